Background: an optimization exercise with open tools, aiming at small area, a short achievable clock period and few clock cycles per item. Do not read the settings as production practice.
In this exercise RTL edits were held to simulation tests only and were not proved equivalent to the original.
Order is by start time. A run may have started before the one above it ended, and the first run may already hold edits.
Not every run is shown, and edits may drop behaviour that the tests do not exercise.

$ cat flow/config.mk
export PLATFORM = sky130hd
export DESIGN_NAME = md5_crack
export DESIGN_NICKNAME = md5_crack
export VERILOG_FILES = /design/flow/design.v
export SDC_FILE = /design/flow/constraint.sdc
export NUM_CORES = 4
export LEC_CHECK = 0
export CAP_MARGIN = 20
export CORE_MARGIN = 2
export CORE_UTILIZATION = 40
export SLEW_MARGIN = 20
$ cat flow/constraint.sdc
create_clock -name core_clock -period 5.0 [get_ports {clk}]
set_input_delay 1.0000 -clock core_clock [delete_from_list [all_inputs] [get_ports {clk}]]
set_output_delay 1.0000 -clock core_clock [all_outputs]
set_load 0.01 [all_outputs]
$ cat flow/design.v
`timescale 1ns / 1ps
module md5_crack(
  input clk,
  input reset_n,
  input start,               
  input [31:0] first,        
  input [127:0] target,      
  output done,               
  output found,              
  output [31:0] password     
    );
wire [0:127] passwd_hash = target;
localparam [3:0] S_MAIN_INIT = 0,     S_MAIN_WAIT = 1,     S_MAIN_IDLE = 2,     S_MAIN_RESET = 3,
				 S_MAIN_MEMSET = 4,   S_MAIN_MEMCPY = 5,   S_MAIN_BREAK = 6,    S_MAIN_IF_ELSE = 7,
				 S_MAIN_ASSIGN1 = 8,  S_MAIN_ROTATE = 9,   S_MAIN_ASSIGN2 = 10, S_MAIN_ADD_CHUNK = 11,
				 S_MAIN_STORE = 12,   S_MAIN_COMPARE = 13, S_MAIN_BUF = 14,     S_MAIN_SHOW = 15;
reg [31:0]  h0;
reg [31:0]  h1;
reg [31:0]  h2;
reg [31:0]  h3;
reg [31:0]  a;
reg [31:0]  b;
reg [31:0]  c;
reg [31:0]  d;
reg [31:0]  f;
reg [31:0]  g;
reg [31:0]  temp;
reg [31:0]  x;
reg [31:0]  y;
reg [31:0]  z;
reg done_r;
reg [7:0]msg[0:119];
reg [7:0]index[0:7];
reg [31:0]w[0:15];
reg [7:0]hash[0:15];
reg [3:0]    P,P_next;
reg [31:0]   i;
reg finish;
wire last_index = (index[0] == 8'h39) && (index[1] == 8'h39) && (index[2] == 8'h39) && (index[3] == 8'h39) &&
                  (index[4] == 8'h39) && (index[5] == 8'h39) && (index[6] == 8'h39) && (index[7] == 8'h39);
assign done = (P == S_MAIN_SHOW);
assign found = finish;
assign password = { index[0][3:0], index[1][3:0], index[2][3:0], index[3][3:0],
                    index[4][3:0], index[5][3:0], index[6][3:0], index[7][3:0] };
function [31:0] r_rom(input [5:0] n);
  case (n[5:4])
    2'd0: case (n[1:0]) 2'd0: r_rom = 32'd7; 2'd1: r_rom = 32'd12; 2'd2: r_rom = 32'd17; default: r_rom = 32'd22; endcase
    2'd1: case (n[1:0]) 2'd0: r_rom = 32'd5; 2'd1: r_rom = 32'd9;  2'd2: r_rom = 32'd14; default: r_rom = 32'd20; endcase
    2'd2: case (n[1:0]) 2'd0: r_rom = 32'd4; 2'd1: r_rom = 32'd11; 2'd2: r_rom = 32'd16; default: r_rom = 32'd23; endcase
    default: case (n[1:0]) 2'd0: r_rom = 32'd6; 2'd1: r_rom = 32'd10; 2'd2: r_rom = 32'd15; default: r_rom = 32'd21; endcase
  endcase
endfunction
function [31:0] k_rom(input [5:0] n);
  case (n)
    6'd0 : k_rom = 32'hd76aa478; 6'd1 : k_rom = 32'he8c7b756; 6'd2 : k_rom = 32'h242070db; 6'd3 : k_rom = 32'hc1bdceee;
    6'd4 : k_rom = 32'hf57c0faf; 6'd5 : k_rom = 32'h4787c62a; 6'd6 : k_rom = 32'ha8304613; 6'd7 : k_rom = 32'hfd469501;
    6'd8 : k_rom = 32'h698098d8; 6'd9 : k_rom = 32'h8b44f7af; 6'd10: k_rom = 32'hffff5bb1; 6'd11: k_rom = 32'h895cd7be;
    6'd12: k_rom = 32'h6b901122; 6'd13: k_rom = 32'hfd987193; 6'd14: k_rom = 32'ha679438e; 6'd15: k_rom = 32'h49b40821;
    6'd16: k_rom = 32'hf61e2562; 6'd17: k_rom = 32'hc040b340; 6'd18: k_rom = 32'h265e5a51; 6'd19: k_rom = 32'he9b6c7aa;
    6'd20: k_rom = 32'hd62f105d; 6'd21: k_rom = 32'h02441453; 6'd22: k_rom = 32'hd8a1e681; 6'd23: k_rom = 32'he7d3fbc8;
    6'd24: k_rom = 32'h21e1cde6; 6'd25: k_rom = 32'hc33707d6; 6'd26: k_rom = 32'hf4d50d87; 6'd27: k_rom = 32'h455a14ed;
    6'd28: k_rom = 32'ha9e3e905; 6'd29: k_rom = 32'hfcefa3f8; 6'd30: k_rom = 32'h676f02d9; 6'd31: k_rom = 32'h8d2a4c8a;
    6'd32: k_rom = 32'hfffa3942; 6'd33: k_rom = 32'h8771f681; 6'd34: k_rom = 32'h6d9d6122; 6'd35: k_rom = 32'hfde5380c;
    6'd36: k_rom = 32'ha4beea44; 6'd37: k_rom = 32'h4bdecfa9; 6'd38: k_rom = 32'hf6bb4b60; 6'd39: k_rom = 32'hbebfbc70;
    6'd40: k_rom = 32'h289b7ec6; 6'd41: k_rom = 32'heaa127fa; 6'd42: k_rom = 32'hd4ef3085; 6'd43: k_rom = 32'h04881d05;
    6'd44: k_rom = 32'hd9d4d039; 6'd45: k_rom = 32'he6db99e5; 6'd46: k_rom = 32'h1fa27cf8; 6'd47: k_rom = 32'hc4ac5665;
    6'd48: k_rom = 32'hf4292244; 6'd49: k_rom = 32'h432aff97; 6'd50: k_rom = 32'hab9423a7; 6'd51: k_rom = 32'hfc93a039;
    6'd52: k_rom = 32'h655b59c3; 6'd53: k_rom = 32'h8f0ccc92; 6'd54: k_rom = 32'hffeff47d; 6'd55: k_rom = 32'h85845dd1;
    6'd56: k_rom = 32'h6fa87e4f; 6'd57: k_rom = 32'hfe2ce6e0; 6'd58: k_rom = 32'ha3014314; 6'd59: k_rom = 32'h4e0811a1;
    6'd60: k_rom = 32'hf7537e82; 6'd61: k_rom = 32'hbd3af235; 6'd62: k_rom = 32'h2ad7d2bb; default: k_rom = 32'heb86d391;
  endcase
endfunction
always@(posedge clk)begin
    if(~reset_n) begin
        P <= S_MAIN_WAIT;
		end
    else begin
		P <= P_next;
		end
end
always@(*)begin
    case (P)
        S_MAIN_INIT:
            P_next = S_MAIN_WAIT;
		S_MAIN_WAIT:
			if (start == 1) P_next = S_MAIN_IDLE;
			else P_next = S_MAIN_WAIT;
		S_MAIN_IDLE:
			P_next = S_MAIN_RESET;
		S_MAIN_RESET:
			P_next = S_MAIN_MEMSET;
		S_MAIN_MEMSET:
			P_next = S_MAIN_MEMCPY;
		S_MAIN_MEMCPY:
			P_next = S_MAIN_BREAK;
		S_MAIN_BREAK:
			P_next = S_MAIN_IF_ELSE;
		S_MAIN_IF_ELSE:
			P_next = S_MAIN_ASSIGN1;
		S_MAIN_ASSIGN1:
			P_next = S_MAIN_ROTATE;
		S_MAIN_ROTATE:
			P_next = S_MAIN_ASSIGN2;
		S_MAIN_ASSIGN2:
			if (done_r == 1) P_next = S_MAIN_ADD_CHUNK;
			else P_next = S_MAIN_IF_ELSE;
		S_MAIN_ADD_CHUNK:
			P_next = S_MAIN_STORE;
		S_MAIN_STORE:
			P_next = S_MAIN_COMPARE;
		S_MAIN_COMPARE:
			P_next = S_MAIN_BUF;
		S_MAIN_BUF:
			if (finish == 1 || last_index) P_next = S_MAIN_SHOW;
			else P_next = S_MAIN_IDLE;
		S_MAIN_SHOW:
			if (start == 1) P_next = S_MAIN_IDLE;
			else P_next = S_MAIN_SHOW;
    endcase
end
always @(posedge clk) begin
	if ((P == S_MAIN_WAIT || P == S_MAIN_SHOW) && P_next == S_MAIN_IDLE) begin
		{ index[0], index[1], index[2], index[3], index[4], index[5], index[6], index[7] } <=
		{ 4'h3, first[31:28], 4'h3, first[27:24], 4'h3, first[23:20], 4'h3, first[19:16],
		  4'h3, first[15:12], 4'h3, first[11:8],  4'h3, first[7:4],   4'h3, first[3:0] };
		end else if (P == S_MAIN_BUF && P_next == S_MAIN_IDLE) begin
			if (index[7] != 8'h39) index[7] <= index[7] + 1;
			else if (index[6] != 8'h39) begin index[6] <= index[6] + 1; index[7] <= 8'h30; end
			else if (index[5] != 8'h39) begin index[5] <= index[5] + 1; index[7] <= 8'h30; index[6] <= 8'h30; end
			else if (index[4] != 8'h39) begin index[4] <= index[4] + 1; index[7] <= 8'h30; index[6] <= 8'h30; index[5] <= 8'h30; end
			else if (index[3] != 8'h39) begin index[3] <= index[3] + 1; index[7] <= 8'h30; index[6] <= 8'h30; index[5] <= 8'h30; index[4] <= 8'h30; end
			else if (index[2] != 8'h39) begin index[2] <= index[2] + 1; index[7] <= 8'h30; index[6] <= 8'h30; index[5] <= 8'h30; index[4] <= 8'h30; index[3] <= 8'h30; end
			else if (index[1] != 8'h39) begin index[1] <= index[1] + 1; index[7] <= 8'h30; index[6] <= 8'h30; index[5] <= 8'h30; index[4] <= 8'h30; index[3] <= 8'h30; index[2] <= 8'h30; end
			else if (index[0] != 8'h39) begin index[0] <= index[0] + 1; index[7] <= 8'h30; index[6] <= 8'h30; index[5] <= 8'h30; index[4] <= 8'h30; index[3] <= 8'h30; index[2] <= 8'h30; index[1] <= 8'h30; end
			end
end
integer m;
always @(posedge clk) begin
	if (P == S_MAIN_MEMSET) begin
		for (m = 0; m < 120; m = m + 1) msg[m] <= 8'h0;
		end
    if (P == S_MAIN_MEMCPY) begin
        { msg[0], msg[1], msg[2], msg[3], msg[4], msg[5], msg[6], msg[7], msg[8]} <=
        { index[0], index[1], index[2], index[3], index[4], index[5], index[6], index[7], 8'd128} ;
        msg[56] <= {8'd64};
        end
end
always @(posedge clk) begin
	if (P == S_MAIN_BREAK) begin
		w[0 ] <= { msg[3 ], msg[2 ], msg[1 ], msg[0 ]};
		w[1 ] <= { msg[7 ], msg[6 ], msg[5 ], msg[4 ]};
		w[2 ] <= { msg[11], msg[10], msg[9 ], msg[8 ]};
		w[3 ] <= { msg[15], msg[14], msg[13], msg[12]};
		w[4 ] <= { msg[19], msg[18], msg[17], msg[16]};
		w[5 ] <= { msg[23], msg[22], msg[21], msg[20]};
		w[6 ] <= { msg[27], msg[26], msg[25], msg[24]};
		w[7 ] <= { msg[31], msg[30], msg[29], msg[28]};
		w[8 ] <= { msg[35], msg[34], msg[33], msg[32]};
		w[9 ] <= { msg[39], msg[38], msg[37], msg[36]};
		w[10] <= { msg[43], msg[42], msg[41], msg[40]};
		w[11] <= { msg[47], msg[46], msg[45], msg[44]};
		w[12] <= { msg[51], msg[50], msg[49], msg[48]};
		w[13] <= { msg[55], msg[54], msg[53], msg[52]};
		w[14] <= { msg[59], msg[58], msg[57], msg[56]};
		w[15] <= { msg[63], msg[62], msg[61], msg[60]};
		end
end
always @(posedge clk) begin
	if (P == S_MAIN_IF_ELSE) begin
		if (i < 16) begin
			f <= (b & c) | ((~b) & d);
			g <= i;
		end else if (i < 32) begin
			f <= (d & b) | ((~d) & c);
			g <= (5*i + 1) % 16;
		end else if (i < 48) begin
			f <= b ^ c ^ d;
			g <= (3*i + 5) % 16;
		end else begin
			f <= c ^ (b | (~d));
			g <= (7*i) % 16;
		end
	end
end
always @(posedge clk) begin
    if (P == S_MAIN_BREAK) begin c <= h2; d <= h3; end
	if (P == S_MAIN_ASSIGN1) begin
		temp <= d;
		d <= c;
		c <= b;
		x <= a + f + k_rom(i[5:0]) + w[g[3:0]];
		y <= r_rom(i[5:0]);
		end
end
always @(posedge clk) begin
	if (P == S_MAIN_ROTATE) begin
		z <= (((x) << (y)) | ((x) >> (32 - (y))));
		end
end
always @(posedge clk) begin
    if (P == S_MAIN_RESET) begin  i <= 32'd0; done_r <= 0; end
    if (P == S_MAIN_ADD_CHUNK)  done_r <= 0;
    if (P == S_MAIN_BREAK) begin a <= h0; b <= h1; end
	if (P == S_MAIN_ASSIGN2) begin
		b <= b + z;
		a <= temp;
		if (i < 32'd64) begin
			i <= i + 32'd1;
			done_r <= (i >= 32'd62);
			end
		end
end
always @(posedge clk) begin
    if (P == S_MAIN_RESET) begin
		h0 <= 32'h67452301;
		h1 <= 32'hefcdab89;
		h2 <= 32'h98badcfe;
		h3 <= 32'h10325476;
		end
	if (P == S_MAIN_ADD_CHUNK) begin
		h0 <= h0 + a;
        h1 <= h1 + b;
        h2 <= h2 + c;
        h3 <= h3 + d;
		end
end
always @(posedge clk) begin
	if (P == S_MAIN_RESET) begin
        { hash[0 ], hash[1 ], hash[2 ], hash[3 ], hash[4 ], hash[5 ], hash[6 ], hash[7 ],
           hash[8 ], hash[9 ], hash[10], hash[11], hash[12], hash[13], hash[14], hash[15]} <=
        { 8'd0, 8'd0, 8'd0, 8'd0, 8'd0, 8'd0, 8'd0, 8'd0,
          8'd0, 8'd0, 8'd0, 8'd0, 8'd0, 8'd0, 8'd0, 8'd0};
        end
	if (P == S_MAIN_STORE) begin
		hash[0 ] <= h0[7 :0 ];
		hash[1 ] <= h0[15:8 ];
		hash[2 ] <= h0[23:16];
		hash[3 ] <= h0[31:24];
		hash[4 ] <= h1[7 :0 ];
		hash[5 ] <= h1[15:8 ];
		hash[6 ] <= h1[23:16];
		hash[7 ] <= h1[31:24];
		hash[8 ] <= h2[7 :0 ];
		hash[9 ] <= h2[15:8 ];
		hash[10] <= h2[23:16];
		hash[11] <= h2[31:24];
		hash[12] <= h3[7 :0 ];
		hash[13] <= h3[15:8 ];
		hash[14] <= h3[23:16];
		hash[15] <= h3[31:24];
		end
end
always @(posedge clk) begin
    if (P == S_MAIN_RESET) finish <= 0;
	if (P == S_MAIN_COMPARE) begin
		if ( hash[0 ] == passwd_hash[0  :7  ] && hash[1 ] == passwd_hash[8  :15 ] && hash[2 ] == passwd_hash[16 :23 ] && hash[3 ] == passwd_hash[24 :31 ] &&
			 hash[4 ] == passwd_hash[32 :39 ] && hash[5 ] == passwd_hash[40 :47 ] && hash[6 ] == passwd_hash[48 :55 ] && hash[7 ] == passwd_hash[56 :63 ] &&
			 hash[8 ] == passwd_hash[64 :71 ] && hash[9 ] == passwd_hash[72 :79 ] && hash[10] == passwd_hash[80 :87 ] && hash[11] == passwd_hash[88 :95 ] &&
		     hash[12] == passwd_hash[96 :103] && hash[13] == passwd_hash[104:111] && hash[14] == passwd_hash[112:119] && hash[15] == passwd_hash[120:127] )
			 finish <= 1;
			 else finish <= 0;
		end
end
endmodule
$ cat flow/run.sh
#!/bin/bash
# synth_recipe.tcl (not shown) runs the flow's synth.tcl, then flattens the netlist and writes it again
# the make line also repeats each setting of config.mk as NAME=value (left out here)
make -C /OpenROAD-flow-scripts/flow DESIGN_CONFIG=/design/flow/config.mk WORK_HOME=/design/flow/orfs CLKGATE_MAP_FILE= SYNTH_SCRIPT=/design/flow/synth_recipe.tcl finish
==> results of run 1 <==
[worst max-delay path by stage]
stage / start / to / slack, ps / depth (start not counted)
finish: g[3] / x[30] / 350 / 16
global route: g[3] / x[30] / 10 / 16
CTS: g[3] / x[30] / 390 / 16
detailed placement: g[3] / x[30] / 390 / 16
global placement: g[3] / x[30] / 330 / 16
floorplan: P[1] / c[0] / 40 / 6
[cell families (layout without fill, tap and decap cells)]
family                   count (synthesis)  in the layout  share of synthesized area (%)
other                                    0              1                              0
AND/OR/NAND/NOR                       1642           1642                           15.6
XOR/XNOR                               328            328                           5.75
flip-flops                             785            785                           45.1
adder cells (fa/ha/maj)                301            301                           8.57
buffers and inverters                  446            599                           3.72
AO/OA/AOI/OAI                         1268           1268                           16.5
multiplexers                           192            192                           4.73
[cells in the mapped netlist (102+ instances only)]
| master | instances | area share, % |
|---|---|---|
| sky130_fd_sc_hd__xor2_1 | 182 | 3.2 |
| sky130_fd_sc_hd__edfxtp_1 | 683 | 41 |
| sky130_fd_sc_hd__dfxtp_1 | 102 | 4.1 |
| sky130_fd_sc_hd__mux2_2 | 103 | 2.3 |
| sky130_fd_sc_hd__ha_1 | 232 | 5.8 |
| sky130_fd_sc_hd__inv_1 | 103 | 0.77 |
| sky130_fd_sc_hd__and3_1 | 158 | 2.0 |
| sky130_fd_sc_hd__nor3_1 | 126 | 1.3 |
| sky130_fd_sc_hd__clkbuf_1 | 227 | 1.7 |
| sky130_fd_sc_hd__a21oi_1 | 278 | 2.8 |
| sky130_fd_sc_hd__xnor2_1 | 146 | 2.6 |
| sky130_fd_sc_hd__nor2_1 | 378 | 2.8 |
| sky130_fd_sc_hd__nand2_1 | 551 | 4.1 |
| sky130_fd_sc_hd__o21ai_0 | 371 | 3.7 |
[registers in the layout (all words and copies together) (netlist names), 64 cells and up, named ones only]
register	count
hash	128
msg	65
w	65
index	64
[metal layers]
layer	part of all wire [%]	track usage (%)
met1	44	39.0
met2	45	42.1
met3	7.2	4.06
met4	4.0	9.69
met5	0.034	0
[through the flow]
step / setup slack (ps) / instances / utilization, %
after floorplan: 41.5 / 4962 / -
after global placement: 330 / 6585 / 43.4
after detailed placement: 387 / 6585 / 43.4
after CTS: 391 / 6751 / 45.8
after global routing: 15.0 / 6752 / 45.8
final: 354 / 6753 / 45.8
[area by class of cell]
class | instances | area (um2)
multi-input cells | 3731 | 25700
repair buffers | 319 | 2960
clock buffers | 115 | 2400
diodes | 1 | 2.50
inverters | 114 | 428
flip-flops and latches | 785 | 22600
clock inverters | 51 | 581
fillers | 11607 | 67100
well taps | 1637 | 2050
==> impl_results.html, run 1 <==
<table>
<tr><th>Metric</th><th>Value</th></tr>
<tr><th colspan="2">Outcome</th></tr>
<tr><td>Result of the run</td><td>finished clean</td></tr>
<tr><th colspan="2">Layout</th></tr>
<tr><td>Design area</td><td>0.0567 mm2</td></tr>
<tr><td>Synthesis-to-layout area growth</td><td>13.4%</td></tr>
<tr><td>Layout net count</td><td>5504</td></tr>
<tr><td>Commonest non-fill, non-tap cells in the layout</td><td>sky130_fd_sc_hd__edfxtp_1, sky130_fd_sc_hd__nand2_1, sky130_fd_sc_hd__o21ai_0</td></tr>
<tr><td>Fraction of layout cells with a size suffix above 1</td><td>9.09%</td></tr>
<tr><td>Most common cell after layout, fill and taps aside</td><td>sky130_fd_sc_hd__edfxtp_1</td></tr>
<tr><th colspan="2">Setup path</th></tr>
<tr><td>Crit path buf inv count</td><td>1</td></tr>
<tr><td>Reg-to-reg setup timing slack</td><td>350 ps</td></tr>
<tr><td>Critical R2R Capture</td><td>x[30]</td></tr>
<tr><td>Classification of the worst setup path</td><td>flip-flop to flip-flop</td></tr>
<tr><td>Worst EP required</td><td>5450 ps</td></tr>
<tr><td>Arrival time of data at the critical path endpoint</td><td>5100 ps</td></tr>
<tr><td>CP most frequent cell</td><td>sky130_fd_sc_hd__a21oi_1</td></tr>
<tr><td>Slowest cell delay on critical path</td><td>430 ps</td></tr>
<tr><td>Worst path slowest cell</td><td>sky130_fd_sc_hd__edfxtp_1</td></tr>
<tr><td>Type of origin of the critical path</td><td>flip-flop</td></tr>
<tr><td>Critical register-to-register path startpoint</td><td>g[3]</td></tr>
<tr><td>Worst-path fanout max</td><td>12</td></tr>
<tr><td>Cell family with most CP delay</td><td>compound AO/OA/AOI/OAI gates</td></tr>
<tr><td>Critical path cell sequence</td><td>nor3_1, and2_1, buf_4, a22o_1, fa_1, ha_1, a21oi_1, o21ai_1, nor4_1, a21oi_1, o311a_1, a41o_1, or4_1, a31o_1, a21oi_2, xnor2_1</td></tr>
<tr><td>Critical Path Sink Type</td><td>flip-flop</td></tr>
<tr><td>Worst Reg2Reg Path Length in Cells</td><td>16</td></tr>
<tr><th colspan="2">Synthesis</th></tr>
<tr><td>Mean cell area of the mapped netlist</td><td>10.1 um2</td></tr>
<tr><td>Most frequently used flop master after synthesis</td><td>sky130_fd_sc_hd__edfxtp_1</td></tr>
<tr><td>Number of synthesized register bits</td><td>785</td></tr>
<tr><td>Number of standard cells after synthesis</td><td>4962</td></tr>
<tr><td>Sequential element share of the synthesized area</td><td>45.1%</td></tr>
<tr><td>Syn_nets</td><td>5426</td></tr>
<tr><td>EDFF count, synth</td><td>683</td></tr>
<tr><td>Post-Syn Area</td><td>0.0500 mm2</td></tr>
<tr><td>Library cells used by synthesis</td><td>100</td></tr>
<tr><td>Total of warnings raised by yosys</td><td>5</td></tr>
<tr><td>Fraction of registers with async set or reset after synthesis</td><td>0%</td></tr>
<tr><th colspan="2">GRT</th></tr>
<tr><td>Antenna violations before repair</td><td>12</td></tr>
<tr><td>Overflow left after global routing</td><td>0</td></tr>
<tr><td>Via count of the first global-routing pass</td><td>37769</td></tr>
<tr><td>Combined global-route utilization of all metal layers</td><td>27.3%</td></tr>
<tr><td>Global-route wire length before repair</td><td>258000 um</td></tr>
<tr><td>Maximum number of pins on one net before global-route repair</td><td>136</td></tr>
<tr><th colspan="2">Drt</th></tr>
<tr><td>Pre-Repair DR Iteration Count</td><td>7</td></tr>
<tr><td>1st-iter DRT viols</td><td>5415</td></tr>
<tr><td>Routed len/inst</td><td>26.3 um</td></tr>
<tr><td>Vias per cell</td><td>6.02</td></tr>
<tr><td>Total number of vias</td><td>40628</td></tr>
<tr><td>Aggregate routed wire length</td><td>178000 um</td></tr>
<tr><td>Post-route DRC violation count</td><td>0</td></tr>
<tr><td>Routed Antenna Nets</td><td>0</td></tr>
<tr><th colspan="2">Worst hold path</th></tr>
<tr><td>Worst hold path stage count</td><td>0</td></tr>
<tr><td>Hold wc startpoint</td><td>msg[3][7]</td></tr>
<tr><td>Path category of the worst min-delay check</td><td>flip-flop to flip-flop</td></tr>
<tr><td>Worst Hold Endpoint</td><td>w[0][31]</td></tr>
<tr><th colspan="2">STA</th></tr>
<tr><td>Post-route clock skew</td><td>22.9 ps</td></tr>
<tr><td>Worst slew pin tran</td><td>1130 ps</td></tr>
<tr><td>Final setup TNS</td><td>0 ps</td></tr>
<tr><td>Final max-slew violation count</td><td>0</td></tr>
<tr><td>Min Hold Slack</td><td>413 ps</td></tr>
<tr><td>Peak clock frequency supported by timing</td><td>215 MHz</td></tr>
<tr><td>Final-report setup violation count</td><td>0</td></tr>
<tr><td>Unrepaired setup endpoints after global routing</td><td>false</td></tr>
<tr><td>Final period util</td><td>92.9%</td></tr>
<tr><td>Hold Fails Final Rpt</td><td>0</td></tr>
<tr><td>Fin crit period</td><td>4650 ps</td></tr>
<tr><td>Slew headroom</td><td>24.4%</td></tr>
<tr><th colspan="2">CTS</th></tr>
<tr><td>Clock root cell</td><td>sky130_fd_sc_hd__clkbuf_16</td></tr>
<tr><td>Num CTS Buffers</td><td>89</td></tr>
<tr><td>Maximum buffer depth of the clock tree</td><td>3</td></tr>
<tr><td>Post-CTS resize count</td><td>0</td></tr>
<tr><td>Clk slew on worst S/H paths</td><td>70 ps</td></tr>
<tr><td>CTS Hold Buffers Added</td><td>0</td></tr>
<tr><td>Clock tree sinks</td><td>785</td></tr>
<tr><td>Htree depth</td><td>3</td></tr>
<tr><td>TritonCTS clock tree</td><td>yes</td></tr>
<tr><td>Insertion delay of the later-clocked pin in the worst-skew pair</td><td>700 ps</td></tr>
<tr><td>Buffer count from post-CTS setup fixing</td><td>0</td></tr>
<tr><th colspan="2">Placement</th></tr>
<tr><td>Half-perimeter wire length of the detailed placement result</td><td>134000 um</td></tr>
<tr><td>Port Buf Inserts</td><td>196</td></tr>
<tr><td>Standard cell area after detailed placement</td><td>0.0537 mm2</td></tr>
<tr><td>Weighted congestion reported at the end of routability-driven placement</td><td>0.957</td></tr>
<tr><th colspan="2">Die</th></tr>
<tr><td>Cell row count</td><td>129</td></tr>
<tr><td>Total I/O pin count</td><td>197</td></tr>
<tr><td>Standard cell core area</td><td>0.124 mm2</td></tr>
<tr><td>Die height</td><td>358 um</td></tr>
<tr><td>Effective utilization at floorplan</td><td>40.4%</td></tr>
<tr><td>Area of the die</td><td>0.128 mm2</td></tr>
<tr><td>Width of the die</td><td>358 um</td></tr>
<tr><th colspan="2">Job</th></tr>
<tr><td># Max-Cap Violations</td><td>0</td></tr>
</table>
Testbench counts, summed over its fixed seeds: cycles 2,120,329, candidates 8,001.
Power of run 1 is not shown: the default activity estimate is doubtful for this run.
==> run 2: changes to the inputs <==
==> flow/design.v (replaced) <==
`timescale 1ns / 1ps
module md5_crack(
  input clk,
  input reset_n,
  input start,               
  input [31:0] first,        
  input [127:0] target,      
  output done,               
  output found,              
  output [31:0] password     
    );
localparam [31:0] IV_A = 32'h67452301, IV_B = 32'hefcdab89,
                  IV_C = 32'h98badcfe, IV_D = 32'h10325476;
reg        busy;        
reg        pre;         
reg        done_r;
reg        found_r;
reg        win;         
reg [7:0]  t;           
reg [31:1] base;        
reg        valid0;      
reg        m0, m1;      
assign done     = done_r;
assign found    = found_r;
assign password = {base, win};
function [31:0] kw_rom(input [5:0] r);    
  case (r)
      6'd0: kw_rom = 32'h079ad4a8;
      6'd1: kw_rom = 32'h18f7e786;
      6'd2: kw_rom = 32'h2420715b;
      6'd3: kw_rom = 32'hc1bdceee;
      6'd4: kw_rom = 32'hf57c0faf;
      6'd5: kw_rom = 32'h4787c62a;
      6'd6: kw_rom = 32'ha8304613;
      6'd7: kw_rom = 32'hfd469501;
      6'd8: kw_rom = 32'h698098d8;
      6'd9: kw_rom = 32'h8b44f7af;
      6'd10: kw_rom = 32'hffff5bb1;
      6'd11: kw_rom = 32'h895cd7be;
      6'd12: kw_rom = 32'h6b901122;
      6'd13: kw_rom = 32'hfd987193;
      6'd14: kw_rom = 32'ha67943ce;
      6'd15: kw_rom = 32'h49b40821;
      6'd16: kw_rom = 32'h264e5592;
      6'd17: kw_rom = 32'hc040b340;
      6'd18: kw_rom = 32'h265e5a51;
      6'd19: kw_rom = 32'h19e6f7da;
      6'd20: kw_rom = 32'hd62f105d;
      6'd21: kw_rom = 32'h02441453;
      6'd22: kw_rom = 32'hd8a1e681;
      6'd23: kw_rom = 32'he7d3fbc8;
      6'd24: kw_rom = 32'h21e1cde6;
      6'd25: kw_rom = 32'hc3370816;
      6'd26: kw_rom = 32'hf4d50d87;
      6'd27: kw_rom = 32'h455a14ed;
      6'd28: kw_rom = 32'ha9e3e905;
      6'd29: kw_rom = 32'hfcefa478;
      6'd30: kw_rom = 32'h676f02d9;
      6'd31: kw_rom = 32'h8d2a4c8a;
      6'd32: kw_rom = 32'hfffa3942;
      6'd33: kw_rom = 32'h8771f681;
      6'd34: kw_rom = 32'h6d9d6122;
      6'd35: kw_rom = 32'hfde5384c;
      6'd36: kw_rom = 32'hd4ef1a74;
      6'd37: kw_rom = 32'h4bdecfa9;
      6'd38: kw_rom = 32'hf6bb4b60;
      6'd39: kw_rom = 32'hbebfbc70;
      6'd40: kw_rom = 32'h289b7ec6;
      6'd41: kw_rom = 32'h1ad1582a;
      6'd42: kw_rom = 32'hd4ef3085;
      6'd43: kw_rom = 32'h04881d05;
      6'd44: kw_rom = 32'hd9d4d039;
      6'd45: kw_rom = 32'he6db99e5;
      6'd46: kw_rom = 32'h1fa27cf8;
      6'd47: kw_rom = 32'hc4ac56e5;
      6'd48: kw_rom = 32'h24595274;
      6'd49: kw_rom = 32'h432aff97;
      6'd50: kw_rom = 32'hab9423e7;
      6'd51: kw_rom = 32'hfc93a039;
      6'd52: kw_rom = 32'h655b59c3;
      6'd53: kw_rom = 32'h8f0ccc92;
      6'd54: kw_rom = 32'hffeff47d;
      6'd55: kw_rom = 32'hb5b48e01;
      6'd56: kw_rom = 32'h6fa87e4f;
      6'd57: kw_rom = 32'hfe2ce6e0;
      6'd58: kw_rom = 32'ha3014314;
      6'd59: kw_rom = 32'h4e0811a1;
      6'd60: kw_rom = 32'hf7537e82;
      6'd61: kw_rom = 32'hbd3af235;
      6'd62: kw_rom = 32'h2ad7d33b;
      6'd63: kw_rom = 32'heb86d391;
  endcase
endfunction
function [4:0] s_of(input [5:0] r);
  case ({r[5:4], r[1:0]})
    4'd0:  s_of = 5'd7;   4'd1:  s_of = 5'd12;  4'd2:  s_of = 5'd17;  4'd3:  s_of = 5'd22;
    4'd4:  s_of = 5'd5;   4'd5:  s_of = 5'd9;   4'd6:  s_of = 5'd14;  4'd7:  s_of = 5'd20;
    4'd8:  s_of = 5'd4;   4'd9:  s_of = 5'd11;  4'd10: s_of = 5'd16;  4'd11: s_of = 5'd23;
    4'd12: s_of = 5'd6;   4'd13: s_of = 5'd10;  4'd14: s_of = 5'd15;  default: s_of = 5'd21;
  endcase
endfunction
function [31:0] add32(input [31:0] x, input [31:0] y);
  reg [31:0] g, p, p0;
  integer i, l;
  begin
    g = x & y; p = x ^ y; p0 = p;
    for (l = 0; l < 5; l = l + 1)
      for (i = 0; i < 32; i = i + 1)
        if (((i >> l) & 1) == 1) begin
          g[i] = g[i] | (p[i] & g[((i >> l) << l) - 1]);
          p[i] = p[i] & p[((i >> l) << l) - 1];
        end
    add32 = p0 ^ {g[30:0], 1'b0};
  end
endfunction
reg [31:0] a1, b1, c1, d1;    
reg [31:0] kw1;               
reg [31:0] x2, b2, c2, d2;    
reg [4:0]  s2;                
wire [5:0] r1 = t[6:1];       
reg [31:0] f1;
always @(*) begin
  case (r1[5:4])
    2'd0: f1 = (b1 & c1) | (~b1 & d1);
    2'd1: f1 = (d1 & b1) | (~d1 & c1);
    2'd2: f1 = b1 ^ c1 ^ d1;
    default: f1 = c1 ^ (b1 | ~d1);
  endcase
end
wire [31:0] s_a = f1 ^ a1 ^ kw1;
wire [31:0] c_a = (f1 & a1) | (f1 & kw1) | (a1 & kw1);
wire [31:0] x1  = add32(s_a, {c_a[30:0], 1'b0});
wire [31:0] l0 = s2[0] ? {x2[30:0], x2[31]}    : x2;
wire [31:0] l1 = s2[1] ? {l0[29:0], l0[31:30]} : l0;
wire [31:0] l2 = s2[2] ? {l1[27:0], l1[31:28]} : l1;
wire [31:0] l3 = s2[3] ? {l2[23:0], l2[31:24]} : l2;
wire [31:0] l4 = s2[4] ? {l3[15:0], l3[31:16]} : l3;
wire [31:0] bn = add32(b2, l4);
wire [1:0] widx = t[2:1] - 2'd1;
function [31:0] bswap(input [31:0] v);
  bswap = {v[7:0], v[15:8], v[23:16], v[31:24]};
endfunction
reg [31:0] ivw, tw;
always @(*) begin
  case (widx)
    2'd0: begin ivw = IV_A; tw = bswap(target[127:96]); end
    2'd1: begin ivw = IV_D; tw = bswap(target[31:0]);   end
    2'd2: begin ivw = IV_C; tw = bswap(target[63:32]);  end
    default: begin ivw = IV_B; tw = bswap(target[95:64]); end
  endcase
end
wire [31:0] creq = b1 ^ ivw ^ tw;
wire [31:0] cgen = (b1 & ivw) | (b1 & creq) | (ivw & creq);
wire [31:0] bitok = ~({creq[31:1], 1'b0} ^ {cgen[30:0], creq[0]}) ;
reg  [3:0]  pc;
wire        ok = &pc;
reg  [31:0] inc;
reg         cy;
integer     k;
always @(*) begin
  inc = {base, 1'b0};
  if (inc[3:0] == 4'd8) begin inc[3:0] = 4'd0; cy = 1'b1; end
  else begin inc[3:0] = inc[3:0] + 4'd2; cy = 1'b0; end
  for (k = 1; k < 8; k = k + 1) begin
    if (cy) begin
      if (inc[4*k +: 4] == 4'd9) inc[4*k +: 4] = 4'd0;
      else begin inc[4*k +: 4] = inc[4*k +: 4] + 4'd1; cy = 1'b0; end
    end
  end
end
wire at_end = ({base, 1'b0} == 32'h99999998);
wire grp_end = busy & (((t == 8'd124) & ~m0 & ~ok) | ((t == 8'd130) & ~(m1 & ok)));
wire hit0    = busy & (t == 8'd129) & m0 & ok;
wire hit1    = busy & (t == 8'd130) & m1 & ok;
wire restart = pre | (grp_end & ~at_end);
wire ld      = restart | (busy & (t == 8'd0));
wire [7:0] tn  = t + 8'd1;
wire [5:0] rn  = restart ? 6'd0 : tn[6:1];
wire       jn  = restart ? 1'b0 : tn[0];
wire use_w0 = (rn == 6'd0) | (rn == 6'd19) | (rn == 6'd41) | (rn == 6'd48);
wire use_w1 = (rn == 6'd1) | (rn == 6'd16) | (rn == 6'd36) | (rn == 6'd55);
wire [31:1] bn_ = grp_end ? inc[31:1] : base;    
wire [31:0] v_w0 = {4'h0, bn_[19:16], 4'h0, bn_[23:20], 4'h0, bn_[27:24], 4'h0, bn_[31:28]};
wire [31:0] v_w1 = {4'h0, bn_[3:1], jn, 4'h0, bn_[7:4], 4'h0, bn_[11:8], 4'h0, bn_[15:12]};
wire [31:0] vn = (use_w0 ? v_w0 : 32'd0) | (use_w1 ? v_w1 : 32'd0);
always @(posedge clk) begin
  if (~reset_n) begin
    busy   <= 1'b0;
    pre    <= 1'b0;
    done_r <= 1'b0;
  end else if (start & ~busy & ~pre) begin
    pre     <= 1'b1;
    done_r  <= 1'b0;
    found_r <= 1'b0;
    win     <= 1'b0;
    base    <= first[31:1];
    valid0  <= ~first[0];
  end else if (pre) begin
    pre  <= 1'b0;
    busy <= 1'b1;
    t    <= 8'd0;
  end else if (busy) begin
    t <= tn;
    if (t == 8'd123) m0 <= ok & valid0;
    if (t == 8'd124) m1 <= ok;
    if (t == 8'd125 || t == 8'd127) m0 <= m0 & ok;
    if (t == 8'd126 || t == 8'd128) m1 <= m1 & ok;
    if (hit0 | hit1) begin
      busy    <= 1'b0;
      done_r  <= 1'b1;
      found_r <= 1'b1;
      win     <= hit1 & ~hit0;
    end else if (grp_end) begin
      if (at_end) begin
        busy   <= 1'b0;
        done_r <= 1'b1;
      end else begin
        t      <= 8'd0;
        base   <= inc[31:1];
        valid0 <= 1'b1;
      end
    end
  end
end
always @(posedge clk) begin
  pc <= {&bitok[31:24], &bitok[23:16], &bitok[15:8], &bitok[7:0]};
  if (ld) begin
    b1 <= IV_B; c1 <= IV_C; d1 <= IV_D;
  end else begin
    b1 <= bn; c1 <= b2; d1 <= c2;
  end
  a1  <= add32(ld ? IV_A : d2, vn);
  kw1 <= kw_rom(rn);
  x2  <= x1;
  b2  <= b1;
  c2  <= c1;
  d2  <= d1;
  s2  <= s_of(r1);
end
endmodule
==> impl_results.html, run 2 <==
<table>
<tr><th>Metric</th><th>Value</th></tr>
<tr><th colspan="2">Outcome</th></tr>
<tr><td>Result of the run</td><td>finished with violations</td></tr>
<tr><td>Violated layout checks</td><td>setup timing</td></tr>
<tr><th colspan="2">Synthesis</th></tr>
<tr><td>Complex-gate fraction of the synthesized area</td><td>21.1%</td></tr>
<tr><td>EDFF count, synth</td><td>44</td></tr>
<tr><td>Most frequently used flop master after synthesis</td><td>sky130_fd_sc_hd__dfxtp_1</td></tr>
<tr><td>Synthesized-area fraction occupied by and/or/nand/nor cells</td><td>17.6%</td></tr>
<tr><td>Share of synthesized cell area in full adder, half adder and majority cells</td><td>11.6%</td></tr>
<tr><td>Mux share of post-synthesis cell area</td><td>6.79%</td></tr>
<tr><td>Post-Syn Area</td><td>0.0237 mm2</td></tr>
<tr><td>Number of synthesized register bits</td><td>344</td></tr>
<tr><td>Mean cell area of the mapped netlist</td><td>8.56 um2</td></tr>
<tr><td>Fraction of synthesized cell area taken by the top area cell type</td><td>25.4%</td></tr>
<tr><td>Cell taking the most area after synthesis</td><td>sky130_fd_sc_hd__dfxtp_1</td></tr>
<tr><td>Total of warnings raised by yosys</td><td>1</td></tr>
<tr><td>Fraction of registers with async set or reset after synthesis</td><td>0%</td></tr>
<tr><td>Sequential element share of the synthesized area</td><td>30.9%</td></tr>
<tr><td>Cell types occupying the most area after synthesis</td><td>sky130_fd_sc_hd__dfxtp_1, sky130_fd_sc_hd__fa_1, sky130_fd_sc_hd__edfxtp_1</td></tr>
<tr><td>Syn_nets</td><td>3104</td></tr>
<tr><td>Post-synth top cells</td><td>sky130_fd_sc_hd__dfxtp_1, sky130_fd_sc_hd__nand2_1, sky130_fd_sc_hd__o21ai_0</td></tr>
<tr><td>Number of standard cells after synthesis</td><td>2766</td></tr>
<tr><td>Top-count cell post-synth</td><td>sky130_fd_sc_hd__dfxtp_1</td></tr>
<tr><td>Main combinational cell family by area after synthesis</td><td>compound AO/OA/AOI/OAI gates</td></tr>
<tr><td>Post-Synth XOR/XNOR Area</td><td>5.84%</td></tr>
<tr><td>Library cells used by synthesis</td><td>96</td></tr>
<tr><th colspan="2">GRT</th></tr>
<tr><td>Global-route wire length before repair</td><td>145000 um</td></tr>
<tr><td>Antenna violations before repair</td><td>4</td></tr>
<tr><td>Overflow left after global routing</td><td>0</td></tr>
<tr><td>Maximum number of pins on one net before global-route repair</td><td>82</td></tr>
<tr><td>Combined global-route utilization of all metal layers</td><td>32.2%</td></tr>
<tr><td>Via count of the first global-routing pass</td><td>22218</td></tr>
<tr><th colspan="2">STA</th></tr>
<tr><td>Peak clock frequency supported by timing</td><td>200 MHz</td></tr>
<tr><td>Final max-slew violation count</td><td>0</td></tr>
<tr><td>Hold Fails Final Rpt</td><td>0</td></tr>
<tr><td>Post-route clock skew</td><td>49.1 ps</td></tr>
<tr><td>Worst slew pin tran</td><td>1130 ps</td></tr>
<tr><td>Final period util</td><td>100%</td></tr>
<tr><td>Unrepaired setup endpoints after global routing</td><td>true</td></tr>
<tr><td>Fin crit period</td><td>5010 ps</td></tr>
<tr><td>Final-report setup violation count</td><td>1</td></tr>
<tr><td>Final Worst Setup Slack</td><td>-8.66 ps</td></tr>
<tr><td>Slew headroom</td><td>24.5%</td></tr>
<tr><th colspan="2">Layout</th></tr>
<tr><td>Fraction of layout cells with a size suffix above 1</td><td>13.4%</td></tr>
<tr><td>Diode count</td><td>0</td></tr>
<tr><td>Post-route insts no fill</td><td>3845</td></tr>
<tr><td>Synthesis-to-layout area growth</td><td>23.7%</td></tr>
<tr><td>Layout net count</td><td>3378</td></tr>
<tr><td>Most common cell after layout, fill and taps aside</td><td>sky130_fd_sc_hd__dfxtp_1</td></tr>
<tr><td>Design area</td><td>0.0293 mm2</td></tr>
<tr><td>Commonest non-fill, non-tap cells in the layout</td><td>sky130_fd_sc_hd__dfxtp_1, sky130_fd_sc_hd__nand2_1, sky130_fd_sc_hd__o21ai_0</td></tr>
<tr><td>Fraction of the core area covered by cells at the end of the flow</td><td>49.8%</td></tr>
<tr><th colspan="2">CTS</th></tr>
<tr><td>Htree depth</td><td>2</td></tr>
<tr><td>Insertion delay of the later-clocked pin in the worst-skew pair</td><td>600 ps</td></tr>
<tr><td>CTS Hold Buffers Added</td><td>0</td></tr>
<tr><td>Maximum buffer depth of the clock tree</td><td>3</td></tr>
<tr><td>TritonCTS clock tree</td><td>yes</td></tr>
<tr><td>Clk slew on worst S/H paths</td><td>60 ps</td></tr>
<tr><td>Clock root cell</td><td>sky130_fd_sc_hd__clkbuf_16</td></tr>
<tr><td>Clock tree sinks</td><td>344</td></tr>
<tr><td>Num CTS Buffers</td><td>42</td></tr>
<tr><th colspan="2">Setup path</th></tr>
<tr><td>Worst-path fanout max</td><td>6</td></tr>
<tr><td>Slowest cell delay on critical path</td><td>520 ps</td></tr>
<tr><td>Critical path cell sequence</td><td>inv_2, ha_4, and4b_2, nand4_4, nor4_4, and2_4, nor2_2, nor2_4, inv_4, ha_4, buf_4, o21a_1, o22ai_4, o22ai_2, ha_4, and3_4, nand3_4, nor4b_4, nand2b_4, and4_4, nand3_2, o21ba_4, xnor2_2</td></tr>
<tr><td>Classification of the worst setup path</td><td>flip-flop to flip-flop</td></tr>
<tr><td>Worst path slowest cell</td><td>sky130_fd_sc_hd__nor4b_4</td></tr>
<tr><td>Critical Path Sink Type</td><td>flip-flop</td></tr>
<tr><td>Worst EP required</td><td>5460 ps</td></tr>
<tr><td>CP most frequent cell</td><td>sky130_fd_sc_hd__ha_4</td></tr>
<tr><td>Type of origin of the critical path</td><td>flip-flop</td></tr>
<tr><td>Arrival time of data at the critical path endpoint</td><td>5470 ps</td></tr>
<tr><th colspan="2">Die</th></tr>
<tr><td>Effective utilization at floorplan</td><td>40.3%</td></tr>
<tr><td>Area of the die</td><td>0.0612 mm2</td></tr>
<tr><td>Cell row count</td><td>89</td></tr>
<tr><td>Total I/O pin count</td><td>197</td></tr>
<tr><td>Standard cell core area</td><td>0.0588 mm2</td></tr>
<tr><td>Width of the die</td><td>247 um</td></tr>
<tr><td>Die height</td><td>247 um</td></tr>
<tr><th colspan="2">Drt</th></tr>
<tr><td>Total number of vias</td><td>23022</td></tr>
<tr><td>Post-route DRC violation count</td><td>0</td></tr>
<tr><td>Vias per cell</td><td>5.99</td></tr>
<tr><td>Aggregate routed wire length</td><td>100000 um</td></tr>
<tr><td>Routed Antenna Nets</td><td>0</td></tr>
<tr><td>Pre-Repair DR Iteration Count</td><td>6</td></tr>
<tr><td>1st-iter DRT viols</td><td>2268</td></tr>
<tr><td>Routed len/inst</td><td>26.1 um</td></tr>
<tr><th colspan="2">Job</th></tr>
<tr><td># Max-Cap Violations</td><td>0</td></tr>
<tr><th colspan="2">Placement</th></tr>
<tr><td>Placed Instances</td><td>3757</td></tr>
<tr><td>Port Buf Inserts</td><td>196</td></tr>
<tr><td>Standard cell area after detailed placement</td><td>0.0276 mm2</td></tr>
<tr><td>Half-perimeter wire length of the detailed placement result</td><td>77200 um</td></tr>
<tr><td>Weighted congestion reported at the end of routability-driven placement</td><td>1.12</td></tr>
<tr><th colspan="2">Worst hold path</th></tr>
<tr><td>Path category of the worst min-delay check</td><td>flip-flop to flip-flop</td></tr>
</table>
[run 2: through the flow]
| stage | setup WS [ps] | hold slack [ps] | TNS (ps) |
|---|---|---|---|
| after global routing | -190 | 398 | -2020 |
| after global placement | 200 | 371 | 0 |
| after detailed placement | 57.0 | 379 | 0 |
| after CTS | 2.54 | 380 | 0 |
| final | -8.66 | 384 | -8.66 |
| after floorplan | 8.20 | 360 | 0 |
[run 2: cell type report]
class,count,area (um2)
fillers,5542,29500
inverters,207,779
clock buffers,57,1180
flip-flops and latches,344,7330
well taps,773,967
clock inverters,19,225
multi-input cells,2048,15200
repair buffers,397,3590
[run 2: cells by family after synthesis]
| kind of cell | Yosys count |
|---|---|
| AOI/OAI and AO/OA | 754 |
| xor gates and xnor gates | 158 |
| adders and majority gates | 176 |
| buffers and inverters | 374 |
| DFF | 344 |
| muxes | 117 |
| and+or+nand+nor | 843 |
[run 2: timing repair]
item,CTS,global route
gates resized for setup,0,45
setup buffers,0,12
endpoints found under the setup margin,0,28
[run 2: routing by layer]
metal	share of wire (%)	global-route usage [%]	wire [um]	vias to the layer above
met1	43	43.8	42900	11246
met3	10	8.42	10000	183
met4	4.6	14.1	4630	0
li1	-	-	-	10443
met2	43	48.0	42700	1150
met5	0	0	0	-
[run 2: worst paths after layout]
| kind | start | endpoint | slack (ps) | depth (start not counted) |
|---|---|---|---|---|
| setup / recovery | base[1] | a1[19] | -9 | 23 |
| hold / removal | d1[28] | d2[28] | 380 | 0 |
| setup reg to reg | base[1] | a1[19] | -9 | 23 |
| hold reg to reg | d1[28] | d2[28] | 380 | 0 |
[run 2: worst max-delay path: cells and delay by family, from the launching register on]
kind,cells,cell delay (ps)
AND/OR/NAND/NOR,12,2590
AO/OA/AOI/OAI,4,830
adder cells (fa/ha/maj),3,600
flip-flops,1,390
buffers and inverters,3,300
XOR/XNOR,1,130
Testbench counts for the RTL of run 2, summed over its fixed seeds: cycles 504,483, candidates 8,001.
Power of run 2 is not shown: the default activity estimate is doubtful for this run.
==> run 3: changes to the inputs <==
--- a/flow/design.v
+++ b/flow/design.v
@@ -136,22 +136,25 @@
 wire [31:0] l3 = s2[3] ? {l2[23:0], l2[31:24]} : l2;
 wire [31:0] l4 = s2[4] ? {l3[15:0], l3[31:16]} : l3;
 wire [31:0] bn = add32(b2, l4);
-wire [1:0] widx = t[2:1] - 2'd1;
 function [31:0] bswap(input [31:0] v);
   bswap = {v[7:0], v[15:8], v[23:16], v[31:24]};
 endfunction
-reg [31:0] ivw, tw;
+wire [1:0] widx  = t[2:1] - 2'd1;      
+wire [7:0] t1    = t + 8'd1;
+wire [1:0] widxn = t1[2:1] - 2'd1;     
+reg  [31:0] tw;
+reg  [31:0] ivw;
 always @(*) begin
   case (widx)
-    2'd0: begin ivw = IV_A; tw = bswap(target[127:96]); end
-    2'd1: begin ivw = IV_D; tw = bswap(target[31:0]);   end
-    2'd2: begin ivw = IV_C; tw = bswap(target[63:32]);  end
-    default: begin ivw = IV_B; tw = bswap(target[95:64]); end
+    2'd0: ivw = IV_A;
+    2'd1: ivw = IV_D;
+    2'd2: ivw = IV_C;
+    default: ivw = IV_B;
   endcase
 end
 wire [31:0] creq = b1 ^ ivw ^ tw;
 wire [31:0] cgen = (b1 & ivw) | (b1 & creq) | (ivw & creq);
-wire [31:0] bitok = ~({creq[31:1], 1'b0} ^ {cgen[30:0], creq[0]}) ;
+wire [31:0] bitok = ~({creq[31:1], 1'b0} ^ {cgen[30:0], creq[0]});
 reg  [3:0]  pc;
 wire        ok = &pc;
 reg  [31:0] inc;
@@ -168,21 +171,21 @@
     end
   end
 end
-wire at_end = ({base, 1'b0} == 32'h99999998);
+reg at_end;             
 wire grp_end = busy & (((t == 8'd124) & ~m0 & ~ok) | ((t == 8'd130) & ~(m1 & ok)));
 wire hit0    = busy & (t == 8'd129) & m0 & ok;
 wire hit1    = busy & (t == 8'd130) & m1 & ok;
-wire restart = pre | (grp_end & ~at_end);
-wire ld      = restart | (busy & (t == 8'd0));
-wire [7:0] tn  = t + 8'd1;
-wire [5:0] rn  = restart ? 6'd0 : tn[6:1];
-wire       jn  = restart ? 1'b0 : tn[0];
-wire use_w0 = (rn == 6'd0) | (rn == 6'd19) | (rn == 6'd41) | (rn == 6'd48);
-wire use_w1 = (rn == 6'd1) | (rn == 6'd16) | (rn == 6'd36) | (rn == 6'd55);
-wire [31:1] bn_ = grp_end ? inc[31:1] : base;    
-wire [31:0] v_w0 = {4'h0, bn_[19:16], 4'h0, bn_[23:20], 4'h0, bn_[27:24], 4'h0, bn_[31:28]};
-wire [31:0] v_w1 = {4'h0, bn_[3:1], jn, 4'h0, bn_[7:4], 4'h0, bn_[11:8], 4'h0, bn_[15:12]};
-wire [31:0] vn = (use_w0 ? v_w0 : 32'd0) | (use_w1 ? v_w1 : 32'd0);
+wire ld      = (t == 8'd255) | (t == 8'd0);
+wire       rst_nx = pre | (grp_end & ~at_end);
+wire [7:0] t2   = t + 8'd2;
+wire [5:0] r2   = t2[6:1];
+wire       j2   = t2[0];
+wire       u0   = rst_nx | (r2 == 6'd0) | (r2 == 6'd19) | (r2 == 6'd41) | (r2 == 6'd48);
+wire       u1   = ~rst_nx & ((r2 == 6'd1) | (r2 == 6'd16) | (r2 == 6'd36) | (r2 == 6'd55));
+wire [31:1] bv  = (grp_end & ~pre) ? inc[31:1] : base;
+wire [31:0] v_w0 = {4'h0, bv[19:16], 4'h0, bv[23:20], 4'h0, bv[27:24], 4'h0, bv[31:28]};
+wire [31:0] v_w1 = {4'h0, bv[3:1], j2 & ~rst_nx, 4'h0, bv[7:4], 4'h0, bv[11:8], 4'h0, bv[15:12]};
+reg  [31:0] vn;         
 always @(posedge clk) begin
   if (~reset_n) begin
     busy   <= 1'b0;
@@ -198,9 +201,9 @@
   end else if (pre) begin
     pre  <= 1'b0;
     busy <= 1'b1;
-    t    <= 8'd0;
+    t    <= 8'd255;
   end else if (busy) begin
-    t <= tn;
+    t <= t1;
     if (t == 8'd123) m0 <= ok & valid0;
     if (t == 8'd124) m1 <= ok;
     if (t == 8'd125 || t == 8'd127) m0 <= m0 & ok;
@@ -215,7 +218,7 @@
         busy   <= 1'b0;
         done_r <= 1'b1;
       end else begin
-        t      <= 8'd0;
+        t      <= 8'd255;
         base   <= inc[31:1];
         valid0 <= 1'b1;
       end
@@ -223,6 +226,14 @@
   end
 end
 always @(posedge clk) begin
+  at_end <= ({base, 1'b0} == 32'h99999998);
+  vn  <= (u0 ? v_w0 : 32'd0) | (u1 ? v_w1 : 32'd0);
+  case (widxn)
+    2'd0: tw <= bswap(target[127:96]);
+    2'd1: tw <= bswap(target[31:0]);
+    2'd2: tw <= bswap(target[63:32]);
+    default: tw <= bswap(target[95:64]);
+  endcase
   pc <= {&bitok[31:24], &bitok[23:16], &bitok[15:8], &bitok[7:0]};
   if (ld) begin
     b1 <= IV_B; c1 <= IV_C; d1 <= IV_D;
@@ -230,7 +241,7 @@
     b1 <= bn; c1 <= b2; d1 <= c2;
   end
   a1  <= add32(ld ? IV_A : d2, vn);
-  kw1 <= kw_rom(rn);
+  kw1 <= kw_rom(t1[6:1]);
   x2  <= x1;
   b2  <= b1;
   c2  <= c1;
--- a/flow/config.mk
+++ b/flow/config.mk
@@ -8,4 +8,5 @@
 export CAP_MARGIN = 20
 export CORE_MARGIN = 2
 export CORE_UTILIZATION = 40
+export SETUP_SLACK_MARGIN = 1.0
 export SLEW_MARGIN = 20
==> impl_results.html, run 3 <==
<table>
<tr><th>Metric</th><th>Value</th></tr>
<tr><th colspan="2">Synthesis</th></tr>
<tr><td>Fraction of registers with async set or reset after synthesis</td><td>0%</td></tr>
<tr><td>Mean cell area of the mapped netlist</td><td>8.71 um2</td></tr>
<tr><td>Share of synthesized cell area in full adder, half adder and majority cells</td><td>11.6%</td></tr>
<tr><td>Mux share of post-synthesis cell area</td><td>8.35%</td></tr>
<tr><td>Cell taking the most area after synthesis</td><td>sky130_fd_sc_hd__dfxtp_1</td></tr>
<tr><td>Total of warnings raised by yosys</td><td>1</td></tr>
<tr><td>Library cells used by synthesis</td><td>77</td></tr>
<tr><td>Top-count cell post-synth</td><td>sky130_fd_sc_hd__dfxtp_1</td></tr>
<tr><td>Cell types occupying the most area after synthesis</td><td>sky130_fd_sc_hd__dfxtp_1, sky130_fd_sc_hd__fa_1, sky130_fd_sc_hd__mux2i_1</td></tr>
<tr><td>Number of standard cells after synthesis</td><td>2793</td></tr>
<tr><td>Number of synthesized register bits</td><td>393</td></tr>
<tr><td>Post-synth top cells</td><td>sky130_fd_sc_hd__dfxtp_1, sky130_fd_sc_hd__nand2_1, sky130_fd_sc_hd__o21ai_0</td></tr>
<tr><td>Syn_nets</td><td>3133</td></tr>
<tr><td>Synthesized-area fraction occupied by and/or/nand/nor cells</td><td>15.3%</td></tr>
<tr><td>Most frequently used flop master after synthesis</td><td>sky130_fd_sc_hd__dfxtp_1</td></tr>
<tr><td>EDFF count, synth</td><td>44</td></tr>
<tr><td>Post-Syn Area</td><td>0.0243 mm2</td></tr>
<tr><td>Post-Synth XOR/XNOR Area</td><td>5.94%</td></tr>
<tr><td>Complex-gate fraction of the synthesized area</td><td>18.7%</td></tr>
<tr><td>Sequential element share of the synthesized area</td><td>34.2%</td></tr>
<tr><td>Fraction of synthesized cell area taken by the top area cell type</td><td>28.7%</td></tr>
<tr><td>Main combinational cell family by area after synthesis</td><td>compound AO/OA/AOI/OAI gates</td></tr>
<tr><th colspan="2">CTS</th></tr>
<tr><td>TritonCTS clock tree</td><td>yes</td></tr>
<tr><td>Clk slew on worst S/H paths</td><td>70 ps</td></tr>
<tr><td>Insertion delay of the later-clocked pin in the worst-skew pair</td><td>590 ps</td></tr>
<tr><td>Maximum buffer depth of the clock tree</td><td>3</td></tr>
<tr><td>Clock root cell</td><td>sky130_fd_sc_hd__clkbuf_16</td></tr>
<tr><td>Htree depth</td><td>2</td></tr>
<tr><td>Clock tree sinks</td><td>393</td></tr>
<tr><td>Num CTS Buffers</td><td>44</td></tr>
<tr><th colspan="2">Drt</th></tr>
<tr><td>Routed Antenna Nets</td><td>0</td></tr>
<tr><td>Pre-Repair DR Iteration Count</td><td>9</td></tr>
<tr><td>Total number of vias</td><td>22432</td></tr>
<tr><td>1st-iter DRT viols</td><td>2117</td></tr>
<tr><td>Aggregate routed wire length</td><td>88000 um</td></tr>
<tr><td>Vias per cell</td><td>5.83</td></tr>
<tr><td>Post-route DRC violation count</td><td>0</td></tr>
<tr><td>Routed len/inst</td><td>22.9 um</td></tr>
<tr><th colspan="2">Die</th></tr>
<tr><td>Effective utilization at floorplan</td><td>40.4%</td></tr>
<tr><td>Total I/O pin count</td><td>197</td></tr>
<tr><td>Cell row count</td><td>90</td></tr>
<tr><td>Die height</td><td>251 um</td></tr>
<tr><td>Width of the die</td><td>251 um</td></tr>
<tr><td>Area of the die</td><td>0.0628 mm2</td></tr>
<tr><td>Standard cell core area</td><td>0.0602 mm2</td></tr>
<tr><th colspan="2">GRT</th></tr>
<tr><td>Global-route wire length before repair</td><td>129000 um</td></tr>
<tr><td>Antenna violations before repair</td><td>3</td></tr>
<tr><td>Combined global-route utilization of all metal layers</td><td>26.5%</td></tr>
<tr><td>Overflow left after global routing</td><td>0</td></tr>
<tr><td>Via count of the first global-routing pass</td><td>21585</td></tr>
<tr><td>GR peak layer</td><td>met2</td></tr>
<tr><td>Maximum number of pins on one net before global-route repair</td><td>62</td></tr>
<tr><td>GR met3 Demand/Resource</td><td>2.76%</td></tr>
<tr><td>Met1 Resource Use GR</td><td>36.9%</td></tr>
<tr><td>Met2 track demand over resource</td><td>42.7%</td></tr>
<tr><th colspan="2">STA</th></tr>
<tr><td>Hold Fails Final Rpt</td><td>0</td></tr>
<tr><td>Min Hold Slack</td><td>367 ps</td></tr>
<tr><td>Final period util</td><td>87.8%</td></tr>
<tr><td>Peak clock frequency supported by timing</td><td>228 MHz</td></tr>
<tr><td>Worst slew pin tran</td><td>926 ps</td></tr>
<tr><td>Final-report setup violation count</td><td>0</td></tr>
<tr><td>Unrepaired setup endpoints after global routing</td><td>true</td></tr>
<tr><td>Final setup TNS</td><td>0 ps</td></tr>
<tr><td>Final max-slew violation count</td><td>0</td></tr>
<tr><td>Slew headroom</td><td>38.3%</td></tr>
<tr><td>Fin crit period</td><td>4390 ps</td></tr>
<tr><td>Post-route clock skew</td><td>35.4 ps</td></tr>
<tr><th colspan="2">Job</th></tr>
<tr><td># Max-Cap Violations</td><td>0</td></tr>
<tr><th colspan="2">Outcome</th></tr>
<tr><td>Result of the run</td><td>finished clean</td></tr>
<tr><th colspan="2">Setup path</th></tr>
<tr><td>Critical R2R Capture</td><td>x2[31]</td></tr>
<tr><td>Worst Reg2Reg Path Length in Cells</td><td>17</td></tr>
<tr><td>Worst-path fanout max</td><td>14</td></tr>
<tr><td>Slowest cell delay on critical path</td><td>500 ps</td></tr>
<tr><td>Type of origin of the critical path</td><td>flip-flop</td></tr>
<tr><td>Classification of the worst setup path</td><td>flip-flop to flip-flop</td></tr>
<tr><td>Worst path slowest cell</td><td>sky130_fd_sc_hd__fa_1</td></tr>
<tr><td>Critical register-to-register path startpoint</td><td>t[6]</td></tr>
<tr><td>Worst EP required</td><td>5410 ps</td></tr>
<tr><td>Reg-to-reg setup timing slack</td><td>610 ps</td></tr>
<tr><td>Arrival time of data at the critical path endpoint</td><td>4800 ps</td></tr>
<tr><td>Critical path cell sequence</td><td>buf_6, buf_12, or2_2, o21ai_0, a21oi_1, o211ai_1, fa_1, inv_1, ha_4, nand4_1, inv_1, a21oi_2, o21ai_2, a22oi_2, nand3_4, a2111o_1, o211ai_1</td></tr>
<tr><td>Critical Path Sink Type</td><td>flip-flop</td></tr>
<tr><th colspan="2">Worst hold path</th></tr>
<tr><td>Worst hold path stage count</td><td>0</td></tr>
<tr><td>Hold wc startpoint</td><td>d1[13]</td></tr>
<tr><td>Worst Hold Endpoint</td><td>d2[13]</td></tr>
<tr><td>Path category of the worst min-delay check</td><td>flip-flop to flip-flop</td></tr>
<tr><th colspan="2">Placement</th></tr>
<tr><td>Weighted congestion reported at the end of routability-driven placement</td><td>0.963</td></tr>
<tr><td>Port Buf Inserts</td><td>196</td></tr>
<tr><td>Half-perimeter wire length of the detailed placement result</td><td>62400 um</td></tr>
<tr><th colspan="2">Layout</th></tr>
<tr><td>Layout net count</td><td>3367</td></tr>
<tr><td>Fraction of the core area covered by cells at the end of the flow</td><td>51.3%</td></tr>
<tr><td>Most common cell after layout, fill and taps aside</td><td>sky130_fd_sc_hd__dfxtp_1</td></tr>
<tr><td>Commonest non-fill, non-tap cells in the layout</td><td>sky130_fd_sc_hd__dfxtp_1, sky130_fd_sc_hd__nand2_1, sky130_fd_sc_hd__inv_1, sky130_fd_sc_hd__o21ai_0, sky130_fd_sc_hd__clkdlybuf4s50_1</td></tr>
<tr><td>Fill cell instance count of the final layout</td><td>5495</td></tr>
<tr><td>Synthesis-to-layout area growth</td><td>27.2%</td></tr>
<tr><td>Fraction of layout cells with a size suffix above 1</td><td>15.3%</td></tr>
</table>
run 3: cells by family after synthesis:
logic type,after synthesis
mux,182
simple gates,779
compound gates,715
fa+ha+maj,182
xor+xnor,165
flops,393
buf+inv,377
run 3: layout make-up:
class | count | area, um2 | area share (%)
tap | 782 | 978 | 3.16
inverter | 213 | 800 | 2.58
antenna | 2 | 5.00 | 0.0162
timing repair buffer | 351 | 3590 | 11.6
multi-input combinational | 2024 | 15700 | 50.8
clock buffer | 58 | 1250 | 4.06
clock inverter | 24 | 265 | 0.857
sequential | 393 | 8310 | 26.9
run 3: worst max-delay path by stage:
stage | cells after the start | from | end
2_1_floorplan | 20 | s2[1] | b1[17]
3_3_place_gp | 18 | s2[1] | b1[17]
3_5_place_dp | 17 | s2[1] | b1[30]
4_1_cts | 20 | s2[1] | b1[17]
5_1_grt | 17 | t[6] | x2[31]
6_report | 17 | t[6] | x2[31]
run 3: critical path, delay by kind of cell, from the launching register on:
kind / cells / cell delay (ps)
flops: 1 / 390
fa+ha+maj: 2 / 730
buf+inv: 4 / 580
simple gates: 3 / 670
compound gates: 8 / 1840
run 3: timing repair:
action                     CTS  global route
setup endpoints to repair   46            47
hold buffers                 0             0
cloned                       6             5
pin swaps                   26            79
resized for setup           90           153
setup buffers               44            41
run 3: layer usage:
layer	up-vias	share of wire, %
met5	-	0
met4	0	4.0
met3	181	6.4
met2	929	46
met1	11008	43
li1	10314	-
run 3: stage by stage:
stage          cells  setup slack, ps  instance area, um2
6_report        3847              610               30900
5_1_grt         3845              493               30900
4_1_cts         3799              826               29800
3_5_place_dp    3667              326               27300
3_3_place_gp    3667              459               27300
2_1_floorplan   2793              909               24400
Testbench counts for the RTL of run 3, summed over its fixed seeds: cycles 508,515, candidates 8,001.
Power of run 3 is not shown: the default activity estimate is doubtful for this run.
==> run 4: changes to the inputs <==
==> flow/design.v (replaced) <==
`timescale 1ns / 1ps
module md5_crack(
  input clk,
  input reset_n,
  input start,               
  input [31:0] first,        
  input [127:0] target,      
  output done,               
  output found,              
  output [31:0] password     
    );
localparam [31:0] IV_A = 32'h67452301, IV_B = 32'hefcdab89,
                  IV_C = 32'h98badcfe, IV_D = 32'h10325476;
function [31:0] kw_rom(input [5:0] r);    
  case (r)
      6'd0: kw_rom = 32'h079ad4a8;
      6'd1: kw_rom = 32'h18f7e786;
      6'd2: kw_rom = 32'h2420715b;
      6'd3: kw_rom = 32'hc1bdceee;
      6'd4: kw_rom = 32'hf57c0faf;
      6'd5: kw_rom = 32'h4787c62a;
      6'd6: kw_rom = 32'ha8304613;
      6'd7: kw_rom = 32'hfd469501;
      6'd8: kw_rom = 32'h698098d8;
      6'd9: kw_rom = 32'h8b44f7af;
      6'd10: kw_rom = 32'hffff5bb1;
      6'd11: kw_rom = 32'h895cd7be;
      6'd12: kw_rom = 32'h6b901122;
      6'd13: kw_rom = 32'hfd987193;
      6'd14: kw_rom = 32'ha67943ce;
      6'd15: kw_rom = 32'h49b40821;
      6'd16: kw_rom = 32'h264e5592;
      6'd17: kw_rom = 32'hc040b340;
      6'd18: kw_rom = 32'h265e5a51;
      6'd19: kw_rom = 32'h19e6f7da;
      6'd20: kw_rom = 32'hd62f105d;
      6'd21: kw_rom = 32'h02441453;
      6'd22: kw_rom = 32'hd8a1e681;
      6'd23: kw_rom = 32'he7d3fbc8;
      6'd24: kw_rom = 32'h21e1cde6;
      6'd25: kw_rom = 32'hc3370816;
      6'd26: kw_rom = 32'hf4d50d87;
      6'd27: kw_rom = 32'h455a14ed;
      6'd28: kw_rom = 32'ha9e3e905;
      6'd29: kw_rom = 32'hfcefa478;
      6'd30: kw_rom = 32'h676f02d9;
      6'd31: kw_rom = 32'h8d2a4c8a;
      6'd32: kw_rom = 32'hfffa3942;
      6'd33: kw_rom = 32'h8771f681;
      6'd34: kw_rom = 32'h6d9d6122;
      6'd35: kw_rom = 32'hfde5384c;
      6'd36: kw_rom = 32'hd4ef1a74;
      6'd37: kw_rom = 32'h4bdecfa9;
      6'd38: kw_rom = 32'hf6bb4b60;
      6'd39: kw_rom = 32'hbebfbc70;
      6'd40: kw_rom = 32'h289b7ec6;
      6'd41: kw_rom = 32'h1ad1582a;
      6'd42: kw_rom = 32'hd4ef3085;
      6'd43: kw_rom = 32'h04881d05;
      6'd44: kw_rom = 32'hd9d4d039;
      6'd45: kw_rom = 32'he6db99e5;
      6'd46: kw_rom = 32'h1fa27cf8;
      6'd47: kw_rom = 32'hc4ac56e5;
      6'd48: kw_rom = 32'h24595274;
      6'd49: kw_rom = 32'h432aff97;
      6'd50: kw_rom = 32'hab9423e7;
      6'd51: kw_rom = 32'hfc93a039;
      6'd52: kw_rom = 32'h655b59c3;
      6'd53: kw_rom = 32'h8f0ccc92;
      6'd54: kw_rom = 32'hffeff47d;
      6'd55: kw_rom = 32'hb5b48e01;
      6'd56: kw_rom = 32'h6fa87e4f;
      6'd57: kw_rom = 32'hfe2ce6e0;
      6'd58: kw_rom = 32'ha3014314;
      6'd59: kw_rom = 32'h4e0811a1;
      6'd60: kw_rom = 32'hf7537e82;
      6'd61: kw_rom = 32'hbd3af235;
      6'd62: kw_rom = 32'h2ad7d33b;
      6'd63: kw_rom = 32'heb86d391;
  endcase
endfunction
function [4:0] s_of(input [5:0] r);
  case ({r[5:4], r[1:0]})
    4'd0:  s_of = 5'd7;   4'd1:  s_of = 5'd12;  4'd2:  s_of = 5'd17;  4'd3:  s_of = 5'd22;
    4'd4:  s_of = 5'd5;   4'd5:  s_of = 5'd9;   4'd6:  s_of = 5'd14;  4'd7:  s_of = 5'd20;
    4'd8:  s_of = 5'd4;   4'd9:  s_of = 5'd11;  4'd10: s_of = 5'd16;  4'd11: s_of = 5'd23;
    4'd12: s_of = 5'd6;   4'd13: s_of = 5'd10;  4'd14: s_of = 5'd15;  default: s_of = 5'd21;
  endcase
endfunction
function [31:0] pg_sum(input [31:0] p0, input [31:0] g0);
  reg [31:0] g, p;
  integer i, l;
  begin
    g = g0; p = p0;
    for (l = 0; l < 5; l = l + 1)
      for (i = 0; i < 32; i = i + 1)
        if (((i >> l) & 1) == 1) begin
          g[i] = g[i] | (p[i] & g[((i >> l) << l) - 1]);
          p[i] = p[i] & p[((i >> l) << l) - 1];
        end
    pg_sum = p0 ^ {g[30:0], 1'b0};
  end
endfunction
function [31:0] bswap(input [31:0] v);
  bswap = {v[7:0], v[15:8], v[23:16], v[31:24]};
endfunction
reg        busy;        
reg        pre;         
reg        done_r;
reg        found_r;
reg [8:0]  t;           
reg [31:8] base;        
reg [7:0]  lo;          
reg [7:0]  plo;         
reg [3:0]  valid;       
reg [3:0]  m;           
reg        at_end;      
reg [31:8] nbase;       
reg [7:0]  nlo;         
reg        u0r, u1r;    
assign done     = done_r;
assign found    = found_r;
assign password = {base, plo};
function [7:0] lo_plus(input [7:0] l, input [1:0] j);
  reg [4:0] u;
  begin
    u = {1'b0, l[3:0]} + {3'b0, j};
    if (u >= 5'd10) lo_plus = {l[7:4] + 4'd1, u[3:0] - 4'd10};
    else            lo_plus = {l[7:4], u[3:0]};
  end
endfunction
reg [31:0] aA, bA, cA, dA;            
reg [31:0] kwA;                       
reg [31:0] vA;                        
reg [1:0]  fA;                        
reg [31:0] uB, wB, bB, cB, dB;        
reg [31:0] xC, bC, cC, dC;            
reg [31:0] pD, gD, bD, cD, dD;        
reg [4:0]  sB, sC;                    
reg [5:0]  rr;                        
reg [31:0] fa;
always @(*) begin
  case (fA)
    2'd0: fa = (bA & cA) | (~bA & dA);
    2'd1: fa = (dA & bA) | (~dA & cA);
    2'd2: fa = bA ^ cA ^ dA;
    default: fa = cA ^ (bA | ~dA);
  endcase
end
wire [31:0] u1 = fa ^ aA ^ kwA;
wire [31:0] w1 = (fa & aA) | (fa & kwA) | (aA & kwA);
wire [31:0] w1s = {w1[30:0], 1'b0};
wire [31:0] u2 = u1 ^ w1s ^ vA;
wire [31:0] w2 = (u1 & w1s) | (u1 & vA) | (w1s & vA);
wire [31:0] xB = pg_sum(uB ^ wB, uB & wB);
wire [31:0] l0 = sC[0] ? {xC[30:0], xC[31]}    : xC;
wire [31:0] l1 = sC[1] ? {l0[29:0], l0[31:30]} : l0;
wire [31:0] l2 = sC[2] ? {l1[27:0], l1[31:28]} : l1;
wire [31:0] l3 = sC[3] ? {l2[23:0], l2[31:24]} : l2;
wire [31:0] l4 = sC[4] ? {l3[15:0], l3[31:16]} : l3;
wire [31:0] bnD = pg_sum(pD, gD);
wire [8:0] t1   = t + 9'd1;
wire [1:0] widx  = t[3:2] - 2'd1;      
wire [1:0] widxn = t1[3:2] - 2'd1;
reg  [31:0] tw;
reg  [31:0] ivw;
always @(*) begin
  case (widx)
    2'd0: ivw = IV_A;
    2'd1: ivw = IV_D;
    2'd2: ivw = IV_C;
    default: ivw = IV_B;
  endcase
end
wire [31:0] creq  = bA ^ ivw ^ tw;
wire [31:0] cgen  = (bA & ivw) | (bA & creq) | (ivw & creq);
wire [31:0] bitok = ~({creq[31:1], 1'b0} ^ {cgen[30:0], creq[0]});
reg  [3:0]  pc;
wire        ok = &pc;                  
wire [7:0] lo4 = (lo[3:0] >= 4'd6) ? {lo[7:4] + 4'd1, lo[3:0] - 4'd6} : {lo[7:4], lo[3:0] + 4'd4};
wire       lo_wrap = (lo == 8'h96);
reg  [31:8] inc6;
reg         cy;
integer     k;
always @(*) begin
  inc6 = base;
  cy = 1'b1;
  for (k = 2; k < 8; k = k + 1) begin
    if (cy) begin
      if (inc6[4*k +: 4] == 4'd9) inc6[4*k +: 4] = 4'd0;
      else begin inc6[4*k +: 4] = inc6[4*k +: 4] + 4'd1; cy = 1'b0; end
    end
  end
end
wire [1:0] foff = {first[4], 1'b0} + first[1:0];            
wire [3:0] fd7  = first[3:0];
wire [7:0] flo  = (fd7 >= {2'b0, foff}) ? {first[7:4], fd7 - {2'b0, foff}}
                                        : {first[7:4] - 4'd1, fd7 + 4'd10 - {2'b0, foff}};
wire cont    = m[0] | m[1] | m[2] | (ok & valid[3]);
wire grp_end = busy & (((t == 9'd248) & ~cont) | ((t == 9'd260) & ~(m[3] & ok)));
wire hit0    = busy & (t == 9'd257) & m[0] & ok;
wire hit1    = busy & (t == 9'd258) & m[1] & ok;
wire hit2    = busy & (t == 9'd259) & m[2] & ok;
wire hit3    = busy & (t == 9'd260) & m[3] & ok;
wire hit     = hit0 | hit1 | hit2 | hit3;
wire [1:0] hj = hit0 ? 2'd0 : hit1 ? 2'd1 : hit2 ? 2'd2 : 2'd3;
wire restart = grp_end & ~at_end;
wire ldD     = (t == 9'd510) | (t == 9'd511) | (t == 9'd0) | (t == 9'd1);
wire [8:0] t2 = t + 9'd2;
wire [5:0] rn2 = t2[7:2];
wire [1:0] jn = t1[1:0];
wire use_w0 = (rn2 == 6'd0) | (rn2 == 6'd19) | (rn2 == 6'd41) | (rn2 == 6'd48);
wire use_w1 = (rn2 == 6'd1) | (rn2 == 6'd16) | (rn2 == 6'd36) | (rn2 == 6'd55);
wire [7:0] lon = lo_plus(lo, jn);
wire [31:0] v_w0 = {4'h0, base[19:16], 4'h0, base[23:20], 4'h0, base[27:24], 4'h0, base[31:28]};
wire [31:0] v_w1 = {4'h0, lon[3:0], 4'h0, lon[7:4], 4'h0, base[11:8], 4'h0, base[15:12]};
always @(posedge clk) begin
  if (~reset_n) begin
    busy   <= 1'b0;
    pre    <= 1'b0;
    done_r <= 1'b0;
  end else if (start & ~busy & ~pre) begin
    pre     <= 1'b1;
    done_r  <= 1'b0;
    found_r <= 1'b0;
    base    <= first[31:8];
    lo      <= flo;
    valid   <= (foff == 2'd0) ? 4'b1111 : (foff == 2'd1) ? 4'b1110 : (foff == 2'd2) ? 4'b1100 : 4'b1000;
  end else if (pre) begin
    pre  <= 1'b0;
    busy <= 1'b1;
    t    <= 9'd510;
  end else if (busy) begin
    t <= t1;
    if (t == 9'd245) m[0] <= ok & valid[0];
    if (t == 9'd246) m[1] <= ok & valid[1];
    if (t == 9'd247) m[2] <= ok & valid[2];
    if (t == 9'd248) m[3] <= ok & valid[3];
    if (t == 9'd249 || t == 9'd253) m[0] <= m[0] & ok;
    if (t == 9'd250 || t == 9'd254) m[1] <= m[1] & ok;
    if (t == 9'd251 || t == 9'd255) m[2] <= m[2] & ok;
    if (t == 9'd252 || t == 9'd256) m[3] <= m[3] & ok;
    if (hit) begin
      busy    <= 1'b0;
      done_r  <= 1'b1;
      found_r <= 1'b1;
      plo     <= lo_plus(lo, t[1:0] - 2'd1);    
    end else if (grp_end) begin
      if (at_end) begin
        busy   <= 1'b0;
        done_r <= 1'b1;
      end else begin
        t     <= 9'd510;
        lo    <= nlo;
        base  <= nbase;
        valid <= 4'b1111;
      end
    end
  end
end
always @(posedge clk) begin
  at_end <= (base == 24'h999999) & (lo == 8'h96);
  nlo    <= lo_wrap ? 8'h00 : lo4;
  nbase  <= lo_wrap ? inc6 : base;
  u0r    <= use_w0;
  u1r    <= use_w1;
  rr  <= t1[7:2] + {5'd0, (t1[1:0] == 2'd3)};
  kwA <= kw_rom(rr);
  fA  <= rr[5:4];
  vA  <= (u0r ? v_w0 : 32'd0) | (u1r ? v_w1 : 32'd0);
  case (widxn)
    2'd0: tw <= bswap(target[127:96]);
    2'd1: tw <= bswap(target[31:0]);
    2'd2: tw <= bswap(target[63:32]);
    default: tw <= bswap(target[95:64]);
  endcase
  pc <= {&bitok[31:24], &bitok[23:16], &bitok[15:8], &bitok[7:0]};
  aA <= dD; bA <= bnD; cA <= bD; dA <= cD;
  uB <= u2;  wB <= {w2[30:0], 1'b0};
  bB <= bA;  cB <= cA;  dB <= dA;
  sB <= s_of(t[7:2]);
  xC <= xB;  bC <= bB;  cC <= cB;  dC <= dB;
  sC <= sB;
  if (ldD) begin
    pD <= IV_B;  gD <= 32'd0;
    bD <= IV_C;  cD <= IV_D;  dD <= IV_A;
  end else begin
    pD <= bC ^ l4;  gD <= bC & l4;
    bD <= bC;  cD <= cC;  dD <= dC;
  end
end
endmodule
--- a/flow/config.mk
+++ b/flow/config.mk
@@ -8,5 +8,5 @@
 export CAP_MARGIN = 20
 export CORE_MARGIN = 2
 export CORE_UTILIZATION = 40
-export SETUP_SLACK_MARGIN = 1.0
+export SETUP_SLACK_MARGIN = 2.7
 export SLEW_MARGIN = 20
==> impl_results.html, run 4 <==
<table>
<tr><th>Metric</th><th>Value</th></tr>
<tr><th colspan="2">Synthesis</th></tr>
<tr><td>Number of synthesized register bits</td><td>771</td></tr>
<tr><td>Fraction of registers with async set or reset after synthesis</td><td>0%</td></tr>
<tr><td>Most frequently used flop master after synthesis</td><td>sky130_fd_sc_hd__dfxtp_1</td></tr>
<tr><td>Library cells used by synthesis</td><td>81</td></tr>
<tr><td>Cell types occupying the most area after synthesis</td><td>sky130_fd_sc_hd__dfxtp_1, sky130_fd_sc_hd__edfxtp_1, sky130_fd_sc_hd__fa_1</td></tr>
<tr><td>Post-synth top cells</td><td>sky130_fd_sc_hd__dfxtp_1, sky130_fd_sc_hd__nand2_1, sky130_fd_sc_hd__inv_1</td></tr>
<tr><td>Cell taking the most area after synthesis</td><td>sky130_fd_sc_hd__dfxtp_1</td></tr>
<tr><td>Post-Syn Area</td><td>0.0326 mm2</td></tr>
<tr><td>Sequential element share of the synthesized area</td><td>49.1%</td></tr>
<tr><td>Fraction of synthesized cell area taken by the top area cell type</td><td>43.8%</td></tr>
<tr><td>Mean cell area of the mapped netlist</td><td>10.4 um2</td></tr>
<tr><td>Top-count cell post-synth</td><td>sky130_fd_sc_hd__dfxtp_1</td></tr>
<tr><td>EDFF count, synth</td><td>57</td></tr>
<tr><td>Syn_nets</td><td>3516</td></tr>
<tr><td>Number of standard cells after synthesis</td><td>3145</td></tr>
<tr><td>Total of warnings raised by yosys</td><td>1</td></tr>
<tr><th colspan="2">STA</th></tr>
<tr><td>Final period util</td><td>52.1%</td></tr>
<tr><td>Slew headroom</td><td>36.5%</td></tr>
<tr><td>Final Worst Setup Slack</td><td>2390 ps</td></tr>
<tr><td>Fin crit period</td><td>2610 ps</td></tr>
<tr><td>Final setup TNS</td><td>0 ps</td></tr>
<tr><td>Peak clock frequency supported by timing</td><td>384 MHz</td></tr>
<tr><td>Post-route clock skew</td><td>19.1 ps</td></tr>
<tr><td>Unrepaired setup endpoints after global routing</td><td>true</td></tr>
<tr><td>Final-report setup violation count</td><td>0</td></tr>
<tr><td>Hold Fails Final Rpt</td><td>0</td></tr>
<tr><td>Final max-slew violation count</td><td>0</td></tr>
<tr><td>Worst slew pin tran</td><td>951 ps</td></tr>
<tr><th colspan="2">Die</th></tr>
<tr><td>Area of the die</td><td>0.0838 mm2</td></tr>
<tr><td>Cell row count</td><td>104</td></tr>
<tr><td>Standard cell core area</td><td>0.0807 mm2</td></tr>
<tr><td>Die height</td><td>290 um</td></tr>
<tr><td>Total I/O pin count</td><td>197</td></tr>
<tr><td>Effective utilization at floorplan</td><td>40.4%</td></tr>
<tr><td>Width of the die</td><td>290 um</td></tr>
<tr><th colspan="2">Setup path</th></tr>
<tr><td>Worst path slowest cell</td><td>sky130_fd_sc_hd__edfxtp_1</td></tr>
<tr><td>Critical register-to-register path startpoint</td><td>t[0]</td></tr>
<tr><td>CP most frequent cell</td><td>sky130_fd_sc_hd__ha_4</td></tr>
<tr><td>Classification of the worst setup path</td><td>flip-flop to flip-flop</td></tr>
<tr><td>Critical R2R Capture</td><td>plo[7]</td></tr>
<tr><td>Type of origin of the critical path</td><td>flip-flop</td></tr>
<tr><td>Critical Path Sink Type</td><td>flip-flop</td></tr>
<tr><td>Critical path cell sequence</td><td>inv_2, ha_4, buf_4, fa_2, xor2_4, ha_4, a21boi_4, o21ai_4, nand4_1, xnor2_1</td></tr>
<tr><td>Worst-path fanout max</td><td>6</td></tr>
<tr><td>Slowest cell delay on critical path</td><td>400 ps</td></tr>
<tr><td>Reg-to-reg setup timing slack</td><td>2390 ps</td></tr>
<tr><td>Worst EP required</td><td>5370 ps</td></tr>
<tr><td>Worst Reg2Reg Path Length in Cells</td><td>10</td></tr>
<tr><td>Cell family with most CP delay</td><td>adder cells</td></tr>
<tr><td>Crit path buf inv count</td><td>2</td></tr>
<tr><td>Arrival time of data at the critical path endpoint</td><td>2980 ps</td></tr>
<tr><th colspan="2">GRT</th></tr>
<tr><td>Via count of the first global-routing pass</td><td>24041</td></tr>
<tr><td>Global-route wire length before repair</td><td>147000 um</td></tr>
<tr><td>Maximum number of pins on one net before global-route repair</td><td>81</td></tr>
<tr><td>Antenna violations before repair</td><td>3</td></tr>
<tr><td>Overflow left after global routing</td><td>0</td></tr>
<tr><td>Combined global-route utilization of all metal layers</td><td>23.2%</td></tr>
<tr><th colspan="2">Job</th></tr>
<tr><td># Max-Cap Violations</td><td>0</td></tr>
<tr><th colspan="2">Drt</th></tr>
<tr><td>Routed len/inst</td><td>21.9 um</td></tr>
<tr><td>1st-iter DRT viols</td><td>2103</td></tr>
<tr><td>Post-route DRC violation count</td><td>0</td></tr>
<tr><td>Aggregate routed wire length</td><td>102000 um</td></tr>
<tr><td>Vias per cell</td><td>5.40</td></tr>
<tr><td>Pre-Repair DR Iteration Count</td><td>6</td></tr>
<tr><td>Total number of vias</td><td>25139</td></tr>
<tr><td>Routed Antenna Nets</td><td>0</td></tr>
<tr><th colspan="2">CTS</th></tr>
<tr><td>Clk slew on worst S/H paths</td><td>70 ps</td></tr>
<tr><td>Maximum buffer depth of the clock tree</td><td>3</td></tr>
<tr><td>Insertion delay of the later-clocked pin in the worst-skew pair</td><td>640 ps</td></tr>
<tr><td>Htree depth</td><td>3</td></tr>
<tr><td>TritonCTS clock tree</td><td>yes</td></tr>
<tr><td>Clock root cell</td><td>sky130_fd_sc_hd__clkbuf_16</td></tr>
<tr><td>Num CTS Buffers</td><td>80</td></tr>
<tr><td>Clock tree sinks</td><td>771</td></tr>
<tr><th colspan="2">Layout</th></tr>
<tr><td>Fraction of the core area covered by cells at the end of the flow</td><td>54.5%</td></tr>
<tr><td>Layout net count</td><td>3895</td></tr>
<tr><td>Multi-input gate area</td><td>0.0179 mm2</td></tr>
<tr><td>Fraction of layout cells with a size suffix above 1</td><td>27.2%</td></tr>
<tr><td>Synthesis-to-layout area growth</td><td>34.8%</td></tr>
<tr><td>Commonest non-fill, non-tap cells in the layout</td><td>sky130_fd_sc_hd__dfxtp_1, sky130_fd_sc_hd__nand2_1, sky130_fd_sc_hd__inv_1</td></tr>
<tr><td>Most common cell after layout, fill and taps aside</td><td>sky130_fd_sc_hd__dfxtp_1</td></tr>
<tr><td>Fill cell instance count of the final layout</td><td>6814</td></tr>
<tr><td>Area used by sequential logic in the layout</td><td>0.0161 mm2</td></tr>
<tr><th colspan="2">Outcome</th></tr>
<tr><td>Result of the run</td><td>finished clean</td></tr>
<tr><th colspan="2">Placement</th></tr>
<tr><td>Half-perimeter wire length of the detailed placement result</td><td>63200 um</td></tr>
<tr><td>Setup WS pre-CTS</td><td>1640 ps</td></tr>
<tr><td>Port Buf Inserts</td><td>196</td></tr>
<tr><td>Weighted congestion reported at the end of routability-driven placement</td><td>0.980</td></tr>
<tr><th colspan="2">Worst hold path</th></tr>
<tr><td>Path category of the worst min-delay check</td><td>flip-flop to flip-flop</td></tr>
<tr><td>Hold wc startpoint</td><td>bB[19]</td></tr>
<tr><td>Worst hold path stage count</td><td>0</td></tr>
<tr><td>Worst Hold Endpoint</td><td>bC[19]</td></tr>
</table>
run 4: changes by cell type after synthesis, sizes merged, moves of 38 or more:
cell / change
dfxtp: +365
mux2i: -88
o21ai: -64
or3: +60
nor3: +56
nand2b: -53
mux4: +52
nor2: -48
and2: +47
o211ai: -46
nand2: +38
run 4: what timing repair did:
item | in CTS | in global routing
endpoints found under the setup margin | 431 | 321
buffers inserted | 144 | 64
pin swaps | 181 | 198
resized for setup | 475 | 345
cloned | 20 | 6
hold buffers | 0 | 0
run 4: worst max path at each step:
stage | startpoint | end | cells after the start
6_report | t[0] | plo[7] | 10
5_1_grt | t[0] | vA[19] | 11
4_1_cts | sC[0] | pD[13] | 7
3_5_place_dp | t[6] | lo[2] | 8
3_3_place_gp | t[6] | valid[0] | 8
2_1_floorplan | t[2] | pc[0] | 7
run 4: through the flow:
stage          hold slack [ps]  instance area, um2  instances
4_1_cts                    320               41800       4579
3_5_place_dp               312               35900       4267
5_1_grt                    326               44000       4650
3_3_place_gp               310               35900       4267
6_report                   321               44000       4652
2_1_floorplan              310               33100       3145
run 4: final cells by class:
type | instances | area share (%)
flip-flops and latches | 771 | 36.5
multi-input cells | 1976 | 40.8
well taps | 1060 | 3.02
clock inverters | 36 | 0.954
repair inverters | 2 | 0.0285
diodes | 2 | 0.0114
clock buffers | 112 | 5.31
repair buffers | 456 | 11.2
inverters | 237 | 2.10
run 4: layer usage:
| metal | GRT usage [%] | wire [um] | vias to the layer above |
|---|---|---|---|
| met4 | 8.72 | 4020 | 0 |
| met2 | 37.5 | 47700 | 1003 |
| met1 | 31.3 | 42700 | 12246 |
| met5 | 0 | 0 | - |
| met3 | 3.81 | 7470 | 227 |
| li1 | - | - | 11663 |
run 4: kinds of logic (layout without fill, tap and decap cells):
| kind of cell | Yosys count | count (layout) | synth area share, % |
|---|---|---|---|
| simple gates | 869 | 870 | 13.2 |
| flops | 771 | 771 | 49.1 |
| compound gates | 576 | 577 | 11.3 |
| buf+inv | 400 | 843 | 4.65 |
| fa+ha+maj | 209 | 209 | 9.94 |
| xor+xnor | 170 | 170 | 4.57 |
| mux | 150 | 150 | 7.26 |
| other cells | 0 | 2 | 0 |
run 4: worst register-to-register path, cell delays in order, from the launching register on:
cell	delay, ps
sky130_fd_sc_hd__edfxtp_1	400
sky130_fd_sc_hd__inv_2	130
sky130_fd_sc_hd__ha_4	230
sky130_fd_sc_hd__buf_4	140
sky130_fd_sc_hd__fa_2	400
sky130_fd_sc_hd__xor2_4	180
sky130_fd_sc_hd__ha_4	170
sky130_fd_sc_hd__a21boi_4	140
sky130_fd_sc_hd__o21ai_4	260
sky130_fd_sc_hd__nand4_1	150
sky130_fd_sc_hd__xnor2_1	160
Testbench counts for the RTL of run 4, summed over its fixed seeds: cycles 515,351, candidates 8,001.
Power of run 4 is not shown: the default activity estimate is doubtful for this run.
==> run 5: changes to the inputs <==
==> flow/design.v (replaced) <==
`timescale 1ns / 1ps
module md5_dp(
  input clk,
  input [31:0] kwA,         
  input [31:0] vA,          
  input [1:0]  fA,          
  input [4:0]  sC,          
  input        ldD,         
  output reg [31:0] bA      
);
localparam [31:0] IV_A = 32'h67452301, IV_B = 32'hefcdab89,
                  IV_C = 32'h98badcfe, IV_D = 32'h10325476;
function [31:0] pg_sum(input [31:0] p0, input [31:0] g0);
  reg [31:0] g, p;
  integer i, l;
  begin
    g = g0; p = p0;
    for (l = 0; l < 5; l = l + 1)
      for (i = 0; i < 32; i = i + 1)
        if (((i >> l) & 1) == 1) begin
          g[i] = g[i] | (p[i] & g[((i >> l) << l) - 1]);
          p[i] = p[i] & p[((i >> l) << l) - 1];
        end
    pg_sum = p0 ^ {g[30:0], 1'b0};
  end
endfunction
reg [31:0] aA, cA, dA;                
reg [31:0] uB, wB, bB, cB, dB;        
reg [31:0] xC, bC, cC, dC;            
reg [31:0] pD, gD, bD, cD, dD;        
reg [31:0] fa;
always @(*) begin
  case (fA)
    2'd0: fa = (bA & cA) | (~bA & dA);
    2'd1: fa = (dA & bA) | (~dA & cA);
    2'd2: fa = bA ^ cA ^ dA;
    default: fa = cA ^ (bA | ~dA);
  endcase
end
wire [31:0] u1  = fa ^ aA ^ kwA;
wire [31:0] w1  = (fa & aA) | (fa & kwA) | (aA & kwA);
wire [31:0] w1s = {w1[30:0], 1'b0};
wire [31:0] u2  = u1 ^ w1s ^ vA;
wire [31:0] w2  = (u1 & w1s) | (u1 & vA) | (w1s & vA);
wire [31:0] xB = pg_sum(uB ^ wB, uB & wB);
wire [31:0] l0 = sC[0] ? {xC[30:0], xC[31]}    : xC;
wire [31:0] l1 = sC[1] ? {l0[29:0], l0[31:30]} : l0;
wire [31:0] l2 = sC[2] ? {l1[27:0], l1[31:28]} : l1;
wire [31:0] l3 = sC[3] ? {l2[23:0], l2[31:24]} : l2;
wire [31:0] l4 = sC[4] ? {l3[15:0], l3[31:16]} : l3;
wire [31:0] bnD = pg_sum(pD, gD);
always @(posedge clk) begin
  aA <= dD; bA <= bnD; cA <= bD; dA <= cD;
  uB <= u2;  wB <= {w2[30:0], 1'b0};
  bB <= bA;  cB <= cA;  dB <= dA;
  xC <= xB;  bC <= bB;  cC <= cB;  dC <= dB;
  if (ldD) begin
    pD <= IV_B;  gD <= 32'd0;
    bD <= IV_C;  cD <= IV_D;  dD <= IV_A;
  end else begin
    pD <= bC ^ l4;  gD <= bC & l4;
    bD <= bC;  cD <= cC;  dD <= dC;
  end
end
endmodule
module md5_crack(
  input clk,
  input reset_n,
  input start,               
  input [31:0] first,        
  input [127:0] target,      
  output done,               
  output found,              
  output [31:0] password     
    );
localparam [31:0] IV_A = 32'h67452301, IV_B = 32'hefcdab89,
                  IV_C = 32'h98badcfe, IV_D = 32'h10325476;
function [31:0] kw_rom(input [5:0] r);    
  case (r)
      6'd0: kw_rom = 32'h079ad4a8;
      6'd1: kw_rom = 32'h18f7e786;
      6'd2: kw_rom = 32'h2420715b;
      6'd3: kw_rom = 32'hc1bdceee;
      6'd4: kw_rom = 32'hf57c0faf;
      6'd5: kw_rom = 32'h4787c62a;
      6'd6: kw_rom = 32'ha8304613;
      6'd7: kw_rom = 32'hfd469501;
      6'd8: kw_rom = 32'h698098d8;
      6'd9: kw_rom = 32'h8b44f7af;
      6'd10: kw_rom = 32'hffff5bb1;
      6'd11: kw_rom = 32'h895cd7be;
      6'd12: kw_rom = 32'h6b901122;
      6'd13: kw_rom = 32'hfd987193;
      6'd14: kw_rom = 32'ha67943ce;
      6'd15: kw_rom = 32'h49b40821;
      6'd16: kw_rom = 32'h264e5592;
      6'd17: kw_rom = 32'hc040b340;
      6'd18: kw_rom = 32'h265e5a51;
      6'd19: kw_rom = 32'h19e6f7da;
      6'd20: kw_rom = 32'hd62f105d;
      6'd21: kw_rom = 32'h02441453;
      6'd22: kw_rom = 32'hd8a1e681;
      6'd23: kw_rom = 32'he7d3fbc8;
      6'd24: kw_rom = 32'h21e1cde6;
      6'd25: kw_rom = 32'hc3370816;
      6'd26: kw_rom = 32'hf4d50d87;
      6'd27: kw_rom = 32'h455a14ed;
      6'd28: kw_rom = 32'ha9e3e905;
      6'd29: kw_rom = 32'hfcefa478;
      6'd30: kw_rom = 32'h676f02d9;
      6'd31: kw_rom = 32'h8d2a4c8a;
      6'd32: kw_rom = 32'hfffa3942;
      6'd33: kw_rom = 32'h8771f681;
      6'd34: kw_rom = 32'h6d9d6122;
      6'd35: kw_rom = 32'hfde5384c;
      6'd36: kw_rom = 32'hd4ef1a74;
      6'd37: kw_rom = 32'h4bdecfa9;
      6'd38: kw_rom = 32'hf6bb4b60;
      6'd39: kw_rom = 32'hbebfbc70;
      6'd40: kw_rom = 32'h289b7ec6;
      6'd41: kw_rom = 32'h1ad1582a;
      6'd42: kw_rom = 32'hd4ef3085;
      6'd43: kw_rom = 32'h04881d05;
      6'd44: kw_rom = 32'hd9d4d039;
      6'd45: kw_rom = 32'he6db99e5;
      6'd46: kw_rom = 32'h1fa27cf8;
      6'd47: kw_rom = 32'hc4ac56e5;
      6'd48: kw_rom = 32'h24595274;
      6'd49: kw_rom = 32'h432aff97;
      6'd50: kw_rom = 32'hab9423e7;
      6'd51: kw_rom = 32'hfc93a039;
      6'd52: kw_rom = 32'h655b59c3;
      6'd53: kw_rom = 32'h8f0ccc92;
      6'd54: kw_rom = 32'hffeff47d;
      6'd55: kw_rom = 32'hb5b48e01;
      6'd56: kw_rom = 32'h6fa87e4f;
      6'd57: kw_rom = 32'hfe2ce6e0;
      6'd58: kw_rom = 32'ha3014314;
      6'd59: kw_rom = 32'h4e0811a1;
      6'd60: kw_rom = 32'hf7537e82;
      6'd61: kw_rom = 32'hbd3af235;
      6'd62: kw_rom = 32'h2ad7d33b;
      6'd63: kw_rom = 32'heb86d391;
  endcase
endfunction
function [4:0] s_of(input [5:0] r);
  case ({r[5:4], r[1:0]})
    4'd0:  s_of = 5'd7;   4'd1:  s_of = 5'd12;  4'd2:  s_of = 5'd17;  4'd3:  s_of = 5'd22;
    4'd4:  s_of = 5'd5;   4'd5:  s_of = 5'd9;   4'd6:  s_of = 5'd14;  4'd7:  s_of = 5'd20;
    4'd8:  s_of = 5'd4;   4'd9:  s_of = 5'd11;  4'd10: s_of = 5'd16;  4'd11: s_of = 5'd23;
    4'd12: s_of = 5'd6;   4'd13: s_of = 5'd10;  4'd14: s_of = 5'd15;  default: s_of = 5'd21;
  endcase
endfunction
function [31:0] bswap(input [31:0] v);
  bswap = {v[7:0], v[15:8], v[23:16], v[31:24]};
endfunction
reg        busy;        
reg        pre;         
reg        done_r;
reg        found_r;
reg [8:0]  t;           
reg [31:8] base;        
reg [7:0]  lo;          
reg [31:8] base1;       
reg [7:0]  lo1;         
reg [7:0]  plo;         
reg [3:0]  valid;       
reg        valid1;      
reg [3:0]  m0, m1;      
reg        at_end;      
reg        u0r, u1r;    
reg [5:0]  rr;          
reg [31:0] kwA;
reg [1:0]  fA;
reg [4:0]  sB, sC;
reg [31:0] vA0, vA1;    
reg [31:0] tw;
reg [3:0]  pc0, pc1;
assign done     = done_r;
assign found    = found_r;
assign password = {base, plo};
function [7:0] lo_plus(input [7:0] l, input [1:0] j);
  reg [4:0] u;
  begin
    u = {1'b0, l[3:0]} + {3'b0, j};
    if (u >= 5'd10) lo_plus = {l[7:4] + 4'd1, u[3:0] - 4'd10};
    else            lo_plus = {l[7:4], u[3:0]};
  end
endfunction
function [7:0] lo_p4(input [7:0] l);
  if (l == 8'h96) lo_p4 = 8'h00;
  else if (l[3:0] >= 4'd6) lo_p4 = {l[7:4] + 4'd1, l[3:0] - 4'd6};
  else lo_p4 = {l[7:4], l[3:0] + 4'd4};
endfunction
wire        ldD = (t == 9'd510) | (t == 9'd511) | (t == 9'd0) | (t == 9'd1);
wire [31:0] bA0, bA1;
md5_dp dp0 (.clk(clk), .kwA(kwA), .vA(vA0), .fA(fA), .sC(sC), .ldD(ldD), .bA(bA0));
md5_dp dp1 (.clk(clk), .kwA(kwA), .vA(vA1), .fA(fA), .sC(sC), .ldD(ldD), .bA(bA1));
wire [8:0] t1    = t + 9'd1;
wire [1:0] widx  = t[3:2] - 2'd1;      
wire [1:0] widxn = t1[3:2] - 2'd1;
reg  [31:0] ivw;
always @(*) begin
  case (widx)
    2'd0: ivw = IV_A;
    2'd1: ivw = IV_D;
    2'd2: ivw = IV_C;
    default: ivw = IV_B;
  endcase
end
function [3:0] check(input [31:0] b, input [31:0] iv, input [31:0] tg);
  reg [31:0] creq, cgen, bitok;
  begin
    creq  = b ^ iv ^ tg;
    cgen  = (b & iv) | (b & creq) | (iv & creq);
    bitok = ~({creq[31:1], 1'b0} ^ {cgen[30:0], creq[0]});
    check = {&bitok[31:24], &bitok[23:16], &bitok[15:8], &bitok[7:0]};
  end
endfunction
wire ok0 = &pc0;                       
wire ok1 = &pc1;
wire [1:0] foff = {first[4], 1'b0} + first[1:0];            
wire [3:0] fd7  = first[3:0];
wire [7:0] flo  = (fd7 >= {2'b0, foff}) ? {first[7:4], fd7 - {2'b0, foff}}
                                        : {first[7:4] - 4'd1, fd7 + 4'd10 - {2'b0, foff}};
reg  [31:8] inc6;
reg         cy;
integer     k;
always @(*) begin
  inc6 = base;
  cy = 1'b1;
  for (k = 2; k < 8; k = k + 1) begin
    if (cy) begin
      if (inc6[4*k +: 4] == 4'd9) inc6[4*k +: 4] = 4'd0;
      else begin inc6[4*k +: 4] = inc6[4*k +: 4] + 4'd1; cy = 1'b0; end
    end
  end
end
wire        wrap1  = (lo == 8'h96);                  
wire [31:8] b1sel  = wrap1 ? base1 : base;           
wire        wrap8  = (lo == 8'h92) | wrap1;          
wire [7:0]  lo8    = lo_p4(lo1);
wire cont    = (|m0[2:0]) | (|m1[2:0]) | (ok0 & valid[3]) | (ok1 & valid1);
wire fin     = busy & (t == 9'd261);
wire any0    = |m0;
wire any1    = |m1;
wire grp_end = busy & (((t == 9'd248) & ~cont) | (fin & ~any0 & ~any1));
wire hit     = fin & (any0 | any1);
wire [1:0] hj0 = m0[0] ? 2'd0 : m0[1] ? 2'd1 : m0[2] ? 2'd2 : 2'd3;
wire [1:0] hj1 = m1[0] ? 2'd0 : m1[1] ? 2'd1 : m1[2] ? 2'd2 : 2'd3;
wire [8:0] t2 = t + 9'd2;
wire [5:0] rn2 = t2[7:2];
wire [1:0] jn = t1[1:0];
wire use_w0 = (rn2 == 6'd0) | (rn2 == 6'd19) | (rn2 == 6'd41) | (rn2 == 6'd48);
wire use_w1 = (rn2 == 6'd1) | (rn2 == 6'd16) | (rn2 == 6'd36) | (rn2 == 6'd55);
wire [7:0] lon0 = lo_plus(lo, jn);
wire [7:0] lon1 = lo_plus(lo1, jn);
wire [31:0] v0_w0 = {4'h0, base[19:16], 4'h0, base[23:20], 4'h0, base[27:24], 4'h0, base[31:28]};
wire [31:0] v0_w1 = {4'h0, lon0[3:0], 4'h0, lon0[7:4], 4'h0, base[11:8], 4'h0, base[15:12]};
wire [31:0] v1_w0 = {4'h0, b1sel[19:16], 4'h0, b1sel[23:20], 4'h0, b1sel[27:24], 4'h0, b1sel[31:28]};
wire [31:0] v1_w1 = {4'h0, lon1[3:0], 4'h0, lon1[7:4], 4'h0, b1sel[11:8], 4'h0, b1sel[15:12]};
always @(posedge clk) begin
  if (~reset_n) begin
    busy   <= 1'b0;
    pre    <= 1'b0;
    done_r <= 1'b0;
  end else if (start & ~busy & ~pre) begin
    pre     <= 1'b1;
    done_r  <= 1'b0;
    found_r <= 1'b0;
    base    <= first[31:8];
    lo      <= flo;
    valid   <= (foff == 2'd0) ? 4'b1111 : (foff == 2'd1) ? 4'b1110 : (foff == 2'd2) ? 4'b1100 : 4'b1000;
  end else if (pre) begin
    pre  <= 1'b0;
    busy <= 1'b1;
    t    <= 9'd510;
  end else if (busy) begin
    t <= t1;
    if (t == 9'd245) begin m0[0] <= ok0 & valid[0]; m1[0] <= ok1 & valid1; end
    if (t == 9'd246) begin m0[1] <= ok0 & valid[1]; m1[1] <= ok1 & valid1; end
    if (t == 9'd247) begin m0[2] <= ok0 & valid[2]; m1[2] <= ok1 & valid1; end
    if (t == 9'd248) begin m0[3] <= ok0 & valid[3]; m1[3] <= ok1 & valid1; end
    if (t == 9'd249 || t == 9'd253 || t == 9'd257) begin m0[0] <= m0[0] & ok0; m1[0] <= m1[0] & ok1; end
    if (t == 9'd250 || t == 9'd254 || t == 9'd258) begin m0[1] <= m0[1] & ok0; m1[1] <= m1[1] & ok1; end
    if (t == 9'd251 || t == 9'd255 || t == 9'd259) begin m0[2] <= m0[2] & ok0; m1[2] <= m1[2] & ok1; end
    if (t == 9'd252 || t == 9'd256 || t == 9'd260) begin m0[3] <= m0[3] & ok0; m1[3] <= m1[3] & ok1; end
    if (hit) begin
      busy    <= 1'b0;
      done_r  <= 1'b1;
      found_r <= 1'b1;
      if (any0) plo <= lo_plus(lo, hj0);
      else begin
        plo  <= lo_plus(lo1, hj1);
        base <= b1sel;
      end
    end else if (grp_end) begin
      if (at_end) begin
        busy   <= 1'b0;
        done_r <= 1'b1;
      end else begin
        t     <= 9'd510;
        lo    <= lo8;
        if (wrap8) base <= base1;
        valid <= 4'b1111;
      end
    end
  end
end
always @(posedge clk) begin
  base1  <= inc6;
  lo1    <= lo_p4(lo);
  at_end <= (base == 24'h999999) & ((lo == 8'h92) | (lo == 8'h96));
  valid1 <= ~((base == 24'h999999) & (lo == 8'h96));
  u0r    <= use_w0;
  u1r    <= use_w1;
  rr  <= t1[7:2] + {5'd0, (t1[1:0] == 2'd3)};
  kwA <= kw_rom(rr);
  fA  <= rr[5:4];
  sB  <= s_of(t[7:2]);
  sC  <= sB;
  vA0 <= (u0r ? v0_w0 : 32'd0) | (u1r ? v0_w1 : 32'd0);
  vA1 <= (u0r ? v1_w0 : 32'd0) | (u1r ? v1_w1 : 32'd0);
  case (widxn)
    2'd0: tw <= bswap(target[127:96]);
    2'd1: tw <= bswap(target[31:0]);
    2'd2: tw <= bswap(target[63:32]);
    default: tw <= bswap(target[95:64]);
  endcase
  pc0 <= check(bA0, ivw, tw);
  pc1 <= check(bA1, ivw, tw);
end
endmodule
==> impl_results.html, run 5 <==
<table>
<tr><th>Metric</th><th>Value</th></tr>
<tr><th colspan="2">Outcome</th></tr>
<tr><td>Result of the run</td><td>finished clean</td></tr>
<tr><th colspan="2">Die</th></tr>
<tr><td>Die height</td><td>377 um</td></tr>
<tr><td>Standard cell core area</td><td>0.138 mm2</td></tr>
<tr><td>Effective utilization at floorplan</td><td>40.4%</td></tr>
<tr><td>Area of the die</td><td>0.142 mm2</td></tr>
<tr><td>Cell row count</td><td>136</td></tr>
<tr><td>Total I/O pin count</td><td>197</td></tr>
<tr><td>Width of the die</td><td>377 um</td></tr>
<tr><th colspan="2">Synthesis</th></tr>
<tr><td>Fraction of registers with async set or reset after synthesis</td><td>0%</td></tr>
<tr><td>Mean cell area of the mapped netlist</td><td>10.8 um2</td></tr>
<tr><td>Cell taking the most area after synthesis</td><td>sky130_fd_sc_hd__dfxtp_1</td></tr>
<tr><td>Number of standard cells after synthesis</td><td>5123</td></tr>
<tr><td>Number of synthesized register bits</td><td>1370</td></tr>
<tr><td>Top-count cell post-synth</td><td>sky130_fd_sc_hd__dfxtp_1</td></tr>
<tr><td>Total of warnings raised by yosys</td><td>2</td></tr>
<tr><td>Most frequently used flop master after synthesis</td><td>sky130_fd_sc_hd__dfxtp_1</td></tr>
<tr><td>Sequential element share of the synthesized area</td><td>50.5%</td></tr>
<tr><td>Library cells used by synthesis</td><td>87</td></tr>
<tr><td>Fraction of synthesized cell area taken by the top area cell type</td><td>47.2%</td></tr>
<tr><td>Syn_nets</td><td>5672</td></tr>
<tr><td>Post-Syn Area</td><td>0.0556 mm2</td></tr>
<tr><td>EDFF count, synth</td><td>61</td></tr>
<tr><td>Cell types occupying the most area after synthesis</td><td>sky130_fd_sc_hd__dfxtp_1, sky130_fd_sc_hd__fa_1, sky130_fd_sc_hd__ha_1</td></tr>
<tr><td>Post-synth top cells</td><td>sky130_fd_sc_hd__dfxtp_1, sky130_fd_sc_hd__inv_1, sky130_fd_sc_hd__nand2_1</td></tr>
<tr><th colspan="2">Layout</th></tr>
<tr><td>Fraction of layout cells with a size suffix above 1</td><td>34.7%</td></tr>
<tr><td>Layout net count</td><td>6342</td></tr>
<tr><td>Most common cell after layout, fill and taps aside</td><td>sky130_fd_sc_hd__dfxtp_1</td></tr>
<tr><td>Synthesis-to-layout area growth</td><td>41.6%</td></tr>
<tr><td>Design area</td><td>0.0787 mm2</td></tr>
<tr><td>Commonest non-fill, non-tap cells in the layout</td><td>sky130_fd_sc_hd__dfxtp_1, sky130_fd_sc_hd__inv_1, sky130_fd_sc_hd__nand2_1</td></tr>
<tr><th colspan="2">Setup path</th></tr>
<tr><td>Classification of the worst setup path</td><td>flip-flop to flip-flop</td></tr>
<tr><td>Reg-to-reg setup timing slack</td><td>2280 ps</td></tr>
<tr><td>Worst-path fanout max</td><td>6</td></tr>
<tr><td>Type of origin of the critical path</td><td>flip-flop</td></tr>
<tr><td>Arrival time of data at the critical path endpoint</td><td>3400 ps</td></tr>
<tr><td>Critical Path Sink Type</td><td>flip-flop</td></tr>
<tr><td>Worst EP required</td><td>5680 ps</td></tr>
<tr><th colspan="2">STA</th></tr>
<tr><td>Final-report setup violation count</td><td>0</td></tr>
<tr><td>Fin crit period</td><td>2720 ps</td></tr>
<tr><td>Final period util</td><td>54.5%</td></tr>
<tr><td>Slew headroom</td><td>17.0%</td></tr>
<tr><td>Final max-slew violation count</td><td>0</td></tr>
<tr><td>Unrepaired setup endpoints after global routing</td><td>true</td></tr>
<tr><td>Hold Fails Final Rpt</td><td>0</td></tr>
<tr><td>Post-route clock skew</td><td>53.5 ps</td></tr>
<tr><td>Worst slew pin tran</td><td>1240 ps</td></tr>
<tr><td>Peak clock frequency supported by timing</td><td>367 MHz</td></tr>
<tr><td>Final setup TNS</td><td>0 ps</td></tr>
<tr><th colspan="2">Drt</th></tr>
<tr><td>Total number of vias</td><td>42643</td></tr>
<tr><td>Routed len/inst</td><td>26.0 um</td></tr>
<tr><td>Routed Antenna Nets</td><td>0</td></tr>
<tr><td>Vias per cell</td><td>5.54</td></tr>
<tr><td>Aggregate routed wire length</td><td>200000 um</td></tr>
<tr><td>Post-route DRC violation count</td><td>0</td></tr>
<tr><td>1st-iter DRT viols</td><td>3587</td></tr>
<tr><td>Pre-Repair DR Iteration Count</td><td>8</td></tr>
<tr><th colspan="2">CTS</th></tr>
<tr><td>TritonCTS clock tree</td><td>yes</td></tr>
<tr><td>Clock tree sinks</td><td>1370</td></tr>
<tr><td>CTS Hold Buffers Added</td><td>0</td></tr>
<tr><td>Num CTS Buffers</td><td>141</td></tr>
<tr><td>Maximum buffer depth of the clock tree</td><td>3</td></tr>
<tr><td>Clock root cell</td><td>sky130_fd_sc_hd__clkbuf_16</td></tr>
<tr><td>Insertion delay of the later-clocked pin in the worst-skew pair</td><td>800 ps</td></tr>
<tr><td>Clk slew on worst S/H paths</td><td>60 ps</td></tr>
<tr><td>Htree depth</td><td>4</td></tr>
<tr><th colspan="2">GRT</th></tr>
<tr><td>Global-route wire length before repair</td><td>278000 um</td></tr>
<tr><td>Maximum number of pins on one net before global-route repair</td><td>65</td></tr>
<tr><td>Combined global-route utilization of all metal layers</td><td>26.6%</td></tr>
<tr><td>Overflow left after global routing</td><td>0</td></tr>
<tr><td>Via count of the first global-routing pass</td><td>41299</td></tr>
<tr><td>Antenna violations before repair</td><td>10</td></tr>
<tr><th colspan="2">Placement</th></tr>
<tr><td>Standard cell area after detailed placement</td><td>0.0597 mm2</td></tr>
<tr><td>Port Buf Inserts</td><td>196</td></tr>
<tr><td>Weighted congestion reported at the end of routability-driven placement</td><td>0.941</td></tr>
<tr><td>Half-perimeter wire length of the detailed placement result</td><td>115000 um</td></tr>
<tr><th colspan="2">Worst hold path</th></tr>
<tr><td>Path category of the worst min-delay check</td><td>flip-flop to flip-flop</td></tr>
<tr><th colspan="2">Job</th></tr>
<tr><td># Max-Cap Violations</td><td>0</td></tr>
</table>
-- run 5: cell types whose count changed after synthesis, moves of 60 or more --
cell                       previous run  this run
sky130_fd_sc_hd__xor2_1              85       152
sky130_fd_sc_hd__a21oi_1            151       235
sky130_fd_sc_hd__and2_1             100       204
sky130_fd_sc_hd__nand2b_1            13       152
sky130_fd_sc_hd__dfxtp_1            714      1309
sky130_fd_sc_hd__ha_1               124       219
sky130_fd_sc_hd__xnor2_1             85       148
sky130_fd_sc_hd__mux2i_1             61       137
sky130_fd_sc_hd__inv_1              235       390
sky130_fd_sc_hd__or3_1               66         6
sky130_fd_sc_hd__o21ai_0            161       255
sky130_fd_sc_hd__nor3_1              91       159
sky130_fd_sc_hd__fa_1                84       167
-- run 5: layer usage --
metal / wire (um) / track usage (%) / up-vias
met5: 46 / 0 / -
met2: 93200 / 43.3 / 1932
met4: 14200 / 14.7 / 6
li1: - / - / 18994
met3: 14000 / 4.65 / 596
met1: 79000 / 33.5 / 21115
-- run 5: timing repair --
item / CTS / global route
pin swaps: 259 / 330
setup endpoints to repair: 755 / 684
gates cloned: 95 / 24
resized for setup: 1156 / 689
buffers inserted: 288 / 108
-- run 5: final cells by class --
cell class,count,area (um2)
repair inverters,1,5.00
clock inverters,58,803
clock buffers,198,3990
multi-input cells,3135,31900
repair buffers,750,10100
inverters,394,1520
well taps,1794,2240
diodes,4,10.0
fillers,10694,59000
flip-flops and latches,1370,28100
-- run 5: worst paths after layout --
| kind | end | from | cells after the start |
|---|---|---|---|
| setup reg to reg | dp0.uB[11] | fA[0] | 10 |
| hold / removal | dp1.bC[19] | dp1.bB[19] | 0 |
| setup / recovery | dp0.uB[11] | fA[0] | 10 |
| hold reg to reg | dp1.bC[19] | dp1.bB[19] | 0 |
-- run 5: kinds of logic (layout without fill, tap and decap cells) --
family / after synthesis / count (layout) / synth area share, %
flip-flops: 1370 / 1370 / 50.5
AND/OR/NAND/NOR: 1272 / 1276 / 11.8
AO/OA/AOI/OAI: 890 / 891 / 10.2
buffers and inverters: 623 / 1401 / 4.28
adder cells (fa/ha/maj): 386 / 386 / 10.9
XOR/XNOR: 300 / 300 / 4.73
multiplexers: 282 / 282 / 7.55
other: 0 / 4 / 0
-- run 5: worst max-delay path, stage by stage, from the launching register on --
cell and delay, ps:
sky130_fd_sc_hd__dfxtp_4 370, sky130_fd_sc_hd__buf_12 160, sky130_fd_sc_hd__buf_12 140, sky130_fd_sc_hd__buf_12 130, sky130_fd_sc_hd__buf_16 140, sky130_fd_sc_hd__nor3b_1 320
sky130_fd_sc_hd__a21oi_1 150, sky130_fd_sc_hd__o22ai_2 210, sky130_fd_sc_hd__fa_1 460, sky130_fd_sc_hd__inv_2 70, sky130_fd_sc_hd__fa_2 430
-- run 5: stage by stage --
step	setup slack (ps)	util, %	cells	hold slack, ps
after global placement	1680	43.4	6929	310
after global routing	2220	57.1	7701	318
after detailed placement	1670	43.4	6929	312
final	2280	57.1	7704	312
after floorplan	1670	-	5123	310
after CTS	2360	53.7	7568	311
Testbench counts for the RTL of run 5, summed over its fixed seeds: cycles 263,255, candidates 8,001.
Power of run 5 is not shown: the default activity estimate is doubtful for this run.
==> run 6: changes to the inputs <==
--- a/flow/config.mk
+++ b/flow/config.mk
@@ -7,6 +7,6 @@
 export LEC_CHECK = 0
 export CAP_MARGIN = 20
 export CORE_MARGIN = 2
-export CORE_UTILIZATION = 40
-export SETUP_SLACK_MARGIN = 2.7
+export CORE_UTILIZATION = 55
+export SETUP_SLACK_MARGIN = 2.4
 export SLEW_MARGIN = 20
==> impl_results.html, run 6 <==
<table>
<tr><th>Metric</th><th>Value</th></tr>
<tr><th colspan="2">GRT</th></tr>
<tr><td>Global-route wire length before repair</td><td>235000 um</td></tr>
<tr><td>Antenna violations before repair</td><td>5</td></tr>
<tr><td>Combined global-route utilization of all metal layers</td><td>30.8%</td></tr>
<tr><td>Via count of the first global-routing pass</td><td>37057</td></tr>
<tr><td>Overflow left after global routing</td><td>0</td></tr>
<tr><td>Maximum number of pins on one net before global-route repair</td><td>82</td></tr>
<tr><th colspan="2">Die</th></tr>
<tr><td>Die height</td><td>322 um</td></tr>
<tr><td>Width of the die</td><td>322 um</td></tr>
<tr><td>Area of the die</td><td>0.104 mm2</td></tr>
<tr><td>Effective utilization at floorplan</td><td>55.5%</td></tr>
<tr><td>Cell row count</td><td>116</td></tr>
<tr><td>Total I/O pin count</td><td>197</td></tr>
<tr><td>Standard cell core area</td><td>0.100 mm2</td></tr>
<tr><th colspan="2">Synthesis</th></tr>
<tr><td>Number of standard cells after synthesis</td><td>5123</td></tr>
<tr><td>Most frequently used flop master after synthesis</td><td>sky130_fd_sc_hd__dfxtp_1</td></tr>
<tr><td>Post-Syn Area</td><td>0.0556 mm2</td></tr>
<tr><td>Mean cell area of the mapped netlist</td><td>10.8 um2</td></tr>
<tr><td>Post-synth top cells</td><td>sky130_fd_sc_hd__dfxtp_1, sky130_fd_sc_hd__inv_1, sky130_fd_sc_hd__nand2_1</td></tr>
<tr><td>Total of warnings raised by yosys</td><td>2</td></tr>
<tr><td>Library cells used by synthesis</td><td>87</td></tr>
<tr><td>Sequential element share of the synthesized area</td><td>50.5%</td></tr>
<tr><td>Cell taking the most area after synthesis</td><td>sky130_fd_sc_hd__dfxtp_1</td></tr>
<tr><td>EDFF count, synth</td><td>61</td></tr>
<tr><td>Top-count cell post-synth</td><td>sky130_fd_sc_hd__dfxtp_1</td></tr>
<tr><td>Syn_nets</td><td>5672</td></tr>
<tr><td>Number of synthesized register bits</td><td>1370</td></tr>
<tr><td>Fraction of synthesized cell area taken by the top area cell type</td><td>47.2%</td></tr>
<tr><td>Cell types occupying the most area after synthesis</td><td>sky130_fd_sc_hd__dfxtp_1, sky130_fd_sc_hd__fa_1, sky130_fd_sc_hd__ha_1</td></tr>
<tr><td>Fraction of registers with async set or reset after synthesis</td><td>0%</td></tr>
<tr><th colspan="2">CTS</th></tr>
<tr><td>Clock tree sinks</td><td>1370</td></tr>
<tr><td>CTS Hold Buffers Added</td><td>0</td></tr>
<tr><td>Num CTS Buffers</td><td>142</td></tr>
<tr><td>Maximum buffer depth of the clock tree</td><td>3</td></tr>
<tr><td>TritonCTS clock tree</td><td>yes</td></tr>
<tr><td>Htree depth</td><td>4</td></tr>
<tr><td>Clk slew on worst S/H paths</td><td>60 ps</td></tr>
<tr><td>Insertion delay of the later-clocked pin in the worst-skew pair</td><td>750 ps</td></tr>
<tr><td>Clock root cell</td><td>sky130_fd_sc_hd__clkbuf_16</td></tr>
<tr><th colspan="2">STA</th></tr>
<tr><td>Slew headroom</td><td>35.6%</td></tr>
<tr><td>Final Worst Setup Slack</td><td>2320 ps</td></tr>
<tr><td>Unrepaired setup endpoints after global routing</td><td>true</td></tr>
<tr><td>Final setup TNS</td><td>0 ps</td></tr>
<tr><td>Hold Fails Final Rpt</td><td>0</td></tr>
<tr><td>Fin crit period</td><td>2680 ps</td></tr>
<tr><td>Worst slew pin tran</td><td>953 ps</td></tr>
<tr><td>Post-route clock skew</td><td>24.8 ps</td></tr>
<tr><td>Final-report setup violation count</td><td>0</td></tr>
<tr><td>Final period util</td><td>53.7%</td></tr>
<tr><td>Final max-slew violation count</td><td>0</td></tr>
<tr><td>Min Hold Slack</td><td>317 ps</td></tr>
<tr><td>Peak clock frequency supported by timing</td><td>373 MHz</td></tr>
<tr><th colspan="2">Drt</th></tr>
<tr><td>Vias per cell</td><td>5.71</td></tr>
<tr><td>1st-iter DRT viols</td><td>3846</td></tr>
<tr><td>Total number of vias</td><td>39256</td></tr>
<tr><td>Aggregate routed wire length</td><td>166000 um</td></tr>
<tr><td>Routed len/inst</td><td>24.1 um</td></tr>
<tr><td>Post-route DRC violation count</td><td>0</td></tr>
<tr><td>Pre-Repair DR Iteration Count</td><td>10</td></tr>
<tr><td>Routed Antenna Nets</td><td>0</td></tr>
<tr><th colspan="2">Placement</th></tr>
<tr><td>Weighted congestion reported at the end of routability-driven placement</td><td>0.964</td></tr>
<tr><td>Port Buf Inserts</td><td>196</td></tr>
<tr><td>Setup WS pre-CTS</td><td>1380 ps</td></tr>
<tr><td>Half-perimeter wire length of the detailed placement result</td><td>115000 um</td></tr>
<tr><th colspan="2">Layout</th></tr>
<tr><td>Fill cell instance count of the final layout</td><td>7801</td></tr>
<tr><td>Synthesis-to-layout area growth</td><td>20.7%</td></tr>
<tr><td>Most common cell after layout, fill and taps aside</td><td>sky130_fd_sc_hd__dfxtp_1</td></tr>
<tr><td>Fraction of the core area covered by cells at the end of the flow</td><td>67.0%</td></tr>
<tr><td>Commonest non-fill, non-tap cells in the layout</td><td>sky130_fd_sc_hd__dfxtp_1, sky130_fd_sc_hd__inv_1, sky130_fd_sc_hd__nand2_1</td></tr>
<tr><td>Layout net count</td><td>6017</td></tr>
<tr><td>Fraction of layout cells with a size suffix above 1</td><td>15.0%</td></tr>
<tr><th colspan="2">Setup path</th></tr>
<tr><td>Worst EP required</td><td>5600 ps</td></tr>
<tr><td>Worst-path fanout max</td><td>4</td></tr>
<tr><td>Classification of the worst setup path</td><td>flip-flop to flip-flop</td></tr>
<tr><td>Arrival time of data at the critical path endpoint</td><td>3290 ps</td></tr>
<tr><td>Critical Path Sink Type</td><td>flip-flop</td></tr>
<tr><td>Type of origin of the critical path</td><td>flip-flop</td></tr>
<tr><th colspan="2">Outcome</th></tr>
<tr><td>Result of the run</td><td>finished clean</td></tr>
<tr><th colspan="2">Job</th></tr>
<tr><td># Max-Cap Violations</td><td>0</td></tr>
<tr><th colspan="2">Worst hold path</th></tr>
<tr><td>Path category of the worst min-delay check</td><td>flip-flop to flip-flop</td></tr>
</table>
[run 6: final cells by class]
class                      instances  area [um2]  share of cell area [%]
sequential                      1370       28100                    41.9
multi-input combinational       3134       26300                    39.2
timing repair buffer             426        4560                    6.80
clock buffer                     202        4160                    6.20
tap                             1298        1620                    2.42
inverter                         394        1490                    2.22
clock inverter                    55         867                    1.29
antenna                            1        2.50                 0.00373
[run 6: layer usage]
| metal | vias up | track usage [%] | part of all wire, % | wire (um) |
|---|---|---|---|---|
| li1 | 18290 | - | - | - |
| met1 | 19016 | 42.6 | 44 | 72200 |
| met2 | 1632 | 49.3 | 45 | 75500 |
| met3 | 318 | 4.98 | 7.5 | 12500 |
| met4 | 0 | 9.96 | 3.4 | 5720 |
| met5 | - | 0 | 0 | 0 |
[run 6: logic make-up (layout without fill, tap and decap cells)]
kind of cell    after synthesis  count (layout)  synth area share, %
mux                         282             282                 7.55
simple gates               1272            1275                 11.8
compound gates              890             891                 10.2
xor+xnor                    300             300                 4.73
flops                      1370            1370                 50.5
fa+ha+maj                   386             386                 10.9
buf+inv                     623            1077                 4.28
other cells                   0               1                    0
[run 6: worst paths after layout]
| path | start | to | slack, ps | cells after the start |
|---|---|---|---|---|
| min reg2reg | dp0.dD[15] | dp0.aA[15] | 320 | 0 |
| min | dp0.dD[15] | dp0.aA[15] | 320 | 0 |
| max reg2reg | m1[1] | plo[2] | 2320 | 12 |
| max | m1[1] | plo[2] | 2320 | 12 |
[run 6: metrics by stage]
stage / area, um2 / instances
finish: 67100 / 6880
detailed placement: 58900 / 6436
global route: 67100 / 6879
CTS: 65500 / 6811
floorplan: 55700 / 5123
global placement: 58900 / 6436
[run 6: critical path, stage by stage, from the launching register on]
cell and delay, ps:
sky130_fd_sc_hd__edfxtp_1 390, sky130_fd_sc_hd__inv_1 70, sky130_fd_sc_hd__a21oi_2 150, sky130_fd_sc_hd__ha_2 200, sky130_fd_sc_hd__inv_2 40, sky130_fd_sc_hd__fa_2 360
sky130_fd_sc_hd__xor2_2 170, sky130_fd_sc_hd__ha_2 200, sky130_fd_sc_hd__a21boi_2 150, sky130_fd_sc_hd__o21ai_2 230, sky130_fd_sc_hd__buf_4 170, sky130_fd_sc_hd__mux2_4 300
sky130_fd_sc_hd__a21oi_2 130
[run 6: timing repair]
item	4_1_cts	5_1_grt
endpoints found under the setup margin	664	414
cloned	7	17
pin swaps	50	67
hold endpoints to repair	0	0
gates resized for setup	147	182
setup buffers	111	51
Power of run 6 is not shown: the default activity estimate is doubtful for this run.
==> run 7: changes to the inputs <==
--- a/flow/design.v
+++ b/flow/design.v
@@ -37,11 +37,11 @@
     default: fa = cA ^ (bA | ~dA);
   endcase
 end
-wire [31:0] u1  = fa ^ aA ^ kwA;
-wire [31:0] w1  = (fa & aA) | (fa & kwA) | (aA & kwA);
+wire [31:0] u1  = aA ^ kwA ^ vA;               
+wire [31:0] w1  = (aA & kwA) | (aA & vA) | (kwA & vA);
 wire [31:0] w1s = {w1[30:0], 1'b0};
-wire [31:0] u2  = u1 ^ w1s ^ vA;
-wire [31:0] w2  = (u1 & w1s) | (u1 & vA) | (w1s & vA);
+wire [31:0] u2  = u1 ^ w1s ^ fa;
+wire [31:0] w2  = (u1 & w1s) | (u1 & fa) | (w1s & fa);
 wire [31:0] xB = pg_sum(uB ^ wB, uB & wB);
 wire [31:0] l0 = sC[0] ? {xC[30:0], xC[31]}    : xC;
 wire [31:0] l1 = sC[1] ? {l0[29:0], l0[31:30]} : l0;
@@ -180,11 +180,32 @@
 assign found    = found_r;
 assign password = {base, plo};
 function [7:0] lo_plus(input [7:0] l, input [1:0] j);
-  reg [4:0] u;
+  reg [4:0] u;    
   begin
-    u = {1'b0, l[3:0]} + {3'b0, j};
-    if (u >= 5'd10) lo_plus = {l[7:4] + 4'd1, u[3:0] - 4'd10};
-    else            lo_plus = {l[7:4], u[3:0]};
+    case ({l[3:1], j})
+      5'd0: u = 5'h00;
+      5'd1: u = 5'h01;
+      5'd2: u = 5'h02;
+      5'd3: u = 5'h03;
+      5'd4: u = 5'h02;
+      5'd5: u = 5'h03;
+      5'd6: u = 5'h04;
+      5'd7: u = 5'h05;
+      5'd8: u = 5'h04;
+      5'd9: u = 5'h05;
+      5'd10: u = 5'h06;
+      5'd11: u = 5'h07;
+      5'd12: u = 5'h06;
+      5'd13: u = 5'h07;
+      5'd14: u = 5'h08;
+      5'd15: u = 5'h09;
+      5'd16: u = 5'h08;
+      5'd17: u = 5'h09;
+      5'd18: u = 5'h10;
+      5'd19: u = 5'h11;
+      default: u = 5'h00;
+    endcase
+    lo_plus = {u[4] ? l[7:4] + 4'd1 : l[7:4], u[3:0]};
   end
 endfunction
 function [7:0] lo_p4(input [7:0] l);
@@ -197,7 +218,7 @@
 md5_dp dp0 (.clk(clk), .kwA(kwA), .vA(vA0), .fA(fA), .sC(sC), .ldD(ldD), .bA(bA0));
 md5_dp dp1 (.clk(clk), .kwA(kwA), .vA(vA1), .fA(fA), .sC(sC), .ldD(ldD), .bA(bA1));
 wire [8:0] t1    = t + 9'd1;
-wire [1:0] widx  = t[3:2] - 2'd1;      
+reg  [1:0] widx;                       
 wire [1:0] widxn = t1[3:2] - 2'd1;
 reg  [31:0] ivw;
 always @(*) begin
@@ -327,6 +348,7 @@
     2'd2: tw <= bswap(target[63:32]);
     default: tw <= bswap(target[95:64]);
   endcase
+  widx <= widxn;
   pc0 <= check(bA0, ivw, tw);
   pc1 <= check(bA1, ivw, tw);
 end
--- a/flow/config.mk
+++ b/flow/config.mk
@@ -8,5 +8,7 @@
 export CAP_MARGIN = 20
 export CORE_MARGIN = 2
 export CORE_UTILIZATION = 55
+export CTS_CLUSTER_DIAMETER = 150
+export CTS_CLUSTER_SIZE = 22
 export SETUP_SLACK_MARGIN = 2.4
 export SLEW_MARGIN = 20
==> impl_results.html, run 7 <==
<table>
<tr><th>Metric</th><th>Value</th></tr>
<tr><th colspan="2">Drt</th></tr>
<tr><td>Total number of vias</td><td>38609</td></tr>
<tr><td>Routed len/inst</td><td>23.8 um</td></tr>
<tr><td>Vias per cell</td><td>5.72</td></tr>
<tr><td>1st-iter DRT viols</td><td>3493</td></tr>
<tr><td>Pre-Repair DR Iteration Count</td><td>8</td></tr>
<tr><td>Post-route DRC violation count</td><td>0</td></tr>
<tr><td>Aggregate routed wire length</td><td>161000 um</td></tr>
<tr><td>Routed Antenna Nets</td><td>0</td></tr>
<tr><th colspan="2">CTS</th></tr>
<tr><td>Clock root cell</td><td>sky130_fd_sc_hd__clkbuf_16</td></tr>
<tr><td>CTS Hold Buffers Added</td><td>0</td></tr>
<tr><td>Htree depth</td><td>3</td></tr>
<tr><td>Insertion delay of the later-clocked pin in the worst-skew pair</td><td>680 ps</td></tr>
<tr><td>Clk slew on worst S/H paths</td><td>90 ps</td></tr>
<tr><td>Maximum buffer depth of the clock tree</td><td>3</td></tr>
<tr><td>TritonCTS clock tree</td><td>yes</td></tr>
<tr><td>Clock tree sinks</td><td>1372</td></tr>
<tr><td>Num CTS Buffers</td><td>72</td></tr>
<tr><th colspan="2">Setup path</th></tr>
<tr><td>Arrival time of data at the critical path endpoint</td><td>3300 ps</td></tr>
<tr><td>Type of origin of the critical path</td><td>flip-flop</td></tr>
<tr><td>Worst-path fanout max</td><td>5</td></tr>
<tr><td>Critical register-to-register path startpoint</td><td>dp0.wB[15]</td></tr>
<tr><td>Critical path endpoint</td><td>dp0.xC[30]</td></tr>
<tr><td>Reg-to-reg setup timing slack</td><td>2290 ps</td></tr>
<tr><td>Classification of the worst setup path</td><td>flip-flop to flip-flop</td></tr>
<tr><td>Worst EP required</td><td>5590 ps</td></tr>
<tr><td>Worst Reg2Reg Path Length in Cells</td><td>10</td></tr>
<tr><td>Critical R2R Capture</td><td>dp0.xC[30]</td></tr>
<tr><td>Critical Path Sink Type</td><td>flip-flop</td></tr>
<tr><td>Launch point of the critical path</td><td>dp0.wB[15]</td></tr>
<tr><th colspan="2">Layout</th></tr>
<tr><td>Synthesis-to-layout area growth</td><td>14.6%</td></tr>
<tr><td>Layout net count</td><td>5990</td></tr>
<tr><td>Commonest non-fill, non-tap cells in the layout</td><td>sky130_fd_sc_hd__dfxtp_1, sky130_fd_sc_hd__nand2_1, sky130_fd_sc_hd__nor2_1</td></tr>
<tr><td>Fraction of layout cells with a size suffix above 1</td><td>11.1%</td></tr>
<tr><td>Fill cell instance count of the final layout</td><td>8097</td></tr>
<tr><td>Most common cell after layout, fill and taps aside</td><td>sky130_fd_sc_hd__dfxtp_1</td></tr>
<tr><th colspan="2">Die</th></tr>
<tr><td>Width of the die</td><td>321 um</td></tr>
<tr><td>Total I/O pin count</td><td>197</td></tr>
<tr><td>Die height</td><td>321 um</td></tr>
<tr><td>Area of the die</td><td>0.103 mm2</td></tr>
<tr><td>Effective utilization at floorplan</td><td>55.3%</td></tr>
<tr><td>Standard cell core area</td><td>0.0999 mm2</td></tr>
<tr><td>Cell row count</td><td>116</td></tr>
<tr><th colspan="2">Outcome</th></tr>
<tr><td>Result of the run</td><td>finished clean</td></tr>
<tr><th colspan="2">GRT</th></tr>
<tr><td>Maximum number of pins on one net before global-route repair</td><td>88</td></tr>
<tr><td>Antenna violations before repair</td><td>6</td></tr>
<tr><td>Combined global-route utilization of all metal layers</td><td>30.1%</td></tr>
<tr><td>Overflow left after global routing</td><td>0</td></tr>
<tr><td>Global-route wire length before repair</td><td>231000 um</td></tr>
<tr><td>Via count of the first global-routing pass</td><td>36137</td></tr>
<tr><th colspan="2">STA</th></tr>
<tr><td>Final max-slew violation count</td><td>0</td></tr>
<tr><td>Unrepaired setup endpoints after global routing</td><td>true</td></tr>
<tr><td>Fin crit period</td><td>2710 ps</td></tr>
<tr><td>Final-report setup violation count</td><td>0</td></tr>
<tr><td>Worst slew pin tran</td><td>971 ps</td></tr>
<tr><td>Final period util</td><td>54.1%</td></tr>
<tr><td>Slew headroom</td><td>35.3%</td></tr>
<tr><td>Hold Fails Final Rpt</td><td>0</td></tr>
<tr><td>Peak clock frequency supported by timing</td><td>370 MHz</td></tr>
<tr><td>Post-route clock skew</td><td>35.3 ps</td></tr>
<tr><td>Final setup TNS</td><td>0 ps</td></tr>
<tr><th colspan="2">Synthesis</th></tr>
<tr><td>Fraction of registers with async set or reset after synthesis</td><td>0%</td></tr>
<tr><td>Post-Syn Area</td><td>0.0552 mm2</td></tr>
<tr><td>Syn_nets</td><td>5758</td></tr>
<tr><td>Total of warnings raised by yosys</td><td>2</td></tr>
<tr><td>Top-count cell post-synth</td><td>sky130_fd_sc_hd__dfxtp_1</td></tr>
<tr><td>Cell types occupying the most area after synthesis</td><td>sky130_fd_sc_hd__dfxtp_1, sky130_fd_sc_hd__fa_1, sky130_fd_sc_hd__ha_1</td></tr>
<tr><td>Cell taking the most area after synthesis</td><td>sky130_fd_sc_hd__dfxtp_1</td></tr>
<tr><td>Number of standard cells after synthesis</td><td>5203</td></tr>
<tr><td>Number of synthesized register bits</td><td>1372</td></tr>
<tr><td>Library cells used by synthesis</td><td>78</td></tr>
<tr><td>Most frequently used flop master after synthesis</td><td>sky130_fd_sc_hd__dfxtp_1</td></tr>
<tr><td>Mean cell area of the mapped netlist</td><td>10.6 um2</td></tr>
<tr><td>Post-synth top cells</td><td>sky130_fd_sc_hd__dfxtp_1, sky130_fd_sc_hd__nand2_1, sky130_fd_sc_hd__nor2_1</td></tr>
<tr><td>Sequential element share of the synthesized area</td><td>50.9%</td></tr>
<tr><td>EDFF count, synth</td><td>61</td></tr>
<tr><td>Fraction of synthesized cell area taken by the top area cell type</td><td>47.5%</td></tr>
<tr><th colspan="2">Placement</th></tr>
<tr><td>Port Buf Inserts</td><td>196</td></tr>
<tr><td>Weighted congestion reported at the end of routability-driven placement</td><td>0.943</td></tr>
<tr><td>Half-perimeter wire length of the detailed placement result</td><td>111000 um</td></tr>
<tr><th colspan="2">Worst hold path</th></tr>
<tr><td>Path category of the worst min-delay check</td><td>flip-flop to flip-flop</td></tr>
<tr><th colspan="2">Job</th></tr>
<tr><td># Max-Cap Violations</td><td>0</td></tr>
</table>
run 7: cell types whose count changed after synthesis, sizes merged, moves of 50 or more:
cell and delta:
nor3b -51, a21oi +53, a31oi +53, nor2 +129, o22ai -50, nand2 +92
o311a -59, inv -104
run 7: final cells by class:
class | count | area, um2 | area share [%]
diodes | 1 | 2.50 | 0.00395
clock buffers | 88 | 1970 | 3.11
clock inverters | 3 | 36.3 | 0.0573
inverters | 292 | 1120 | 1.78
multi-input cells | 3300 | 26300 | 41.6
flip-flops and latches | 1372 | 28100 | 44.5
well taps | 1298 | 1620 | 2.57
repair buffers | 395 | 4040 | 6.39
repair inverters | 2 | 12.5 | 0.0198
run 7: kinds of logic after synthesis:
kind of cell / Yosys count / synth area share [%]
fa+ha+maj: 393 / 11.1
simple gates: 1376 / 12.1
buf+inv: 533 / 3.66
mux: 270 / 6.56
xor+xnor: 305 / 4.84
compound gates: 954 / 10.9
flops: 1372 / 50.9
run 7: how the worst min path moves through the flow:
stage	startpoint	to	cells past startpoint	slack, ps
2_1_floorplan	dp0.dD[0]	dp0.aA[0]	0	310
3_3_place_gp	dp1.cB[27]	dp1.cC[27]	0	310
3_5_place_dp	dp0.bB[27]	dp0.bC[27]	0	310
4_1_cts	dp0.cD[5]	dp0.dA[5]	0	320
5_1_grt	dp0.cD[5]	dp0.dA[5]	0	320
6_report	dp1.bD[10]	dp1.cA[10]	0	310
run 7: layer usage:
metal / vias to the layer above / track usage, % / wire length, um
li1: 18205 / - / -
met3: 220 / 4.70 / 11000
met1: 18783 / 43.8 / 74100
met5: - / 0 / 53
met4: 8 / 9.56 / 5580
met2: 1393 / 46.0 / 69900
run 7: critical path, stage by stage, from the launching register on:
cell and delay, ps:
sky130_fd_sc_hd__dfxtp_1 350, sky130_fd_sc_hd__ha_4 300, sky130_fd_sc_hd__and4_4 260, sky130_fd_sc_hd__nand3_1 80, sky130_fd_sc_hd__or3b_4 430, sky130_fd_sc_hd__a211o_1 330
sky130_fd_sc_hd__a21boi_2 220, sky130_fd_sc_hd__o21ai_4 110, sky130_fd_sc_hd__buf_6 130, sky130_fd_sc_hd__o31ai_4 220, sky130_fd_sc_hd__xor2_2 200
run 7: per-stage QoR:
step	worst slack, ps	cell area (um2)	hold WS, ps	std cells	util [%]
2_1_floorplan	2230	55300	310	5203	-
3_3_place_gp	1540	58400	309	6498	58.5
3_5_place_dp	1480	58400	312	6498	58.5
4_1_cts	2320	61900	319	6684	62.0
5_1_grt	2220	63300	322	6750	63.4
6_report	2290	63300	314	6751	63.4
run 7: what timing repair did:
item	in CTS	in global routing
gates resized for setup	180	181
gates cloned	5	8
pin swaps	31	53
endpoints found under the setup margin	426	390
setup buffers	90	58
Testbench counts for the RTL of run 7, summed over its fixed seeds: cycles 263,255, candidates 8,001.
Power of run 7 is not shown: the default activity estimate is doubtful for this run.
==> run 8: changes to the inputs <==
--- a/flow/design.v
+++ b/flow/design.v
@@ -154,6 +154,7 @@
 function [31:0] bswap(input [31:0] v);
   bswap = {v[7:0], v[15:8], v[23:16], v[31:24]};
 endfunction
+localparam NDP = 3;     
 reg        busy;        
 reg        pre;         
 reg        done_r;
@@ -162,20 +163,21 @@
 reg [31:8] base;        
 reg [7:0]  lo;          
 reg [31:8] base1;       
-reg [7:0]  lo1;         
+reg [7:0]  lo1, lo2;    
 reg [7:0]  plo;         
 reg [3:0]  valid;       
-reg        valid1;      
-reg [3:0]  m0, m1;      
+reg [NDP-1:1] vdp;      
+reg [4*NDP-1:0] m;      
 reg        at_end;      
 reg        u0r, u1r;    
 reg [5:0]  rr;          
 reg [31:0] kwA;
 reg [1:0]  fA;
 reg [4:0]  sB, sC;
-reg [31:0] vA0, vA1;    
+reg [32*NDP-1:0] vA;    
 reg [31:0] tw;
-reg [3:0]  pc0, pc1;
+reg [4*NDP-1:0] pc;
+reg [1:0]  widx;        
 assign done     = done_r;
 assign found    = found_r;
 assign password = {base, plo};
@@ -213,12 +215,29 @@
   else if (l[3:0] >= 4'd6) lo_p4 = {l[7:4] + 4'd1, l[3:0] - 4'd6};
   else lo_p4 = {l[7:4], l[3:0] + 4'd4};
 endfunction
-wire        ldD = (t == 9'd510) | (t == 9'd511) | (t == 9'd0) | (t == 9'd1);
-wire [31:0] bA0, bA1;
-md5_dp dp0 (.clk(clk), .kwA(kwA), .vA(vA0), .fA(fA), .sC(sC), .ldD(ldD), .bA(bA0));
-md5_dp dp1 (.clk(clk), .kwA(kwA), .vA(vA1), .fA(fA), .sC(sC), .ldD(ldD), .bA(bA1));
+wire [NDP:1] wrap = {lo >= 8'h88, lo >= 8'h92, lo >= 8'h96};     
+wire [31:8] bdp1 = wrap[1] ? base1 : base;
+wire [31:8] bdp2 = wrap[2] ? base1 : base;
+wire [32*NDP-1:0] dlo = {lo2, lo1, lo};                            
+wire [24*NDP-1:0] dbase = {bdp2, bdp1, base};                      
+wire [1:0] foff = {first[4], 1'b0} + first[1:0];            
+wire [3:0] fd7  = first[3:0];
+wire [7:0] flo  = (fd7 >= {2'b0, foff}) ? {first[7:4], fd7 - {2'b0, foff}}
+                                        : {first[7:4] - 4'd1, fd7 + 4'd10 - {2'b0, foff}};
+reg  [31:8] inc6;
+reg         cy;
+integer     k;
+always @(*) begin
+  inc6 = base;
+  cy = 1'b1;
+  for (k = 2; k < 8; k = k + 1) begin
+    if (cy) begin
+      if (inc6[4*k +: 4] == 4'd9) inc6[4*k +: 4] = 4'd0;
+      else begin inc6[4*k +: 4] = inc6[4*k +: 4] + 4'd1; cy = 1'b0; end
+    end
+  end
+end
 wire [8:0] t1    = t + 9'd1;
-reg  [1:0] widx;                       
 wire [1:0] widxn = t1[3:2] - 2'd1;
 reg  [31:0] ivw;
 always @(*) begin
@@ -238,48 +257,47 @@
     check = {&bitok[31:24], &bitok[23:16], &bitok[15:8], &bitok[7:0]};
   end
 endfunction
-wire ok0 = &pc0;                       
-wire ok1 = &pc1;
-wire [1:0] foff = {first[4], 1'b0} + first[1:0];            
-wire [3:0] fd7  = first[3:0];
-wire [7:0] flo  = (fd7 >= {2'b0, foff}) ? {first[7:4], fd7 - {2'b0, foff}}
-                                        : {first[7:4] - 4'd1, fd7 + 4'd10 - {2'b0, foff}};
-reg  [31:8] inc6;
-reg         cy;
-integer     k;
-always @(*) begin
-  inc6 = base;
-  cy = 1'b1;
-  for (k = 2; k < 8; k = k + 1) begin
-    if (cy) begin
-      if (inc6[4*k +: 4] == 4'd9) inc6[4*k +: 4] = 4'd0;
-      else begin inc6[4*k +: 4] = inc6[4*k +: 4] + 4'd1; cy = 1'b0; end
-    end
+wire        ldD = (t == 9'd510) | (t == 9'd511) | (t == 9'd0) | (t == 9'd1);
+wire [32*NDP-1:0] bA;
+wire [NDP-1:0]    ok;                  
+wire [NDP-1:0]    vk = {vdp, valid[3]};    
+genvar gk;
+generate
+  for (gk = 0; gk < NDP; gk = gk + 1) begin : g
+    md5_dp dp (.clk(clk), .kwA(kwA), .vA(vA[32*gk +: 32]), .fA(fA), .sC(sC), .ldD(ldD),
+               .bA(bA[32*gk +: 32]));
+    assign ok[gk] = &pc[4*gk +: 4];
   end
-end
-wire        wrap1  = (lo == 8'h96);                  
-wire [31:8] b1sel  = wrap1 ? base1 : base;           
-wire        wrap8  = (lo == 8'h92) | wrap1;          
-wire [7:0]  lo8    = lo_p4(lo1);
-wire cont    = (|m0[2:0]) | (|m1[2:0]) | (ok0 & valid[3]) | (ok1 & valid1);
+endgenerate
+wire cont    = (|(m & {NDP{4'b0111}})) | (|(ok & vk));
 wire fin     = busy & (t == 9'd261);
-wire any0    = |m0;
-wire any1    = |m1;
-wire grp_end = busy & (((t == 9'd248) & ~cont) | (fin & ~any0 & ~any1));
-wire hit     = fin & (any0 | any1);
-wire [1:0] hj0 = m0[0] ? 2'd0 : m0[1] ? 2'd1 : m0[2] ? 2'd2 : 2'd3;
-wire [1:0] hj1 = m1[0] ? 2'd0 : m1[1] ? 2'd1 : m1[2] ? 2'd2 : 2'd3;
+wire grp_end = busy & (((t == 9'd248) & ~cont) | (fin & ~(|m)));
+wire hit     = fin & (|m);
+reg  [3:0] hidx;
+integer    h;
+always @(*) begin
+  hidx = 4'd0;
+  for (h = 4*NDP-1; h >= 0; h = h - 1)
+    if (m[h]) hidx = h[3:0];
+end
 wire [8:0] t2 = t + 9'd2;
 wire [5:0] rn2 = t2[7:2];
 wire [1:0] jn = t1[1:0];
 wire use_w0 = (rn2 == 6'd0) | (rn2 == 6'd19) | (rn2 == 6'd41) | (rn2 == 6'd48);
 wire use_w1 = (rn2 == 6'd1) | (rn2 == 6'd16) | (rn2 == 6'd36) | (rn2 == 6'd55);
-wire [7:0] lon0 = lo_plus(lo, jn);
-wire [7:0] lon1 = lo_plus(lo1, jn);
-wire [31:0] v0_w0 = {4'h0, base[19:16], 4'h0, base[23:20], 4'h0, base[27:24], 4'h0, base[31:28]};
-wire [31:0] v0_w1 = {4'h0, lon0[3:0], 4'h0, lon0[7:4], 4'h0, base[11:8], 4'h0, base[15:12]};
-wire [31:0] v1_w0 = {4'h0, b1sel[19:16], 4'h0, b1sel[23:20], 4'h0, b1sel[27:24], 4'h0, b1sel[31:28]};
-wire [31:0] v1_w1 = {4'h0, lon1[3:0], 4'h0, lon1[7:4], 4'h0, b1sel[11:8], 4'h0, b1sel[15:12]};
+reg  [32*NDP-1:0] vnext;
+reg  [7:0]  ln;
+reg  [31:8] bk;
+integer     q;
+always @(*) begin
+  for (q = 0; q < NDP; q = q + 1) begin
+    ln = lo_plus(dlo[8*q +: 8], jn);
+    bk = dbase[24*q +: 24];
+    vnext[32*q +: 32] =
+      (u0r ? {4'h0, bk[19:16], 4'h0, bk[23:20], 4'h0, bk[27:24], 4'h0, bk[31:28]} : 32'd0) |
+      (u1r ? {4'h0, ln[3:0], 4'h0, ln[7:4], 4'h0, bk[11:8], 4'h0, bk[15:12]} : 32'd0);
+  end
+end
 always @(posedge clk) begin
   if (~reset_n) begin
     busy   <= 1'b0;
@@ -298,31 +316,30 @@
     t    <= 9'd510;
   end else if (busy) begin
     t <= t1;
-    if (t == 9'd245) begin m0[0] <= ok0 & valid[0]; m1[0] <= ok1 & valid1; end
-    if (t == 9'd246) begin m0[1] <= ok0 & valid[1]; m1[1] <= ok1 & valid1; end
-    if (t == 9'd247) begin m0[2] <= ok0 & valid[2]; m1[2] <= ok1 & valid1; end
-    if (t == 9'd248) begin m0[3] <= ok0 & valid[3]; m1[3] <= ok1 & valid1; end
-    if (t == 9'd249 || t == 9'd253 || t == 9'd257) begin m0[0] <= m0[0] & ok0; m1[0] <= m1[0] & ok1; end
-    if (t == 9'd250 || t == 9'd254 || t == 9'd258) begin m0[1] <= m0[1] & ok0; m1[1] <= m1[1] & ok1; end
-    if (t == 9'd251 || t == 9'd255 || t == 9'd259) begin m0[2] <= m0[2] & ok0; m1[2] <= m1[2] & ok1; end
-    if (t == 9'd252 || t == 9'd256 || t == 9'd260) begin m0[3] <= m0[3] & ok0; m1[3] <= m1[3] & ok1; end
+    for (q = 0; q < NDP; q = q + 1) begin
+      if (t == 9'd245) m[4*q+0] <= ok[q] & (q == 0 ? valid[0] : vdp[q]);
+      if (t == 9'd246) m[4*q+1] <= ok[q] & (q == 0 ? valid[1] : vdp[q]);
+      if (t == 9'd247) m[4*q+2] <= ok[q] & (q == 0 ? valid[2] : vdp[q]);
+      if (t == 9'd248) m[4*q+3] <= ok[q] & (q == 0 ? valid[3] : vdp[q]);
+      if (t == 9'd249 || t == 9'd253 || t == 9'd257) m[4*q+0] <= m[4*q+0] & ok[q];
+      if (t == 9'd250 || t == 9'd254 || t == 9'd258) m[4*q+1] <= m[4*q+1] & ok[q];
+      if (t == 9'd251 || t == 9'd255 || t == 9'd259) m[4*q+2] <= m[4*q+2] & ok[q];
+      if (t == 9'd252 || t == 9'd256 || t == 9'd260) m[4*q+3] <= m[4*q+3] & ok[q];
+    end
     if (hit) begin
       busy    <= 1'b0;
       done_r  <= 1'b1;
       found_r <= 1'b1;
-      if (any0) plo <= lo_plus(lo, hj0);
-      else begin
-        plo  <= lo_plus(lo1, hj1);
-        base <= b1sel;
-      end
+      plo     <= lo_plus(dlo[8*hidx[3:2] +: 8], hidx[1:0]);
+      base    <= dbase[24*hidx[3:2] +: 24];
     end else if (grp_end) begin
       if (at_end) begin
         busy   <= 1'b0;
         done_r <= 1'b1;
       end else begin
         t     <= 9'd510;
-        lo    <= lo8;
-        if (wrap8) base <= base1;
+        lo    <= lo_p4(lo2);
+        if (wrap[3]) base <= base1;
         valid <= 4'b1111;
       end
     end
@@ -331,8 +348,9 @@
 always @(posedge clk) begin
   base1  <= inc6;
   lo1    <= lo_p4(lo);
-  at_end <= (base == 24'h999999) & ((lo == 8'h92) | (lo == 8'h96));
-  valid1 <= ~((base == 24'h999999) & (lo == 8'h96));
+  lo2    <= lo_p4(lo_p4(lo));
+  at_end <= (base == 24'h999999) & wrap[3];
+  vdp    <= ~({wrap[2], wrap[1]} & {2{base == 24'h999999}});
   u0r    <= use_w0;
   u1r    <= use_w1;
   rr  <= t1[7:2] + {5'd0, (t1[1:0] == 2'd3)};
@@ -340,8 +358,7 @@
   fA  <= rr[5:4];
   sB  <= s_of(t[7:2]);
   sC  <= sB;
-  vA0 <= (u0r ? v0_w0 : 32'd0) | (u1r ? v0_w1 : 32'd0);
-  vA1 <= (u0r ? v1_w0 : 32'd0) | (u1r ? v1_w1 : 32'd0);
+  vA  <= vnext;
   case (widxn)
     2'd0: tw <= bswap(target[127:96]);
     2'd1: tw <= bswap(target[31:0]);
@@ -349,7 +366,7 @@
     default: tw <= bswap(target[95:64]);
   endcase
   widx <= widxn;
-  pc0 <= check(bA0, ivw, tw);
-  pc1 <= check(bA1, ivw, tw);
+  for (q = 0; q < NDP; q = q + 1)
+    pc[4*q +: 4] <= check(bA[32*q +: 32], ivw, tw);
 end
 endmodule
==> impl_results.html, run 8 <==
<table>
<tr><th>Metric</th><th>Value</th></tr>
<tr><th colspan="2">Synthesis</th></tr>
<tr><td>Syn_nets</td><td>7882</td></tr>
<tr><td>EDFF count, synth</td><td>65</td></tr>
<tr><td>Sequential element share of the synthesized area</td><td>51.5%</td></tr>
<tr><td>Number of synthesized register bits</td><td>1978</td></tr>
<tr><td>Fraction of synthesized cell area taken by the top area cell type</td><td>49.0%</td></tr>
<tr><td>Cell types occupying the most area after synthesis</td><td>sky130_fd_sc_hd__dfxtp_1, sky130_fd_sc_hd__fa_1, sky130_fd_sc_hd__ha_1</td></tr>
<tr><td>Mean cell area of the mapped netlist</td><td>10.9 um2</td></tr>
<tr><td>Post-Syn Area</td><td>0.0781 mm2</td></tr>
<tr><td>Top-count cell post-synth</td><td>sky130_fd_sc_hd__dfxtp_1</td></tr>
<tr><td>Fraction of registers with async set or reset after synthesis</td><td>0%</td></tr>
<tr><td>Cell taking the most area after synthesis</td><td>sky130_fd_sc_hd__dfxtp_1</td></tr>
<tr><td>Number of standard cells after synthesis</td><td>7153</td></tr>
<tr><td>Post-synth top cells</td><td>sky130_fd_sc_hd__dfxtp_1, sky130_fd_sc_hd__nand2_1, sky130_fd_sc_hd__nor2_1</td></tr>
<tr><td>Total of warnings raised by yosys</td><td>2</td></tr>
<tr><td>Most frequently used flop master after synthesis</td><td>sky130_fd_sc_hd__dfxtp_1</td></tr>
<tr><td>Library cells used by synthesis</td><td>96</td></tr>
<tr><th colspan="2">STA</th></tr>
<tr><td>Post-route clock skew</td><td>61.8 ps</td></tr>
<tr><td>Fin crit period</td><td>2710 ps</td></tr>
<tr><td>Final-report setup violation count</td><td>0</td></tr>
<tr><td>Worst slew pin tran</td><td>1070 ps</td></tr>
<tr><td>Final period util</td><td>54.2%</td></tr>
<tr><td>Final setup TNS</td><td>0 ps</td></tr>
<tr><td>Slew headroom</td><td>28.7%</td></tr>
<tr><td>Final max-slew violation count</td><td>0</td></tr>
<tr><td>Peak clock frequency supported by timing</td><td>369 MHz</td></tr>
<tr><td>Hold Fails Final Rpt</td><td>0</td></tr>
<tr><td>Unrepaired setup endpoints after global routing</td><td>true</td></tr>
<tr><th colspan="2">GRT</th></tr>
<tr><td>Overflow left after global routing</td><td>0</td></tr>
<tr><td>Global-route wire length before repair</td><td>327000 um</td></tr>
<tr><td>Via count of the first global-routing pass</td><td>49729</td></tr>
<tr><td>Antenna violations before repair</td><td>14</td></tr>
<tr><td>Maximum number of pins on one net before global-route repair</td><td>133</td></tr>
<tr><td>Combined global-route utilization of all metal layers</td><td>30.3%</td></tr>
<tr><th colspan="2">Drt</th></tr>
<tr><td>Aggregate routed wire length</td><td>227000 um</td></tr>
<tr><td>Pre-Repair DR Iteration Count</td><td>6</td></tr>
<tr><td>1st-iter DRT viols</td><td>4462</td></tr>
<tr><td>Vias per cell</td><td>5.61</td></tr>
<tr><td>Routed Antenna Nets</td><td>0</td></tr>
<tr><td>Post-route DRC violation count</td><td>0</td></tr>
<tr><td>Total number of vias</td><td>52489</td></tr>
<tr><td>Routed len/inst</td><td>24.3 um</td></tr>
<tr><th colspan="2">Layout</th></tr>
<tr><td>Layout net count</td><td>8178</td></tr>
<tr><td>Fill cell instance count of the final layout</td><td>11381</td></tr>
<tr><td>Most common cell after layout, fill and taps aside</td><td>sky130_fd_sc_hd__dfxtp_1</td></tr>
<tr><td>Commonest non-fill, non-tap cells in the layout</td><td>sky130_fd_sc_hd__dfxtp_1, sky130_fd_sc_hd__nand2_1, sky130_fd_sc_hd__nor2_1</td></tr>
<tr><td>Synthesis-to-layout area growth</td><td>14.7%</td></tr>
<tr><td>Fraction of layout cells with a size suffix above 1</td><td>13.2%</td></tr>
<tr><th colspan="2">Die</th></tr>
<tr><td>Total I/O pin count</td><td>197</td></tr>
<tr><td>Standard cell core area</td><td>0.141 mm2</td></tr>
<tr><td>Area of the die</td><td>0.145 mm2</td></tr>
<tr><td>Effective utilization at floorplan</td><td>55.3%</td></tr>
<tr><td>Width of the die</td><td>381 um</td></tr>
<tr><td>Die height</td><td>381 um</td></tr>
<tr><td>Cell row count</td><td>138</td></tr>
<tr><th colspan="2">Setup path</th></tr>
<tr><td>Crit path buf inv count</td><td>0</td></tr>
<tr><td>Slowest cell delay on critical path</td><td>600 ps</td></tr>
<tr><td>Worst path slowest cell</td><td>sky130_fd_sc_hd__or4_4</td></tr>
<tr><td>Worst EP required</td><td>5540 ps</td></tr>
<tr><td>Cell family with most CP delay</td><td>simple AND/OR/NAND/NOR gates</td></tr>
<tr><td>Worst-path fanout max</td><td>5</td></tr>
<tr><td>Critical path cell sequence</td><td>or4_4, nand3_4, nand2_8, o21ai_4, ha_2, o211ai_1, nor4_4, nand2_1, xnor2_1, o22ai_1, a21oi_2</td></tr>
<tr><td>Arrival time of data at the critical path endpoint</td><td>3250 ps</td></tr>
<tr><td>Classification of the worst setup path</td><td>flip-flop to flip-flop</td></tr>
<tr><td>Critical Path Sink Type</td><td>flip-flop</td></tr>
<tr><td>Type of origin of the critical path</td><td>flip-flop</td></tr>
<tr><th colspan="2">CTS</th></tr>
<tr><td>Insertion delay of the later-clocked pin in the worst-skew pair</td><td>780 ps</td></tr>
<tr><td>Num CTS Buffers</td><td>99</td></tr>
<tr><td>TritonCTS clock tree</td><td>yes</td></tr>
<tr><td>Maximum buffer depth of the clock tree</td><td>3</td></tr>
<tr><td>Clk slew on worst S/H paths</td><td>100 ps</td></tr>
<tr><td>Clock tree sinks</td><td>1978</td></tr>
<tr><td>Htree depth</td><td>3</td></tr>
<tr><td>CTS Hold Buffers Added</td><td>0</td></tr>
<tr><td>Clock root cell</td><td>sky130_fd_sc_hd__clkbuf_16</td></tr>
<tr><th colspan="2">Placement</th></tr>
<tr><td>Half-perimeter wire length of the detailed placement result</td><td>159000 um</td></tr>
<tr><td>Port Buf Inserts</td><td>196</td></tr>
<tr><td>Weighted congestion reported at the end of routability-driven placement</td><td>0.921</td></tr>
<tr><th colspan="2">Outcome</th></tr>
<tr><td>Result of the run</td><td>finished clean</td></tr>
<tr><th colspan="2">Worst hold path</th></tr>
<tr><td>Path category of the worst min-delay check</td><td>flip-flop to flip-flop</td></tr>
<tr><th colspan="2">Job</th></tr>
<tr><td># Max-Cap Violations</td><td>0</td></tr>
</table>
## run 8: cell types whose count changed after synthesis, sizes merged, moves of 40 or more
| cell | before | now |
|---|---|---|
| nand2b | 151 | 225 |
| nand2 | 409 | 545 |
| clkbuf | 191 | 231 |
| nor2 | 300 | 433 |
| dfxtp | 1311 | 1913 |
| fa | 163 | 244 |
| ha | 229 | 322 |
| xnor2 | 157 | 260 |
| and2 | 207 | 304 |
| a21oi | 293 | 381 |
| mux2i | 166 | 246 |
| o22ai | 44 | 88 |
| xor2 | 148 | 215 |
| inv | 288 | 391 |
## run 8: cell type report
| type | instances | area (um2) | share of cell area (%) |
|---|---|---|---|
| clock inverter | 7 | 141 | 0.158 |
| tap | 1890 | 2360 | 2.64 |
| clock buffer | 112 | 2530 | 2.82 |
| sequential | 1978 | 40300 | 45.0 |
| antenna | 5 | 12.5 | 0.0140 |
| multi-input combinational | 4474 | 37400 | 41.7 |
| inverter | 394 | 1510 | 1.69 |
| timing repair inverter | 1 | 7.51 | 0.00838 |
| timing repair buffer | 501 | 5350 | 5.97 |
## run 8: metal layers
metal	routed length [um]	share of wire (%)	GRT usage [%]	vias up
met1	103000	45	44.2	25831
met5	34	0.015	0	-
li1	-	-	-	24752
met3	15500	6.8	5.05	299
met4	9930	4.4	11.5	4
met2	98300	43	45.0	1603
## run 8: cell families (layout without fill, tap and decap cells)
logic type	count (synthesis)	in the layout	share of synthesized area (%)
compound gates	1214	1215	9.96
xor+xnor	475	475	5.33
buf+inv	702	1015	3.46
other cells	0	5	0
simple gates	1820	1820	11.5
fa+ha+maj	566	566	11.4
flops	1978	1978	51.5
mux	398	398	6.81
## run 8: path summary, 6_finish.rpt
kind / from / to / slack (ps) / depth (start not counted)
max: m[10] / plo[7] / 2290 / 11
min: g[0].dp.cD[19] / g[0].dp.dA[19] / 290 / 0
max reg2reg: m[10] / plo[7] / 2290 / 11
min reg2reg: g[0].dp.cD[19] / g[0].dp.dA[19] / 290 / 0
## run 8: repair_timing
item                                    CTS  global route
endpoints found under the setup margin  836           487
buffers inserted                        165            64
pin swaps                                80            88
resized for setup                       322           313
cloned                                    6            11
## run 8: metrics by stage
stage	std cells	area, um2	worst slack [ps]	util (%)	hold WS (ps)
6_report	9362	89600	2290	63.4	286
3_5_place_dp	8992	82000	1420	58.1	312
5_1_grt	9357	89600	2170	63.4	302
4_1_cts	9282	87500	2290	61.9	283
2_1_floorplan	7153	78200	1650	-	310
3_3_place_gp	8989	82000	166	58.0	310
Testbench counts for the RTL of run 8, summed over its fixed seeds: cycles 177,915, candidates 8,001.
Power of run 8 is not shown: the default activity estimate is doubtful for this run.
==> run 9: changes to the inputs <==
--- a/flow/design.v
+++ b/flow/design.v
@@ -25,7 +25,7 @@
   end
 endfunction
 reg [31:0] aA, cA, dA;                
-reg [31:0] uB, wB, bB, cB, dB;        
+reg [31:0] pB, gB, bB, cB, dB;        
 reg [31:0] xC, bC, cC, dC;            
 reg [31:0] pD, gD, bD, cD, dD;        
 reg [31:0] fa;
@@ -42,7 +42,8 @@
 wire [31:0] w1s = {w1[30:0], 1'b0};
 wire [31:0] u2  = u1 ^ w1s ^ fa;
 wire [31:0] w2  = (u1 & w1s) | (u1 & fa) | (w1s & fa);
-wire [31:0] xB = pg_sum(uB ^ wB, uB & wB);
+wire [31:0] w2s = {w2[30:0], 1'b0};
+wire [31:0] xB  = pg_sum(pB, gB);
 wire [31:0] l0 = sC[0] ? {xC[30:0], xC[31]}    : xC;
 wire [31:0] l1 = sC[1] ? {l0[29:0], l0[31:30]} : l0;
 wire [31:0] l2 = sC[2] ? {l1[27:0], l1[31:28]} : l1;
@@ -51,7 +52,7 @@
 wire [31:0] bnD = pg_sum(pD, gD);
 always @(posedge clk) begin
   aA <= dD; bA <= bnD; cA <= bD; dA <= cD;
-  uB <= u2;  wB <= {w2[30:0], 1'b0};
+  pB <= u2 ^ w2s;  gB <= u2 & w2s;
   bB <= bA;  cB <= cA;  dB <= dA;
   xC <= xB;  bC <= bB;  cC <= cB;  dC <= dB;
   if (ldD) begin
@@ -177,7 +178,8 @@
 reg [32*NDP-1:0] vA;    
 reg [31:0] tw;
 reg [4*NDP-1:0] pc;
-reg [1:0]  widx;        
+reg [3:0]  wsel;        
+reg [3:0]  wseln;       
 assign done     = done_r;
 assign found    = found_r;
 assign password = {base, plo};
@@ -238,16 +240,10 @@
   end
 end
 wire [8:0] t1    = t + 9'd1;
-wire [1:0] widxn = t1[3:2] - 2'd1;
-reg  [31:0] ivw;
-always @(*) begin
-  case (widx)
-    2'd0: ivw = IV_A;
-    2'd1: ivw = IV_D;
-    2'd2: ivw = IV_C;
-    default: ivw = IV_B;
-  endcase
-end
+wire [8:0] t2s   = t + 9'd2;
+wire [1:0] widx2 = t2s[3:2] - 2'd1;    
+wire [31:0] ivw  = ({32{wsel[0]}} & IV_A) | ({32{wsel[1]}} & IV_D) |
+                   ({32{wsel[2]}} & IV_C) | ({32{wsel[3]}} & IV_B);
 function [3:0] check(input [31:0] b, input [31:0] iv, input [31:0] tg);
   reg [31:0] creq, cgen, bitok;
   begin
@@ -359,13 +355,10 @@
   sB  <= s_of(t[7:2]);
   sC  <= sB;
   vA  <= vnext;
-  case (widxn)
-    2'd0: tw <= bswap(target[127:96]);
-    2'd1: tw <= bswap(target[31:0]);
-    2'd2: tw <= bswap(target[63:32]);
-    default: tw <= bswap(target[95:64]);
-  endcase
-  widx <= widxn;
+  tw <= ({32{wseln[0]}} & bswap(target[127:96])) | ({32{wseln[1]}} & bswap(target[31:0])) |
+        ({32{wseln[2]}} & bswap(target[63:32]))  | ({32{wseln[3]}} & bswap(target[95:64]));
+  wseln <= 4'b0001 << widx2;
+  wsel  <= wseln;
   for (q = 0; q < NDP; q = q + 1)
     pc[4*q +: 4] <= check(bA[32*q +: 32], ivw, tw);
 end
==> impl_results.html, run 9 <==
<table>
<tr><th>Metric</th><th>Value</th></tr>
<tr><th colspan="2">Outcome</th></tr>
<tr><td>Result of the run</td><td>finished clean</td></tr>
<tr><th colspan="2">Placement</th></tr>
<tr><td>Placed Instances</td><td>9000</td></tr>
<tr><td>Port Buf Inserts</td><td>196</td></tr>
<tr><td>Standard cell area after detailed placement</td><td>0.0818 mm2</td></tr>
<tr><td>Half-perimeter wire length of the detailed placement result</td><td>167000 um</td></tr>
<tr><td>Weighted congestion reported at the end of routability-driven placement</td><td>0.950</td></tr>
<tr><th colspan="2">Synthesis</th></tr>
<tr><td>Fraction of synthesized cell area taken by the top area cell type</td><td>49.4%</td></tr>
<tr><td>Sequential element share of the synthesized area</td><td>51.9%</td></tr>
<tr><td>Number of standard cells after synthesis</td><td>7163</td></tr>
<tr><td>Cell types occupying the most area after synthesis</td><td>sky130_fd_sc_hd__dfxtp_1, sky130_fd_sc_hd__fa_1, sky130_fd_sc_hd__ha_1</td></tr>
<tr><td>Number of synthesized register bits</td><td>1981</td></tr>
<tr><td>Fraction of registers with async set or reset after synthesis</td><td>0%</td></tr>
<tr><td>Syn_nets</td><td>7890</td></tr>
<tr><td>Most frequently used flop master after synthesis</td><td>sky130_fd_sc_hd__dfxtp_1</td></tr>
<tr><td>Library cells used by synthesis</td><td>85</td></tr>
<tr><td>Post-Syn Area</td><td>0.0777 mm2</td></tr>
<tr><td>Post-synth top cells</td><td>sky130_fd_sc_hd__dfxtp_1, sky130_fd_sc_hd__nand2_1, sky130_fd_sc_hd__nor2_1</td></tr>
<tr><td>Mean cell area of the mapped netlist</td><td>10.8 um2</td></tr>
<tr><td>Total of warnings raised by yosys</td><td>2</td></tr>
<tr><td>Top-count cell post-synth</td><td>sky130_fd_sc_hd__dfxtp_1</td></tr>
<tr><td>Cell taking the most area after synthesis</td><td>sky130_fd_sc_hd__dfxtp_1</td></tr>
<tr><td>EDFF count, synth</td><td>65</td></tr>
<tr><th colspan="2">Layout</th></tr>
<tr><td>Fill cell instance count of the final layout</td><td>11287</td></tr>
<tr><td>Fraction of layout cells with a size suffix above 1</td><td>12.0%</td></tr>
<tr><td>Design area</td><td>0.0886 mm2</td></tr>
<tr><td>Commonest non-fill, non-tap cells in the layout</td><td>sky130_fd_sc_hd__dfxtp_1, sky130_fd_sc_hd__nand2_1, sky130_fd_sc_hd__nor2_1</td></tr>
<tr><td>Most common cell after layout, fill and taps aside</td><td>sky130_fd_sc_hd__dfxtp_1</td></tr>
<tr><td>Layout net count</td><td>8164</td></tr>
<tr><td>Post-route insts no fill</td><td>9332</td></tr>
<tr><td>Synthesis-to-layout area growth</td><td>14.0%</td></tr>
<tr><th colspan="2">STA</th></tr>
<tr><td>Min Hold Slack</td><td>303 ps</td></tr>
<tr><td>Post-route clock skew</td><td>57.1 ps</td></tr>
<tr><td>Final setup TNS</td><td>0 ps</td></tr>
<tr><td>Final max-slew violation count</td><td>0</td></tr>
<tr><td>Fin crit period</td><td>2720 ps</td></tr>
<tr><td>Unrepaired setup endpoints after global routing</td><td>true</td></tr>
<tr><td>Slew headroom</td><td>31.5%</td></tr>
<tr><td>Worst slew pin tran</td><td>1010 ps</td></tr>
<tr><td>Peak clock frequency supported by timing</td><td>368 MHz</td></tr>
<tr><td>Final-report setup violation count</td><td>0</td></tr>
<tr><td>Final period util</td><td>54.4%</td></tr>
<tr><td>Hold Fails Final Rpt</td><td>0</td></tr>
<tr><th colspan="2">Die</th></tr>
<tr><td>Cell row count</td><td>137</td></tr>
<tr><td>Width of the die</td><td>380 um</td></tr>
<tr><td>Area of the die</td><td>0.144 mm2</td></tr>
<tr><td>Total I/O pin count</td><td>197</td></tr>
<tr><td>Effective utilization at floorplan</td><td>55.5%</td></tr>
<tr><td>Die height</td><td>380 um</td></tr>
<tr><td>Standard cell core area</td><td>0.140 mm2</td></tr>
<tr><th colspan="2">Setup path</th></tr>
<tr><td>Reg-to-reg setup timing slack</td><td>2280 ps</td></tr>
<tr><td>Type of origin of the critical path</td><td>flip-flop</td></tr>
<tr><td>Worst-path fanout max</td><td>3</td></tr>
<tr><td>Worst Reg2Reg Path Length in Cells</td><td>11</td></tr>
<tr><td>Critical register-to-register path startpoint</td><td>g[0].dp.pD[1]</td></tr>
<tr><td>Critical path endpoint</td><td>g[0].dp.bA[31]</td></tr>
<tr><td>Arrival time of data at the critical path endpoint</td><td>3440 ps</td></tr>
<tr><td>Critical Path Sink Type</td><td>flip-flop</td></tr>
<tr><td>Critical R2R Capture</td><td>g[0].dp.bA[31]</td></tr>
<tr><td>Worst EP required</td><td>5720 ps</td></tr>
<tr><td>Classification of the worst setup path</td><td>flip-flop to flip-flop</td></tr>
<tr><td>Launch point of the critical path</td><td>g[0].dp.pD[1]</td></tr>
<tr><th colspan="2">CTS</th></tr>
<tr><td>Maximum buffer depth of the clock tree</td><td>3</td></tr>
<tr><td>Clock root cell</td><td>sky130_fd_sc_hd__clkbuf_16</td></tr>
<tr><td>Clock tree sinks</td><td>1981</td></tr>
<tr><td>Htree depth</td><td>3</td></tr>
<tr><td>Insertion delay of the later-clocked pin in the worst-skew pair</td><td>780 ps</td></tr>
<tr><td>TritonCTS clock tree</td><td>yes</td></tr>
<tr><td>Num CTS Buffers</td><td>100</td></tr>
<tr><td>Clk slew on worst S/H paths</td><td>90 ps</td></tr>
<tr><th colspan="2">Worst hold path</th></tr>
<tr><td>Path category of the worst min-delay check</td><td>flip-flop to flip-flop</td></tr>
<tr><th colspan="2">GRT</th></tr>
<tr><td>Maximum number of pins on one net before global-route repair</td><td>97</td></tr>
<tr><td>Combined global-route utilization of all metal layers</td><td>31.2%</td></tr>
<tr><td>Global-route wire length before repair</td><td>334000 um</td></tr>
<tr><td>Overflow left after global routing</td><td>0</td></tr>
<tr><td>Antenna violations before repair</td><td>8</td></tr>
<tr><td>Via count of the first global-routing pass</td><td>50392</td></tr>
<tr><th colspan="2">Drt</th></tr>
<tr><td>Vias per cell</td><td>5.70</td></tr>
<tr><td>1st-iter DRT viols</td><td>4563</td></tr>
<tr><td>Met2 routed wirelength</td><td>107000 um</td></tr>
<tr><td>Pre-Repair DR Iteration Count</td><td>6</td></tr>
<tr><td>Routed len/inst</td><td>25.2 um</td></tr>
<tr><td>Top routing layer used</td><td>met5</td></tr>
<tr><td>Aggregate routed wire length</td><td>235000 um</td></tr>
<tr><td>Routed met3 length</td><td>14000 um</td></tr>
<tr><td>Post-route DRC violation count</td><td>0</td></tr>
<tr><td>M1 wire length</td><td>102000 um</td></tr>
<tr><td>Routed Antenna Nets</td><td>0</td></tr>
<tr><td>Total number of vias</td><td>53218</td></tr>
<tr><th colspan="2">Job</th></tr>
<tr><td># Max-Cap Violations</td><td>0</td></tr>
</table>
## run 9: cell types whose count changed in the layout (fill, tap and decap cells not counted), sizes merged, moves of 32 or more
| cell | previous run | this run |
|---|---|---|
| nand3 | 56 | 92 |
| nand2 | 545 | 589 |
| a222oi | 32 | 0 |
| a21oi | 381 | 339 |
| nor2 | 433 | 375 |
| inv | 388 | 342 |
| o22ai | 88 | 44 |
| a22oi | 37 | 92 |
| o21ai | 252 | 311 |
| mux2i | 246 | 189 |
| nor3 | 101 | 185 |
## run 9: how the worst min path moves through the flow
stage | from | endpoint | depth (start not counted) | slack (ps)
after detailed placement | g[0].dp.cB[8] | g[0].dp.cC[8] | 0 | 310
final | g[2].dp.bD[19] | g[2].dp.cA[19] | 0 | 300
after floorplan | g[0].dp.dD[0] | g[0].dp.aA[0] | 0 | 310
after global placement | g[2].dp.bD[13] | g[2].dp.cA[13] | 0 | 310
after CTS | g[2].dp.bD[19] | g[2].dp.cA[19] | 0 | 290
after global routing | g[1].dp.bB[6] | g[1].dp.bC[6] | 0 | 300
## run 9: critical path, stage by stage (launching register included)
cell                       delay, ps
sky130_fd_sc_hd__dfxtp_1         340
sky130_fd_sc_hd__ha_4            160
sky130_fd_sc_hd__o211ai_1        160
sky130_fd_sc_hd__buf_4           170
sky130_fd_sc_hd__a21oi_4          70
sky130_fd_sc_hd__o221a_4         270
sky130_fd_sc_hd__a32oi_2         230
sky130_fd_sc_hd__a41o_4          310
sky130_fd_sc_hd__o21ai_4          80
sky130_fd_sc_hd__o41a_1          360
sky130_fd_sc_hd__or4_1           410
sky130_fd_sc_hd__nand4_1         100
## run 9: routing by layer
| layer | global-route usage, % | vias to the layer above |
|---|---|---|
| met4 | 12.7 | 8 |
| li1 | - | 24811 |
| met2 | 50.1 | 1801 |
| met5 | 0 | - |
| met1 | 42.5 | 26148 |
| met3 | 4.54 | 450 |
## run 9: through the flow
stage               util (%)  setup WS, ps
floorplan                  -          2340
global placement        58.4          1590
detailed placement      58.4          1640
CTS                     62.0          2250
global route            63.3          2150
finish                  63.3          2280
## run 9: what timing repair did
action	in CTS	in global routing
hold buffers	0	0
setup buffers	125	63
endpoints found under the hold margin	0	0
resized for setup	237	269
endpoints found under the setup margin	867	507
cloned	8	15
pin swaps	42	59
## run 9: cell families (layout without fill, tap and decap cells)
logic type,after synthesis,after routing,share of synthesized area [%]
flip-flops,1981,1981,51.9
AND/OR/NAND/NOR,1953,1954,12.3
AO/OA/AOI/OAI,1219,1219,9.98
buffers and inverters,654,944,3.20
adder cells (fa/ha/maj),564,564,11.3
XOR/XNOR,432,432,4.87
multiplexers,360,360,6.39
other,0,2,0
## run 9: cell type report
class	instances	area, um2	share of cell area, %
diodes	2	5.00	0.00565
clock buffers	110	2540	2.87
clock inverters	9	214	0.242
inverters	342	1290	1.46
multi-input cells	4529	36500	41.2
flip-flops and latches	1981	40300	45.6
well taps	1876	2350	2.65
repair buffers	483	5310	5.99
Testbench counts for the RTL of run 9, summed over its fixed seeds: cycles 177,915, candidates 8,001.
Power of run 9 is not shown: the default activity estimate is doubtful for this run.
==> run 10: changes to the inputs <==
--- a/flow/config.mk
+++ b/flow/config.mk
@@ -5,6 +5,7 @@
 export SDC_FILE = /design/flow/constraint.sdc
 export NUM_CORES = 4
 export LEC_CHECK = 0
+export ABC_AREA = 1
 export CAP_MARGIN = 20
 export CORE_MARGIN = 2
 export CORE_UTILIZATION = 55
==> impl_results.html, run 10 <==
<table>
<tr><th>Metric</th><th>Value</th></tr>
<tr><th colspan="2">Outcome</th></tr>
<tr><td>Result of the run</td><td>finished clean</td></tr>
<tr><th colspan="2">Synthesis</th></tr>
<tr><td>Number of synthesized register bits</td><td>1981</td></tr>
<tr><td>EDFF count, synth</td><td>65</td></tr>
<tr><td>Top-count cell post-synth</td><td>sky130_fd_sc_hd__dfxtp_1</td></tr>
<tr><td>Post-Synth XOR/XNOR Area</td><td>2.60%</td></tr>
<tr><td>Sequential element share of the synthesized area</td><td>49.6%</td></tr>
<tr><td>Syn_nets</td><td>10106</td></tr>
<tr><td>Mean cell area of the mapped netlist</td><td>8.66 um2</td></tr>
<tr><td>Library cells used by synthesis</td><td>64</td></tr>
<tr><td>Post-Syn Area</td><td>0.0813 mm2</td></tr>
<tr><td>Complex-gate fraction of the synthesized area</td><td>9.48%</td></tr>
<tr><td>Most frequently used flop master after synthesis</td><td>sky130_fd_sc_hd__dfxtp_1</td></tr>
<tr><td>Post-synth top cells</td><td>sky130_fd_sc_hd__dfxtp_1, sky130_fd_sc_hd__nand2_1, sky130_fd_sc_hd__inv_1</td></tr>
<tr><td>Mux share of post-synthesis cell area</td><td>0%</td></tr>
<tr><td>Fraction of registers with async set or reset after synthesis</td><td>0%</td></tr>
<tr><td>Fraction of synthesized cell area taken by the top area cell type</td><td>47.2%</td></tr>
<tr><td>Share of synthesized cell area in full adder, half adder and majority cells</td><td>10.8%</td></tr>
<tr><td>Synthesized-area fraction occupied by and/or/nand/nor cells</td><td>20.5%</td></tr>
<tr><td>Number of standard cells after synthesis</td><td>9379</td></tr>
<tr><td>Main combinational cell family by area after synthesis</td><td>simple AND/OR/NAND/NOR gates</td></tr>
<tr><td>Cell types occupying the most area after synthesis</td><td>sky130_fd_sc_hd__dfxtp_1, sky130_fd_sc_hd__nand2_1, sky130_fd_sc_hd__fa_1</td></tr>
<tr><td>Cell taking the most area after synthesis</td><td>sky130_fd_sc_hd__dfxtp_1</td></tr>
<tr><td>Total of warnings raised by yosys</td><td>2</td></tr>
<tr><th colspan="2">Drt</th></tr>
<tr><td>Total number of vias</td><td>64722</td></tr>
<tr><td>Vias per cell</td><td>5.61</td></tr>
<tr><td>1st-iter DRT viols</td><td>6552</td></tr>
<tr><td>Pre-Repair DR Iteration Count</td><td>10</td></tr>
<tr><td>Routed len/inst</td><td>23.4 um</td></tr>
<tr><td>Routed Antenna Nets</td><td>0</td></tr>
<tr><td>Aggregate routed wire length</td><td>271000 um</td></tr>
<tr><td>Post-route DRC violation count</td><td>0</td></tr>
<tr><th colspan="2">Layout</th></tr>
<tr><td>Synthesis-to-layout area growth</td><td>11.4%</td></tr>
<tr><td>Fraction of layout cells with a size suffix above 1</td><td>8.20%</td></tr>
<tr><td>Most common cell after layout, fill and taps aside</td><td>sky130_fd_sc_hd__dfxtp_1</td></tr>
<tr><td>Layout net count</td><td>10317</td></tr>
<tr><td>Fraction of the core area covered by cells at the end of the flow</td><td>61.5%</td></tr>
<tr><td>Commonest non-fill, non-tap cells in the layout</td><td>sky130_fd_sc_hd__dfxtp_1, sky130_fd_sc_hd__nand2_1, sky130_fd_sc_hd__inv_1</td></tr>
<tr><td>Fill cell instance count of the final layout</td><td>12763</td></tr>
<tr><th colspan="2">STA</th></tr>
<tr><td>Hold Fails Final Rpt</td><td>0</td></tr>
<tr><td>Final max-slew violation count</td><td>0</td></tr>
<tr><td>Final period util</td><td>53.6%</td></tr>
<tr><td>Final Worst Setup Slack</td><td>2320 ps</td></tr>
<tr><td>Min Hold Slack</td><td>299 ps</td></tr>
<tr><td>Final setup TNS</td><td>0 ps</td></tr>
<tr><td>Final-report setup violation count</td><td>0</td></tr>
<tr><td>Peak clock frequency supported by timing</td><td>373 MHz</td></tr>
<tr><td>Worst slew pin tran</td><td>1230 ps</td></tr>
<tr><td>Unrepaired setup endpoints after global routing</td><td>true</td></tr>
<tr><td>Slew headroom</td><td>17.3%</td></tr>
<tr><td>Post-route clock skew</td><td>54.8 ps</td></tr>
<tr><td>Fin crit period</td><td>2680 ps</td></tr>
<tr><th colspan="2">Setup path</th></tr>
<tr><td>Type of origin of the critical path</td><td>flip-flop</td></tr>
<tr><td>CP most frequent cell</td><td>sky130_fd_sc_hd__nand2_1</td></tr>
<tr><td>Launch point of the critical path</td><td>rr[0]</td></tr>
<tr><td>Critical Path Sink Type</td><td>flip-flop</td></tr>
<tr><td>Worst-path fanout max</td><td>13</td></tr>
<tr><td>Worst EP required</td><td>5530 ps</td></tr>
<tr><td>Slowest cell delay on critical path</td><td>420 ps</td></tr>
<tr><td>Crit path buf inv count</td><td>3</td></tr>
<tr><td>Worst path slowest cell</td><td>sky130_fd_sc_hd__nand2_1</td></tr>
<tr><td>Arrival time of data at the critical path endpoint</td><td>3210 ps</td></tr>
<tr><td>Critical register-to-register path startpoint</td><td>rr[0]</td></tr>
<tr><td>Critical path cell sequence</td><td>buf_4, inv_1, buf_4, ha_1, nand2_1, nand2_1, nor2_1, o311ai_0, nand2_1</td></tr>
<tr><td>Cell family with most CP delay</td><td>simple AND/OR/NAND/NOR gates</td></tr>
<tr><td>Classification of the worst setup path</td><td>flip-flop to flip-flop</td></tr>
<tr><th colspan="2">GRT</th></tr>
<tr><td>Global-route wire length before repair</td><td>387000 um</td></tr>
<tr><td>Overflow left after global routing</td><td>0</td></tr>
<tr><td>Antenna violations before repair</td><td>26</td></tr>
<tr><td>Via count of the first global-routing pass</td><td>59924</td></tr>
<tr><td>Maximum number of pins on one net before global-route repair</td><td>79</td></tr>
<tr><td>Combined global-route utilization of all metal layers</td><td>34.8%</td></tr>
<tr><th colspan="2">Worst hold path</th></tr>
<tr><td>Hold wc startpoint</td><td>g[0].dp.dB[24]</td></tr>
<tr><td>Path category of the worst min-delay check</td><td>flip-flop to flip-flop</td></tr>
<tr><th colspan="2">CTS</th></tr>
<tr><td>Num CTS Buffers</td><td>100</td></tr>
<tr><td>Maximum buffer depth of the clock tree</td><td>3</td></tr>
<tr><td>Clk slew on worst S/H paths</td><td>90 ps</td></tr>
<tr><td>Insertion delay of the later-clocked pin in the worst-skew pair</td><td>790 ps</td></tr>
<tr><td>Clock root cell</td><td>sky130_fd_sc_hd__clkbuf_16</td></tr>
<tr><td>Clock tree sinks</td><td>1981</td></tr>
<tr><td>TritonCTS clock tree</td><td>yes</td></tr>
<tr><td>Htree depth</td><td>3</td></tr>
<tr><td>CTS Hold Buffers Added</td><td>0</td></tr>
<tr><th colspan="2">Placement</th></tr>
<tr><td>Weighted congestion reported at the end of routability-driven placement</td><td>0.977</td></tr>
<tr><td>Half-perimeter wire length of the detailed placement result</td><td>193000 um</td></tr>
<tr><td>Port Buf Inserts</td><td>196</td></tr>
<tr><td>Setup WS pre-CTS</td><td>1470 ps</td></tr>
<tr><th colspan="2">Die</th></tr>
<tr><td>Cell row count</td><td>141</td></tr>
<tr><td>Standard cell core area</td><td>0.147 mm2</td></tr>
<tr><td>Area of the die</td><td>0.151 mm2</td></tr>
<tr><td>Total I/O pin count</td><td>197</td></tr>
<tr><td>Die height</td><td>388 um</td></tr>
<tr><td>Width of the die</td><td>388 um</td></tr>
<tr><td>Effective utilization at floorplan</td><td>55.2%</td></tr>
<tr><th colspan="2">Job</th></tr>
<tr><td># Max-Cap Violations</td><td>0</td></tr>
</table>
[run 10: cell types whose count changed after synthesis, sizes merged, moves of 222 or more]
cell / delta
inv: +821
nand2: +1242
nor2: +504
or2: +277
nand2b: -222
nand3: +499
and2: -302
[run 10: worst paths after layout]
| check | endpoint | slack (ps) | cells after the start |
|---|---|---|---|
| min | g[0].dp.dC[24] | 300 | 0 |
| max | kwA[31] | 2320 | 9 |
| max reg2reg | kwA[31] | 2320 | 9 |
| min reg2reg | g[0].dp.dC[24] | 300 | 0 |
[run 10: metrics by stage]
step,std cells,instance area [um2]
floorplan,9379,81300
global placement,11279,85100
detailed placement,11279,85100
CTS,11486,89400
global route,11541,90500
finish,11547,90500
[run 10: worst reg2reg max path, delay by kind of cell (launching register included)]
kind / cells / cell delay, ps
fa+ha+maj: 1 / 250
flops: 1 / 310
compound gates: 1 / 370
buf+inv: 3 / 550
simple gates: 4 / 990
[run 10: kinds of logic (layout without fill, tap and decap cells)]
logic type,after synthesis,after routing
adder cells (fa/ha/maj),564,564
other,0,11
flip-flops,1981,1981
XOR/XNOR,240,240
AND/OR/NAND/NOR,3862,3869
buffers and inverters,1467,1686
AO/OA/AOI/OAI,1265,1266
[run 10: cell type report]
class	instances	area (um2)	area share, %
Antenna cell	11	27.5	0.0304
Clock buffer	110	2560	2.83
Clock inverter	8	154	0.170
Inverter	1167	4500	4.97
Multi-Input combinational cell	5939	36200	40.0
Sequential cell	1981	40300	44.6
Tap cell	1930	2410	2.67
Timing Repair Buffer	400	4310	4.76
Timing Repair inverter	1	8.76	0.00968
[run 10: metal layers]
metal	global-route usage [%]	part of all wire (%)	wire length, um	up-vias
li1	-	-	-	30426
met1	47.0	42	114000	30944
met2	54.4	44	119000	2742
met3	5.21	7.7	20800	604
met4	17.4	6.1	16500	6
met5	0	0.015	40	-
[run 10: timing repair]
item	in CTS	in global routing
setup buffers	73	42
pin swaps	12	23
endpoints found under the setup margin	792	350
cloned	16	8
gates resized for setup	157	155
Power of run 10 is not shown: the default activity estimate is doubtful for this run.
==> run 11: changes to the inputs <==
--- a/flow/design.v
+++ b/flow/design.v
@@ -166,8 +166,8 @@
 reg [31:8] base1;       
 reg [7:0]  lo1, lo2;    
 reg [7:0]  plo;         
-reg [3:0]  valid;       
-reg [NDP-1:1] vdp;      
+reg [4*NDP-1:0] vm;     
+reg [NDP-1:1] wr;       
 reg [4*NDP-1:0] m;      
 reg        at_end;      
 reg        u0r, u1r;    
@@ -183,49 +183,73 @@
 assign done     = done_r;
 assign found    = found_r;
 assign password = {base, plo};
-function [7:0] lo_plus(input [7:0] l, input [1:0] j);
+function [8:0] lo_plus(input [7:0] l, input [1:0] j);
   reg [4:0] u;    
   begin
-    case ({l[3:1], j})
-      5'd0: u = 5'h00;
-      5'd1: u = 5'h01;
-      5'd2: u = 5'h02;
-      5'd3: u = 5'h03;
-      5'd4: u = 5'h02;
-      5'd5: u = 5'h03;
-      5'd6: u = 5'h04;
-      5'd7: u = 5'h05;
-      5'd8: u = 5'h04;
-      5'd9: u = 5'h05;
-      5'd10: u = 5'h06;
-      5'd11: u = 5'h07;
-      5'd12: u = 5'h06;
-      5'd13: u = 5'h07;
-      5'd14: u = 5'h08;
-      5'd15: u = 5'h09;
-      5'd16: u = 5'h08;
-      5'd17: u = 5'h09;
-      5'd18: u = 5'h10;
-      5'd19: u = 5'h11;
+    case ({l[3:0], j})
+      6'd0: u = 5'h00;
+      6'd1: u = 5'h01;
+      6'd2: u = 5'h02;
+      6'd3: u = 5'h03;
+      6'd4: u = 5'h01;
+      6'd5: u = 5'h02;
+      6'd6: u = 5'h03;
+      6'd7: u = 5'h04;
+      6'd8: u = 5'h02;
+      6'd9: u = 5'h03;
+      6'd10: u = 5'h04;
+      6'd11: u = 5'h05;
+      6'd12: u = 5'h03;
+      6'd13: u = 5'h04;
+      6'd14: u = 5'h05;
+      6'd15: u = 5'h06;
+      6'd16: u = 5'h04;
+      6'd17: u = 5'h05;
+      6'd18: u = 5'h06;
+      6'd19: u = 5'h07;
+      6'd20: u = 5'h05;
+      6'd21: u = 5'h06;
+      6'd22: u = 5'h07;
+      6'd23: u = 5'h08;
+      6'd24: u = 5'h06;
+      6'd25: u = 5'h07;
+      6'd26: u = 5'h08;
+      6'd27: u = 5'h09;
+      6'd28: u = 5'h07;
+      6'd29: u = 5'h08;
+      6'd30: u = 5'h09;
+      6'd31: u = 5'h10;
+      6'd32: u = 5'h08;
+      6'd33: u = 5'h09;
+      6'd34: u = 5'h10;
+      6'd35: u = 5'h11;
+      6'd36: u = 5'h09;
+      6'd37: u = 5'h10;
+      6'd38: u = 5'h11;
+      6'd39: u = 5'h12;
       default: u = 5'h00;
     endcase
-    lo_plus = {u[4] ? l[7:4] + 4'd1 : l[7:4], u[3:0]};
+    if (!u[4])              lo_plus = {1'b0, l[7:4], u[3:0]};
+    else if (l[7:4] == 4'd9) lo_plus = {1'b1, 4'd0, u[3:0]};
+    else                    lo_plus = {1'b0, l[7:4] + 4'd1, u[3:0]};
   end
 endfunction
-function [7:0] lo_p4(input [7:0] l);
-  if (l == 8'h96) lo_p4 = 8'h00;
-  else if (l[3:0] >= 4'd6) lo_p4 = {l[7:4] + 4'd1, l[3:0] - 4'd6};
-  else lo_p4 = {l[7:4], l[3:0] + 4'd4};
+function [8:0] lo_add(input [7:0] l, input [4:0] n);
+  reg [4:0] u, tn;
+  begin
+    u  = {1'b0, l[3:0]} + (n >= 5'd10 ? n - 5'd10 : n);
+    tn = {1'b0, l[7:4]} + (n >= 5'd10 ? 5'd1 : 5'd0);
+    if (u >= 5'd10) begin u = u - 5'd10; tn = tn + 5'd1; end
+    if (tn >= 5'd10) lo_add = {1'b1, tn[3:0] - 4'd10, u[3:0]};
+    else             lo_add = {1'b0, tn[3:0], u[3:0]};
+  end
+endfunction
+function ge2(input [7:0] l, input [7:0] c);
+  ge2 = (l[7:4] > c[7:4]) | ((l[7:4] == c[7:4]) & (l[3:0] >= c[3:0]));
 endfunction
-wire [NDP:1] wrap = {lo >= 8'h88, lo >= 8'h92, lo >= 8'h96};     
-wire [31:8] bdp1 = wrap[1] ? base1 : base;
-wire [31:8] bdp2 = wrap[2] ? base1 : base;
-wire [32*NDP-1:0] dlo = {lo2, lo1, lo};                            
-wire [24*NDP-1:0] dbase = {bdp2, bdp1, base};                      
-wire [1:0] foff = {first[4], 1'b0} + first[1:0];            
-wire [3:0] fd7  = first[3:0];
-wire [7:0] flo  = (fd7 >= {2'b0, foff}) ? {first[7:4], fd7 - {2'b0, foff}}
-                                        : {first[7:4] - 4'd1, fd7 + 4'd10 - {2'b0, foff}};
+wire [8*NDP-1:0] dlo = {lo2, lo1, lo};                             
+wire [NDP-1:0]   dwr = {wr, 1'b0};
+wire [8:0]       nlo = lo_add(lo, 5'd12);                          
 reg  [31:8] inc6;
 reg         cy;
 integer     k;
@@ -256,7 +280,7 @@
 wire        ldD = (t == 9'd510) | (t == 9'd511) | (t == 9'd0) | (t == 9'd1);
 wire [32*NDP-1:0] bA;
 wire [NDP-1:0]    ok;                  
-wire [NDP-1:0]    vk = {vdp, valid[3]};    
+wire [NDP-1:0]    vk = {vm[11], vm[7], vm[3]};    
 genvar gk;
 generate
   for (gk = 0; gk < NDP; gk = gk + 1) begin : g
@@ -276,19 +300,20 @@
   for (h = 4*NDP-1; h >= 0; h = h - 1)
     if (m[h]) hidx = h[3:0];
 end
+wire [8:0] hl = lo_plus(dlo[8*hidx[3:2] +: 8], hidx[1:0]);         
 wire [8:0] t2 = t + 9'd2;
 wire [5:0] rn2 = t2[7:2];
 wire [1:0] jn = t1[1:0];
 wire use_w0 = (rn2 == 6'd0) | (rn2 == 6'd19) | (rn2 == 6'd41) | (rn2 == 6'd48);
 wire use_w1 = (rn2 == 6'd1) | (rn2 == 6'd16) | (rn2 == 6'd36) | (rn2 == 6'd55);
 reg  [32*NDP-1:0] vnext;
-reg  [7:0]  ln;
+reg  [8:0]  ln;
 reg  [31:8] bk;
 integer     q;
 always @(*) begin
   for (q = 0; q < NDP; q = q + 1) begin
     ln = lo_plus(dlo[8*q +: 8], jn);
-    bk = dbase[24*q +: 24];
+    bk = (ln[8] | dwr[q]) ? base1 : base;
     vnext[32*q +: 32] =
       (u0r ? {4'h0, bk[19:16], 4'h0, bk[23:20], 4'h0, bk[27:24], 4'h0, bk[31:28]} : 32'd0) |
       (u1r ? {4'h0, ln[3:0], 4'h0, ln[7:4], 4'h0, bk[11:8], 4'h0, bk[15:12]} : 32'd0);
@@ -304,8 +329,7 @@
     done_r  <= 1'b0;
     found_r <= 1'b0;
     base    <= first[31:8];
-    lo      <= flo;
-    valid   <= (foff == 2'd0) ? 4'b1111 : (foff == 2'd1) ? 4'b1110 : (foff == 2'd2) ? 4'b1100 : 4'b1000;
+    lo      <= first[7:0];
   end else if (pre) begin
     pre  <= 1'b0;
     busy <= 1'b1;
@@ -313,10 +337,10 @@
   end else if (busy) begin
     t <= t1;
     for (q = 0; q < NDP; q = q + 1) begin
-      if (t == 9'd245) m[4*q+0] <= ok[q] & (q == 0 ? valid[0] : vdp[q]);
-      if (t == 9'd246) m[4*q+1] <= ok[q] & (q == 0 ? valid[1] : vdp[q]);
-      if (t == 9'd247) m[4*q+2] <= ok[q] & (q == 0 ? valid[2] : vdp[q]);
-      if (t == 9'd248) m[4*q+3] <= ok[q] & (q == 0 ? valid[3] : vdp[q]);
+      if (t == 9'd245) m[4*q+0] <= ok[q] & vm[4*q+0];
+      if (t == 9'd246) m[4*q+1] <= ok[q] & vm[4*q+1];
+      if (t == 9'd247) m[4*q+2] <= ok[q] & vm[4*q+2];
+      if (t == 9'd248) m[4*q+3] <= ok[q] & vm[4*q+3];
       if (t == 9'd249 || t == 9'd253 || t == 9'd257) m[4*q+0] <= m[4*q+0] & ok[q];
       if (t == 9'd250 || t == 9'd254 || t == 9'd258) m[4*q+1] <= m[4*q+1] & ok[q];
       if (t == 9'd251 || t == 9'd255 || t == 9'd259) m[4*q+2] <= m[4*q+2] & ok[q];
@@ -326,27 +350,29 @@
       busy    <= 1'b0;
       done_r  <= 1'b1;
       found_r <= 1'b1;
-      plo     <= lo_plus(dlo[8*hidx[3:2] +: 8], hidx[1:0]);
-      base    <= dbase[24*hidx[3:2] +: 24];
+      plo     <= hl[7:0];
+      if (hl[8] | dwr[hidx[3:2]]) base <= base1;
     end else if (grp_end) begin
       if (at_end) begin
         busy   <= 1'b0;
         done_r <= 1'b1;
       end else begin
         t     <= 9'd510;
-        lo    <= lo_p4(lo2);
-        if (wrap[3]) base <= base1;
-        valid <= 4'b1111;
+        lo    <= nlo[7:0];
+        if (nlo[8]) base <= base1;
       end
     end
   end
 end
 always @(posedge clk) begin
   base1  <= inc6;
-  lo1    <= lo_p4(lo);
-  lo2    <= lo_p4(lo_p4(lo));
-  at_end <= (base == 24'h999999) & wrap[3];
-  vdp    <= ~({wrap[2], wrap[1]} & {2{base == 24'h999999}});
+  {wr[1], lo1} <= lo_add(lo, 5'd4);
+  {wr[2], lo2} <= lo_add(lo, 5'd8);
+  at_end <= (base == 24'h999999) & ge2(lo, 8'h88);                  
+  vm <= ~({4*NDP{base == 24'h999999}} &
+          {ge2(lo, 8'h89), ge2(lo, 8'h90), ge2(lo, 8'h91), ge2(lo, 8'h92),
+           ge2(lo, 8'h93), ge2(lo, 8'h94), ge2(lo, 8'h95), ge2(lo, 8'h96),
+           ge2(lo, 8'h97), ge2(lo, 8'h98), ge2(lo, 8'h99), 1'b0});
   u0r    <= use_w0;
   u1r    <= use_w1;
   rr  <= t1[7:2] + {5'd0, (t1[1:0] == 2'd3)};
==> impl_results.html, run 11 <==
<table>
<tr><th>Metric</th><th>Value</th></tr>
<tr><th colspan="2">Outcome</th></tr>
<tr><td>Result of the run</td><td>finished clean</td></tr>
<tr><th colspan="2">Synthesis</th></tr>
<tr><td>Post-synth top cells</td><td>sky130_fd_sc_hd__dfxtp_1, sky130_fd_sc_hd__nand2_1, sky130_fd_sc_hd__inv_1</td></tr>
<tr><td>Number of synthesized register bits</td><td>1989</td></tr>
<tr><td>Syn_nets</td><td>9732</td></tr>
<tr><td>Mean cell area of the mapped netlist</td><td>8.88 um2</td></tr>
<tr><td>Complex-gate fraction of the synthesized area</td><td>10.1%</td></tr>
<tr><td>Total of warnings raised by yosys</td><td>2</td></tr>
<tr><td>EDFF count, synth</td><td>62</td></tr>
<tr><td>Post-Syn Area</td><td>0.0801 mm2</td></tr>
<tr><td>Post-Synth XOR/XNOR Area</td><td>2.70%</td></tr>
<tr><td>Number of standard cells after synthesis</td><td>9019</td></tr>
<tr><td>Mux share of post-synthesis cell area</td><td>1.51%</td></tr>
<tr><td>Synthesized-area fraction occupied by and/or/nand/nor cells</td><td>18.0%</td></tr>
<tr><td>Most frequently used flop master after synthesis</td><td>sky130_fd_sc_hd__dfxtp_1</td></tr>
<tr><td>Cell taking the most area after synthesis</td><td>sky130_fd_sc_hd__dfxtp_1</td></tr>
<tr><td>Library cells used by synthesis</td><td>66</td></tr>
<tr><td>Fraction of registers with async set or reset after synthesis</td><td>0%</td></tr>
<tr><td>Top-count cell post-synth</td><td>sky130_fd_sc_hd__dfxtp_1</td></tr>
<tr><td>Fraction of synthesized cell area taken by the top area cell type</td><td>48.2%</td></tr>
<tr><td>Cell types occupying the most area after synthesis</td><td>sky130_fd_sc_hd__dfxtp_1, sky130_fd_sc_hd__nand2_1, sky130_fd_sc_hd__fa_1</td></tr>
<tr><td>Sequential element share of the synthesized area</td><td>50.5%</td></tr>
<tr><td>Main combinational cell family by area after synthesis</td><td>simple AND/OR/NAND/NOR gates</td></tr>
<tr><td>Share of synthesized cell area in full adder, half adder and majority cells</td><td>10.8%</td></tr>
<tr><th colspan="2">Drt</th></tr>
<tr><td>Post-route DRC violation count</td><td>0</td></tr>
<tr><td>1st-iter DRT viols</td><td>6532</td></tr>
<tr><td>Pre-Repair DR Iteration Count</td><td>8</td></tr>
<tr><td>Routed Antenna Nets</td><td>0</td></tr>
<tr><td>Vias per cell</td><td>5.62</td></tr>
<tr><td>Total number of vias</td><td>63110</td></tr>
<tr><td>Routed len/inst</td><td>23.8 um</td></tr>
<tr><td>Aggregate routed wire length</td><td>268000 um</td></tr>
<tr><th colspan="2">Layout</th></tr>
<tr><td>Post-route insts no fill</td><td>11232</td></tr>
<tr><td>Fill cell instance count of the final layout</td><td>12267</td></tr>
<tr><td>Layout net count</td><td>10019</td></tr>
<tr><td>Synthesis-to-layout area growth</td><td>13.9%</td></tr>
<tr><td>Design area</td><td>0.0912 mm2</td></tr>
<tr><td>Most common cell after layout, fill and taps aside</td><td>sky130_fd_sc_hd__dfxtp_1</td></tr>
<tr><td>Commonest non-fill, non-tap cells in the layout</td><td>sky130_fd_sc_hd__dfxtp_1, sky130_fd_sc_hd__nand2_1, sky130_fd_sc_hd__inv_1</td></tr>
<tr><td>Fraction of layout cells with a size suffix above 1</td><td>11.2%</td></tr>
<tr><td>Area used by sequential logic in the layout</td><td>0.0405 mm2</td></tr>
<tr><td>Multi-input gate area</td><td>0.0365 mm2</td></tr>
<tr><th colspan="2">Setup path</th></tr>
<tr><td>Type of origin of the critical path</td><td>flip-flop</td></tr>
<tr><td>Worst-path fanout max</td><td>8</td></tr>
<tr><td>Slowest cell delay on critical path</td><td>500 ps</td></tr>
<tr><td>Cell family with most CP delay</td><td>multiplexers</td></tr>
<tr><td>Worst EP required</td><td>5650 ps</td></tr>
<tr><td>Crit path buf inv count</td><td>3</td></tr>
<tr><td>Critical path cell sequence</td><td>buf_6, buf_12, buf_16, nand2_1, nand3_1, o21ai_1, mux2i_1, o21ai_0, mux2i_1, ha_1, or2_2</td></tr>
<tr><td>CP most frequent cell</td><td>sky130_fd_sc_hd__mux2i_1</td></tr>
<tr><td>Arrival time of data at the critical path endpoint</td><td>3340 ps</td></tr>
<tr><td>Classification of the worst setup path</td><td>flip-flop to flip-flop</td></tr>
<tr><td>Worst path slowest cell</td><td>sky130_fd_sc_hd__dfxtp_4</td></tr>
<tr><td>Critical Path Sink Type</td><td>flip-flop</td></tr>
<tr><th colspan="2">Die</th></tr>
<tr><td>Total I/O pin count</td><td>197</td></tr>
<tr><td>Standard cell core area</td><td>0.144 mm2</td></tr>
<tr><td>Effective utilization at floorplan</td><td>55.6%</td></tr>
<tr><td>Width of the die</td><td>386 um</td></tr>
<tr><td>Area of the die</td><td>0.149 mm2</td></tr>
<tr><td>Cell row count</td><td>139</td></tr>
<tr><td>Die height</td><td>386 um</td></tr>
<tr><th colspan="2">GRT</th></tr>
<tr><td>Overflow left after global routing</td><td>0</td></tr>
<tr><td>Via count of the first global-routing pass</td><td>58509</td></tr>
<tr><td>Global-route wire length before repair</td><td>377000 um</td></tr>
<tr><td>Combined global-route utilization of all metal layers</td><td>34.6%</td></tr>
<tr><td>Antenna violations before repair</td><td>23</td></tr>
<tr><td>Maximum number of pins on one net before global-route repair</td><td>97</td></tr>
<tr><th colspan="2">STA</th></tr>
<tr><td>Final setup TNS</td><td>0 ps</td></tr>
<tr><td>Peak clock frequency supported by timing</td><td>371 MHz</td></tr>
<tr><td>Final Worst Setup Slack</td><td>2300 ps</td></tr>
<tr><td>Unrepaired setup endpoints after global routing</td><td>true</td></tr>
<tr><td>Post-route clock skew</td><td>42.2 ps</td></tr>
<tr><td>Hold Fails Final Rpt</td><td>0</td></tr>
<tr><td>Final max-slew violation count</td><td>0</td></tr>
<tr><td>Worst slew pin tran</td><td>1100 ps</td></tr>
<tr><td>Final period util</td><td>53.9%</td></tr>
<tr><td>Fin crit period</td><td>2700 ps</td></tr>
<tr><td>Final-report setup violation count</td><td>0</td></tr>
<tr><td>Slew headroom</td><td>26.7%</td></tr>
<tr><th colspan="2">CTS</th></tr>
<tr><td>CTS Hold Buffers Added</td><td>0</td></tr>
<tr><td>Insertion delay of the later-clocked pin in the worst-skew pair</td><td>780 ps</td></tr>
<tr><td>Clock tree sinks</td><td>1989</td></tr>
<tr><td>Htree depth</td><td>3</td></tr>
<tr><td>Clock root cell</td><td>sky130_fd_sc_hd__clkbuf_16</td></tr>
<tr><td>Maximum buffer depth of the clock tree</td><td>3</td></tr>
<tr><td>Num CTS Buffers</td><td>100</td></tr>
<tr><td>Clk slew on worst S/H paths</td><td>100 ps</td></tr>
<tr><td>TritonCTS clock tree</td><td>yes</td></tr>
<tr><th colspan="2">Placement</th></tr>
<tr><td>Setup WS pre-CTS</td><td>1510 ps</td></tr>
<tr><td>Standard cell area after detailed placement</td><td>0.0839 mm2</td></tr>
<tr><td>Placed Instances</td><td>10907</td></tr>
<tr><td>Half-perimeter wire length of the detailed placement result</td><td>190000 um</td></tr>
<tr><td>Port Buf Inserts</td><td>196</td></tr>
<tr><td>Weighted congestion reported at the end of routability-driven placement</td><td>0.968</td></tr>
<tr><th colspan="2">Job</th></tr>
<tr><td># Max-Cap Violations</td><td>0</td></tr>
<tr><th colspan="2">Worst hold path</th></tr>
<tr><td>Path category of the worst min-delay check</td><td>flip-flop to flip-flop</td></tr>
</table>
==> run 11: path summary, 6_finish.rpt <==
kind                                      from  cells past startpoint        endpoint  slack (ps)
worst max-delay path                     sC[0]                     11  g[2].dp.pD[25]        2300
worst min-delay path            g[2].dp.cD[14]                      0  g[2].dp.dA[14]         310
worst max register to register           sC[0]                     11  g[2].dp.pD[25]        2300
worst min register to register  g[2].dp.cD[14]                      0  g[2].dp.dA[14]         310
==> run 11: layout make-up <==
class,count,area share (%)
Clock inverter,5,0.0768
Inverter,1031,4.40
Clock buffer,111,2.84
Multi-Input combinational cell,5721,40.1
Sequential cell,1989,44.4
Timing Repair inverter,5,0.0480
Antenna cell,9,0.0247
Tap cell,1903,2.61
Timing Repair Buffer,458,5.57
==> run 11: stage by stage <==
stage               hold slack [ps]  utilization (%)
finish                          313             63.3
floorplan                       310                -
global placement                309             58.3
detailed placement              312             58.3
global route                    305             63.3
CTS                             311             61.8
==> run 11: layer usage <==
layer / up-vias / wire length [um] / global-route usage (%)
li1: 29560 / - / -
met1: 30367 / 113000 / 47.5
met2: 2648 / 117000 / 54.0
met3: 525 / 22100 / 4.83
met4: 10 / 15100 / 16.0
met5: - / 57 / 0
==> run 11: cell families (layout without fill, tap and decap cells) <==
logic type	after synthesis	in the layout
AND/OR/NAND/NOR	3370	3375
multiplexers	121	121
other	0	9
AO/OA/AOI/OAI	1427	1429
flip-flops	1989	1989
XOR/XNOR	246	246
adder cells (fa/ha/maj)	550	550
buffers and inverters	1316	1610
==> run 11: timing repair <==
action                     in CTS  in global routing
buffers inserted              104                 58
gates resized for setup       361                335
cloned                         22                 16
pin swaps                      33                 65
setup endpoints to repair     872                435
Testbench counts for the RTL of run 11, summed over its fixed seeds: cycles 176,158, candidates 8,001.
Power of run 11 is not shown: the default activity estimate is doubtful for this run.
==> run 12: changes to the inputs <==
==> flow/design.v: back to that of run 9 <==
--- a/flow/config.mk
+++ b/flow/config.mk
@@ -5,11 +5,10 @@
 export SDC_FILE = /design/flow/constraint.sdc
 export NUM_CORES = 4
 export LEC_CHECK = 0
-export ABC_AREA = 1
 export CAP_MARGIN = 20
 export CORE_MARGIN = 2
 export CORE_UTILIZATION = 55
 export CTS_CLUSTER_DIAMETER = 150
 export CTS_CLUSTER_SIZE = 22
-export SETUP_SLACK_MARGIN = 2.4
+export SETUP_SLACK_MARGIN = 2.5
 export SLEW_MARGIN = 20
==> impl_results.html, run 12 <==
<table>
<tr><th>Metric</th><th>Value</th></tr>
<tr><th colspan="2">Outcome</th></tr>
<tr><td>Result of the run</td><td>finished clean</td></tr>
<tr><th colspan="2">Synthesis</th></tr>
<tr><td>Synthesized-area fraction occupied by and/or/nand/nor cells</td><td>12.3%</td></tr>
<tr><td>Post-synth top cells</td><td>sky130_fd_sc_hd__dfxtp_1, sky130_fd_sc_hd__nand2_1, sky130_fd_sc_hd__nor2_1</td></tr>
<tr><td>Total of warnings raised by yosys</td><td>2</td></tr>
<tr><td>Most frequently used flop master after synthesis</td><td>sky130_fd_sc_hd__dfxtp_1</td></tr>
<tr><td>Complex-gate fraction of the synthesized area</td><td>9.98%</td></tr>
<tr><td>Sequential element share of the synthesized area</td><td>51.9%</td></tr>
<tr><td>Syn_nets</td><td>7890</td></tr>
<tr><td>Number of synthesized register bits</td><td>1981</td></tr>
<tr><td>Top-count cell post-synth</td><td>sky130_fd_sc_hd__dfxtp_1</td></tr>
<tr><td>Mux share of post-synthesis cell area</td><td>6.39%</td></tr>
<tr><td>Main combinational cell family by area after synthesis</td><td>simple AND/OR/NAND/NOR gates</td></tr>
<tr><td>Library cells used by synthesis</td><td>85</td></tr>
<tr><td>EDFF count, synth</td><td>65</td></tr>
<tr><td>Fraction of registers with async set or reset after synthesis</td><td>0%</td></tr>
<tr><td>Post-Syn Area</td><td>0.0777 mm2</td></tr>
<tr><td>Fraction of synthesized cell area taken by the top area cell type</td><td>49.4%</td></tr>
<tr><td>Number of standard cells after synthesis</td><td>7163</td></tr>
<tr><td>Post-Synth XOR/XNOR Area</td><td>4.87%</td></tr>
<tr><td>Cell taking the most area after synthesis</td><td>sky130_fd_sc_hd__dfxtp_1</td></tr>
<tr><td>Share of synthesized cell area in full adder, half adder and majority cells</td><td>11.3%</td></tr>
<tr><td>Mean cell area of the mapped netlist</td><td>10.8 um2</td></tr>
<tr><td>Cell types occupying the most area after synthesis</td><td>sky130_fd_sc_hd__dfxtp_1, sky130_fd_sc_hd__fa_1, sky130_fd_sc_hd__ha_1</td></tr>
<tr><th colspan="2">STA</th></tr>
<tr><td>Fin crit period</td><td>2810 ps</td></tr>
<tr><td>Peak clock frequency supported by timing</td><td>356 MHz</td></tr>
<tr><td>Hold Fails Final Rpt</td><td>0</td></tr>
<tr><td>Final period util</td><td>56.2%</td></tr>
<tr><td>Post-route clock skew</td><td>51.9 ps</td></tr>
<tr><td>Unrepaired setup endpoints after global routing</td><td>true</td></tr>
<tr><td>Final setup TNS</td><td>0 ps</td></tr>
<tr><td>Final max-slew violation count</td><td>0</td></tr>
<tr><td>Slew headroom</td><td>11.0%</td></tr>
<tr><td>Worst slew pin tran</td><td>1340 ps</td></tr>
<tr><td>Final-report setup violation count</td><td>0</td></tr>
<tr><th colspan="2">Setup path</th></tr>
<tr><td>Critical register-to-register path startpoint</td><td>g[0].dp.gD[0]</td></tr>
<tr><td>Critical path endpoint</td><td>g[0].dp.bA[31]</td></tr>
<tr><td>Launch point of the critical path</td><td>g[0].dp.gD[0]</td></tr>
<tr><td>Reg-to-reg setup timing slack</td><td>2190 ps</td></tr>
<tr><td>Worst path slowest cell</td><td>sky130_fd_sc_hd__or4_1</td></tr>
<tr><td>Arrival time of data at the critical path endpoint</td><td>3520 ps</td></tr>
<tr><td>Classification of the worst setup path</td><td>flip-flop to flip-flop</td></tr>
<tr><td>Worst EP required</td><td>5710 ps</td></tr>
<tr><td>Critical path cell sequence</td><td>ha_2, o211ai_1, a21oi_2, o221a_4, a32oi_4, a41o_2, o21ai_4, o41a_1, or4_1, nand4_1</td></tr>
<tr><td>Critical R2R Capture</td><td>g[0].dp.bA[31]</td></tr>
<tr><td>Critical Path Sink Type</td><td>flip-flop</td></tr>
<tr><td>Slowest cell delay on critical path</td><td>400 ps</td></tr>
<tr><td>Worst-path fanout max</td><td>3</td></tr>
<tr><td>Type of origin of the critical path</td><td>flip-flop</td></tr>
<tr><td>Worst Reg2Reg Path Length in Cells</td><td>10</td></tr>
<tr><th colspan="2">Placement</th></tr>
<tr><td>Weighted congestion reported at the end of routability-driven placement</td><td>0.936</td></tr>
<tr><td>Half-perimeter wire length of the detailed placement result</td><td>167000 um</td></tr>
<tr><td>Port Buf Inserts</td><td>196</td></tr>
<tr><td>Standard cell area after detailed placement</td><td>0.0818 mm2</td></tr>
<tr><td>Placed Instances</td><td>9004</td></tr>
<tr><th colspan="2">GRT</th></tr>
<tr><td>Via count of the first global-routing pass</td><td>51715</td></tr>
<tr><td>Maximum number of pins on one net before global-route repair</td><td>97</td></tr>
<tr><td>Combined global-route utilization of all metal layers</td><td>31.9%</td></tr>
<tr><td>Overflow left after global routing</td><td>0</td></tr>
<tr><td>Antenna violations before repair</td><td>10</td></tr>
<tr><td>Global-route wire length before repair</td><td>341000 um</td></tr>
<tr><th colspan="2">Layout</th></tr>
<tr><td>Fill cell instance count of the final layout</td><td>10578</td></tr>
<tr><td>Synthesis-to-layout area growth</td><td>21.3%</td></tr>
<tr><td>Most common cell after layout, fill and taps aside</td><td>sky130_fd_sc_hd__dfxtp_1</td></tr>
<tr><td>Post-route insts no fill</td><td>9496</td></tr>
<tr><td>Fraction of the core area covered by cells at the end of the flow</td><td>67.4%</td></tr>
<tr><td>Commonest non-fill, non-tap cells in the layout</td><td>sky130_fd_sc_hd__dfxtp_1, sky130_fd_sc_hd__nand2_1, sky130_fd_sc_hd__inv_1</td></tr>
<tr><td>Design area</td><td>0.0942 mm2</td></tr>
<tr><td>Layout net count</td><td>8326</td></tr>
<tr><td>Fraction of layout cells with a size suffix above 1</td><td>19.1%</td></tr>
<tr><th colspan="2">Die</th></tr>
<tr><td>Total I/O pin count</td><td>197</td></tr>
<tr><td>Effective utilization at floorplan</td><td>55.5%</td></tr>
<tr><td>Cell row count</td><td>137</td></tr>
<tr><td>Die height</td><td>380 um</td></tr>
<tr><td>Standard cell core area</td><td>0.140 mm2</td></tr>
<tr><td>Width of the die</td><td>380 um</td></tr>
<tr><td>Area of the die</td><td>0.144 mm2</td></tr>
<tr><th colspan="2">CTS</th></tr>
<tr><td>CTS Hold Buffers Added</td><td>0</td></tr>
<tr><td>Clock root cell</td><td>sky130_fd_sc_hd__clkbuf_16</td></tr>
<tr><td>Num CTS Buffers</td><td>100</td></tr>
<tr><td>Clock tree sinks</td><td>1981</td></tr>
<tr><td>Maximum buffer depth of the clock tree</td><td>3</td></tr>
<tr><td>Htree depth</td><td>3</td></tr>
<tr><td>Clk slew on worst S/H paths</td><td>90 ps</td></tr>
<tr><td>Insertion delay of the later-clocked pin in the worst-skew pair</td><td>780 ps</td></tr>
<tr><td>TritonCTS clock tree</td><td>yes</td></tr>
<tr><th colspan="2">Drt</th></tr>
<tr><td>Vias per cell</td><td>5.79</td></tr>
<tr><td>Routed len/inst</td><td>26.5 um</td></tr>
<tr><td>Pre-Repair DR Iteration Count</td><td>6</td></tr>
<tr><td>Total number of vias</td><td>55003</td></tr>
<tr><td>1st-iter DRT viols</td><td>4685</td></tr>
<tr><td>Aggregate routed wire length</td><td>251000 um</td></tr>
<tr><td>Routed Antenna Nets</td><td>0</td></tr>
<tr><td>Post-route DRC violation count</td><td>0</td></tr>
<tr><th colspan="2">Worst hold path</th></tr>
<tr><td>Path category of the worst min-delay check</td><td>flip-flop to flip-flop</td></tr>
<tr><td>Hold wc startpoint</td><td>g[1].dp.cB[27]</td></tr>
<tr><th colspan="2">Job</th></tr>
<tr><td># Max-Cap Violations</td><td>0</td></tr>
</table>
-- run 12: cell count changes after synthesis, moves of 87 or more --
| cell | before | now |
|---|---|---|
| sky130_fd_sc_hd__nand3_1 | 390 | 92 |
| sky130_fd_sc_hd__inv_1 | 1015 | 340 |
| sky130_fd_sc_hd__a22oi_1 | 1 | 92 |
| sky130_fd_sc_hd__a21oi_1 | 500 | 339 |
| sky130_fd_sc_hd__xnor2_1 | 131 | 232 |
| sky130_fd_sc_hd__nand2_1 | 1639 | 588 |
| sky130_fd_sc_hd__or2_2 | 252 | 14 |
| sky130_fd_sc_hd__o21ai_0 | 554 | 297 |
| sky130_fd_sc_hd__nor2_1 | 852 | 373 |
| sky130_fd_sc_hd__o32ai_1 | 88 | 0 |
| sky130_fd_sc_hd__and2_1 | 1 | 305 |
| sky130_fd_sc_hd__clkbuf_1 | 154 | 241 |
| sky130_fd_sc_hd__nand2b_1 | 0 | 222 |
| sky130_fd_sc_hd__mux4_2 | 0 | 102 |
-- run 12: timing repair --
item / 4_1_cts / 5_1_grt
gates cloned: 30 / 62
resized for setup: 634 / 634
buffers inserted: 163 / 114
endpoints found under the setup margin: 906 / 670
pin swaps: 72 / 235
-- run 12: layout make-up --
cell class	instances	area (um2)	share of cell area, %
sequential	1981	40400	42.8
inverter	342	1310	1.39
antenna	2	5.00	0.00531
multi-input combinational	4528	39400	41.8
timing repair inverter	1	5.00	0.00531
tap	1876	2350	2.49
clock buffer	112	2550	2.70
timing repair buffer	645	8110	8.60
clock inverter	9	189	0.200
-- run 12: metal layers --
metal | vias to the layer above | routed length (um) | global-route usage [%]
met5 | - | 55 | 0
met4 | 8 | 15000 | 15.4
met3 | 511 | 17600 | 5.02
met2 | 1950 | 116000 | 51.7
met1 | 27316 | 102000 | 41.7
li1 | 25218 | - | -
-- run 12: cells by family after synthesis --
kind of cell,after synthesis
multiplexers,360
adder cells (fa/ha/maj),564
XOR/XNOR,432
buffers and inverters,654
AO/OA/AOI/OAI,1219
AND/OR/NAND/NOR,1953
flip-flops,1981
-- run 12: worst min path at each step --
stage / end / slack (ps) / cells past startpoint
after global routing: g[2].dp.dA[22] / 310 / 0
after floorplan: g[0].dp.aA[0] / 310 / 0
after global placement: g[2].dp.bC[6] / 310 / 0
final: g[1].dp.cC[27] / 310 / 0
after detailed placement: g[0].dp.cA[7] / 310 / 0
after CTS: g[2].dp.bC[26] / 310 / 0
-- run 12: through the flow --
stage	setup slack, ps	hold WS (ps)
3_3_place_gp	1580	310
4_1_cts	2270	310
6_report	2190	312
5_1_grt	2110	312
3_5_place_dp	1610	312
2_1_floorplan	2340	310
-- run 12: critical path: cells and delay by family (launching register included) --
family | cells | cell delay, ps
fa+ha+maj | 1 | 170
flops | 1 | 310
compound gates | 7 | 1760
simple gates | 2 | 510
Testbench counts for the RTL of run 12, summed over its fixed seeds: cycles 177,915, candidates 8,001.
Power of run 12 is not shown: the default activity estimate is doubtful for this run.
==> run 13: changes to the inputs <==
--- a/flow/config.mk
+++ b/flow/config.mk
@@ -10,5 +10,5 @@
 export CORE_UTILIZATION = 55
 export CTS_CLUSTER_DIAMETER = 150
 export CTS_CLUSTER_SIZE = 22
-export SETUP_SLACK_MARGIN = 2.5
+export SETUP_SLACK_MARGIN = 2.35
 export SLEW_MARGIN = 20
==> impl_results.html, run 13 <==
<table>
<tr><th>Metric</th><th>Value</th></tr>
<tr><th colspan="2">Drt</th></tr>
<tr><td>Aggregate routed wire length</td><td>232000 um</td></tr>
<tr><td>Routed len/inst</td><td>24.9 um</td></tr>
<tr><td>Vias per cell</td><td>5.71</td></tr>
<tr><td>Post-route DRC violation count</td><td>0</td></tr>
<tr><td>Routed Antenna Nets</td><td>0</td></tr>
<tr><td>Pre-Repair DR Iteration Count</td><td>6</td></tr>
<tr><td>Total number of vias</td><td>53226</td></tr>
<tr><td>1st-iter DRT viols</td><td>4401</td></tr>
<tr><th colspan="2">CTS</th></tr>
<tr><td>Clock root cell</td><td>sky130_fd_sc_hd__clkbuf_16</td></tr>
<tr><td>TritonCTS clock tree</td><td>yes</td></tr>
<tr><td>Insertion delay of the later-clocked pin in the worst-skew pair</td><td>800 ps</td></tr>
<tr><td>Maximum buffer depth of the clock tree</td><td>3</td></tr>
<tr><td>Num CTS Buffers</td><td>100</td></tr>
<tr><td>Htree depth</td><td>3</td></tr>
<tr><td>Clock tree sinks</td><td>1981</td></tr>
<tr><td>CTS Hold Buffers Added</td><td>0</td></tr>
<tr><td>Clk slew on worst S/H paths</td><td>90 ps</td></tr>
<tr><th colspan="2">Synthesis</th></tr>
<tr><td>Mean cell area of the mapped netlist</td><td>10.8 um2</td></tr>
<tr><td>Most frequently used flop master after synthesis</td><td>sky130_fd_sc_hd__dfxtp_1</td></tr>
<tr><td>Syn_nets</td><td>7890</td></tr>
<tr><td>Total of warnings raised by yosys</td><td>2</td></tr>
<tr><td>Top-count cell post-synth</td><td>sky130_fd_sc_hd__dfxtp_1</td></tr>
<tr><td>Post-Syn Area</td><td>0.0777 mm2</td></tr>
<tr><td>Number of standard cells after synthesis</td><td>7163</td></tr>
<tr><td>Cell taking the most area after synthesis</td><td>sky130_fd_sc_hd__dfxtp_1</td></tr>
<tr><td>Library cells used by synthesis</td><td>85</td></tr>
<tr><td>Number of synthesized register bits</td><td>1981</td></tr>
<tr><td>Fraction of synthesized cell area taken by the top area cell type</td><td>49.4%</td></tr>
<tr><td>Fraction of registers with async set or reset after synthesis</td><td>0%</td></tr>
<tr><td>Post-synth top cells</td><td>sky130_fd_sc_hd__dfxtp_1, sky130_fd_sc_hd__nand2_1, sky130_fd_sc_hd__nor2_1</td></tr>
<tr><td>Cell types occupying the most area after synthesis</td><td>sky130_fd_sc_hd__dfxtp_1, sky130_fd_sc_hd__fa_1, sky130_fd_sc_hd__ha_1</td></tr>
<tr><td>EDFF count, synth</td><td>65</td></tr>
<tr><td>Sequential element share of the synthesized area</td><td>51.9%</td></tr>
<tr><th colspan="2">Die</th></tr>
<tr><td>Total I/O pin count</td><td>197</td></tr>
<tr><td>Standard cell core area</td><td>0.140 mm2</td></tr>
<tr><td>Die height</td><td>380 um</td></tr>
<tr><td>Effective utilization at floorplan</td><td>55.5%</td></tr>
<tr><td>Width of the die</td><td>380 um</td></tr>
<tr><td>Area of the die</td><td>0.144 mm2</td></tr>
<tr><td>Cell row count</td><td>137</td></tr>
<tr><th colspan="2">GRT</th></tr>
<tr><td>Via count of the first global-routing pass</td><td>50780</td></tr>
<tr><td>Global-route wire length before repair</td><td>333000 um</td></tr>
<tr><td>Combined global-route utilization of all metal layers</td><td>31.0%</td></tr>
<tr><td>Maximum number of pins on one net before global-route repair</td><td>97</td></tr>
<tr><td>Overflow left after global routing</td><td>0</td></tr>
<tr><td>Antenna violations before repair</td><td>8</td></tr>
<tr><th colspan="2">Setup path</th></tr>
<tr><td>Worst path slowest cell</td><td>sky130_fd_sc_hd__or4_1</td></tr>
<tr><td>Worst-path fanout max</td><td>3</td></tr>
<tr><td>Type of origin of the critical path</td><td>flip-flop</td></tr>
<tr><td>Worst EP required</td><td>5700 ps</td></tr>
<tr><td>Arrival time of data at the critical path endpoint</td><td>3420 ps</td></tr>
<tr><td>Critical Path Sink Type</td><td>flip-flop</td></tr>
<tr><td>Slowest cell delay on critical path</td><td>410 ps</td></tr>
<tr><td>Critical R2R Capture</td><td>g[0].dp.bA[31]</td></tr>
<tr><td>Worst Reg2Reg Path Length in Cells</td><td>9</td></tr>
<tr><td>Critical register-to-register path startpoint</td><td>g[0].dp.pD[5]</td></tr>
<tr><td>Classification of the worst setup path</td><td>flip-flop to flip-flop</td></tr>
<tr><td>Reg-to-reg setup timing slack</td><td>2270 ps</td></tr>
<tr><td>Critical path cell sequence</td><td>a21o_1, or2_1, o221a_4, a32oi_4, a41o_4, o21ai_4, o41a_1, or4_1, nand4_1</td></tr>
<tr><th colspan="2">STA</th></tr>
<tr><td>Unrepaired setup endpoints after global routing</td><td>true</td></tr>
<tr><td>Fin crit period</td><td>2730 ps</td></tr>
<tr><td>Hold Fails Final Rpt</td><td>0</td></tr>
<tr><td>Final-report setup violation count</td><td>0</td></tr>
<tr><td>Peak clock frequency supported by timing</td><td>367 MHz</td></tr>
<tr><td>Final setup TNS</td><td>0 ps</td></tr>
<tr><td>Worst slew pin tran</td><td>1000 ps</td></tr>
<tr><td>Slew headroom</td><td>33.1%</td></tr>
<tr><td>Final period util</td><td>54.5%</td></tr>
<tr><td>Final max-slew violation count</td><td>0</td></tr>
<tr><td>Post-route clock skew</td><td>74.2 ps</td></tr>
<tr><th colspan="2">Layout</th></tr>
<tr><td>Synthesis-to-layout area growth</td><td>13.5%</td></tr>
<tr><td>Most common cell after layout, fill and taps aside</td><td>sky130_fd_sc_hd__dfxtp_1</td></tr>
<tr><td>Layout net count</td><td>8152</td></tr>
<tr><td>Commonest non-fill, non-tap cells in the layout</td><td>sky130_fd_sc_hd__dfxtp_1, sky130_fd_sc_hd__nand2_1, sky130_fd_sc_hd__nor2_1</td></tr>
<tr><td>Fraction of layout cells with a size suffix above 1</td><td>11.3%</td></tr>
<tr><td>Fill cell instance count of the final layout</td><td>11334</td></tr>
<tr><th colspan="2">Placement</th></tr>
<tr><td>Half-perimeter wire length of the detailed placement result</td><td>166000 um</td></tr>
<tr><td>Port Buf Inserts</td><td>196</td></tr>
<tr><td>Weighted congestion reported at the end of routability-driven placement</td><td>0.910</td></tr>
<tr><th colspan="2">Worst hold path</th></tr>
<tr><td>Worst Hold Endpoint</td><td>g[2].dp.dC[25]</td></tr>
<tr><td>Path category of the worst min-delay check</td><td>flip-flop to flip-flop</td></tr>
<tr><td>Worst hold path stage count</td><td>0</td></tr>
<tr><td>Hold wc startpoint</td><td>g[2].dp.dB[25]</td></tr>
<tr><th colspan="2">Job</th></tr>
<tr><td># Max-Cap Violations</td><td>0</td></tr>
<tr><th colspan="2">Outcome</th></tr>
<tr><td>Result of the run</td><td>finished clean</td></tr>
</table>
==> run 13: cell counts after synthesis <==
No cell type changed its count.
==> run 13: cell families after synthesis <==
kind of cell	after synthesis	share of synthesized area [%]
AO/OA/AOI/OAI	1219	9.98
XOR/XNOR	432	4.87
adder cells (fa/ha/maj)	564	11.3
buffers and inverters	654	3.20
flip-flops	1981	51.9
multiplexers	360	6.39
AND/OR/NAND/NOR	1953	12.3
==> run 13: worst max-delay path by stage <==
stage,endpoint,from,cells past startpoint,slack [ps]
CTS,plo[7],m[5],9,2110
detailed placement,at_end,base[8],10,1550
floorplan,g[0].dp.pB[13],fA[0],8,2330
global placement,at_end,base[9],11,1560
global route,g[2].dp.bA[31],g[2].dp.pD[1],11,2200
finish,g[0].dp.bA[31],g[0].dp.pD[5],9,2270
==> run 13: cell type report <==
class | count | area (um2) | share of cell area (%)
multi-input combinational | 4530 | 36300 | 41.1
inverter | 342 | 1300 | 1.47
clock buffer | 116 | 2580 | 2.93
timing repair buffer | 470 | 5100 | 5.78
tap | 1876 | 2350 | 2.66
antenna | 4 | 10.0 | 0.0114
sequential | 1981 | 40400 | 45.8
clock inverter | 8 | 193 | 0.219
==> run 13: timing repair <==
action / in CTS / in global routing
pin swaps: 41 / 58
gates cloned: 7 / 14
endpoints found under the setup margin: 820 / 481
setup buffers: 118 / 42
gates resized for setup: 207 / 245
==> run 13: layer usage <==
metal / GRT usage, % / part of all wire (%) / vias up
met3: 3.68 / 5.9 / 412
met1: 42.6 / 43 / 26207
li1: - / - / 24842
met5: 0 / 0.017 / -
met2: 49.8 / 46 / 1759
met4: 13.1 / 5.1 / 6
==> run 13: critical path, delay by kind of cell, from the launching register on <==
family | cells | cell delay, ps
and+or+nand+nor | 3 | 770
AOI/OAI and AO/OA | 6 | 1530
DFF | 1 | 350
==> run 13: per-stage QoR <==
stage          hold WS (ps)  area [um2]  util, %  std cells  setup WS (ps)
6_report                295       88100     63.0       9327           2270
2_1_floorplan           310       77800        -       7163           2330
3_5_place_dp            312       81900     58.5       9018           1550
5_1_grt                 304       88100     63.0       9323           2200
3_3_place_gp            310       81800     58.5       9016           1560
4_1_cts                 303       86600     61.9       9267           2110
Power of run 13 is not shown: the default activity estimate is doubtful for this run.
==> run 14: changes to the inputs <==
--- a/flow/config.mk
+++ b/flow/config.mk
@@ -7,8 +7,8 @@
 export LEC_CHECK = 0
 export CAP_MARGIN = 20
 export CORE_MARGIN = 2
-export CORE_UTILIZATION = 55
+export CORE_UTILIZATION = 48
 export CTS_CLUSTER_DIAMETER = 150
 export CTS_CLUSTER_SIZE = 22
-export SETUP_SLACK_MARGIN = 2.35
+export SETUP_SLACK_MARGIN = 2.4
 export SLEW_MARGIN = 20
==> impl_results.html, run 14 <==
<table>
<tr><th>Metric</th><th>Value</th></tr>
<tr><th colspan="2">Drt</th></tr>
<tr><td>Aggregate routed wire length</td><td>240000 um</td></tr>
<tr><td>Post-route DRC violation count</td><td>0</td></tr>
<tr><td>Pre-Repair DR Iteration Count</td><td>5</td></tr>
<tr><td>1st-iter DRT viols</td><td>4179</td></tr>
<tr><td>Vias per cell</td><td>5.52</td></tr>
<tr><td>Total number of vias</td><td>52965</td></tr>
<tr><td>Routed len/inst</td><td>25.0 um</td></tr>
<tr><td>Routed Antenna Nets</td><td>0</td></tr>
<tr><th colspan="2">Worst hold path</th></tr>
<tr><td>Worst Hold Endpoint</td><td>g[2].dp.xC[0]</td></tr>
<tr><td>Path category of the worst min-delay check</td><td>flip-flop to flip-flop</td></tr>
<tr><td>Worst hold path stage count</td><td>0</td></tr>
<tr><td>Hold wc startpoint</td><td>g[2].dp.pB[0]</td></tr>
<tr><th colspan="2">Synthesis</th></tr>
<tr><td>Fraction of synthesized cell area taken by the top area cell type</td><td>49.4%</td></tr>
<tr><td>Most frequently used flop master after synthesis</td><td>sky130_fd_sc_hd__dfxtp_1</td></tr>
<tr><td>Number of synthesized register bits</td><td>1981</td></tr>
<tr><td>Cell types occupying the most area after synthesis</td><td>sky130_fd_sc_hd__dfxtp_1, sky130_fd_sc_hd__fa_1, sky130_fd_sc_hd__ha_1</td></tr>
<tr><td>EDFF count, synth</td><td>65</td></tr>
<tr><td>Post-synth top cells</td><td>sky130_fd_sc_hd__dfxtp_1, sky130_fd_sc_hd__nand2_1, sky130_fd_sc_hd__nor2_1</td></tr>
<tr><td>Library cells used by synthesis</td><td>85</td></tr>
<tr><td>Post-Syn Area</td><td>0.0777 mm2</td></tr>
<tr><td>Cell taking the most area after synthesis</td><td>sky130_fd_sc_hd__dfxtp_1</td></tr>
<tr><td>Top-count cell post-synth</td><td>sky130_fd_sc_hd__dfxtp_1</td></tr>
<tr><td>Syn_nets</td><td>7890</td></tr>
<tr><td>Mean cell area of the mapped netlist</td><td>10.8 um2</td></tr>
<tr><td>Total of warnings raised by yosys</td><td>2</td></tr>
<tr><td>Number of standard cells after synthesis</td><td>7163</td></tr>
<tr><td>Sequential element share of the synthesized area</td><td>51.9%</td></tr>
<tr><td>Fraction of registers with async set or reset after synthesis</td><td>0%</td></tr>
<tr><th colspan="2">Setup path</th></tr>
<tr><td>Critical path cell sequence</td><td>ha_2, o211ai_1, a21oi_2, o221a_4, a32oi_4, a41o_4, o21ai_4, o41a_1, or4_1, nand4_1</td></tr>
<tr><td>Critical R2R Capture</td><td>g[0].dp.bA[31]</td></tr>
<tr><td>Arrival time of data at the critical path endpoint</td><td>3370 ps</td></tr>
<tr><td>Slowest cell delay on critical path</td><td>430 ps</td></tr>
<tr><td>Worst Reg2Reg Path Length in Cells</td><td>10</td></tr>
<tr><td>Worst EP required</td><td>5690 ps</td></tr>
<tr><td>Worst path slowest cell</td><td>sky130_fd_sc_hd__or4_1</td></tr>
<tr><td>Critical register-to-register path startpoint</td><td>g[0].dp.gD[0]</td></tr>
<tr><td>Classification of the worst setup path</td><td>flip-flop to flip-flop</td></tr>
<tr><td>Reg-to-reg setup timing slack</td><td>2330 ps</td></tr>
<tr><td>Worst-path fanout max</td><td>4</td></tr>
<tr><td>Critical Path Sink Type</td><td>flip-flop</td></tr>
<tr><td>Type of origin of the critical path</td><td>flip-flop</td></tr>
<tr><th colspan="2">CTS</th></tr>
<tr><td>Insertion delay of the later-clocked pin in the worst-skew pair</td><td>770 ps</td></tr>
<tr><td>Htree depth</td><td>3</td></tr>
<tr><td>Clock root cell</td><td>sky130_fd_sc_hd__clkbuf_16</td></tr>
<tr><td>Clock tree sinks</td><td>1981</td></tr>
<tr><td>TritonCTS clock tree</td><td>yes</td></tr>
<tr><td>Num CTS Buffers</td><td>100</td></tr>
<tr><td>Maximum buffer depth of the clock tree</td><td>3</td></tr>
<tr><td>Clk slew on worst S/H paths</td><td>100 ps</td></tr>
<tr><th colspan="2">STA</th></tr>
<tr><td>Unrepaired setup endpoints after global routing</td><td>true</td></tr>
<tr><td>Final-report setup violation count</td><td>0</td></tr>
<tr><td>Fin crit period</td><td>2670 ps</td></tr>
<tr><td>Post-route clock skew</td><td>40.2 ps</td></tr>
<tr><td>Final period util</td><td>53.5%</td></tr>
<tr><td>Peak clock frequency supported by timing</td><td>374 MHz</td></tr>
<tr><td>Final max-slew violation count</td><td>0</td></tr>
<tr><td>Hold Fails Final Rpt</td><td>0</td></tr>
<tr><td>Slew headroom</td><td>26.4%</td></tr>
<tr><td>Worst slew pin tran</td><td>1100 ps</td></tr>
<tr><td>Final setup TNS</td><td>0 ps</td></tr>
<tr><th colspan="2">Placement</th></tr>
<tr><td>Standard cell area after detailed placement</td><td>0.0820 mm2</td></tr>
<tr><td>Weighted congestion reported at the end of routability-driven placement</td><td>0.909</td></tr>
<tr><td>Port Buf Inserts</td><td>196</td></tr>
<tr><td>Half-perimeter wire length of the detailed placement result</td><td>168000 um</td></tr>
<tr><th colspan="2">Layout</th></tr>
<tr><td>Synthesis-to-layout area growth</td><td>14.9%</td></tr>
<tr><td>Layout net count</td><td>8146</td></tr>
<tr><td>Fill cell instance count of the final layout</td><td>13793</td></tr>
<tr><td>Multi-input gate area</td><td>0.0368 mm2</td></tr>
<tr><td>Area used by sequential logic in the layout</td><td>0.0403 mm2</td></tr>
<tr><td>Commonest non-fill, non-tap cells in the layout</td><td>sky130_fd_sc_hd__dfxtp_1, sky130_fd_sc_hd__nand2_1, sky130_fd_sc_hd__nor2_1</td></tr>
<tr><td>Fraction of the core area covered by cells at the end of the flow</td><td>55.6%</td></tr>
<tr><td>Most common cell after layout, fill and taps aside</td><td>sky130_fd_sc_hd__dfxtp_1</td></tr>
<tr><td>Design area</td><td>0.0892 mm2</td></tr>
<tr><td>Fraction of layout cells with a size suffix above 1</td><td>12.4%</td></tr>
<tr><th colspan="2">GRT</th></tr>
<tr><td>Overflow left after global routing</td><td>0</td></tr>
<tr><td>Antenna violations before repair</td><td>10</td></tr>
<tr><td>Maximum number of pins on one net before global-route repair</td><td>97</td></tr>
<tr><td>Combined global-route utilization of all metal layers</td><td>28.1%</td></tr>
<tr><td>Global-route wire length before repair</td><td>338000 um</td></tr>
<tr><td>Via count of the first global-routing pass</td><td>51279</td></tr>
<tr><th colspan="2">Die</th></tr>
<tr><td>Effective utilization at floorplan</td><td>48.4%</td></tr>
<tr><td>Standard cell core area</td><td>0.161 mm2</td></tr>
<tr><td>Die height</td><td>406 um</td></tr>
<tr><td>Cell row count</td><td>147</td></tr>
<tr><td>Width of the die</td><td>406 um</td></tr>
<tr><td>Area of the die</td><td>0.165 mm2</td></tr>
<tr><td>Total I/O pin count</td><td>197</td></tr>
<tr><th colspan="2">Outcome</th></tr>
<tr><td>Result of the run</td><td>finished clean</td></tr>
<tr><th colspan="2">Job</th></tr>
<tr><td># Max-Cap Violations</td><td>0</td></tr>
</table>
==> run 14: changes by cell type in the layout (fill, tap and decap cells not counted), sizes merged <==
| cell | before | now |
|---|---|---|
| buf | 257 | 247 |
| clkbuf | 130 | 132 |
| clkinvlp | 2 | 4 |
| bufinv | 1 | 0 |
| clkdlybuf4s15 | 2 | 3 |
| clkinv | 6 | 5 |
| clkdlybuf4s50 | 162 | 161 |
| nor3 | 186 | 185 |
| inv | 341 | 342 |
==> run 14: layout make-up <==
class	instances	share of cell area [%]
diodes	4	0.0112
clock buffers	113	2.86
inverters	342	1.46
flip-flops and latches	1981	45.2
repair buffers	465	5.97
clock inverters	9	0.149
multi-input cells	4529	41.3
well taps	2160	3.03
==> run 14: kinds of logic after synthesis <==
group           share of synthesized area [%]
flops                                    51.9
fa+ha+maj                                11.3
mux                                      6.39
compound gates                           9.98
simple gates                             12.3
buf+inv                                  3.20
xor+xnor                                 4.87
==> run 14: routing by layer <==
metal	share of wire, %	GRT usage [%]	vias up
li1	-	-	24825
met1	43	37.1	26145
met2	47	46.4	1641
met3	4.9	2.66	354
met4	5.2	13.2	0
met5	0	0	-
==> run 14: worst max path at each step <==
stage,start,slack [ps],cells after the start,end
final,g[0].dp.gD[0],2330,10,g[0].dp.bA[31]
after global routing,g[0].dp.gD[0],2180,10,g[0].dp.bA[31]
after detailed placement,fA[0],1570,8,g[2].dp.pB[22]
after global placement,lo[3],1420,10,base[28]
after floorplan,t[5],2340,8,base[10]
after CTS,g[0].dp.gD[0],2210,10,g[0].dp.bA[31]
==> run 14: critical path: cells and delay by family, from the launching register on <==
family	cells	cell delay, ps
AO/OA/AOI/OAI	7	1590
AND/OR/NAND/NOR	2	530
adder cells (fa/ha/maj)	1	180
flip-flops	1	310
==> run 14: what timing repair did <==
item                       CTS  global route
cloned                      15            20
pin swaps                   41            63
setup endpoints to repair  886           413
gates resized for setup    336           275
hold buffers                 0             0
buffers inserted           114            49
==> run 14: through the flow <==
| step | instances | setup WS, ps | hold WS (ps) |
|---|---|---|---|
| 2_1_floorplan | 7163 | 2340 | 310 |
| 3_3_place_gp | 9278 | 1420 | 310 |
| 3_5_place_dp | 9279 | 1570 | 312 |
| 4_1_cts | 9530 | 2210 | 315 |
| 5_1_grt | 9599 | 2180 | 320 |
| 6_report | 9603 | 2330 | 319 |
Power of run 14 is not shown: the default activity estimate is doubtful for this run.
==> run 15: changes to the inputs <==
--- a/flow/config.mk
+++ b/flow/config.mk
@@ -10,5 +10,5 @@
 export CORE_UTILIZATION = 48
 export CTS_CLUSTER_DIAMETER = 150
 export CTS_CLUSTER_SIZE = 22
-export SETUP_SLACK_MARGIN = 2.4
+export SETUP_SLACK_MARGIN = 2.35
 export SLEW_MARGIN = 20
==> impl_results.html, run 15 <==
<table>
<tr><th>Metric</th><th>Value</th></tr>
<tr><th colspan="2">Outcome</th></tr>
<tr><td>Result of the run</td><td>finished clean</td></tr>
<tr><th colspan="2">Drt</th></tr>
<tr><td>Post-route DRC violation count</td><td>0</td></tr>
<tr><td>Aggregate routed wire length</td><td>239000 um</td></tr>
<tr><td>Vias per cell</td><td>5.54</td></tr>
<tr><td>1st-iter DRT viols</td><td>4125</td></tr>
<tr><td>Routed Antenna Nets</td><td>0</td></tr>
<tr><td>Routed len/inst</td><td>25.0 um</td></tr>
<tr><td>Total number of vias</td><td>52979</td></tr>
<tr><td>Routed met3 length</td><td>13500 um</td></tr>
<tr><td>M1 wire length</td><td>101000 um</td></tr>
<tr><td>Top routing layer used</td><td>met5</td></tr>
<tr><td>Pre-Repair DR Iteration Count</td><td>6</td></tr>
<tr><td>Met2 routed wirelength</td><td>110000 um</td></tr>
<tr><th colspan="2">Setup path</th></tr>
<tr><td>Worst EP required</td><td>5680 ps</td></tr>
<tr><td>Critical Path Sink Type</td><td>flip-flop</td></tr>
<tr><td>Type of origin of the critical path</td><td>flip-flop</td></tr>
<tr><td>Worst-path fanout max</td><td>3</td></tr>
<tr><td>Classification of the worst setup path</td><td>flip-flop to flip-flop</td></tr>
<tr><td>Arrival time of data at the critical path endpoint</td><td>3360 ps</td></tr>
<tr><th colspan="2">Worst hold path</th></tr>
<tr><td>Path category of the worst min-delay check</td><td>flip-flop to flip-flop</td></tr>
<tr><th colspan="2">Die</th></tr>
<tr><td>Die height</td><td>406 um</td></tr>
<tr><td>Total I/O pin count</td><td>197</td></tr>
<tr><td>Cell row count</td><td>147</td></tr>
<tr><td>Width of the die</td><td>406 um</td></tr>
<tr><td>Standard cell core area</td><td>0.161 mm2</td></tr>
<tr><td>Area of the die</td><td>0.165 mm2</td></tr>
<tr><td>Effective utilization at floorplan</td><td>48.4%</td></tr>
<tr><th colspan="2">CTS</th></tr>
<tr><td>Clock root cell</td><td>sky130_fd_sc_hd__clkbuf_16</td></tr>
<tr><td>Clock tree sinks</td><td>1981</td></tr>
<tr><td>Insertion delay of the later-clocked pin in the worst-skew pair</td><td>780 ps</td></tr>
<tr><td>CTS Hold Buffers Added</td><td>0</td></tr>
<tr><td>Htree depth</td><td>3</td></tr>
<tr><td>Num CTS Buffers</td><td>100</td></tr>
<tr><td>TritonCTS clock tree</td><td>yes</td></tr>
<tr><td>Maximum buffer depth of the clock tree</td><td>3</td></tr>
<tr><td>Clk slew on worst S/H paths</td><td>90 ps</td></tr>
<tr><th colspan="2">Synthesis</th></tr>
<tr><td>Sequential element share of the synthesized area</td><td>51.9%</td></tr>
<tr><td>Number of synthesized register bits</td><td>1981</td></tr>
<tr><td>Mean cell area of the mapped netlist</td><td>10.8 um2</td></tr>
<tr><td>Total of warnings raised by yosys</td><td>2</td></tr>
<tr><td>Cell types occupying the most area after synthesis</td><td>sky130_fd_sc_hd__dfxtp_1, sky130_fd_sc_hd__fa_1, sky130_fd_sc_hd__ha_1</td></tr>
<tr><td>Post-Syn Area</td><td>0.0777 mm2</td></tr>
<tr><td>Library cells used by synthesis</td><td>85</td></tr>
<tr><td>Most frequently used flop master after synthesis</td><td>sky130_fd_sc_hd__dfxtp_1</td></tr>
<tr><td>Number of standard cells after synthesis</td><td>7163</td></tr>
<tr><td>Fraction of synthesized cell area taken by the top area cell type</td><td>49.4%</td></tr>
<tr><td>Top-count cell post-synth</td><td>sky130_fd_sc_hd__dfxtp_1</td></tr>
<tr><td>Post-synth top cells</td><td>sky130_fd_sc_hd__dfxtp_1, sky130_fd_sc_hd__nand2_1, sky130_fd_sc_hd__nor2_1</td></tr>
<tr><td>EDFF count, synth</td><td>65</td></tr>
<tr><td>Fraction of registers with async set or reset after synthesis</td><td>0%</td></tr>
<tr><td>Cell taking the most area after synthesis</td><td>sky130_fd_sc_hd__dfxtp_1</td></tr>
<tr><td>Syn_nets</td><td>7890</td></tr>
<tr><th colspan="2">Layout</th></tr>
<tr><td>Commonest non-fill, non-tap cells in the layout</td><td>sky130_fd_sc_hd__dfxtp_1, sky130_fd_sc_hd__nand2_1, sky130_fd_sc_hd__nor2_1</td></tr>
<tr><td>Layout net count</td><td>8111</td></tr>
<tr><td>Fill cell instance count of the final layout</td><td>13901</td></tr>
<tr><td>Area used by sequential logic in the layout</td><td>0.0403 mm2</td></tr>
<tr><td>Most common cell after layout, fill and taps aside</td><td>sky130_fd_sc_hd__dfxtp_1</td></tr>
<tr><td>Synthesis-to-layout area growth</td><td>13.6%</td></tr>
<tr><td>Multi-input gate area</td><td>0.0364 mm2</td></tr>
<tr><td>Fraction of layout cells with a size suffix above 1</td><td>11.1%</td></tr>
<tr><th colspan="2">STA</th></tr>
<tr><td>Worst slew pin tran</td><td>1040 ps</td></tr>
<tr><td>Peak clock frequency supported by timing</td><td>373 MHz</td></tr>
<tr><td>Fin crit period</td><td>2680 ps</td></tr>
<tr><td>Final-report setup violation count</td><td>0</td></tr>
<tr><td>Slew headroom</td><td>30.6%</td></tr>
<tr><td>Final max-slew violation count</td><td>0</td></tr>
<tr><td>Unrepaired setup endpoints after global routing</td><td>true</td></tr>
<tr><td>Final setup TNS</td><td>0 ps</td></tr>
<tr><td>Final period util</td><td>53.6%</td></tr>
<tr><td>Post-route clock skew</td><td>44.2 ps</td></tr>
<tr><td>Hold Fails Final Rpt</td><td>0</td></tr>
<tr><th colspan="2">Placement</th></tr>
<tr><td>Port Buf Inserts</td><td>196</td></tr>
<tr><td>Weighted congestion reported at the end of routability-driven placement</td><td>0.997</td></tr>
<tr><td>Half-perimeter wire length of the detailed placement result</td><td>173000 um</td></tr>
<tr><th colspan="2">GRT</th></tr>
<tr><td>Via count of the first global-routing pass</td><td>51092</td></tr>
<tr><td>Antenna violations before repair</td><td>7</td></tr>
<tr><td>Global-route wire length before repair</td><td>341000 um</td></tr>
<tr><td>Overflow left after global routing</td><td>0</td></tr>
<tr><td>Maximum number of pins on one net before global-route repair</td><td>97</td></tr>
<tr><td>Combined global-route utilization of all metal layers</td><td>28.4%</td></tr>
<tr><th colspan="2">Job</th></tr>
<tr><td># Max-Cap Violations</td><td>0</td></tr>
</table>
==> run 15: repair_timing <==
item / in CTS / in global routing
setup endpoints to repair: 869 / 528
pin swaps: 30 / 41
setup buffers: 101 / 32
cloned: 11 / 12
gates resized for setup: 251 / 238
==> run 15: critical path, stage by stage (launching register included) <==
cell and delay (ps):
sky130_fd_sc_hd__dfxtp_2 320, sky130_fd_sc_hd__ha_2 170, sky130_fd_sc_hd__o211ai_1 170, sky130_fd_sc_hd__buf_4 170
sky130_fd_sc_hd__a21oi_4 60, sky130_fd_sc_hd__o221a_4 260, sky130_fd_sc_hd__a32oi_2 180, sky130_fd_sc_hd__a41o_2 310
sky130_fd_sc_hd__o21ai_4 70, sky130_fd_sc_hd__o41a_1 370, sky130_fd_sc_hd__or4_4 420, sky130_fd_sc_hd__nand4_1 100
==> run 15: final cells by class <==
| cell class | instances | share of cell area [%] |
|---|---|---|
| inverters | 342 | 1.47 |
| clock buffers | 115 | 3.00 |
| clock inverters | 5 | 0.0965 |
| repair buffers | 430 | 5.36 |
| well taps | 2160 | 3.06 |
| multi-input cells | 4529 | 41.3 |
| diodes | 7 | 0.0199 |
| flip-flops and latches | 1981 | 45.7 |
==> run 15: per-layer routing <==
metal,global-route usage [%],vias up
met2,46.9,1693
li1,-,24752
met4,13.1,2
met5,0,-
met3,3.82,402
met1,36.8,26130
==> run 15: worst paths after layout <==
path	end	start	slack [ps]	cells after the start
setup / recovery	g[0].dp.bA[31]	g[0].dp.gD[0]	2320	11
hold / removal	g[0].dp.aA[18]	g[0].dp.dD[18]	310	0
setup reg to reg	g[0].dp.bA[31]	g[0].dp.gD[0]	2320	11
hold reg to reg	g[0].dp.aA[18]	g[0].dp.dD[18]	310	0
==> run 15: kinds of logic after synthesis <==
kind of cell,share of synthesized area (%)
buffers and inverters,3.20
muxes,6.39
xor gates and xnor gates,4.87
and+or+nand+nor,12.3
AOI/OAI and AO/OA,9.98
adders and majority gates,11.3
DFF,51.9
==> run 15: metrics by stage <==
step	hold slack [ps]	util, %	instances	cell area (um2)	setup slack, ps
global route	324	54.9	9562	88200	2220
CTS	308	54.0	9518	86800	2200
finish	310	54.9	9569	88200	2320
global placement	310	51.1	9286	82000	1520
detailed placement	312	51.1	9286	82000	1530
floorplan	310	-	7163	77800	2330
Power of run 15 is not shown: the default activity estimate is doubtful for this run.
==> run 16: changes to the inputs <==
--- a/flow/config.mk
+++ b/flow/config.mk
@@ -7,8 +7,8 @@
 export LEC_CHECK = 0
 export CAP_MARGIN = 20
 export CORE_MARGIN = 2
-export CORE_UTILIZATION = 48
+export CORE_UTILIZATION = 44
 export CTS_CLUSTER_DIAMETER = 150
 export CTS_CLUSTER_SIZE = 22
-export SETUP_SLACK_MARGIN = 2.35
+export SETUP_SLACK_MARGIN = 2.4
 export SLEW_MARGIN = 20
==> impl_results.html, run 16 <==
<table>
<tr><th>Metric</th><th>Value</th></tr>
<tr><th colspan="2">Outcome</th></tr>
<tr><td>Result of the run</td><td>finished clean</td></tr>
<tr><th colspan="2">Layout</th></tr>
<tr><td>Fill cell instance count of the final layout</td><td>15372</td></tr>
<tr><td>Synthesis-to-layout area growth</td><td>17.9%</td></tr>
<tr><td>Fraction of layout cells with a size suffix above 1</td><td>14.9%</td></tr>
<tr><td>Most common cell after layout, fill and taps aside</td><td>sky130_fd_sc_hd__dfxtp_1</td></tr>
<tr><td>Commonest non-fill, non-tap cells in the layout</td><td>sky130_fd_sc_hd__dfxtp_1, sky130_fd_sc_hd__nand2_1, sky130_fd_sc_hd__nor2_1</td></tr>
<tr><td>Layout net count</td><td>8256</td></tr>
<tr><th colspan="2">Synthesis</th></tr>
<tr><td>Top-count cell post-synth</td><td>sky130_fd_sc_hd__dfxtp_1</td></tr>
<tr><td>Synthesized-area fraction occupied by and/or/nand/nor cells</td><td>12.3%</td></tr>
<tr><td>Syn_nets</td><td>7890</td></tr>
<tr><td>Cell types occupying the most area after synthesis</td><td>sky130_fd_sc_hd__dfxtp_1, sky130_fd_sc_hd__fa_1, sky130_fd_sc_hd__ha_1</td></tr>
<tr><td>Mean cell area of the mapped netlist</td><td>10.8 um2</td></tr>
<tr><td>Most frequently used flop master after synthesis</td><td>sky130_fd_sc_hd__dfxtp_1</td></tr>
<tr><td>Complex-gate fraction of the synthesized area</td><td>9.98%</td></tr>
<tr><td>Sequential element share of the synthesized area</td><td>51.9%</td></tr>
<tr><td>EDFF count, synth</td><td>65</td></tr>
<tr><td>Fraction of registers with async set or reset after synthesis</td><td>0%</td></tr>
<tr><td>Share of synthesized cell area in full adder, half adder and majority cells</td><td>11.3%</td></tr>
<tr><td>Main combinational cell family by area after synthesis</td><td>simple AND/OR/NAND/NOR gates</td></tr>
<tr><td>Post-Syn Area</td><td>0.0777 mm2</td></tr>
<tr><td>Number of standard cells after synthesis</td><td>7163</td></tr>
<tr><td>Fraction of synthesized cell area taken by the top area cell type</td><td>49.4%</td></tr>
<tr><td>Library cells used by synthesis</td><td>85</td></tr>
<tr><td>Post-Synth XOR/XNOR Area</td><td>4.87%</td></tr>
<tr><td>Number of synthesized register bits</td><td>1981</td></tr>
<tr><td>Total of warnings raised by yosys</td><td>2</td></tr>
<tr><td>Post-synth top cells</td><td>sky130_fd_sc_hd__dfxtp_1, sky130_fd_sc_hd__nand2_1, sky130_fd_sc_hd__nor2_1</td></tr>
<tr><td>Cell taking the most area after synthesis</td><td>sky130_fd_sc_hd__dfxtp_1</td></tr>
<tr><td>Mux share of post-synthesis cell area</td><td>6.39%</td></tr>
<tr><th colspan="2">STA</th></tr>
<tr><td>Post-route clock skew</td><td>40.5 ps</td></tr>
<tr><td>Hold Fails Final Rpt</td><td>0</td></tr>
<tr><td>Fin crit period</td><td>2690 ps</td></tr>
<tr><td>Final-report setup violation count</td><td>0</td></tr>
<tr><td>Final setup TNS</td><td>0 ps</td></tr>
<tr><td>Final max-slew violation count</td><td>0</td></tr>
<tr><td>Final period util</td><td>53.8%</td></tr>
<tr><td>Slew headroom</td><td>23.9%</td></tr>
<tr><td>Unrepaired setup endpoints after global routing</td><td>true</td></tr>
<tr><td>Worst slew pin tran</td><td>1140 ps</td></tr>
<tr><td>Peak clock frequency supported by timing</td><td>372 MHz</td></tr>
<tr><th colspan="2">Drt</th></tr>
<tr><td>Post-route DRC violation count</td><td>0</td></tr>
<tr><td>Routed len/inst</td><td>25.8 um</td></tr>
<tr><td>Vias per cell</td><td>5.50</td></tr>
<tr><td>Routed Antenna Nets</td><td>0</td></tr>
<tr><td>Aggregate routed wire length</td><td>255000 um</td></tr>
<tr><td>Pre-Repair DR Iteration Count</td><td>6</td></tr>
<tr><td>1st-iter DRT viols</td><td>4761</td></tr>
<tr><td>Total number of vias</td><td>54447</td></tr>
<tr><th colspan="2">GRT</th></tr>
<tr><td>Met1 Resource Use GR</td><td>36.5%</td></tr>
<tr><td>GR peak layer</td><td>met2</td></tr>
<tr><td>Met2 track demand over resource</td><td>41.2%</td></tr>
<tr><td>Global-route wire length before repair</td><td>351000 um</td></tr>
<tr><td>Combined global-route utilization of all metal layers</td><td>26.6%</td></tr>
<tr><td>GR met3 Demand/Resource</td><td>3.66%</td></tr>
<tr><td>Maximum number of pins on one net before global-route repair</td><td>71</td></tr>
<tr><td>Overflow left after global routing</td><td>0</td></tr>
<tr><td>Antenna violations before repair</td><td>18</td></tr>
<tr><td>Via count of the first global-routing pass</td><td>51775</td></tr>
<tr><th colspan="2">Setup path</th></tr>
<tr><td>Reg-to-reg setup timing slack</td><td>2310 ps</td></tr>
<tr><td>Type of origin of the critical path</td><td>flip-flop</td></tr>
<tr><td>Classification of the worst setup path</td><td>flip-flop to flip-flop</td></tr>
<tr><td>Worst-path fanout max</td><td>2</td></tr>
<tr><td>Critical register-to-register path startpoint</td><td>g[1].dp.gD[0]</td></tr>
<tr><td>Critical Path Sink Type</td><td>flip-flop</td></tr>
<tr><td>Arrival time of data at the critical path endpoint</td><td>3360 ps</td></tr>
<tr><td>Launch point of the critical path</td><td>g[1].dp.gD[0]</td></tr>
<tr><td>Worst EP required</td><td>5670 ps</td></tr>
<tr><th colspan="2">CTS</th></tr>
<tr><td>Clock root cell</td><td>sky130_fd_sc_hd__clkbuf_16</td></tr>
<tr><td>Insertion delay of the later-clocked pin in the worst-skew pair</td><td>790 ps</td></tr>
<tr><td>Num CTS Buffers</td><td>100</td></tr>
<tr><td>Clk slew on worst S/H paths</td><td>110 ps</td></tr>
<tr><td>Htree depth</td><td>3</td></tr>
<tr><td>TritonCTS clock tree</td><td>yes</td></tr>
<tr><td>Clock tree sinks</td><td>1981</td></tr>
<tr><td>Maximum buffer depth of the clock tree</td><td>3</td></tr>
<tr><th colspan="2">Die</th></tr>
<tr><td>Standard cell core area</td><td>0.176 mm2</td></tr>
<tr><td>Die height</td><td>424 um</td></tr>
<tr><td>Total I/O pin count</td><td>197</td></tr>
<tr><td>Width of the die</td><td>424 um</td></tr>
<tr><td>Area of the die</td><td>0.180 mm2</td></tr>
<tr><td>Effective utilization at floorplan</td><td>44.2%</td></tr>
<tr><td>Cell row count</td><td>154</td></tr>
<tr><th colspan="2">Worst hold path</th></tr>
<tr><td>Hold wc startpoint</td><td>g[0].dp.cB[18]</td></tr>
<tr><td>Path category of the worst min-delay check</td><td>flip-flop to flip-flop</td></tr>
<tr><th colspan="2">Placement</th></tr>
<tr><td>Half-perimeter wire length of the detailed placement result</td><td>170000 um</td></tr>
<tr><td>Weighted congestion reported at the end of routability-driven placement</td><td>0.936</td></tr>
<tr><td>Port Buf Inserts</td><td>196</td></tr>
<tr><th colspan="2">Job</th></tr>
<tr><td># Max-Cap Violations</td><td>0</td></tr>
</table>
-- run 16: cell types whose count changed in the layout (fill, tap and decap cells not counted), sizes merged --
| cell | before | now |
|---|---|---|
| diode | 7 | 8 |
| buf | 221 | 348 |
| dlygate4sd2 | 31 | 25 |
| nor3 | 185 | 186 |
| nor2 | 375 | 377 |
| inv | 341 | 342 |
| clkbuf | 126 | 141 |
| bufinv | 1 | 0 |
| clkinvlp | 2 | 1 |
| clkinv | 3 | 8 |
| clkdlybuf4s15 | 3 | 6 |
-- run 16: metal layers --
metal / share of wire, % / vias to the layer above
li1: - / 25086
met1: 43 / 26942
met2: 44 / 1952
met3: 6.6 / 461
met4: 6.2 / 6
met5: 0.015 / -
-- run 16: worst max-delay path, cell delays in order (launching register included) --
cell	delay, ps
sky130_fd_sc_hd__dfxtp_2	340
sky130_fd_sc_hd__ha_4	150
sky130_fd_sc_hd__o211ai_1	260
sky130_fd_sc_hd__a21oi_2	110
sky130_fd_sc_hd__o31a_1	390
sky130_fd_sc_hd__a32o_2	330
sky130_fd_sc_hd__o211ai_1	320
sky130_fd_sc_hd__nand3_2	200
sky130_fd_sc_hd__a31oi_4	250
sky130_fd_sc_hd__o21bai_2	100
sky130_fd_sc_hd__xor2_1	140
-- run 16: kinds of logic after synthesis --
kind of cell / after synthesis
AND/OR/NAND/NOR: 1953
buffers and inverters: 654
multiplexers: 360
AO/OA/AOI/OAI: 1219
flip-flops: 1981
XOR/XNOR: 432
adder cells (fa/ha/maj): 564
-- run 16: per-stage QoR --
step                instances  util, %  setup slack (ps)  area [um2]  hold slack [ps]
floorplan                7163        -              2340       77800              310
finish                   9896     52.1              2310       91500              313
detailed placement       9472     46.9              1450       82300              312
CTS                      9756     50.1              2300       88000              301
global route             9890     52.1              2250       91500              320
global placement         9472     46.8              1400       82300              310
-- run 16: worst paths after layout --
path,cells past startpoint,end
setup / recovery,10,g[1].dp.bA[31]
hold / removal,0,g[0].dp.cC[18]
setup reg to reg,10,g[1].dp.bA[31]
hold reg to reg,0,g[0].dp.cC[18]
-- run 16: layout make-up --
class,count,area [um2],share of cell area [%]
multi-input cells,4532,37600,41.1
flip-flops and latches,1981,40400,44.1
repair buffers,572,6630,7.24
diodes,8,20.0,0.0219
well taps,2340,2930,3.20
clock buffers,112,2560,2.79
clock inverters,9,164,0.179
inverters,342,1300,1.42
-- run 16: timing repair --
| item | CTS | global route |
|---|---|---|
| hold buffers | 0 | 0 |
| pin swaps | 49 | 102 |
| endpoints found under the setup margin | 841 | 653 |
| cloned | 22 | 36 |
| gates resized for setup | 391 | 423 |
| setup buffers | 141 | 96 |
Power of run 16 is not shown: the default activity estimate is doubtful for this run.

## port drivers added, routing unchanged
Ports are ideal in the flow. The routed layouts listed here were re-timed in OpenROAD.
Step 1: set_driving_cell puts a clkbuf_16 on clk and a buf_2 on each other input, an assumption about the parent block.
Step 2 moves the port delays by t, midway between the first and last clock arrival at a register: inputs arrive t later, outputs are due t later. That takes back most of the time a late clock gives input paths.
Three values: ideal, step 1, step 2; two values: the first two.
run | t, ns | setup WS [ns] | worst hold slack (ns) | latest minus earliest clock arrival (ns) | worst slew at a driven data input, ns
run 1 | 0.762 | 0.354 / 0.354 / 0.354 | 0.413 / 0.413 / 0.413 | 0.026 / 0.026 | 0.08
run 2 | 0.635 | -0.009 / -0.009 / -0.009 | 0.384 / 0.384 / 0.384 | 0.049 / 0.049 | 0.08
run 3 | 0.632 | 0.610 / 0.610 / 0.610 | 0.367 / 0.367 / 0.367 | 0.036 / 0.036 | 0.06
run 4 | 0.694 | 2.393 / 2.393 / 2.234 | 0.321 / 0.321 / 0.321 | 0.023 / 0.023 | 0.07
run 5 | 0.851 | 2.276 / 2.276 / 2.057 | 0.312 / 0.312 / 0.312 | 0.055 / 0.056 | 0.08
run 6 | 0.819 | 2.316 / 2.284 / 1.737 | 0.317 / 0.317 / 0.317 | 0.025 / 0.025 | 0.09
run 7 | 0.732 | 2.294 / 2.294 / 1.853 | 0.314 / 0.314 / 0.314 | 0.042 / 0.042 | 0.09
run 8 | 0.830 | 2.290 / 2.290 / 1.760 | 0.286 / 0.286 / 0.286 | 0.065 / 0.064 | 0.06
run 9 | 0.825 | 2.279 / 2.279 / 1.818 | 0.303 / 0.303 / 0.303 | 0.059 / 0.058 | 0.06
run 10 | 0.843 | 2.321 / 2.321 / 1.693 | 0.299 / 0.299 / 0.299 | 0.056 / 0.057 | 0.10
run 11 | 0.841 | 2.304 / 2.304 / 1.758 | 0.313 / 0.313 / 0.313 | 0.047 / 0.048 | 0.07
run 12 | 0.839 | 2.190 / 2.190 / 1.725 | 0.312 / 0.312 / 0.312 | 0.052 / 0.051 | 0.06
run 13 | 0.840 | 2.274 / 2.274 / 1.712 | 0.295 / 0.295 / 0.295 | 0.075 / 0.075 | 0.05
run 14 | 0.828 | 2.325 / 2.325 / 1.737 | 0.319 / 0.319 / 0.319 | 0.042 / 0.042 | 0.10
run 15 | 0.843 | 2.322 / 2.322 / 1.626 | 0.310 / 0.310 / 0.310 | 0.045 / 0.045 | 0.11
run 16 | 0.860 | 2.310 / 2.310 / 1.786 | 0.313 / 0.313 / 0.313 | 0.044 / 0.044 | 0.12
For run 15, which loses most, drivers alone change the setup slack by 0.000 ns; drivers and shift together by -0.696 ns.
